Background: an optimization exercise with open tools, aiming at small area. Do not read the settings as production practice.
At most, simulation tests tie the RTL to the original design; equivalence was not proved.
Runs are listed by start time; runs that overlapped did not see each other's results, and the first one shown may already differ from the original design.
Not every run is shown, and edits may drop behaviour that the tests do not exercise.
For run 5, only the layout was checked, not whether the RTL still works.

--- design/flow/config.mk ---
export PLATFORM = sky130hd
export DESIGN_NAME = manyakproject
export DESIGN_NICKNAME = manyakproject
export VERILOG_FILES = /design/flow/design.v
export SDC_FILE = /design/flow/constraint.sdc
export NUM_CORES = 8
export LEC_CHECK = 0
export CAP_MARGIN = 20
export CORE_MARGIN = 2
export CORE_UTILIZATION = 40
export SLEW_MARGIN = 20
export SYNTH_MEMORY_MAX_BITS = 131072
--- design/flow/constraint.sdc ---
create_clock -name core_clock -period 25.0 [get_ports {clock_50}]
set_input_delay 5.0000 -clock core_clock [delete_from_list [all_inputs] [get_ports {clock_50}]]
set_output_delay 5.0000 -clock core_clock [all_outputs]
set_load 0.01 [all_outputs]
--- design/flow/design.v ---
module GetInput(clock, rst, start, high_button, low_button, out_number, done, accept);
	input clock;
	input rst;
	input start;
	input high_button;
	input low_button;
	output reg [3:0] out_number;
	output done;
	output accept;
	reg [4:0] sh;
	reg [12:0] pcnt;
	wire edge_start;
	wire edge_low;
	wire edge_high;
	FallingEdge fe_start(clock, rst, start, edge_start);
	FallingEdge fe_high(clock, rst, high_button, edge_high);
	FallingEdge fe_low(clock, rst, low_button, edge_low);
	assign done = sh[4];
	assign accept = ~pcnt[12];
	always @(posedge clock) begin
		if (rst) begin
			out_number <= 4'b0000;
			sh <= 5'b00000;
			pcnt <= 13'd0;
		end else if (sh[4]) begin
			out_number <= sh[3:0];
			sh <= 5'b00000;
			if (!pcnt[12])
				pcnt <= pcnt + 13'd1;
		end else if (edge_start) begin
			sh <= 5'b00001;
		end else if (edge_high) begin
			if (sh != 5'b00000)
				sh <= {sh[3:0], 1'b1};
		end else if (edge_low) begin
			if (sh != 5'b00000)
				sh <= {sh[3:0], 1'b0};
		end
	end
endmodule
module FallingEdge (clock, rst, signal, edge_signal);
	input clock;
	input rst;
	input signal;
	output reg edge_signal;
	reg past_signal;
	always @(posedge clock) begin
		if(rst) begin
			past_signal <= 1;
			edge_signal <= 0;
		end else begin
			past_signal <= signal;
			edge_signal <= past_signal && !signal;
		end
	end
endmodule
module BufferContainer(clock, rst, in_number, done, accept,
                       recv1, recv2, recv3, recv4, drop1, drop2, drop3, drop4,
                       outc1, outc2, outc3, outc4, cur1, cur2, cur3, cur4,
                       ent1, ent2, ent3, ent4, outputted_buffer_packet);
	localparam OUT_INTERVAL = 1000;
	input clock;
	input rst;
	input [3:0] in_number;
	input done;
	input accept;
	output [11:0] recv1, recv2, recv3, recv4;
	output [11:0] drop1, drop2, drop3, drop4;
	output [11:0] outc1, outc2, outc3, outc4;
	output [2:0] cur1, cur2, cur3, cur4;
	output [11:0] ent1, ent2, ent3, ent4;
	output reg [3:0] outputted_buffer_packet;
	reg [9:0] clock_count;
	reg pend;           
	reg ev;             
	reg [1:0] evb;
	reg evr;            
	reg [1:0] evd;
	wire [1:0] op1, op2, op3, op4;
	Buffer eren    (clock, rst, ev & (evb == 2'd0), evr, evd, cur1, ent1, op1, recv1, drop1, outc1);
	Buffer erenn   (clock, rst, ev & (evb == 2'd1), evr, evd, cur2, ent2, op2, recv2, drop2, outc2);
	Buffer erennn  (clock, rst, ev & (evb == 2'd2), evr, evd, cur3, ent3, op3, recv3, drop3, outc3);
	Buffer erennnn (clock, rst, ev & (evb == 2'd3), evr, evd, cur4, ent4, op4, recv4, drop4, outc4);
	wire [1:0] max_point_buffer;
	Grader canim(cur1, cur2, cur3, cur4, max_point_buffer);
	wire morbin = (clock_count == OUT_INTERVAL);
	reg [2:0] sel_cur;
	reg [1:0] sel_op;
	always @(*) begin
		case (max_point_buffer)
			2'd0: begin sel_cur = cur1; sel_op = op1; end
			2'd1: begin sel_cur = cur2; sel_op = op2; end
			2'd2: begin sel_cur = cur3; sel_op = op3; end
			default: begin sel_cur = cur4; sel_op = op4; end
		endcase
	end
	always @(posedge clock) begin
		if (rst) begin
			clock_count <= 10'd0;
			pend <= 1'b0;
			ev <= 1'b0;
			outputted_buffer_packet <= 4'b0000;
		end else begin
			pend <= done | (pend & morbin);
			ev <= 1'b0;
			if (morbin) begin
				clock_count <= 10'd0;
				if (sel_cur != 3'd0) begin
					outputted_buffer_packet <= {max_point_buffer, sel_op};
					ev <= 1'b1;
					evb <= max_point_buffer;
					evr <= 1'b1;
				end
			end else begin
				clock_count <= clock_count + 10'd1;
				if (pend & accept) begin
					ev <= 1'b1;
					evb <= in_number[3:2];
					evr <= 1'b0;
					evd <= in_number[1:0];
				end
			end
		end
	end
endmodule
module Buffer(clock, rst, ev, rem, val, cur, ent, op, recv, drop, outc);
	input clock;
	input rst;
	input ev;
	input rem;
	input [1:0] val;
	output reg [2:0] cur;
	output reg [11:0] ent;
	output reg [1:0] op;        
	output reg [11:0] recv;
	output reg [11:0] drop;
	output reg [11:0] outc;
	wire act = ev & ~(&(recv ^ outc));
	always @(posedge clock) begin
		if (rst) begin
			cur <= 3'd0;
			recv <= 12'd0;
			drop <= 12'd0;
			outc <= 12'd0;
		end else if (act) begin
			if (rem) begin
				if (cur != 3'd0) begin
					ent <= {val, ent[11:2]};
					cur <= cur - 3'd1;
					outc <= outc + 12'd1;
				end
			end else if (cur < 3'd6) begin
				ent[cur * 2 +: 2] <= val;
				op <= (cur == 3'd0) ? val : ent[1:0];
				recv <= recv + 12'd1;
				cur <= cur + 3'd1;
			end else begin
				recv <= recv + 12'd1;
				drop <= drop + 12'd1;
				op <= ent[3:2];
				ent <= {val, ent[11:2]};
			end
		end
	end
endmodule
module Grader(c1, c2, c3, c4, max_point_buffer);
	input [2:0] c1, c2, c3, c4;
	output [1:0] max_point_buffer;
	function [2:0] t21(input [2:0] k);  
		case (k) 0: t21 = 1; 1: t21 = 3; 2: t21 = 3; 3: t21 = 4; 4: t21 = 4; default: t21 = 5; endcase
	endfunction
	function [2:0] t43(input [2:0] k);  
		case (k) 0: t43 = 1; 1: t43 = 2; 2: t43 = 3; 3: t43 = 4; 4: t43 = 4; 5: t43 = 5; default: t43 = 6; endcase
	endfunction
	function [2:0] t41(input [2:0] k);
		case (k) 0: t41 = 1; 6: t41 = 5; default: t41 = 4; endcase
	endfunction
	function [2:0] t31(input [2:0] k);
		case (k) 0: t31 = 1; 1: t31 = 3; 2: t31 = 4; 3: t31 = 4; 4: t31 = 4; default: t31 = 5; endcase
	endfunction
	wire gt21 = c2 >= t21(c1);
	wire gt43 = c4 >= t43(c3);
	wire gt42 = c4 >= t21(c2);
	wire gt32 = c3 >= t43(c2);
	wire gt41 = c4 >= t41(c1);
	wire gt31 = c3 >= t31(c1);
	assign max_point_buffer = gt21 ? (gt43 ? (gt42 ? 2'b11 : 2'b01) : (gt32 ? 2'b10 : 2'b01))
	                               : (gt43 ? (gt41 ? 2'b11 : 2'b00) : (gt31 ? 2'b10 : 2'b00));
endmodule
module vga_counters(clk, rst, ce, H, V);
	input clk;
	input rst;
	input ce;
	output reg [9:0] H;
	output reg [9:0] V;
	always @(posedge clk) begin
		if (rst) begin
			H <= 10'd0;
			V <= 10'd524;
		end else if (ce) begin
			H <= (H == 10'd799) ? 10'd0 : H + 10'd1;
			if (H == 10'd0)
				V <= (V == 10'd524) ? 10'd0 : V + 10'd1;
		end
	end
endmodule
module digit_rom(input [3:0] s, input [4:0] r, input [4:0] c, output o);
	wire inbox = (r >= 7) && (r <= 21) && (c >= 5) && (c <= 15);
	wire [3:0] rr = r - 7;
	wire [3:0] cc = c - 5;
	reg [10:0] row;
	always @(*) begin
		row = {11{1'bx}};
		case ({s, rr})
			{4'd0, 4'd0}: row = 11'b11100001111;
			{4'd0, 4'd1}: row = 11'b10000000011;
			{4'd0, 4'd2}: row = 11'b10011110011;
			{4'd0, 4'd3}: row = 11'b10011111001;
			{4'd0, 4'd4}: row = 11'b00111111001;
			{4'd0, 4'd5}: row = 11'b00111111001;
			{4'd0, 4'd6}: row = 11'b00111111001;
			{4'd0, 4'd7}: row = 11'b00111111001;
			{4'd0, 4'd8}: row = 11'b00111111001;
			{4'd0, 4'd9}: row = 11'b00111111001;
			{4'd0, 4'd10}: row = 11'b00111111001;
			{4'd0, 4'd11}: row = 11'b10011111001;
			{4'd0, 4'd12}: row = 11'b10011110011;
			{4'd0, 4'd13}: row = 11'b11000100011;
			{4'd0, 4'd14}: row = 11'b11100000111;
			{4'd1, 4'd0}: row = 11'b11111001111;
			{4'd1, 4'd1}: row = 11'b11111000111;
			{4'd1, 4'd2}: row = 11'b11111000001;
			{4'd1, 4'd3}: row = 11'b11111001001;
			{4'd1, 4'd4}: row = 11'b11111001111;
			{4'd1, 4'd5}: row = 11'b11111001111;
			{4'd1, 4'd6}: row = 11'b11111001111;
			{4'd1, 4'd7}: row = 11'b11111001111;
			{4'd1, 4'd8}: row = 11'b11111001111;
			{4'd1, 4'd9}: row = 11'b11111001111;
			{4'd1, 4'd10}: row = 11'b11111001111;
			{4'd1, 4'd11}: row = 11'b11111001111;
			{4'd1, 4'd12}: row = 11'b11111001111;
			{4'd1, 4'd13}: row = 11'b11110000111;
			{4'd1, 4'd14}: row = 11'b11000000001;
			{4'd2, 4'd0}: row = 11'b11110000011;
			{4'd2, 4'd1}: row = 11'b11100000001;
			{4'd2, 4'd2}: row = 11'b11100111101;
			{4'd2, 4'd3}: row = 11'b11000111111;
			{4'd2, 4'd4}: row = 11'b11000111111;
			{4'd2, 4'd5}: row = 11'b11000111111;
			{4'd2, 4'd6}: row = 11'b11100111111;
			{4'd2, 4'd7}: row = 11'b11100011111;
			{4'd2, 4'd8}: row = 11'b11110011111;
			{4'd2, 4'd9}: row = 11'b11111001111;
			{4'd2, 4'd10}: row = 11'b11111100111;
			{4'd2, 4'd11}: row = 11'b11111110011;
			{4'd2, 4'd12}: row = 11'b11111111001;
			{4'd2, 4'd13}: row = 11'b11000000000;
			{4'd2, 4'd14}: row = 11'b11000000000;
			{4'd3, 4'd0}: row = 11'b11110000011;
			{4'd3, 4'd1}: row = 11'b11100000001;
			{4'd3, 4'd2}: row = 11'b11100111101;
			{4'd3, 4'd3}: row = 11'b11000111111;
			{4'd3, 4'd4}: row = 11'b11000111111;
			{4'd3, 4'd5}: row = 11'b11100111111;
			{4'd3, 4'd6}: row = 11'b11110000011;
			{4'd3, 4'd7}: row = 11'b11110000011;
			{4'd3, 4'd8}: row = 11'b11000111111;
			{4'd3, 4'd9}: row = 11'b11001111111;
			{4'd3, 4'd10}: row = 11'b11001111111;
			{4'd3, 4'd11}: row = 11'b11001111111;
			{4'd3, 4'd12}: row = 11'b11001111110;
			{4'd3, 4'd13}: row = 11'b11100010000;
			{4'd3, 4'd14}: row = 11'b11110000001;
			{4'd4, 4'd0}: row = 11'b11100011111;
			{4'd4, 4'd1}: row = 11'b11100001111;
			{4'd4, 4'd2}: row = 11'b11100001111;
			{4'd4, 4'd3}: row = 11'b11100100111;
			{4'd4, 4'd4}: row = 11'b11100100111;
			{4'd4, 4'd5}: row = 11'b11100110011;
			{4'd4, 4'd6}: row = 11'b11100110011;
			{4'd4, 4'd7}: row = 11'b11100111001;
			{4'd4, 4'd8}: row = 11'b11100111101;
			{4'd4, 4'd9}: row = 11'b11100111100;
			{4'd4, 4'd10}: row = 11'b11000001000;
			{4'd4, 4'd11}: row = 11'b10000000000;
			{4'd4, 4'd12}: row = 11'b11100111111;
			{4'd4, 4'd13}: row = 11'b11100111111;
			{4'd4, 4'd14}: row = 11'b11100111111;
			{4'd5, 4'd0}: row = 11'b11100000001;
			{4'd5, 4'd1}: row = 11'b11100000001;
			{4'd5, 4'd2}: row = 11'b11111111001;
			{4'd5, 4'd3}: row = 11'b11111111101;
			{4'd5, 4'd4}: row = 11'b11111111001;
			{4'd5, 4'd5}: row = 11'b11111100001;
			{4'd5, 4'd6}: row = 11'b11100000001;
			{4'd5, 4'd7}: row = 11'b11000111111;
			{4'd5, 4'd8}: row = 11'b11001111111;
			{4'd5, 4'd9}: row = 11'b11001111111;
			{4'd5, 4'd10}: row = 11'b11001111111;
			{4'd5, 4'd11}: row = 11'b11001111111;
			{4'd5, 4'd12}: row = 11'b11000111111;
			{4'd5, 4'd13}: row = 11'b11100000000;
			{4'd5, 4'd14}: row = 11'b11110000001;
			{4'd6, 4'd0}: row = 11'b11000001111;
			{4'd6, 4'd1}: row = 11'b11000000011;
			{4'd6, 4'd2}: row = 11'b11111110001;
			{4'd6, 4'd3}: row = 11'b11111111001;
			{4'd6, 4'd4}: row = 11'b11111111101;
			{4'd6, 4'd5}: row = 11'b11111111100;
			{4'd6, 4'd6}: row = 11'b11100000100;
			{4'd6, 4'd7}: row = 11'b11000000000;
			{4'd6, 4'd8}: row = 11'b10001111100;
			{4'd6, 4'd9}: row = 11'b10011111100;
			{4'd6, 4'd10}: row = 11'b10011111100;
			{4'd6, 4'd11}: row = 11'b10011111101;
			{4'd6, 4'd12}: row = 11'b11001111001;
			{4'd6, 4'd13}: row = 11'b11000000001;
			{4'd6, 4'd14}: row = 11'b11110000011;
			{4'd7, 4'd0}: row = 11'b10000000000;
			{4'd7, 4'd1}: row = 11'b10000000000;
			{4'd7, 4'd2}: row = 11'b11001111111;
			{4'd7, 4'd3}: row = 11'b11001111111;
			{4'd7, 4'd4}: row = 11'b11100111111;
			{4'd7, 4'd5}: row = 11'b11100111111;
			{4'd7, 4'd6}: row = 11'b11110011111;
			{4'd7, 4'd7}: row = 11'b11110011111;
			{4'd7, 4'd8}: row = 11'b11110011111;
			{4'd7, 4'd9}: row = 11'b11111001111;
			{4'd7, 4'd10}: row = 11'b11111001111;
			{4'd7, 4'd11}: row = 11'b11111100111;
			{4'd7, 4'd12}: row = 11'b11111100111;
			{4'd7, 4'd13}: row = 11'b11111100011;
			{4'd7, 4'd14}: row = 11'b11111110011;
			{4'd8, 4'd0}: row = 11'b11100000011;
			{4'd8, 4'd1}: row = 11'b11000000001;
			{4'd8, 4'd2}: row = 11'b11001111001;
			{4'd8, 4'd3}: row = 11'b11001111101;
			{4'd8, 4'd4}: row = 11'b11001111001;
			{4'd8, 4'd5}: row = 11'b11100111001;
			{4'd8, 4'd6}: row = 11'b11110000011;
			{4'd8, 4'd7}: row = 11'b11110000111;
			{4'd8, 4'd8}: row = 11'b11000010001;
			{4'd8, 4'd9}: row = 11'b11001111000;
			{4'd8, 4'd10}: row = 11'b10011111100;
			{4'd8, 4'd11}: row = 11'b10011111100;
			{4'd8, 4'd12}: row = 11'b11001111100;
			{4'd8, 4'd13}: row = 11'b11000000001;
			{4'd8, 4'd14}: row = 11'b11100000011;
			{4'd9, 4'd0}: row = 11'b11100000111;
			{4'd9, 4'd1}: row = 11'b11000000011;
			{4'd9, 4'd2}: row = 11'b10011111001;
			{4'd9, 4'd3}: row = 11'b10011111001;
			{4'd9, 4'd4}: row = 11'b10011111001;
			{4'd9, 4'd5}: row = 11'b00011111001;
			{4'd9, 4'd6}: row = 11'b00011111001;
			{4'd9, 4'd7}: row = 11'b00000000011;
			{4'd9, 4'd8}: row = 11'b10000000111;
			{4'd9, 4'd9}: row = 11'b10011111111;
			{4'd9, 4'd10}: row = 11'b10011111111;
			{4'd9, 4'd11}: row = 11'b10011111111;
			{4'd9, 4'd12}: row = 11'b11001111111;
			{4'd9, 4'd13}: row = 11'b11100010001;
			{4'd9, 4'd14}: row = 11'b11110000011;
		default: ;
		endcase
	end
	assign o = inbox ? row[cc] : 1'b1;
endmodule
module block_rom(input [1:0] s, input [5:0] r, input [5:0] c, output o);
	wire inbox = (r >= 10) && (r <= 29) && (c >= 13) && (c <= 27);
	wire [4:0] rr = r - 10;
	wire [3:0] cc = c - 13;
	reg [14:0] row;
	always @(*) begin
		row = {15{1'bx}};
		case ({s, rr})
			{2'd0, 5'd0}: row = 15'b111110000001111;
			{2'd0, 5'd1}: row = 15'b111000000000111;
			{2'd0, 5'd2}: row = 15'b110000000000011;
			{2'd0, 5'd3}: row = 15'b110000111000001;
			{2'd0, 5'd4}: row = 15'b100000111100001;
			{2'd0, 5'd5}: row = 15'b100001111110000;
			{2'd0, 5'd6}: row = 15'b100001111110000;
			{2'd0, 5'd7}: row = 15'b100001111110000;
			{2'd0, 5'd8}: row = 15'b100001111110000;
			{2'd0, 5'd9}: row = 15'b100001111110000;
			{2'd0, 5'd10}: row = 15'b100001111110000;
			{2'd0, 5'd11}: row = 15'b100001111110000;
			{2'd0, 5'd12}: row = 15'b100001111110000;
			{2'd0, 5'd13}: row = 15'b100001111110000;
			{2'd0, 5'd14}: row = 15'b100001111110000;
			{2'd0, 5'd15}: row = 15'b100000111100000;
			{2'd0, 5'd16}: row = 15'b110000111100001;
			{2'd0, 5'd17}: row = 15'b111000000000001;
			{2'd0, 5'd18}: row = 15'b111000000000011;
			{2'd0, 5'd19}: row = 15'b111110000001111;
			{2'd1, 5'd0}: row = 15'b111100001111111;
			{2'd1, 5'd1}: row = 15'b111100000011111;
			{2'd1, 5'd2}: row = 15'b111100000001111;
			{2'd1, 5'd3}: row = 15'b111100000000111;
			{2'd1, 5'd4}: row = 15'b111100001000011;
			{2'd1, 5'd5}: row = 15'b111100001110011;
			{2'd1, 5'd6}: row = 15'b111100001111111;
			{2'd1, 5'd7}: row = 15'b111100001111111;
			{2'd1, 5'd8}: row = 15'b111100001111111;
			{2'd1, 5'd9}: row = 15'b111100001111111;
			{2'd1, 5'd10}: row = 15'b111100001111111;
			{2'd1, 5'd11}: row = 15'b111100001111111;
			{2'd1, 5'd12}: row = 15'b111100001111111;
			{2'd1, 5'd13}: row = 15'b111100001111111;
			{2'd1, 5'd14}: row = 15'b111100001111111;
			{2'd1, 5'd15}: row = 15'b111100001111111;
			{2'd1, 5'd16}: row = 15'b111100001111111;
			{2'd1, 5'd17}: row = 15'b000000000000111;
			{2'd1, 5'd18}: row = 15'b000000000000111;
			{2'd1, 5'd19}: row = 15'b000000000000111;
			{2'd2, 5'd0}: row = 15'b111110000001111;
			{2'd2, 5'd1}: row = 15'b111000000000011;
			{2'd2, 5'd2}: row = 15'b111000000000001;
			{2'd2, 5'd3}: row = 15'b110000001111001;
			{2'd2, 5'd4}: row = 15'b110000011111101;
			{2'd2, 5'd5}: row = 15'b110000011111111;
			{2'd2, 5'd6}: row = 15'b110000011111111;
			{2'd2, 5'd7}: row = 15'b110000011111111;
			{2'd2, 5'd8}: row = 15'b111000011111111;
			{2'd2, 5'd9}: row = 15'b111000001111111;
			{2'd2, 5'd10}: row = 15'b111100000111111;
			{2'd2, 5'd11}: row = 15'b111100000111111;
			{2'd2, 5'd12}: row = 15'b111110000011111;
			{2'd2, 5'd13}: row = 15'b111111000001111;
			{2'd2, 5'd14}: row = 15'b111111100000111;
			{2'd2, 5'd15}: row = 15'b111111110000011;
			{2'd2, 5'd16}: row = 15'b111111111000001;
			{2'd2, 5'd17}: row = 15'b100000000000000;
			{2'd2, 5'd18}: row = 15'b100000000000000;
			{2'd2, 5'd19}: row = 15'b100000000000000;
			{2'd3, 5'd0}: row = 15'b111110000001111;
			{2'd3, 5'd1}: row = 15'b111000000000011;
			{2'd3, 5'd2}: row = 15'b111000000000001;
			{2'd3, 5'd3}: row = 15'b110000011110001;
			{2'd3, 5'd4}: row = 15'b110000011111101;
			{2'd3, 5'd5}: row = 15'b110000011111111;
			{2'd3, 5'd6}: row = 15'b110000011111111;
			{2'd3, 5'd7}: row = 15'b111000001111111;
			{2'd3, 5'd8}: row = 15'b111100000000011;
			{2'd3, 5'd9}: row = 15'b111100000000011;
			{2'd3, 5'd10}: row = 15'b111000000000011;
			{2'd3, 5'd11}: row = 15'b110000001111111;
			{2'd3, 5'd12}: row = 15'b100000111111111;
			{2'd3, 5'd13}: row = 15'b100000111111111;
			{2'd3, 5'd14}: row = 15'b100000111111111;
			{2'd3, 5'd15}: row = 15'b100000111111111;
			{2'd3, 5'd16}: row = 15'b110000011111100;
			{2'd3, 5'd17}: row = 15'b110000000000000;
			{2'd3, 5'd18}: row = 15'b111000000000000;
			{2'd3, 5'd19}: row = 15'b111111000000011;
		default: ;
		endcase
	end
	assign o = inbox ? row[cc] : 1'b1;
endmodule
module input_text(input [4:0] r, input [6:0] c, output o);
	wire inbox = (r >= 10) && (r <= 21) && (c >= 16) && (c <= 79);
	wire [3:0] rr = r - 10;
	wire [5:0] cc = c - 16;
	reg [63:0] row;
	always @(*) begin
		row = {64{1'bx}};
		case (rr)
			0: row = 64'b1111111111110011111111110000001111110011111111111111111111111100;
			1: row = 64'b1111111111110011111111100111001111110011111111111111111111111100;
			2: row = 64'b0011100011000001000011100111001111000001011100110000011000101100;
			3: row = 64'b0011001101110011001101001111001111110011011100100110011001001100;
			4: row = 64'b1111001111110011001111001111001111110011011101100110011011101100;
			5: row = 64'b1111000001110011000001001111001111110011011100100110010011101100;
			6: row = 64'b1111001100110011001001100111001111110011011101100110010011101100;
			7: row = 64'b0011001100110011001101100111001111110011001101100110010011101100;
			8: row = 64'b0011000001000111000001110000001111000111010001110000010011101100;
			9: row = 64'b1111111111111111111111111111111111111111111111111110011111111111;
			10: row = 64'b1111111111111111111111111111111111111111111111111110011111111111;
			11: row = 64'b1111111111111111111111111111111111111111111111111110011111111111;
		default: ;
		endcase
	end
	assign o = inbox ? row[cc] : 1'b1;
endmodule
module output_text(input [4:0] r, input [6:0] c, output o);
	wire inbox = (r >= 11) && (r <= 22) && (c >= 7) && (c <= 80);
	wire [3:0] rr = r - 11;
	wire [6:0] cc = c - 7;
	reg [73:0] row;
	always @(*) begin
		row = {74{1'bx}};
		case (rr)
			0: row = 74'b11111111111001111111111100000111111001111111111111111110011111111111000011;
			1: row = 74'b11111111111001111111111001100111111001111111111111111110011111111110011100;
			2: row = 74'b00110000110000110000110011100111100000100110011000101000001001100100111100;
			3: row = 74'b00100111011001100110110011100111111001100110010011001110011001100100111110;
			4: row = 74'b11100111111001100111110011100111111001100110010011001110011001100100111100;
			5: row = 74'b11100000111001100000110011100111111001100110010011001110011001100100111110;
			6: row = 74'b11100110011001100110010011100111111001100110010011001110011001100100111100;
			7: row = 74'b00100010011001100110011001100111111001100110010011001110011001100110011100;
			8: row = 74'b00100000110001100000111100000111110011100000111000001000111010001111000001;
			9: row = 74'b11111111111111111111111111111111111111111111111111001111111111111111111111;
			10: row = 74'b11111111111111111111111111111111111111111111111111001111111111111111111111;
			11: row = 74'b11111111111111111111111111111111111111111111111111001111111111111111111111;
		default: ;
		endcase
	end
	assign o = inbox ? row[cc] : 1'b1;
endmodule
module buffer_text(input [3:0] r, input [7:0] c, output o);
	wire inbox = (r >= 0) && (r <= 8) && (c >= 39) && (c <= 218);
	wire [3:0] rr = r - 0;
	wire [7:0] cc = c - 39;
	reg [179:0] row;
	always @(*) begin
		row = {180{1'bx}};
		case (rr)
			0: row = 180'b111111111111111111111001100111111111111111111111111111111111111111100110011111111111111111111111111111111111111110011001111111111111111111111111111111111111111001100111111111111111;
			1: row = 180'b110111111111111111111100110011111111100000111111000111111111111111110011001111111110000011111100011111111111111111001100111111111000001111111011111111111111111100110011111111100000;
			2: row = 180'b110011111111111111111110111011111111101110111110111011111111111111111011101111111110111011111001101111111111111111101110111111111011101111111000111111111111111110111011111111101110;
			3: row = 180'b110101111100001100011000000001011101101110111110011111110000110001100000000101110110111011111011111111000011000110000000010111011011101111111011111100001100011000000001011101101110;
			4: row = 180'b110101111111001101101110111011011101100000111111000111111100110110111011101101110110000011111101111111110011011011101110110111011000001111111011111111001101101110111011011101100000;
			5: row = 180'b110110111111101000001110111011011101101110111110111111111110100000111011101101110110111011111101111111111010000011101110110111011011101111111011111111101000001110111011011101101110;
			6: row = 180'b000000111111101111101110111011011101001110111110111111111110111110111011101101110100111011111110111111111011111011101110110111010011101111111011111111101111101110111011011101001110;
			7: row = 180'b110111111111101111101110111011011101101110111110111011111110111110111011101101110110111011111111001111111011111011101110110111011011101111111011111111101111101110111011011101101110;
			8: row = 180'b110111111111101100011110111011000011100000111111000011111110110001111011101100001110000011111000001111111011000111101110110000111000001111100000111111101100011110111011000011100000;
		default: ;
		endcase
	end
	assign o = inbox ? row[cc] : 1'b1;
endmodule
module top_text(input [6:0] r, input [8:0] c, output o);
	wire inbox = (r >= 2) && (r <= 64) && (c >= 34) && (c <= 343);
	wire [5:0] rr = r - 2;
	wire [8:0] cc = c - 34;
	reg [309:0] row;
	always @(*) begin
		row = {310{1'bx}};
		case (rr)
			0: row = 310'b1111111111111111111111111111111111111111110111111111111111111111111111001111111111111111111111111111111111111111111111111111110111111111111111111111111101111111111111111111111111111111111111111111111111111111111111111100111111111111111111111111111101111111111111111111111111111111111111111111111111111111111111;
			1: row = 310'b1111111111111111111111111111111111111111110111111111111111111111111111100111111111111111111111111111101111111111110111111111110111111111111111111111111101111111111111011101100111111111111111111111111111111111111110111110011111111111111111111111111101111111111111111111011100111111111111111111111111111111111111;
			2: row = 310'b1111111111111111111111111111111111111111110111111111111111111111111111110111111111111111111111111111101111111111110111111111110111111111111111111111111101111111111111011101111111111111111111111111111111111111111110111111011111111111111111111111111101111111111111111111011100111111111111111111111111111111111111;
			3: row = 310'b1111111111111111111111111100001110000111110000111000110000100001100011000010000111000011100001000010000111100001000010001110110110001111000011000001111100001110001100000000101110001000011000011100001110000100001000011100001100011111000011000111000001100010000110111011011000111111111111111111111111111111111111;
			4: row = 310'b1111111111111111111111111111101101111111110111011011011100111001101101110111110110110011011111110011101111111101110110110111010111110110111111011001111101110110110111011101101110110010011111011011001101111111001110111111011011101111110011011011011001101100100110111011010010111111111111111111111111111111111111;
			5: row = 310'b1111111111111111111111111111001100001111110111010000011110111101000001110111100110111011000011111011101111111001110100000111100111110110000111011101111101110100000111011101101110110111011110011011101100001111101110111111010011101111111010000011011101101101110110111011010110111111111111111111111111111111111111;
			6: row = 310'b1111111111111111111111111100111101110111110111011111011110111101111101110110011110111011011101111011101111100111110111110111010111110110111011011101111101110111110111011101101110110111011001111011101101110111101110111111011011101111111011111011011101101101110110111011000110111111111111111111111111111111111111;
			7: row = 310'b1111111111111111111111111101111100110111110111011111011110111101111101110110111110111011001101111011101111101111110111110110110111110110011011011001111101110111110111011101101110110111011011111011101100110111101110111111011011101111111011111011011001101101110110111011001110111111111111111111111111111111111111;
			8: row = 310'b1111111111111111111111111100001100000111110000111000111110111101100011110110000110111011000001111010011111100001001110001100110110001110000011100001111100001110001100110011101110110111011000011011101100000111101001111111011100011111111011000111000001101101110110000111001110111111111111111111111111111111111111;
			9: row = 310'b1111111111111111111111111111111111111111111111111111111111111111111111111111111111111111111111111111111111111111111111111111111111111111111111111101111111111111111111111111111111111111111111111111111111111111111111111111111111111111111111111111111111111111111111111111111111111111111111111111111111111111111111;
			10: row = 310'b1111111111111111111111111111111111111111111111111111111111111111111111111111111111111111111111111111111111111111111111111111111111111111111111111101111111111111111111111111111111111111111111111111111111111111111111111111111111111111111111111111111111111111111111111111111111111111111111111111111111111111111111;
			11: row = 310'b1111111111111111111111111111111111111111111111111111111111111111111111111111111111111111111111111111111111111111111111111111111111111111111111111111111111111111111111111111111111111111111111111111111111111111111111111111111111111111111111111111111111111111111111111111111111111111111111111111111111111111111111;
			12: row = 310'b1111111111111111111111111111111111111111111111111111111111111111111111111111111111111111111111111111111111111111111111111111111111111111111111111111111111111111111111111111111111111111111111111111111111111111111111111111111111111111111111111111111111111111111111111111111111111111111111111111111111111111111111;
			13: row = 310'b1111111111111111111111111111111111111111111111111111111111111111111111111111111111111111111111111111111111111111111111111111111111111111111111111111111111111111111111111111111111111111111111111111111111111111111111111111111111111111111111111111111111111111111111111111111111111111111111111111111111111111111111;
			14: row = 310'b1111111111111111111111111111111111111111111111111111111111111111111111111111111111111111111111111111111111111111111111111111111111111111111111111111111111111111111111111111111111111111111111111111111111111111111111111111111111111111111111111111111111111111111111111111111111111111111111111111111111111111111111;
			15: row = 310'b1111111111111111111111111111111111111111111111111111111111111111111111111111111111111111111111111111111111111111111111111111111111111111111111111111111111111111111111111111111111111111111111111111111111111111111111111111111111111111111111111111111111111111111111111111111111111111111111111111111111111111111111;
			16: row = 310'b1111111111111111111111111111111111111111111111111111111111111111111111111111111111111111111111111111111111111111111111111111111111111111111111111111111111111111111111111111111111111111111111111111111111111111111111111111111111111111111111111111111111111111111111111111111111111111111111111111111111111111111111;
			17: row = 310'b1111111111111111111111111111111111111111111111111111111111111111111111111111111111111111111111111111111111111111111111111111111111111111111111111111111111111111111111111111111111111111111111111111111111111111111111111111111111111111111111111111111111111111111111111111111111111111111111111111111111111111111111;
			18: row = 310'b1111111111111111111111111111111111111111111111111111111111111111111111111111111111111111111111111111111111111111111111111111111111111101111111111111111111111111111111111111111111111111111111111111111111111111111111111111111111111111111111111111111111111111111111111111111111111111111111111111111111111111111111;
			19: row = 310'b1111111111111111111111111111111111111111111111111111111111111111111111111111111111111111111111111111111111111111111111111111011111111101111111111011111111111111111011111111111111111111111111111111111111111111111111111111111111111111111111111111111111111111111111111111111111111111111111111111111111111111111111;
			20: row = 310'b1111111111111111111111111111111111111111111111111111111111111111111111111111111111111111111111111111111111111111111111111111011111111101111111111011111111111111111011111111111111111111111111111111111111111111111111111111111111111111111111111111111111111111111111111111111111111111111111111111111111111111111111;
			21: row = 310'b1111111111111111111111111111111111111111111111111111111111111111111111111111111111111111111111111111111111111111111110000100001100001100001111100001011101100000100001011101110001111111111111111111111111111111111111111111111111111111111111111111111111111111111111111111111111111111111111111111111111111111111111;
			22: row = 310'b1111111111111111111111111111111111111111111111111111111111111111111111111111111111111111111111111111111111111111111101111111011011111101110111111011011101101100111011011101101110111111111111111111111111111111111111111111111111111111111111111111111111111111111111111111111111111111111111111111111111111111111111;
			23: row = 310'b1111111111111111111111111111111111111111111111111111111111111111111111111111111111111111111111111111111111111111111100001111011000011101110111111011011101101110111011011101001110111111111111111111111111111111111111111111111111111111111111111111111111111111111111111111111111111111111111111111111111111111111111;
			24: row = 310'b1111111111111111111111111111111111111111111111111111111111111111111111111111111111111111111111111111111111111111111101110111011011101101110111111011011101101110111011011101101110111111111111111111111111111111111111111111111111111111111111111111111111111111111111111111111111111111111111111111111111111111111111;
			25: row = 310'b1111111111111111111111111111111111111111111111111111111111111111111111111111111111111111111111111111111111111111111100110111011001101101110111111011011101101100111011011101101110111111111111111111111111111111111111111111111111111111111111111111111111111111111111111111111111111111111111111111111111111111111111;
			26: row = 310'b1111111111111111111111111111111111111111111111111111111111111111111111111111111111111111111111111111111111111111111100000100111000001100001111100111000011110000100111000011110001111111111111111111111111111111111111111111111111111111111111111111111111111111111111111111111111111111111111111111111111111111111111;
			27: row = 310'b1111111111111111111111111111111111111111111111111111111111111111111111111111111111111111111111111111111111111111111111111111111111111111111111111111111111111110111111111111111111111111111111111111111111111111111111111111111111111111111111111111111111111111111111111111111111111111111111111111111111111111111111;
			28: row = 310'b1111111111111111111111111111111111111111111111111111111111111111111111111111111111111111111111111111111111111111111111111111111111111111111111111111111111111110111111111111111111111111111111111111111111111111111111111111111111111111111111111111111111111111111111111111111111111111111111111111111111111111111111;
			29: row = 310'b1111111111111111111111111111111111111111111111111111111111111111111111111111111111111111111111111111111111111111111111111111111111111111111111111111111111111111111111111111111111111111111111111111111111111111111111111111111111111111111111111111111111111111111111111111111111111111111111111111111111111111111111;
			30: row = 310'b1111111111111111111111111111111111111111111111111111111111111111111111111111111111111111111111111111111111111111111111111111111111111111111111111111111111111111111111111111111111111111111111111111111111111111111111111111111111111111111111111111111111111111111111111111111111111111111111111111111111111111111111;
			31: row = 310'b1111111111111111111111111111111111111111111111111111111111111111111111111111111111111111111111111111111111111111111111111111111111111111111111111111111111111111111111111111111111111111111111111111111111111111111111111111111111111111111111111111111111111111111111111111111111111111111111111111111111111111111111;
			32: row = 310'b1111111111111111111111111111111111111111111111111111111111111111111111111111111111111111111111111111111111111111111111111111111111111111111111111111111111111111111111111111111111111111111111111111111111111111111111111111111111111111111111111111111111111111111111111111111111111111111111111111111111111111111111;
			33: row = 310'b1111111111111111111111111111111111111111111111111111111111111111111111111111111111111111111111111111111111111111111111111111111111111111111111111111111111111111111111111111111111111111111111111111111111111111111111111111111111111111111111111111111111111111111111111111111111111111111111111111111111111111111111;
			34: row = 310'b1111111111111111111111111111111111111111111111111111111111111111111111111111111111111111111111111111111111111111111111111111111111111111111111111111111111111111111111111111111111111111111111111111111111111111111111111111111111111111111111111111111111111111111111111111111111111111111111111111111111111111111111;
			35: row = 310'b1111111111111111111111111111111111111111111111111111111111111111111111111111111111111111111111111111111111111111111111111111111111111111111111111111111111111111111111111111111111111111111111111111111111111111111111111111111111111111111111111111111111111111111111111111111111111111111111111111111111111111111111;
			36: row = 310'b1111111111111111111111111111111111111111111111111111111111111111111111111111111111111111111111111111111111111111111111111111111111111111111111111111111111111111111111111111111111111111111111111111111111111111111111111111111111111111111111111111111111111111111111111111111111111111111111111111111111111111111111;
			37: row = 310'b1111111111111111111111111111111111111111111111111111111111111111111111111111111111111111111111111111111111111111111111111111111111111111111111111111111111111111111111111111111111111111111111111111111111111111111111111111111111111111111111111111111111111111111111111111111111111111111111111111111111111111111111;
			38: row = 310'b1111111111111111111111111111111111111111111111111111111111111111111111111111111111111111111111111111111111111111111111111111111111111111111111111111111111111111111111111111111111111111111111111111111111111111111111111111111111111111111111111111111111111111111111111111111111111111111111111111111111111111111111;
			39: row = 310'b1111111111111111111111111111111111111111111111111111111111111111111111111111111111111111111111111111111111111111111111111111111111111111111111111111111111111111111111111111111111111111111111111111111111111111111111111111111111111111111111111111111111111111111111111111111111111111111111111111111111111111111111;
			40: row = 310'b1111111111111111111111111111111111111111111111111111111111111111111111111111111111111111111111111111111111111111111111111111111111111111111111111111111111111111111111111111111111111111111111111111111111111111111111111111111111111111111111111111111111111111111111111111111111111111111111111111111111111111111111;
			41: row = 310'b1111111111111111111111111111111111111111111111111111111111111111111111111111111111111111111111111111111111111111111111111111111111111111111111111111111111111111111111111111111111111111111111111111111111111111111111111111111111111111111111111111111111111111111111111111111111111111111111111111111111111111111111;
			42: row = 310'b1111111111111111111111111111111111111111111111111111111111111111111111111111111111111111111111111111111111111111111111111111111111111111111111111111111111111111111111111111111111111111111111111111111111111111111111111111111111111111111111111111111111111111111111111111111111111111111111111111111111111111111111;
			43: row = 310'b1111111111111111111111111111111111111111111111111111111111111111111111111111111111111111111111111111111111111111111111111111111111111111111111111111111111111111111111111111111111111111111111111111111111111111111111111111111111111111111111111111111111111111111111111111111111111111111111111111111111111111111111;
			44: row = 310'b1111111111111111111111111111111111111111111111111111111111111111111111111111111111111111111111111111111111111111111111111111111111111111111111111111111111111111111111111111111111111111111111111111111111111111111111111111111111111111111111111111111111111111111111111111111111111111111111111111111111111111111111;
			45: row = 310'b1111111111111111111111111111111111111111111111111111111111111111111111111111111111111111111111111111111111111111111111111111111111111111111111111111111111111111111111111111111111111111111111111111111111111111111111111111111111111111111111111111111111111111111111111111111111111111111111111111111111111111111111;
			46: row = 310'b1111111111111111111111111111111111111111111111111111111111111111111111111111111111111111111111111111111111111111111111111111111111111111111111111111111111111111111111111111111111111111111111111111111111111111111111111111111111111111111111111111111111111111111111111111111111111111111111111111111111111111111111;
			47: row = 310'b1111111111111111111111111111111111111111111111111111111111111111111111111111111111111111111111111111111111111111111111111111111111111111111111111111111111111111111111111111111111111111111111111111111111111111111111111111111111111111111111111111111111111111111111111111111111111111111111111111111111111111111111;
			48: row = 310'b1111111111111111111111111111111111111111111111111111111111111111111111111111111111111111111111111111111111111111111111111111111111111111111111111111111111111111111111111111111111111111111111111111111111111111111111111111111111111111111111111111111111111111111111111111111111111111111111111111111111111111111111;
			49: row = 310'b1111111111111111111111111111111111111111111111111111111111111111111111111111111111111111111111111111111111111111111111111111111111111111111111111111111111111111111111111111111111111111111111111111111111111111111111111111111111111111111111111111111111111111111111111111111111111111111111111111111111111111111111;
			50: row = 310'b1111111111111111111111111111111111111111111111111111111111111111111111111111111111111111111111111111111111111111111111111111111111111111111111111111111111111111111111111111111111111111111111111111111111111111111111111111111111111111111111111111111111111111111111111111111111111111111111111111111111111111111111;
			51: row = 310'b1111111111111111111111111111111111111111111111111111111111111111111111111111111111111111111111111111111111111111111111111111111111111111111111111111111111111111111111111111111111111111111111111111111111111111111111111111111111111111111111111111111111111111111111111111111111111111111111111111111111111111111111;
			52: row = 310'b1111111111111111111111111111111111111111111111111111111111111111111111111111111111111111111111111111111111111111111111111111111111111111111111111111111111111111111111111111111111111111111111111111111111111111111111111111111111111111111111111111111111111111111111111111111111111111111111111111111111111111111111;
			53: row = 310'b1111111111111111111111111111111111111111111111111111111111111111111111111111111111111111111111111111111111111111111111111111111111111111111111111111111111111111111111111111111111111111111111111111111111111111111111111111111111111111111111111111111111111111111111111111111111111111111111111111111111111111111111;
			54: row = 310'b0111111111111111111111111111111111111111111111111111111111111111111111111111100110011111111111111111111111111111111111111111111111111111111111111110011001111111111111111111111111111111111111111111111111111111111111111100110011111111111111111111111111111111111111111111111111111111111111111001100111111111111111;
			55: row = 310'b0111111111110111111110000001111111111111111111111111111111011111111111111111110011001111111110000011111111111111111111111111111100011111111111111111001100111111111000001111111111111111111111111111111000111111111111111110011001111111110000011111111111111111111111111111111011111111111111111100110011111111100000;
			56: row = 310'b0111111111110111111111101111111111111111111111111111111111001111111111111111111011101111111110111011111111111111111111111111111011101111111111111111101110111111111011101111111111111111111111111111110011011111111111111111011101111111110111011111111111111111111111111111111000111111111111111110111011111111101110;
			57: row = 310'b0111100001000011000111101111111111111111111111111111111111010111110000110001100000000101110110111011111111111111111111111111111001111111000011000110000000010111011011101111111111111111111111111111110111111110000110001100000000101110110111011111111111111111111111111111111011111100001100011000000001011101101110;
			58: row = 310'b0111011111110110111011101111111111111111111111111111111111010111111100110110111011101101110110000011111111111111111111111111111100011111110011011011101110110111011000001111111111111111111111111111111011111111100110110111011101101110110000011111111111111111111111111111111011111111001101101110111011011101100000;
			59: row = 310'b0111000011110100111011101111111111111111111111111111111111011011111110100000111011101101110110111011111111111111111111111111111011111111111010000011101110110111011011101111111111111111111111111111111011111111110100000111011101101110110111011111111111111111111111111111111011111111101000001110111011011101101110;
			60: row = 310'b0111011101110110111011101111111111111111111111111111111100000011111110111110111011101101110100111011111111111111111111111111111011111111111011111011101110110111010011101111111111111111111111111111111101111111110111110111011101101110100111011111111111111111111111111111111011111111101111101110111011011101001110;
			61: row = 310'b0111001101110110111011101111111111111111111111111111111111011111111110111110111011101101110110111011111111111111111111111111111011101111111011111011101110110111011011101111111111111111111111111111111110011111110111110111011101101110110111011111111111111111111111111111111011111111101111101110111011011101101110;
			62: row = 310'b0111000001001111000111101111111111111111111111111111111111011111111110110001111011101100001110000011111111111111111111111111111100001111111011000111101110110000111000001111111111111111111111111111110000011111110110001111011101100001110000011111111111111111111111111111100000111111101100011110111011000011100000;
		default: ;
		endcase
	end
	assign o = inbox ? row[cc] : 1'b1;
endmodule
module mid_text(input [5:0] r, input [8:0] c, output o);
	wire inbox = (r >= 2) && (r <= 40) && (c >= 37) && (c <= 346);
	wire [5:0] rr = r - 2;
	wire [8:0] cc = c - 37;
	reg [309:0] row;
	always @(*) begin
		row = {310{1'bx}};
		case (rr)
			0: row = 310'b1111111111111111111111111111111111111111111111111111111111111111111110111111111111111111111111111111111111111111111111111111111001111111111111111111111111011111111111111111111111110111111111111111111111111111111111111111111111110011111111111111111111111111110111111111111111111111111111111111111111111111111111;
			1: row = 310'b1111111111111111111111111111111111111111111111111110111011111111111110111111001111000011110000010000011111111111111111111111111100111111111111011111111111011111111111111111111111110111111111111111111001111111111111111111111111111001111111111111111111111111110111111111111111111101110011111111111111111111111111;
			2: row = 310'b1111111111111111111111111111111111111111111111111110111011111111111110111111001111011100110111011111011111111111111111111111111110111111111111011111111111011111111111111111111111110111111111111111111111111111111111111111111111111101111111111111111111111111110111111111111111111101110011111111111111111111111111;
			3: row = 310'b1111111111111111111111111111110000111000011100011000000001011101100000111111010111111110100111011111011111000100001110001100001000011110000100001000111011011000111100001100000111110000111000110111001011100011100011100011000011110000110001111100001100011100000110001000011011101101100011111111111111111111111111;
			4: row = 310'b1111111111111111111111111111111110110110011011101110111011011101101100111110110111111110110111011000011111011001001101110111001110111111110111011011011101011111011011111101100111110111011011011011011011101101111101101101110011111101101110111111001101101101100110110010011011101101001011111111111111111111111111;
			5: row = 310'b1111111111111111111111111111111100110111010011101110111011011101101110111110110111000110111000011111011111011011101001110111101110111111100111010000011110011111011000011101110111110111010000011011011011000001111101000001111011111101001110111111101000001101110110110111011011101101011011111111111111111111111111;
			6: row = 310'b1111111111111111111111111111110011110111011011101110111011011101101110111100000011011110111111011111011111011011101101110111101110111110011111011111011101011111011011101101110111110111011111011010011011111101111101111101111011111101101110111111101111101101110110110111011011101100011011111111111111111111111111;
			7: row = 310'b1111111111111111111111111111110111110111011011101110111011011101101100111101111011011100111111011111011111011011101101110111101110111110111111011111011011011111011001101101100111110111011111011100111011111101111101111101111011111101101110111111101111101101100110110111011011101100111011111111111111111111111111;
			8: row = 310'b1111111111111111111111111111110000110111011100011001100111000011100000111101111001000001111111011111011111011011101110001111101110111110000100111000110011011000111000001110000111110000111000111100111011100011100011100011111011111101110001111111101100011100010110110111011000011100111011111111111111111111111111;
			9: row = 310'b1111111111111111111111111111111111111111111111111111111111111111111111111111111111111111111111111111111111111111111111111111111111111111111111111111111111111111111111111111110111111111111111111111111111111111111111111111111111111111111111111111111111111111111111111111111111111111111111111111111111111111111111;
			10: row = 310'b1111111111111111111111111111111111111111111111111111111111111111111111111111111111111111111111111111111111111111111111111111111111111111111111111111111111111111111111111111110111111111111111111111111111111111111111111111111111111111111111111111111111111111111111111111111111111111111111111111111111111111111111;
			11: row = 310'b1111111111111111111111111111111111111111111111111111111111111111111111111111111111111111111111111111111111111111111111111111111111111111111111111111111111111111111111111111111111111111111111111111111111111111111111111111111111111111111111111111111111111111111111111111111111111111111111111111111111111111111111;
			12: row = 310'b1111111111111111111111111111111111111111111111111111111111111111111111111111111111111111111111111111111111111111111111111111111111111111111111111111111111111111111111111111111111111111111111111111111111111111111111111111111111111111111111111111111111111111111111111111111111111111111111111111111111111111111111;
			13: row = 310'b1111111111111111111111111111111111111111111111111111111111111111111111111111111111111111111111111111111111111111111111111111111111111111111111111111111111111111111111111111111111111111111111111111111111111111111111111111111111111111111111111111111111111111111111111111111111111111111111111111111111111111111111;
			14: row = 310'b1111111111111111111111111111111111111111111111111111111111111111111111111111111111111111111111111111111111111111111111111111111111111111111111111111111111111111111111111111111111111111111111111111111111111111111111111111111111111111111111111111111111111111111111111111111111111111111111111111111111111111111111;
			15: row = 310'b1111111111111111111111111111111111111111111111111111111111111111111111111111111111111111111111111111111111111111111111111111111111111111111111111111111111111111111111111111111111111111111111111111111111111111111111111111111111111111111111111111111111111111111111111111111111111111111111111111111111111111111111;
			16: row = 310'b1111111111111111111111111111111111111111111111111111111111111111111111111111111111111111111111111111111111111111111111111111111111111111111111111111111111111111111111111111111111111111111111111111111111111111111111111111111111111111111111111111111111111111111111111111111111111111111111111111111111111111111111;
			17: row = 310'b1111111111111111111111111111111111111111111111111111111111111111111111111111111111111111111111111111111111111111111111111111111111111111111111111111111111111111111111111111111111111111111111111111111111111111111111111111111111111111111111111111111111111111111111111111111111111111111111111111111111111111111111;
			18: row = 310'b1111111111111111111111111111111111111111111111111111111111111111111111111111111111111111111111111111111111111111111111111111111111111111111111111111111111111111111111111111111111111111111111111111111111111111111111111111111111111111111111111111111111111111111111111111111111111111111111111111111111111111111111;
			19: row = 310'b1111111111111111111111111111111111111111111111111111111111111111111111111111111111111111111111111111111111111111111111111111111111111111111111111111111111111111111111111111111111111111111111111111111111111111111111111111111111111111111111111111111111111111111111111111111111111111111111111111111111111111111111;
			20: row = 310'b1111111111111111111111111111111111111111111111111111111111111111111111111111111111111111111111111111111111111111111111111111111111111111111111111111111111111111111111111111111111111111111111111111111111111111111111111111111111111111111111111111111111111111111111111111111111111111111111111111111111111111111111;
			21: row = 310'b1111111111111111111111111111111111111111111111111111111111111111111111111111111111111111111111111111111111111111111111111111111111111111111111111111111111111111111111111111111111111111111111111111111111111111111111111111111111111111111111111111111111111111111111111111111111111111111111111111111111111111111111;
			22: row = 310'b1111111111111111111111111111111111111111111111111111111111111111111111111111111111111111111111111111111111111111111111111111111111111111111111111111111111111111111111111111111111111111111111111111111111111111111111111111111111111111111111111111111111111111111111111111111111111111111111111111111111111111111111;
			23: row = 310'b1111111111111111111111111111111111111111111111111111111111111111111111111111111111111111111111111111111111111111111111111111111111111111111111111111111111111111111111111111111111111111111111111111111111111111111111111111111111111111111111111111111111111111111111111111111111111111111111111111111111111111111111;
			24: row = 310'b1111111111111111111111111111111111111111111111111111111111111111111111111111111111111111111111111111111111111111111111111111111111111111111111111111111111111111111111111111111111111111111111111111111111111111111111111111111111111111111111111111111111111111111111111111111111111111111111111111111111111111111111;
			25: row = 310'b1111111111111111111111111111111111111111111111111111111111111111111111111111111111111111111111111111111111111111111111111111111111111111111111111111111111111111111111111111111111111111111111111111111111111111111111111111111111111111111111111111111111111111111111111111111111111111111111111111111111111111111111;
			26: row = 310'b1111111111111111111111111111111111111111111111111111111111111111111111111111111111111111111111111111111111111111111111111111111111111111111111111111111111111111111111111111111111111111111111111111111111111111111111111111111111111111111111111111111111111111111111111111111111111111111111111111111111111111111111;
			27: row = 310'b1111111111111111111111111111111111111111111111111111111111111111111111111111111111111111111111111111111111111111111111111111111111111111111111111111111111111111111111111111111111111111111111111111111111111111111111111111111111111111111111111111111111111111111111111111111111111111111111111111111111111111111111;
			28: row = 310'b1111111111111111111111111111111111111111111111111111111111111111111111111111111111111111111111111111111111111111111111111111111111111111111111111111111111111111111111111111111111111111111111111111111111111111111111111111111111111111111111111111111111111111111111111111111111111111111111111111111111111111111111;
			29: row = 310'b1111111111111111111111111111111111111111111111111111111111111111111111111111111111111111111111111111111111111111111111111111111111111111111111111111111111111111111111111111111111111111111111111111111111111111111111111111111111111111111111111111111111111111111111111111111111111111111111111111111111111111111111;
			30: row = 310'b0111111111111111111111111111111111111111111111111111111111111111111111111111100110011111111111111111111111111111111111111111111111111111111111111110011001111111111111111111111111111111111111111111111111111111111111111100110011111111111111111111111111111111111111111111111111111111111111111001100111111111111111;
			31: row = 310'b0111111111110111111110000001111111111111111111111111111111011111111111111111110011001111111110000011111111111111111111111111111100011111111111111111001100111111111000001111111111111111111111111111111000111111111111111110011001111111110000011111111111111111111111111111111011111111111111111100110011111111100000;
			32: row = 310'b0111111111110111111111101111111111111111111111111111111111001111111111111111111011101111111110111011111111111111111111111111111011101111111111111111101110111111111011101111111111111111111111111111110011011111111111111111011101111111110111011111111111111111111111111111111000111111111111111110111011111111101110;
			33: row = 310'b0111100001000011000111101111111111111111111111111111111111010111110000110001100000000101110110111011111111111111111111111111111001111111000011000110000000010111011011101111111111111111111111111111110111111110000110001100000000101110110111011111111111111111111111111111111011111100001100011000000001011101101110;
			34: row = 310'b0111011111110110111011101111111111111111111111111111111111010111111100110110111011101101110110000011111111111111111111111111111100011111110011011011101110110111011000001111111111111111111111111111111011111111100110110111011101101110110000011111111111111111111111111111111011111111001101101110111011011101100000;
			35: row = 310'b0111000011110100111011101111111111111111111111111111111111011011111110100000111011101101110110111011111111111111111111111111111011111111111010000011101110110111011011101111111111111111111111111111111011111111110100000111011101101110110111011111111111111111111111111111111011111111101000001110111011011101101110;
			36: row = 310'b0111011101110110111011101111111111111111111111111111111100000011111110111110111011101101110100111011111111111111111111111111111011111111111011111011101110110111010011101111111111111111111111111111111101111111110111110111011101101110100111011111111111111111111111111111111011111111101111101110111011011101001110;
			37: row = 310'b0111001101110110111011101111111111111111111111111111111111011111111110111110111011101101110110111011111111111111111111111111111011101111111011111011101110110111011011101111111111111111111111111111111110011111110111110111011101101110110111011111111111111111111111111111111011111111101111101110111011011101101110;
			38: row = 310'b0111000001001111000111101111111111111111111111111111111111011111111110110001111011101100001110000011111111111111111111111111111100001111111011000111101110110000111000001111111111111111111111111111110000011111110110001111011101100001110000011111111111111111111111111111100000111111101100011110111011000011100000;
		default: ;
		endcase
	end
	assign o = inbox ? row[cc] : 1'b1;
endmodule
module bot_text(input [5:0] r, input [8:0] c, output o);
	wire inbox = (r >= 2) && (r <= 38) && (c >= 36) && (c <= 345);
	wire [5:0] rr = r - 2;
	wire [8:0] cc = c - 36;
	reg [309:0] row;
	always @(*) begin
		row = {310{1'bx}};
		case (rr)
			0: row = 310'b1111111111111111111111111111111111111111111111111111111111111111111111111111111111111111111111111111111111111110111111111111111111111111101111111111111111111111111111111111111101111111100111111111111111111111111111101111111111111111111111111111111111111111111111111111111111111111111111111111111111111111111111;
			1: row = 310'b1111111111111111111111111111111111111111111111111111111111111111111111111111111111111111111111111110111111111110111111111111111111111111101111111111111111111111111111111111111101111111110011111111111111111111111111101111111111111111111011100111111111111111111111111111111111111111111111111111111111111111111111;
			2: row = 310'b1111111111111111111111111111111111111111111111111111111111111111111111111111111111111111111111111110111111111110111111111111111111111111101111111111111111111111111111111111111101111111111011111111111111111111111111101111111111111111111011100111111111111111111111111111111111111111111111111111111111111111111111;
			3: row = 310'b1111111111111111111111111111111111111111111111111111111111111111111111111111111111111111111100001000010001110110110001111000011000001111100001110001110000011000001110001100001100001111100001100011111000011000111000001100010000110111011011000111111111111111111111111111111111111111111111111111111111111111111111;
			4: row = 310'b1111111111111111111111111111111111111111111111111111111111111111111111111111111111111111111111101110110110111010111110110111111011001111101110110110110110011011001101110111001101110111111011011101111110011011011011001101100100110111011010010111111111111111111111111111111111111111111111111111111111111111111111;
			5: row = 310'b1111111111111111111111111111111111111111111111111111111111111111111111111111111111111111111111001110100000111100111110110000111011101111101110100000110111011011101001110111101101110111111010011101111111010000011011101101101110110111011010110111111111111111111111111111111111111111111111111111111111111111111111;
			6: row = 310'b1111111111111111111111111111111111111111111111111111111111111111111111111111111111111111111100111110111110111010111110110111011011101111101110111110110111011011101101110111101101110111111011011101111111011111011011101101101110110111011000110111111111111111111111111111111111111111111111111111111111111111111111;
			7: row = 310'b1111111111111111111111111111111111111111111111111111111111111111111111111111111111111111111101111110111110110110111110110011011011001111101110111110110110011011001101110111101101110111111011011101111111011111011011001101101110110111011001110111111111111111111111111111111111111111111111111111111111111111111111;
			8: row = 310'b1111111111111111111111111111111111111111111111111111111111111111111111111111111111111111111100001001110001100110110001110000011100001111100001110001111000011100001110001111101100001111111011100011111111011000111000001101101110110000111001110111111111111111111111111111111111111111111111111111111111111111111111;
			9: row = 310'b1111111111111111111111111111111111111111111111111111111111111111111111111111111111111111111111111111111111111111111111111111111111101111111111111111111111011111101111111111111111111111111111111111111111111111111111111111111111111111111111111111111111111111111111111111111111111111111111111111111111111111111111;
			10: row = 310'b1111111111111111111111111111111111111111111111111111111111111111111111111111111111111111111111111111111111111111111111111111111111101111111111111111111111011111101111111111111111111111111111111111111111111111111111111111111111111111111111111111111111111111111111111111111111111111111111111111111111111111111111;
			11: row = 310'b1111111111111111111111111111111111111111111111111111111111111111111111111111111111111111111111111111111111111111111111111111111111111111111111111111111111111111111111111111111111111111111111111111111111111111111111111111111111111111111111111111111111111111111111111111111111111111111111111111111111111111111111;
			12: row = 310'b1111111111111111111111111111111111111111111111111111111111111111111111111111111111111111111111111111111111111111111111111111111111111111111111111111111111111111111111111111111111111111111111111111111111111111111111111111111111111111111111111111111111111111111111111111111111111111111111111111111111111111111111;
			13: row = 310'b1111111111111111111111111111111111111111111111111111111111111111111111111111111111111111111111111111111111111111111111111111111111111111111111111111111111111111111111111111111111111111111111111111111111111111111111111111111111111111111111111111111111111111111111111111111111111111111111111111111111111111111111;
			14: row = 310'b1111111111111111111111111111111111111111111111111111111111111111111111111111111111111111111111111111111111111111111111111111111111111111111111111111111111111111111111111111111111111111111111111111111111111111111111111111111111111111111111111111111111111111111111111111111111111111111111111111111111111111111111;
			15: row = 310'b1111111111111111111111111111111111111111111111111111111111111111111111111111111111111111111111111111111111111111111111111111111111111111111111111111111111111111111111111111111111111111111111111111111111111111111111111111111111111111111111111111111111111111111111111111111111111111111111111111111111111111111111;
			16: row = 310'b1111111111111111111111111111111111111111111111111111111111111111111111111111111111111111111111111111111111111111111111111111111111111111111111111111111111111111111111111111111111111111111111111111111111111111111111111111111111111111111111111111111111111111111111111111111111111111111111111111111111111111111111;
			17: row = 310'b1111111111111111111111111111111111111111111111111111111111111111111111111111111111111111111111111111111111111111111111111111111111111111111111111111111111111111111111111111111111111111111111111111111111111111111111111111111111111111111111111111111111111111111111111111111111111111111111111111111111111111111111;
			18: row = 310'b1111111111111111111111111111111111111111111111111111111111111111111111111111111111111111111111111111111111111111111111111111111111111111111111111111111111111111111111111111111111111111111111111111111111111111111111111111111111111111111111111111111111111111111111111111111111111111111111111111111111111111111111;
			19: row = 310'b1111111111111111111111111111111111111111111111111111111111111111111111111111111111111111111111111111111111111111111111111111111111111111111111111111111111111111111111111111111111111111111111111111111111111111111111111111111111111111111111111111111111111111111111111111111111111111111111111111111111111111111111;
			20: row = 310'b1111111111111111111111111111111111111111111111111111111111111111111111111111111111111111111111111111111111111111111111111111111111111111111111111111111111111111111111111111111111111111111111111111111111111111111111111111111111111111111111111111111111111111111111111111111111111111111111111111111111111111111111;
			21: row = 310'b1111111111111111111111111111111111111111111111111111111111111111111111111111111111111111111111111111111111111111111111111111111111111111111111111111111111111111111111111111111111111111111111111111111111111111111111111111111111111111111111111111111111111111111111111111111111111111111111111111111111111111111111;
			22: row = 310'b1111111111111111111111111111111111111111111111111111111111111111111111111111111111111111111111111111111111111111111111111111111111111111111111111111111111111111111111111111111111111111111111111111111111111111111111111111111111111111111111111111111111111111111111111111111111111111111111111111111111111111111111;
			23: row = 310'b1111111111111111111111111111111111111111111111111111111111111111111111111111111111111111111111111111111111111111111111111111111111111111111111111111111111111111111111111111111111111111111111111111111111111111111111111111111111111111111111111111111111111111111111111111111111111111111111111111111111111111111111;
			24: row = 310'b1111111111111111111111111111111111111111111111111111111111111111111111111111111111111111111111111111111111111111111111111111111111111111111111111111111111111111111111111111111111111111111111111111111111111111111111111111111111111111111111111111111111111111111111111111111111111111111111111111111111111111111111;
			25: row = 310'b1111111111111111111111111111111111111111111111111111111111111111111111111111111111111111111111111111111111111111111111111111111111111111111111111111111111111111111111111111111111111111111111111111111111111111111111111111111111111111111111111111111111111111111111111111111111111111111111111111111111111111111111;
			26: row = 310'b1111111111111111111111111111111111111111111111111111111111111111111111111111111111111111111111111111111111111111111111111111111111111111111111111111111111111111111111111111111111111111111111111111111111111111111111111111111111111111111111111111111111111111111111111111111111111111111111111111111111111111111111;
			27: row = 310'b1111111111111111111111111111111111111111111111111111111111111111111111111111111111111111111111111111111111111111111111111111111111111111111111111111111111111111111111111111111111111111111111111111111111111111111111111111111111111111111111111111111111111111111111111111111111111111111111111111111111111111111111;
			28: row = 310'b0111111111111111111111111111111111111111111111111111111111111111111111111111100110011111111111111111111111111111111111111111111111111111111111111110011001111111111111111111111111111111111111111111111111111111111111111100110011111111111111111111111111111111111111111111111111111111111111111001100111111111111111;
			29: row = 310'b0111111111110111111110000001111111111111111111111111111111011111111111111111110011001111111110000011111111111111111111111111111100011111111111111111001100111111111000001111111111111111111111111111111000111111111111111110011001111111110000011111111111111111111111111111111011111111111111111100110011111111100000;
			30: row = 310'b0111111111110111111111101111111111111111111111111111111111001111111111111111111011101111111110111011111111111111111111111111111011101111111111111111101110111111111011101111111111111111111111111111110011011111111111111111011101111111110111011111111111111111111111111111111000111111111111111110111011111111101110;
			31: row = 310'b0111100001000011000111101111111111111111111111111111111111010111110000110001100000000101110110111011111111111111111111111111111001111111000011000110000000010111011011101111111111111111111111111111110111111110000110001100000000101110110111011111111111111111111111111111111011111100001100011000000001011101101110;
			32: row = 310'b0111011111110110111011101111111111111111111111111111111111010111111100110110111011101101110110000011111111111111111111111111111100011111110011011011101110110111011000001111111111111111111111111111111011111111100110110111011101101110110000011111111111111111111111111111111011111111001101101110111011011101100000;
			33: row = 310'b0111000011110100111011101111111111111111111111111111111111011011111110100000111011101101110110111011111111111111111111111111111011111111111010000011101110110111011011101111111111111111111111111111111011111111110100000111011101101110110111011111111111111111111111111111111011111111101000001110111011011101101110;
			34: row = 310'b0111011101110110111011101111111111111111111111111111111100000011111110111110111011101101110100111011111111111111111111111111111011111111111011111011101110110111010011101111111111111111111111111111111101111111110111110111011101101110100111011111111111111111111111111111111011111111101111101110111011011101001110;
			35: row = 310'b0111001101110110111011101111111111111111111111111111111111011111111110111110111011101101110110111011111111111111111111111111111011101111111011111011101110110111011011101111111111111111111111111111111110011111110111110111011101101110110111011111111111111111111111111111111011111111101111101110111011011101101110;
			36: row = 310'b0111000001001111000111101111111111111111111111111111111111011111111110110001111011101100001110000011111111111111111111111111111100001111111011000111101110110000111000001111111111111111111111111111110000011111110110001111011101100001110000011111111111111111111111111111100000111111101100011110111011000011100000;
		default: ;
		endcase
	end
	assign o = inbox ? row[cc] : 1'b1;
endmodule
module DisplayM(clock_50, rst, clock_25, in_number,
                recv1, recv2, recv3, recv4, drop1, drop2, drop3, drop4,
                outc1, outc2, outc3, outc4,
                cur1, cur2, cur3, cur4, ent1, ent2, ent3, ent4,
                outputted_buffer_packet, red_sig, green_sig, blue_sig, hsync, vsync);
	input clock_50;
	input rst;
	input clock_25;
	input [3:0] in_number;
	input [11:0] recv1, recv2, recv3, recv4;
	input [11:0] drop1, drop2, drop3, drop4;
	input [11:0] outc1, outc2, outc3, outc4;
	input [2:0] cur1, cur2, cur3, cur4;
	input [11:0] ent1, ent2, ent3, ent4;
	input [3:0] outputted_buffer_packet;
	output red_sig, green_sig, blue_sig;
	output hsync, vsync;
	reg red, green, blue;
	wire [9:0] H, V;
	vga_counters u_cnt(clock_50, rst, ~clock_25, H, V);
	assign hsync = (H > 655) && (H < 751);
	assign vsync = (V == 490);
	wire vis = (H != 0) && (H <= 639) && (V != 0) && (V <= 479);
	assign red_sig = vis & red;
	assign green_sig = vis & green;
	assign blue_sig = vis & blue;
	wire left_box  = (H >= 1) && (H <= 239);
	wire right_box = (H >= 240) && (H <= 640);
	wire in_box   = (V >= 1) && (V <= 119);
	wire buf_box  = (V >= 120) && (V <= 366);
	wire btxt_box = (V >= 367) && (V <= 381);
	wire out_box  = (V >= 382) && (V <= 480);
	wire in_rows  = (V >= 46) && (V <= 75);
	wire out_rows = (V >= 406) && (V <= 435);
	wire io_text_cols = (H >= 31) && (H <= 120);
	wire io_dig_cols  = (H >= 121) && (H <= 200);
	wire top_text_rows = (V >= 29) && (V <= 95);
	wire top_dig_rows  = (V >= 96) && (V <= 125);
	wire mid_text_rows = (V >= 195) && (V <= 237);
	wire mid_dig_rows  = (V >= 238) && (V <= 267);
	wire bot_text_rows = (V >= 334) && (V <= 374);
	wire bot_dig_rows  = (V >= 375) && (V <= 404);
	wire dig_rows = top_dig_rows | mid_dig_rows | bot_dig_rows;
	wire t_in, t_out, t_buf, t_top, t_mid, t_bot;
	input_text  u_t_in (5'(V - 46), 7'(H - 31), t_in);
	output_text u_t_out(5'(V - 406), 7'(H - 31), t_out);
	buffer_text u_t_buf(4'(V - 371), 8'(H - 1), t_buf);
	top_text    u_t_top(7'(V - 29), 9'(H - 240), t_top);
	mid_text    u_t_mid(6'(V - 195), 9'(H - 240), t_mid);
	bot_text    u_t_bot(6'(V - 334), 9'(H - 240), t_bot);
	wire [1:0] io_cell = (H <= 140) ? 2'd3 : (H <= 160) ? 2'd2 : (H <= 180) ? 2'd1 : 2'd0;
	wire [4:0] io_c = (H <= 140) ? 5'(H - 121) : (H <= 160) ? 5'(H - 141) : (H <= 180) ? 5'(H - 161) : 5'(H - 181);
	wire [3:0] io_bits = in_box ? in_number : outputted_buffer_packet;
	wire io_bit = io_bits[io_cell];
	wire g1 = (H >= 271) && (H <= 330);
	wire g2 = (H >= 342) && (H <= 401);
	wire g3 = (H >= 413) && (H <= 472);
	wire g4 = (H >= 483) && (H <= 542);
	wire g5 = (H >= 555) && (H <= 614);
	wire any_g = g1 | g2 | g3 | g4 | g5;
	reg [1:0] dcell;
	reg [4:0] rc;
	always @(*) begin
		dcell = 2'd0; rc = 5'd0;
		if (H <= 290)      begin dcell = 2'd2; rc = 5'(H - 271); end
		else if (H <= 310) begin dcell = 2'd1; rc = 5'(H - 291); end
		else if (H <= 330) begin dcell = 2'd0; rc = 5'(H - 311); end
		else if (H <= 361) begin dcell = 2'd2; rc = 5'(H - 342); end
		else if (H <= 381) begin dcell = 2'd1; rc = 5'(H - 362); end
		else if (H <= 401) begin dcell = 2'd0; rc = 5'(H - 382); end
		else if (H <= 432) begin dcell = 2'd2; rc = 5'(H - 413); end
		else if (H <= 452) begin dcell = 2'd1; rc = 5'(H - 433); end
		else if (H <= 472) begin dcell = 2'd0; rc = 5'(H - 453); end
		else if (H <= 502) begin dcell = 2'd2; rc = 5'(H - 483); end
		else if (H <= 522) begin dcell = 2'd1; rc = 5'(H - 503); end
		else if (H <= 542) begin dcell = 2'd0; rc = 5'(H - 523); end
		else if (H <= 574) begin dcell = 2'd2; rc = 5'(H - 555); end
		else if (H <= 594) begin dcell = 2'd1; rc = 5'(H - 575); end
		else               begin dcell = 2'd0; rc = 5'(H - 595); end
	end
	wire [11:0] k1 = top_dig_rows ? outc1 : mid_dig_rows ? recv1 : drop1;
	wire [11:0] k2 = top_dig_rows ? outc2 : mid_dig_rows ? recv2 : drop2;
	wire [11:0] k3 = top_dig_rows ? outc3 : mid_dig_rows ? recv3 : drop3;
	wire [11:0] k4 = top_dig_rows ? outc4 : mid_dig_rows ? recv4 : drop4;
	wire [13:0] ktot = k1 + k2 + k3 + k4;
	wire [13:0] x = g1 ? {2'b00, k1} : g2 ? {2'b00, k2} : g3 ? {2'b00, k3} : g4 ? {2'b00, k4} : ktot;
	wire [3:0] d_u, d_t, d_h;
	bin2dec u_b2d(x, d_u, d_t, d_h);
	wire big = (x >= 14'd1000);
	wire [3:0] cnt_digit = (dcell == 2'd2) ? d_h : (dcell == 2'd1) ? d_t : d_u;
	wire [4:0] dig_r = left_box ? (in_box ? 5'(V - 46) : 5'(V - 406)) :
	                   top_dig_rows ? 5'(V - 96) : mid_dig_rows ? 5'(V - 238) : 5'(V - 375);
	wire [4:0] dig_c = left_box ? io_c : rc;
	wire [3:0] dig_v = left_box ? {3'b000, io_bit} : cnt_digit;
	wire t_dig;
	digit_rom u_dig(dig_v, dig_r, dig_c, t_dig);
	wire b1c = (H >= 40) && (H <= 81);
	wire b2c = (H >= 85) && (H <= 126);
	wire b3c = (H >= 130) && (H <= 171);
	wire b4c = (H >= 175) && (H <= 216);
	wire any_bc = b1c | b2c | b3c | b4c;
	wire edge_col = (H == 40) || (H == 81) || (H == 85) || (H == 126) ||
	                (H == 130) || (H == 171) || (H == 175) || (H == 216);
	wire line_row = (V == 120) || (V == 161) || (V == 202) || (V == 243) ||
	                (V == 284) || (V == 325) || (V == 366);
	reg [2:0] eidx;
	reg [5:0] br;
	always @(*) begin
		if (V <= 160)      begin eidx = 3'd5; br = 6'(V - 121); end
		else if (V <= 201) begin eidx = 3'd4; br = 6'(V - 162); end
		else if (V <= 242) begin eidx = 3'd3; br = 6'(V - 203); end
		else if (V <= 283) begin eidx = 3'd2; br = 6'(V - 244); end
		else if (V <= 324) begin eidx = 3'd1; br = 6'(V - 285); end
		else               begin eidx = 3'd0; br = 6'(V - 326); end
	end
	wire [5:0] bc = b1c ? 6'(H - 41) : b2c ? 6'(H - 86) : b3c ? 6'(H - 131) : 6'(H - 176);
	wire [2:0] bcur = b1c ? cur1 : b2c ? cur2 : b3c ? cur3 : cur4;
	wire [11:0] bent = b1c ? ent1 : b2c ? ent2 : b3c ? ent3 : ent4;
	wire [1:0] bval = bent[eidx * 2 +: 2];
	wire bempty = (eidx >= bcur);
	wire t_blk;
	block_rom u_blk(bval, br, bc, t_blk);
	wire [2:0] bmask = b1c ? 3'b100 : b2c ? 3'b001 : b3c ? 3'b110 : 3'b010;
	reg upd;
	reg p;
	reg [2:0] mask;
	always @(*) begin
		upd = 1'b1; p = 1'b1; mask = 3'b111;
		if (left_box) begin
			if (in_box | out_box) begin
				if (io_text_cols)
					p = (in_box ? in_rows : out_rows) ? (in_box ? t_in : t_out) : 1'b1;
				else if (io_dig_cols)
					p = (in_box ? in_rows : out_rows) ? t_dig : 1'b1;
			end else if (buf_box) begin
				if (any_bc) begin
					if (edge_col | line_row)
						p = 1'b0;
					else if (!bempty) begin
						p = t_blk;
						mask = bmask;
					end
				end
			end else if (btxt_box) begin
				if (H <= 227)
					p = (V >= 371) ? t_buf : 1'b1;
				else
					upd = 1'b0;
			end
		end else if (right_box) begin
			if (top_text_rows) p = t_top;
			else if (mid_text_rows) p = t_mid;
			else if (bot_text_rows) p = t_bot;
			else if (dig_rows & any_g) begin
				if ((dcell == 2'd2) & big) upd = 1'b0;
				else p = t_dig;
			end
		end else
			upd = 1'b0;
	end
	always @(posedge clock_50) begin
		if (rst) begin
			red <= 1'b1;
			green <= 1'b1;
			blue <= 1'b1;
		end else if (upd) begin
			red <= p & mask[2];
			green <= p & mask[1];
			blue <= p & mask[0];
		end
	end
endmodule
module bin2dec(x, d_u, d_t, d_h);
	input [13:0] x;
	output [3:0] d_u, d_t, d_h;
	reg [11:0] bcd;
	integer i;
	always @(*) begin
		bcd = 12'd0;
		for (i = 13; i >= 0; i = i - 1) begin
			if (bcd[3:0] >= 5) bcd[3:0] = bcd[3:0] + 4'd3;
			if (bcd[7:4] >= 5) bcd[7:4] = bcd[7:4] + 4'd3;
			if (bcd[11:8] >= 5) bcd[11:8] = bcd[11:8] + 4'd3;
			bcd = {bcd[10:0], x[i]};
		end
	end
	assign d_u = bcd[3:0];
	assign d_t = bcd[7:4];
	assign d_h = bcd[11:8];
endmodule
module manyakproject(clock_50, rst, clock_25, start, high_button, low_button,
							red_out, blue_out, green_out, hsync, vsync, nsync);
	input clock_50;
	input rst;
	output reg clock_25;
	input start;
	input high_button;
	input low_button;
	output wire [7:0] blue_out;
	output wire [7:0] red_out;
	output wire [7:0] green_out;
	output wire hsync;
	output wire vsync;
	output wire nsync;
	wire red_sig, green_sig, blue_sig;
	wire [3:0] packet;
	wire done, accept;
	wire [11:0] recv1, recv2, recv3, recv4;
	wire [11:0] drop1, drop2, drop3, drop4;
	wire [11:0] outc1, outc2, outc3, outc4;
	wire [2:0] cur1, cur2, cur3, cur4;
	wire [11:0] ent1, ent2, ent3, ent4;
	wire [3:0] outputted_buffer_packet;
	assign blue_out = {8{blue_sig}};
	assign red_out = {8{red_sig}};
	assign green_out = {8{green_sig}};
	assign nsync = 1'b1;
	always @(posedge clock_50) begin
		if (rst)
			clock_25 <= 1'b0;
		else
			clock_25 <= ~clock_25;
	end
	GetInput u_input(clock_50, rst, start, high_button, low_button, packet, done, accept);
	BufferContainer u_buffers(clock_50, rst, packet, done, accept,
		recv1, recv2, recv3, recv4, drop1, drop2, drop3, drop4,
		outc1, outc2, outc3, outc4, cur1, cur2, cur3, cur4,
		ent1, ent2, ent3, ent4, outputted_buffer_packet);
	DisplayM u_display(clock_50, rst, clock_25, packet,
		recv1, recv2, recv3, recv4, drop1, drop2, drop3, drop4,
		outc1, outc2, outc3, outc4, cur1, cur2, cur3, cur4,
		ent1, ent2, ent3, ent4, outputted_buffer_packet,
		red_sig, green_sig, blue_sig, hsync, vsync);
endmodule
--- design/flow/run.sh ---
#!/bin/bash
# synth_recipe.tcl (not shown) runs the flow's synth.tcl, then flattens the netlist and writes it again
# the make line also repeats each setting of config.mk as NAME=value (left out here)
make -C /OpenROAD-flow-scripts/flow DESIGN_CONFIG=/design/flow/config.mk WORK_HOME=/design/flow/orfs CLKGATE_MAP_FILE= SYNTH_SCRIPT=/design/flow/synth_recipe.tcl finish
==> flow_metrics.tcl, run 1 <==
set metrics [dict create \
    maxCapViolCount 0 \
    synth_flop_cell "dfxtp_1" \
    drv_slew 0 \
    regMostFlops "u_input.pcnt" \
    largest_register_ffs 13 \
    route.met2.wl_um 71900 \
    clock_path_buffers 3 \
    cpMaxStageDelayCell "dfxtp_2" \
    synth_nets 6270 \
    ys_ff_latch 285 \
    cp_max_fo 19 \
    status "finished clean" \
    cpPeakStageDelay_ns 0.52 \
    synthTopCellsByArea "dfxtp_1 11%, a21oi_1 7.8%, ha_1 7.0%" \
    cp-end-kind "flip-flop" \
    track_usage_pct 30.8 \
    wl_met3_um 17700 \
    wl_um 168000 \
    yosys.area_share.adder_pct 7.78 \
    cts_tree "built" \
    synthXorXnorAreaFrac_pct 7.16 \
    drt_iter0_drc 7245 \
    min_period_ns 23.26 \
    cts_htree_levels 2 \
    row_count 116 \
    synth-edff-count 61 \
    layout-drive-gt1-share_pct 6.49 \
    grt_start_max_net_pins 85 \
    nets 6035 \
    synth_top_family_by_area "compound AO/OA/AOI/OAI gates" \
    grt_pass1_vias 43454 \
    setup.worst_path.start "u_display.u_cnt.V[3]" \
    drcViolationCount 0 \
    cts_sinks 285 \
    numCtsBuffers 35 \
    critical_path.startpoint_type "flip-flop" \
    fp.dieH_um 323 \
    via_per_inst 6.62 \
    synthSimpleGateAreaFrac_pct 25.6 \
    clk_pin_slew_worst_paths_ns 0.06 \
    synth_mux_area_share_pct 4.03 \
    drtAntennaViolNets 0 \
    path_common_cell "ha_1" \
    fmax_mhz 43.0 \
    wl_per_cell_um 23.4 \
    coreArea_mm2 0.100 \
    grt_pass1_wl_um 258000 \
    hold_class "reg -> reg" \
    worst_slew_margin_rel_pct 18.2 \
    dp_hpwl_um 121000 \
    synth.distinct_cells 117 \
    antenna_found_initial 3 \
    io_buffers 31 \
    dp.cells 7094 \
    drt-met1-wl_um 71100 \
    drt_pass1_iterations 9 \
    insertion_delay_ns 0.55 \
    ios 33 \
    critPathKind "reg -> reg" \
    root_buffer "clkbuf_16" \
    worstPathRequired_ns 25.46 \
    grt.overflow.total 0 \
    routabilityCongestion 1.02 \
    finalHoldViolations 0 \
    synth_top_cell_area_share_pct 11.0 \
    yosys.area.top_type "dfxtp_1" \
    skew_ns 0.0156 \
    tightest_slew_ns 1.22 \
    ys_seq_area_share_pct 15.5 \
    ys_async_sr_fraction_pct 0 \
    arrival_ns 23.72 \
    synth.avg_cell_area_um2 6.75 \
    nFillCells 10626 \
    min-delay-start "u_input.fe_low.past_signal" \
    via_count 47470 \
    netlist_area_mm2 0.0407 \
    fin_crit_sh_pct 93.0 \
    yosys_warnings 17 \
    initial_core_util_pct 40.5 \
    die_x_um 323 \
    whs_ns 0.407 \
    maxUsedRoutingLayer "met5" \
    synth-compound-area-share_pct 33.6 \
    syn_inst 6021 \
    fin_cells 7171 \
    die_area_mm2 0.104 \
    syn_to_final_growth_pct 6.75 \
    setup_viol 0 \
    r2r_start "u_display.u_cnt.V[3]" \
]
cell usage after synthesis, drive strengths merged (124+ instances only):
master	instances
a211oi	124
a21oi	634
clkbuf	352
dfxtp	224
ha	229
inv	177
nand2	656
nand3	170
nor2	761
nor3	166
o21ai	502
xnor2	196
xor2	134
worst paths after layout:
| path | end | slack (ns) | cells past startpoint |
|---|---|---|---|
| max | u_display.red | 1.74 | 101 |
| min | u_input.fe_low.edge_signal | 0.41 | 2 |
| max reg2reg | u_display.red | 1.74 | 101 |
| min reg2reg | u_input.fe_low.edge_signal | 0.41 | 2 |
placed cells by master, fill, tap and decap left out, types with 43 or more instances in the layout:
cell type,instances
nor2_1,758
nand2_1,653
a21oi_1,632
o21ai_0,485
ha_1,222
dfxtp_1,214
xnor2_1,183
inv_1,176
nand3_1,169
nor3_1,162
buf_4,147
xor2_1,128
a211oi_1,119
mux2i_1,102
a31oi_1,94
and3_1,79
o211ai_1,76
o22ai_1,75
a22oi_1,72
nand2b_1,70
or3_1,67
edfxtp_1,61
nand4_1,60
and2_1,45
nor4_1,44
a21o_1,43
o31ai_1,43
what timing repair did:
item	4_1_cts	5_1_grt
hold buffers	0	0
gates resized for setup	0	35
setup buffers	0	11
endpoints found under the setup margin	0	3
per-stage QoR:
stage | area [um2] | utilization (%) | setup WS, ns | setup TNS [ns]
detailed placement | 42000 | 41.9 | 0.594 | 0
CTS | 43200 | 43.0 | 0.482 | 0
global placement | 42000 | 41.9 | 1.03 | 0
global route | 43400 | 43.2 | -0.0367 | -0.0378
finish | 43400 | 43.2 | 1.74 | 0
floorplan | 40700 | - | 3.48 | 0
area by class of cell:
class	count	area [um2]	share of cell area (%)
Clock buffer	55	1040	2.40
Tap cell	1357	1700	3.91
Sequential cell	285	6340	14.6
Multi-Input combinational cell	5094	32100	73.9
Inverter	190	717	1.65
Timing Repair Buffer	180	1440	3.31
Clock inverter	9	78.8	0.182
Antenna cell	1	2.50	0.00576
routing by layer:
metal | vias to the layer above | track usage, %
met2 | 2884 | 47.1
met3 | 587 | 6.22
li1 | 21734 | -
met5 | - | 0
met1 | 22263 | 42.2
met4 | 2 | 12.7
logic make-up after synthesis:
family,count (synthesis)
XOR/XNOR,330
other,1
AO/OA/AOI/OAI,2119
multiplexers,140
adder cells (fa/ha/maj),244
AND/OR/NAND/NOR,2260
flip-flops,285
buffers and inverters,642
critical path: cells and delay by family (launching register included):
family,cells,cell delay [ns]
XOR/XNOR,8,1.60
AO/OA/AOI/OAI,40,9.03
multiplexers,1,0.30
buffers and inverters,8,0.79
flip-flops,1,0.52
AND/OR/NAND/NOR,29,6.61
adder cells (fa/ha/maj),15,4.22
Power of run 1 is left out: the tool's default activity adds up to more than one toggle a clock period on the data nets, which glitch-free logic cannot reach.
==> run 2: changes to the inputs <==
==> design/flow/design.v (replaced) <==
module GetInput(clock, rst, start, high_button, low_button, out_number, done, accept);
	input clock;
	input rst;
	input start;
	input high_button;
	input low_button;
	output reg [3:0] out_number;
	output done;
	output accept;
	reg [4:0] sh;
	reg [12:0] pcnt;
	wire edge_start;
	wire edge_low;
	wire edge_high;
	FallingEdge fe_start(clock, rst, start, edge_start);
	FallingEdge fe_high(clock, rst, high_button, edge_high);
	FallingEdge fe_low(clock, rst, low_button, edge_low);
	assign done = sh[4];
	reg [12:0] pcnt_inc;
	reg pc;
	integer i;
	always @(*) begin
		pc = ~pcnt[12];
		for (i = 0; i < 13; i = i + 1) begin
			pcnt_inc[i] = pcnt[i] ^ pc;
			pc = pc & pcnt[i];
		end
	end
	assign accept = ~pcnt[12];
	always @(posedge clock) begin
		if (rst) begin
			out_number <= 4'b0000;
			sh <= 5'b00000;
			pcnt <= 13'd0;
		end else if (sh[4]) begin
			out_number <= sh[3:0];
			sh <= 5'b00000;
			pcnt <= pcnt_inc;
		end else if (edge_start) begin
			sh <= 5'b00001;
		end else if (edge_high) begin
			if (sh != 5'b00000)
				sh <= {sh[3:0], 1'b1};
		end else if (edge_low) begin
			if (sh != 5'b00000)
				sh <= {sh[3:0], 1'b0};
		end
	end
endmodule
module FallingEdge (clock, rst, signal, edge_signal);
	input clock;
	input rst;
	input signal;
	output reg edge_signal;
	reg past_signal;
	always @(posedge clock) begin
		if(rst) begin
			past_signal <= 1;
			edge_signal <= 0;
		end else begin
			past_signal <= signal;
			edge_signal <= past_signal && !signal;
		end
	end
endmodule
module BufferContainer(clock, rst, in_number, done, accept,
                       recv1, recv2, recv3, recv4, drop1, drop2, drop3, drop4,
                       outc1, outc2, outc3, outc4, cur1, cur2, cur3, cur4,
                       ent1, ent2, ent3, ent4, outputted_buffer_packet,
                       recv1_d, recv2_d, recv3_d, recv4_d, drop1_d, drop2_d, drop3_d, drop4_d,
                       outc1_d, outc2_d, outc3_d, outc4_d);
	localparam OUT_INTERVAL = 1000;
	input clock;
	input rst;
	input [3:0] in_number;
	input done;
	input accept;
	output [11:0] recv1, recv2, recv3, recv4;
	output [11:0] drop1, drop2, drop3, drop4;
	output [11:0] outc1, outc2, outc3, outc4;
	output [2:0] cur1, cur2, cur3, cur4;
	output [11:0] ent1, ent2, ent3, ent4;
	output reg [3:0] outputted_buffer_packet;
	output [11:0] recv1_d, recv2_d, recv3_d, recv4_d;
	output [11:0] drop1_d, drop2_d, drop3_d, drop4_d;
	output [11:0] outc1_d, outc2_d, outc3_d, outc4_d;
	reg [9:0] clock_count;
	reg pend;           
	reg ev;             
	reg [1:0] evb;
	reg evr;            
	reg [1:0] evd;
	wire [1:0] op1, op2, op3, op4;
	Buffer eren    (clock, rst, ev & (evb == 2'd0), evr, evd, cur1, ent1, op1, recv1, drop1, outc1,
		recv1_d, drop1_d, outc1_d);
	Buffer erenn   (clock, rst, ev & (evb == 2'd1), evr, evd, cur2, ent2, op2, recv2, drop2, outc2,
		recv2_d, drop2_d, outc2_d);
	Buffer erennn  (clock, rst, ev & (evb == 2'd2), evr, evd, cur3, ent3, op3, recv3, drop3, outc3,
		recv3_d, drop3_d, outc3_d);
	Buffer erennnn (clock, rst, ev & (evb == 2'd3), evr, evd, cur4, ent4, op4, recv4, drop4, outc4,
		recv4_d, drop4_d, outc4_d);
	wire [1:0] max_point_buffer;
	Grader canim(cur1, cur2, cur3, cur4, max_point_buffer);
	wire morbin = (clock_count == OUT_INTERVAL);
	wire [9:0] cc_inc;
	inc10 u_cci(clock_count, 1'b1, cc_inc);
	reg [2:0] sel_cur;
	reg [1:0] sel_op;
	always @(*) begin
		case (max_point_buffer)
			2'd0: begin sel_cur = cur1; sel_op = op1; end
			2'd1: begin sel_cur = cur2; sel_op = op2; end
			2'd2: begin sel_cur = cur3; sel_op = op3; end
			default: begin sel_cur = cur4; sel_op = op4; end
		endcase
	end
	always @(posedge clock) begin
		if (rst) begin
			clock_count <= 10'd0;
			pend <= 1'b0;
			ev <= 1'b0;
			outputted_buffer_packet <= 4'b0000;
		end else begin
			pend <= done | (pend & morbin);
			ev <= 1'b0;
			if (morbin) begin
				clock_count <= 10'd0;
				if (sel_cur != 3'd0) begin
					outputted_buffer_packet <= {max_point_buffer, sel_op};
					ev <= 1'b1;
					evb <= max_point_buffer;
					evr <= 1'b1;
				end
			end else begin
				clock_count <= cc_inc;
				if (pend & accept) begin
					ev <= 1'b1;
					evb <= in_number[3:2];
					evr <= 1'b0;
					evd <= in_number[1:0];
				end
			end
		end
	end
endmodule
module Buffer(clock, rst, ev, rem, val, cur, ent, op, recv, drop, outc, recv_d, drop_d, outc_d);
	input clock;
	input rst;
	input ev;
	input rem;
	input [1:0] val;
	output reg [2:0] cur;
	output reg [11:0] ent;
	output reg [1:0] op;        
	output reg [11:0] recv;
	output reg [11:0] drop;
	output reg [11:0] outc;
	output [11:0] recv_d, drop_d, outc_d;
	function [11:0] inc12(input [11:0] q, input en);
		reg c;
		integer i;
		begin
			c = en;
			for (i = 0; i < 12; i = i + 1) begin
				inc12[i] = q[i] ^ c;
				c = c & q[i];
			end
		end
	endfunction
	wire act = ev & ~(&(recv ^ outc));
	wire full = cur[2] & cur[1];
	wire empty = (cur == 3'd0);
	wire do_rem = act & rem & ~empty;
	wire do_ins = act & ~rem;
	wire do_drop = do_ins & full;
	assign recv_d = rst ? 12'd0 : inc12(recv, do_ins);
	assign drop_d = rst ? 12'd0 : inc12(drop, do_drop);
	assign outc_d = rst ? 12'd0 : inc12(outc, do_rem);
	always @(posedge clock) begin
		recv <= recv_d;
		drop <= drop_d;
		outc <= outc_d;
	end
	always @(posedge clock) begin
		if (rst)
			cur <= 3'd0;
		else if (do_rem)
			cur <= cur - 3'd1;
		else if (do_ins & ~full)
			cur <= cur + 3'd1;
	end
	always @(posedge clock) begin
		if (do_rem | do_drop)
			ent <= {val, ent[11:2]};
		else if (do_ins)
			ent[cur * 2 +: 2] <= val;
		if (do_ins)
			op <= full ? ent[3:2] : empty ? val : ent[1:0];
	end
endmodule
module Grader(c1, c2, c3, c4, max_point_buffer);
	input [2:0] c1, c2, c3, c4;
	output [1:0] max_point_buffer;
	function [2:0] t21(input [2:0] k);  
		case (k) 0: t21 = 1; 1: t21 = 3; 2: t21 = 3; 3: t21 = 4; 4: t21 = 4; default: t21 = 5; endcase
	endfunction
	function [2:0] t43(input [2:0] k);  
		case (k) 0: t43 = 1; 1: t43 = 2; 2: t43 = 3; 3: t43 = 4; 4: t43 = 4; 5: t43 = 5; default: t43 = 6; endcase
	endfunction
	function [2:0] t41(input [2:0] k);
		case (k) 0: t41 = 1; 6: t41 = 5; default: t41 = 4; endcase
	endfunction
	function [2:0] t31(input [2:0] k);
		case (k) 0: t31 = 1; 1: t31 = 3; 2: t31 = 4; 3: t31 = 4; 4: t31 = 4; default: t31 = 5; endcase
	endfunction
	wire gt21 = c2 >= t21(c1);
	wire gt43 = c4 >= t43(c3);
	wire gt42 = c4 >= t21(c2);
	wire gt32 = c3 >= t43(c2);
	wire gt41 = c4 >= t41(c1);
	wire gt31 = c3 >= t31(c1);
	assign max_point_buffer = gt21 ? (gt43 ? (gt42 ? 2'b11 : 2'b01) : (gt32 ? 2'b10 : 2'b01))
	                               : (gt43 ? (gt41 ? 2'b11 : 2'b00) : (gt31 ? 2'b10 : 2'b00));
endmodule
module vga_counters(clk, rst, ce, H, V, H_d, V_d);
	input clk;
	input rst;
	input ce;
	output reg [9:0] H;
	output reg [9:0] V;
	output [9:0] H_d;
	output [9:0] V_d;
	wire h_end = (H == 10'd799);
	wire v_end = (V == 10'd524);
	wire v_step = ce & (H == 10'd0);
	wire [9:0] h_inc, v_inc;
	inc10 u_hi(H, ce, h_inc);
	inc10 u_vi(V, v_step, v_inc);
	assign H_d = (rst | (ce & h_end)) ? 10'd0 : h_inc;
	assign V_d = rst ? 10'd524 : (v_step & v_end) ? 10'd0 : v_inc;
	always @(posedge clk) begin
		H <= H_d;
		V <= V_d;
	end
endmodule
module inc10(a, en, y);
	input [9:0] a;
	input en;
	output [9:0] y;
	wire [10:0] c;
	assign c[0] = en;
	genvar i;
	generate for (i = 0; i < 10; i = i + 1) begin : g
		assign y[i] = a[i] ^ c[i];
		assign c[i + 1] = a[i] & c[i];
	end endgenerate
endmodule
module digit_rom(input [3:0] s, input [4:0] r, input [4:0] c, output o);
	wire inbox = (r >= 7) && (r <= 21) && (c >= 5) && (c <= 15);
	wire [3:0] rr = r - 7;
	wire [3:0] cc = c - 5;
	reg [10:0] row;
	always @(*) begin
		row = {11{1'bx}};
		case ({s, rr})
			{4'd0, 4'd0}: row = 11'b11100001111;
			{4'd0, 4'd1}: row = 11'b10000000011;
			{4'd0, 4'd2}: row = 11'b10011110011;
			{4'd0, 4'd3}: row = 11'b10011111001;
			{4'd0, 4'd4}: row = 11'b00111111001;
			{4'd0, 4'd5}: row = 11'b00111111001;
			{4'd0, 4'd6}: row = 11'b00111111001;
			{4'd0, 4'd7}: row = 11'b00111111001;
			{4'd0, 4'd8}: row = 11'b00111111001;
			{4'd0, 4'd9}: row = 11'b00111111001;
			{4'd0, 4'd10}: row = 11'b00111111001;
			{4'd0, 4'd11}: row = 11'b10011111001;
			{4'd0, 4'd12}: row = 11'b10011110011;
			{4'd0, 4'd13}: row = 11'b11000100011;
			{4'd0, 4'd14}: row = 11'b11100000111;
			{4'd1, 4'd0}: row = 11'b11111001111;
			{4'd1, 4'd1}: row = 11'b11111000111;
			{4'd1, 4'd2}: row = 11'b11111000001;
			{4'd1, 4'd3}: row = 11'b11111001001;
			{4'd1, 4'd4}: row = 11'b11111001111;
			{4'd1, 4'd5}: row = 11'b11111001111;
			{4'd1, 4'd6}: row = 11'b11111001111;
			{4'd1, 4'd7}: row = 11'b11111001111;
			{4'd1, 4'd8}: row = 11'b11111001111;
			{4'd1, 4'd9}: row = 11'b11111001111;
			{4'd1, 4'd10}: row = 11'b11111001111;
			{4'd1, 4'd11}: row = 11'b11111001111;
			{4'd1, 4'd12}: row = 11'b11111001111;
			{4'd1, 4'd13}: row = 11'b11110000111;
			{4'd1, 4'd14}: row = 11'b11000000001;
			{4'd2, 4'd0}: row = 11'b11110000011;
			{4'd2, 4'd1}: row = 11'b11100000001;
			{4'd2, 4'd2}: row = 11'b11100111101;
			{4'd2, 4'd3}: row = 11'b11000111111;
			{4'd2, 4'd4}: row = 11'b11000111111;
			{4'd2, 4'd5}: row = 11'b11000111111;
			{4'd2, 4'd6}: row = 11'b11100111111;
			{4'd2, 4'd7}: row = 11'b11100011111;
			{4'd2, 4'd8}: row = 11'b11110011111;
			{4'd2, 4'd9}: row = 11'b11111001111;
			{4'd2, 4'd10}: row = 11'b11111100111;
			{4'd2, 4'd11}: row = 11'b11111110011;
			{4'd2, 4'd12}: row = 11'b11111111001;
			{4'd2, 4'd13}: row = 11'b11000000000;
			{4'd2, 4'd14}: row = 11'b11000000000;
			{4'd3, 4'd0}: row = 11'b11110000011;
			{4'd3, 4'd1}: row = 11'b11100000001;
			{4'd3, 4'd2}: row = 11'b11100111101;
			{4'd3, 4'd3}: row = 11'b11000111111;
			{4'd3, 4'd4}: row = 11'b11000111111;
			{4'd3, 4'd5}: row = 11'b11100111111;
			{4'd3, 4'd6}: row = 11'b11110000011;
			{4'd3, 4'd7}: row = 11'b11110000011;
			{4'd3, 4'd8}: row = 11'b11000111111;
			{4'd3, 4'd9}: row = 11'b11001111111;
			{4'd3, 4'd10}: row = 11'b11001111111;
			{4'd3, 4'd11}: row = 11'b11001111111;
			{4'd3, 4'd12}: row = 11'b11001111110;
			{4'd3, 4'd13}: row = 11'b11100010000;
			{4'd3, 4'd14}: row = 11'b11110000001;
			{4'd4, 4'd0}: row = 11'b11100011111;
			{4'd4, 4'd1}: row = 11'b11100001111;
			{4'd4, 4'd2}: row = 11'b11100001111;
			{4'd4, 4'd3}: row = 11'b11100100111;
			{4'd4, 4'd4}: row = 11'b11100100111;
			{4'd4, 4'd5}: row = 11'b11100110011;
			{4'd4, 4'd6}: row = 11'b11100110011;
			{4'd4, 4'd7}: row = 11'b11100111001;
			{4'd4, 4'd8}: row = 11'b11100111101;
			{4'd4, 4'd9}: row = 11'b11100111100;
			{4'd4, 4'd10}: row = 11'b11000001000;
			{4'd4, 4'd11}: row = 11'b10000000000;
			{4'd4, 4'd12}: row = 11'b11100111111;
			{4'd4, 4'd13}: row = 11'b11100111111;
			{4'd4, 4'd14}: row = 11'b11100111111;
			{4'd5, 4'd0}: row = 11'b11100000001;
			{4'd5, 4'd1}: row = 11'b11100000001;
			{4'd5, 4'd2}: row = 11'b11111111001;
			{4'd5, 4'd3}: row = 11'b11111111101;
			{4'd5, 4'd4}: row = 11'b11111111001;
			{4'd5, 4'd5}: row = 11'b11111100001;
			{4'd5, 4'd6}: row = 11'b11100000001;
			{4'd5, 4'd7}: row = 11'b11000111111;
			{4'd5, 4'd8}: row = 11'b11001111111;
			{4'd5, 4'd9}: row = 11'b11001111111;
			{4'd5, 4'd10}: row = 11'b11001111111;
			{4'd5, 4'd11}: row = 11'b11001111111;
			{4'd5, 4'd12}: row = 11'b11000111111;
			{4'd5, 4'd13}: row = 11'b11100000000;
			{4'd5, 4'd14}: row = 11'b11110000001;
			{4'd6, 4'd0}: row = 11'b11000001111;
			{4'd6, 4'd1}: row = 11'b11000000011;
			{4'd6, 4'd2}: row = 11'b11111110001;
			{4'd6, 4'd3}: row = 11'b11111111001;
			{4'd6, 4'd4}: row = 11'b11111111101;
			{4'd6, 4'd5}: row = 11'b11111111100;
			{4'd6, 4'd6}: row = 11'b11100000100;
			{4'd6, 4'd7}: row = 11'b11000000000;
			{4'd6, 4'd8}: row = 11'b10001111100;
			{4'd6, 4'd9}: row = 11'b10011111100;
			{4'd6, 4'd10}: row = 11'b10011111100;
			{4'd6, 4'd11}: row = 11'b10011111101;
			{4'd6, 4'd12}: row = 11'b11001111001;
			{4'd6, 4'd13}: row = 11'b11000000001;
			{4'd6, 4'd14}: row = 11'b11110000011;
			{4'd7, 4'd0}: row = 11'b10000000000;
			{4'd7, 4'd1}: row = 11'b10000000000;
			{4'd7, 4'd2}: row = 11'b11001111111;
			{4'd7, 4'd3}: row = 11'b11001111111;
			{4'd7, 4'd4}: row = 11'b11100111111;
			{4'd7, 4'd5}: row = 11'b11100111111;
			{4'd7, 4'd6}: row = 11'b11110011111;
			{4'd7, 4'd7}: row = 11'b11110011111;
			{4'd7, 4'd8}: row = 11'b11110011111;
			{4'd7, 4'd9}: row = 11'b11111001111;
			{4'd7, 4'd10}: row = 11'b11111001111;
			{4'd7, 4'd11}: row = 11'b11111100111;
			{4'd7, 4'd12}: row = 11'b11111100111;
			{4'd7, 4'd13}: row = 11'b11111100011;
			{4'd7, 4'd14}: row = 11'b11111110011;
			{4'd8, 4'd0}: row = 11'b11100000011;
			{4'd8, 4'd1}: row = 11'b11000000001;
			{4'd8, 4'd2}: row = 11'b11001111001;
			{4'd8, 4'd3}: row = 11'b11001111101;
			{4'd8, 4'd4}: row = 11'b11001111001;
			{4'd8, 4'd5}: row = 11'b11100111001;
			{4'd8, 4'd6}: row = 11'b11110000011;
			{4'd8, 4'd7}: row = 11'b11110000111;
			{4'd8, 4'd8}: row = 11'b11000010001;
			{4'd8, 4'd9}: row = 11'b11001111000;
			{4'd8, 4'd10}: row = 11'b10011111100;
			{4'd8, 4'd11}: row = 11'b10011111100;
			{4'd8, 4'd12}: row = 11'b11001111100;
			{4'd8, 4'd13}: row = 11'b11000000001;
			{4'd8, 4'd14}: row = 11'b11100000011;
			{4'd9, 4'd0}: row = 11'b11100000111;
			{4'd9, 4'd1}: row = 11'b11000000011;
			{4'd9, 4'd2}: row = 11'b10011111001;
			{4'd9, 4'd3}: row = 11'b10011111001;
			{4'd9, 4'd4}: row = 11'b10011111001;
			{4'd9, 4'd5}: row = 11'b00011111001;
			{4'd9, 4'd6}: row = 11'b00011111001;
			{4'd9, 4'd7}: row = 11'b00000000011;
			{4'd9, 4'd8}: row = 11'b10000000111;
			{4'd9, 4'd9}: row = 11'b10011111111;
			{4'd9, 4'd10}: row = 11'b10011111111;
			{4'd9, 4'd11}: row = 11'b10011111111;
			{4'd9, 4'd12}: row = 11'b11001111111;
			{4'd9, 4'd13}: row = 11'b11100010001;
			{4'd9, 4'd14}: row = 11'b11110000011;
		default: ;
		endcase
	end
	assign o = inbox ? row[cc] : 1'b1;
endmodule
module block_rom(input [1:0] s, input [5:0] r, input [5:0] c, output o);
	wire inbox = (r >= 10) && (r <= 29) && (c >= 13) && (c <= 27);
	wire [4:0] rr = r - 10;
	wire [3:0] cc = c - 13;
	reg [14:0] row;
	always @(*) begin
		row = {15{1'bx}};
		case ({s, rr})
			{2'd0, 5'd0}: row = 15'b111110000001111;
			{2'd0, 5'd1}: row = 15'b111000000000111;
			{2'd0, 5'd2}: row = 15'b110000000000011;
			{2'd0, 5'd3}: row = 15'b110000111000001;
			{2'd0, 5'd4}: row = 15'b100000111100001;
			{2'd0, 5'd5}: row = 15'b100001111110000;
			{2'd0, 5'd6}: row = 15'b100001111110000;
			{2'd0, 5'd7}: row = 15'b100001111110000;
			{2'd0, 5'd8}: row = 15'b100001111110000;
			{2'd0, 5'd9}: row = 15'b100001111110000;
			{2'd0, 5'd10}: row = 15'b100001111110000;
			{2'd0, 5'd11}: row = 15'b100001111110000;
			{2'd0, 5'd12}: row = 15'b100001111110000;
			{2'd0, 5'd13}: row = 15'b100001111110000;
			{2'd0, 5'd14}: row = 15'b100001111110000;
			{2'd0, 5'd15}: row = 15'b100000111100000;
			{2'd0, 5'd16}: row = 15'b110000111100001;
			{2'd0, 5'd17}: row = 15'b111000000000001;
			{2'd0, 5'd18}: row = 15'b111000000000011;
			{2'd0, 5'd19}: row = 15'b111110000001111;
			{2'd1, 5'd0}: row = 15'b111100001111111;
			{2'd1, 5'd1}: row = 15'b111100000011111;
			{2'd1, 5'd2}: row = 15'b111100000001111;
			{2'd1, 5'd3}: row = 15'b111100000000111;
			{2'd1, 5'd4}: row = 15'b111100001000011;
			{2'd1, 5'd5}: row = 15'b111100001110011;
			{2'd1, 5'd6}: row = 15'b111100001111111;
			{2'd1, 5'd7}: row = 15'b111100001111111;
			{2'd1, 5'd8}: row = 15'b111100001111111;
			{2'd1, 5'd9}: row = 15'b111100001111111;
			{2'd1, 5'd10}: row = 15'b111100001111111;
			{2'd1, 5'd11}: row = 15'b111100001111111;
			{2'd1, 5'd12}: row = 15'b111100001111111;
			{2'd1, 5'd13}: row = 15'b111100001111111;
			{2'd1, 5'd14}: row = 15'b111100001111111;
			{2'd1, 5'd15}: row = 15'b111100001111111;
			{2'd1, 5'd16}: row = 15'b111100001111111;
			{2'd1, 5'd17}: row = 15'b000000000000111;
			{2'd1, 5'd18}: row = 15'b000000000000111;
			{2'd1, 5'd19}: row = 15'b000000000000111;
			{2'd2, 5'd0}: row = 15'b111110000001111;
			{2'd2, 5'd1}: row = 15'b111000000000011;
			{2'd2, 5'd2}: row = 15'b111000000000001;
			{2'd2, 5'd3}: row = 15'b110000001111001;
			{2'd2, 5'd4}: row = 15'b110000011111101;
			{2'd2, 5'd5}: row = 15'b110000011111111;
			{2'd2, 5'd6}: row = 15'b110000011111111;
			{2'd2, 5'd7}: row = 15'b110000011111111;
			{2'd2, 5'd8}: row = 15'b111000011111111;
			{2'd2, 5'd9}: row = 15'b111000001111111;
			{2'd2, 5'd10}: row = 15'b111100000111111;
			{2'd2, 5'd11}: row = 15'b111100000111111;
			{2'd2, 5'd12}: row = 15'b111110000011111;
			{2'd2, 5'd13}: row = 15'b111111000001111;
			{2'd2, 5'd14}: row = 15'b111111100000111;
			{2'd2, 5'd15}: row = 15'b111111110000011;
			{2'd2, 5'd16}: row = 15'b111111111000001;
			{2'd2, 5'd17}: row = 15'b100000000000000;
			{2'd2, 5'd18}: row = 15'b100000000000000;
			{2'd2, 5'd19}: row = 15'b100000000000000;
			{2'd3, 5'd0}: row = 15'b111110000001111;
			{2'd3, 5'd1}: row = 15'b111000000000011;
			{2'd3, 5'd2}: row = 15'b111000000000001;
			{2'd3, 5'd3}: row = 15'b110000011110001;
			{2'd3, 5'd4}: row = 15'b110000011111101;
			{2'd3, 5'd5}: row = 15'b110000011111111;
			{2'd3, 5'd6}: row = 15'b110000011111111;
			{2'd3, 5'd7}: row = 15'b111000001111111;
			{2'd3, 5'd8}: row = 15'b111100000000011;
			{2'd3, 5'd9}: row = 15'b111100000000011;
			{2'd3, 5'd10}: row = 15'b111000000000011;
			{2'd3, 5'd11}: row = 15'b110000001111111;
			{2'd3, 5'd12}: row = 15'b100000111111111;
			{2'd3, 5'd13}: row = 15'b100000111111111;
			{2'd3, 5'd14}: row = 15'b100000111111111;
			{2'd3, 5'd15}: row = 15'b100000111111111;
			{2'd3, 5'd16}: row = 15'b110000011111100;
			{2'd3, 5'd17}: row = 15'b110000000000000;
			{2'd3, 5'd18}: row = 15'b111000000000000;
			{2'd3, 5'd19}: row = 15'b111111000000011;
		default: ;
		endcase
	end
	assign o = inbox ? row[cc] : 1'b1;
endmodule
module text_engine(clk, rst, ce, H, V, px);
	input clk, rst, ce;
	input [9:0] H, V;
	output px;
	reg [7:0] idx;
	reg [3:0] col;
	reg [5:0] gid;
	reg [3:0] am1;
	always @(*) begin
		case (idx)
			0: begin gid = 0; am1 = 0; end
			1: begin gid = 2; am1 = 7; end
			2: begin gid = 3; am1 = 6; end
			3: begin gid = 4; am1 = 9; end
			4: begin gid = 5; am1 = 6; end
			5: begin gid = 6; am1 = 5; end
			6: begin gid = 7; am1 = 7; end
			7: begin gid = 8; am1 = 12; end
			8: begin gid = 9; am1 = 4; end
			9: begin gid = 7; am1 = 4; end
			10: begin gid = 10; am1 = 6; end
			11: begin gid = 11; am1 = 6; end
			12: begin gid = 12; am1 = 5; end
			13: begin gid = 4; am1 = 9; end
			14: begin gid = 13; am1 = 2; end
			15: begin gid = 14; am1 = 8; end
			16: begin gid = 6; am1 = 5; end
			17: begin gid = 15; am1 = 9; end
			18: begin gid = 16; am1 = 6; end
			19: begin gid = 10; am1 = 6; end
			20: begin gid = 17; am1 = 5; end
			21: begin gid = 18; am1 = 5; end
			22: begin gid = 19; am1 = 9; end
			23: begin gid = 12; am1 = 7; end
			24: begin gid = 9; am1 = 4; end
			25: begin gid = 7; am1 = 4; end
			26: begin gid = 10; am1 = 6; end
			27: begin gid = 11; am1 = 6; end
			28: begin gid = 12; am1 = 4; end
			29: begin gid = 20; am1 = 4; end
			30: begin gid = 6; am1 = 5; end
			31: begin gid = 7; am1 = 4; end
			32: begin gid = 7; am1 = 4; end
			33: begin gid = 6; am1 = 5; end
			34: begin gid = 15; am1 = 9; end
			35: begin gid = 10; am1 = 6; end
			36: begin gid = 12; am1 = 3; end
			37: begin gid = 0; am1 = 0; end
			38: begin gid = 21; am1 = 6; end
			39: begin gid = 3; am1 = 5; end
			40: begin gid = 9; am1 = 4; end
			41: begin gid = 16; am1 = 6; end
			42: begin gid = 3; am1 = 5; end
			43: begin gid = 9; am1 = 7; end
			44: begin gid = 15; am1 = 6; end
			45: begin gid = 10; am1 = 5; end
			46: begin gid = 9; am1 = 4; end
			47: begin gid = 10; am1 = 4; end
			48: begin gid = 0; am1 = 0; end
			49: begin gid = 22; am1 = 6; end
			50: begin gid = 3; am1 = 5; end
			51: begin gid = 23; am1 = 8; end
			52: begin gid = 6; am1 = 5; end
			53: begin gid = 7; am1 = 7; end
			54: begin gid = 24; am1 = 15; end
			55: begin gid = 1; am1 = 15; end
			56: begin gid = 1; am1 = 2; end
			57: begin gid = 22; am1 = 6; end
			58: begin gid = 3; am1 = 5; end
			59: begin gid = 23; am1 = 8; end
			60: begin gid = 6; am1 = 5; end
			61: begin gid = 7; am1 = 7; end
			62: begin gid = 25; am1 = 15; end
			63: begin gid = 1; am1 = 15; end
			64: begin gid = 1; am1 = 2; end
			65: begin gid = 22; am1 = 6; end
			66: begin gid = 3; am1 = 5; end
			67: begin gid = 23; am1 = 8; end
			68: begin gid = 6; am1 = 5; end
			69: begin gid = 7; am1 = 7; end
			70: begin gid = 26; am1 = 15; end
			71: begin gid = 1; am1 = 15; end
			72: begin gid = 1; am1 = 1; end
			73: begin gid = 22; am1 = 6; end
			74: begin gid = 3; am1 = 5; end
			75: begin gid = 23; am1 = 8; end
			76: begin gid = 6; am1 = 5; end
			77: begin gid = 7; am1 = 7; end
			78: begin gid = 27; am1 = 15; end
			79: begin gid = 1; am1 = 15; end
			80: begin gid = 1; am1 = 2; end
			81: begin gid = 28; am1 = 6; end
			82: begin gid = 29; am1 = 10; end
			83: begin gid = 10; am1 = 7; end
			84: begin gid = 30; am1 = 0; end
			85: begin gid = 0; am1 = 0; end
			86: begin gid = 2; am1 = 7; end
			87: begin gid = 3; am1 = 6; end
			88: begin gid = 4; am1 = 9; end
			89: begin gid = 31; am1 = 6; end
			90: begin gid = 6; am1 = 5; end
			91: begin gid = 7; am1 = 7; end
			92: begin gid = 8; am1 = 13; end
			93: begin gid = 7; am1 = 4; end
			94: begin gid = 6; am1 = 5; end
			95: begin gid = 17; am1 = 5; end
			96: begin gid = 6; am1 = 5; end
			97: begin gid = 13; am1 = 2; end
			98: begin gid = 32; am1 = 6; end
			99: begin gid = 6; am1 = 5; end
			100: begin gid = 15; am1 = 9; end
			101: begin gid = 16; am1 = 6; end
			102: begin gid = 10; am1 = 6; end
			103: begin gid = 17; am1 = 5; end
			104: begin gid = 18; am1 = 5; end
			105: begin gid = 19; am1 = 9; end
			106: begin gid = 12; am1 = 7; end
			107: begin gid = 20; am1 = 4; end
			108: begin gid = 7; am1 = 4; end
			109: begin gid = 21; am1 = 6; end
			110: begin gid = 4; am1 = 12; end
			111: begin gid = 33; am1 = 5; end
			112: begin gid = 34; am1 = 6; end
			113: begin gid = 35; am1 = 6; end
			114: begin gid = 36; am1 = 10; end
			115: begin gid = 5; am1 = 6; end
			116: begin gid = 3; am1 = 5; end
			117: begin gid = 14; am1 = 8; end
			118: begin gid = 21; am1 = 6; end
			119: begin gid = 11; am1 = 6; end
			120: begin gid = 12; am1 = 3; end
			121: begin gid = 0; am1 = 0; end
			122: begin gid = 2; am1 = 7; end
			123: begin gid = 3; am1 = 6; end
			124: begin gid = 4; am1 = 9; end
			125: begin gid = 5; am1 = 6; end
			126: begin gid = 6; am1 = 5; end
			127: begin gid = 7; am1 = 7; end
			128: begin gid = 8; am1 = 13; end
			129: begin gid = 15; am1 = 6; end
			130: begin gid = 7; am1 = 4; end
			131: begin gid = 21; am1 = 6; end
			132: begin gid = 16; am1 = 6; end
			133: begin gid = 16; am1 = 6; end
			134: begin gid = 6; am1 = 5; end
			135: begin gid = 15; am1 = 9; end
			136: begin gid = 16; am1 = 6; end
			137: begin gid = 10; am1 = 6; end
			138: begin gid = 17; am1 = 5; end
			139: begin gid = 18; am1 = 5; end
			140: begin gid = 19; am1 = 9; end
			141: begin gid = 12; am1 = 3; end
			142: begin gid = 0; am1 = 0; end
			143: begin gid = 37; am1 = 3; end
			144: begin gid = 38; am1 = 6; end
			145: begin gid = 39; am1 = 6; end
			146: begin gid = 40; am1 = 6; end
			147: begin gid = 41; am1 = 8; end
			148: begin gid = 42; am1 = 8; end
			149: begin gid = 43; am1 = 5; end
			150: begin gid = 44; am1 = 12; end
			151: begin gid = 45; am1 = 1; end
			152: begin gid = 0; am1 = 0; end
			153: begin gid = 46; am1 = 8; end
			154: begin gid = 47; am1 = 6; end
			155: begin gid = 41; am1 = 5; end
			156: begin gid = 48; am1 = 6; end
			157: begin gid = 49; am1 = 6; end
			158: begin gid = 50; am1 = 8; end
			159: begin gid = 51; am1 = 7; end
			160: begin gid = 52; am1 = 6; end
			161: begin gid = 53; am1 = 4; end
			162: begin gid = 54; am1 = 6; end
			163: begin gid = 45; am1 = 1; end
			164: begin gid = 0; am1 = 0; end
			165: begin gid = 22; am1 = 6; end
			166: begin gid = 3; am1 = 5; end
			167: begin gid = 23; am1 = 8; end
			168: begin gid = 6; am1 = 5; end
			169: begin gid = 7; am1 = 7; end
			170: begin gid = 24; am1 = 9; end
			171: begin gid = 22; am1 = 6; end
			172: begin gid = 3; am1 = 5; end
			173: begin gid = 23; am1 = 8; end
			174: begin gid = 6; am1 = 5; end
			175: begin gid = 7; am1 = 7; end
			176: begin gid = 25; am1 = 9; end
			177: begin gid = 22; am1 = 6; end
			178: begin gid = 3; am1 = 5; end
			179: begin gid = 23; am1 = 8; end
			180: begin gid = 6; am1 = 5; end
			181: begin gid = 7; am1 = 7; end
			182: begin gid = 26; am1 = 9; end
			183: begin gid = 22; am1 = 6; end
			184: begin gid = 3; am1 = 5; end
			185: begin gid = 23; am1 = 8; end
			186: begin gid = 6; am1 = 5; end
			187: begin gid = 7; am1 = 7; end
			188: begin gid = 27; am1 = 5; end
			189: begin gid = 0; am1 = 0; end
			default: begin gid = {6{1'bx}}; am1 = 4'bx; end
		endcase
	end
	reg ldL, ldR;
	reg [9:0] xL, xR;
	reg [7:0] sL, sR;
	reg [3:0] rL, rR;
	always @(*) begin
		ldL = 1'b0; xL = 10'bx; sL = {8{1'bx}}; rL = 4'bx;
		ldR = 1'b0; xR = 10'bx; sR = {8{1'bx}}; rR = 4'bx;
		if (V >= 56 && V <= 67) begin ldL = 1'b1; xL = 46; sL = 143; rL = 4'(V - 56); end
		if (V >= 417 && V <= 428) begin ldL = 1'b1; xL = 37; sL = 153; rL = 4'(V - 417); end
		if (V >= 371 && V <= 379) begin ldL = 1'b1; xL = 39; sL = 165; rL = 4'(V - 371); end
		if (V >= 31 && V <= 41) begin ldR = 1'b1; xR = 309; sR = 1; rR = 4'(V - 31); end
		if (V >= 49 && V <= 59) begin ldR = 1'b1; xR = 405; sR = 38; rR = 4'(V - 49); end
		if (V >= 85 && V <= 93) begin ldR = 1'b1; xR = 273; sR = 49; rR = 4'(V - 85); end
		if (V >= 197 && V <= 207) begin ldR = 1'b1; xR = 302; sR = 86; rR = 4'(V - 197); end
		if (V >= 227 && V <= 235) begin ldR = 1'b1; xR = 276; sR = 49; rR = 4'(V - 227); end
		if (V >= 336 && V <= 346) begin ldR = 1'b1; xR = 344; sR = 122; rR = 4'(V - 336); end
		if (V >= 364 && V <= 372) begin ldR = 1'b1; xR = 275; sR = 49; rR = 4'(V - 364); end
	end
	wire load = (ldL && H == xL) || (ldR && H == xR);
	reg [7:0] idx_inc;
	reg [3:0] col_inc;
	reg ic;
	integer i;
	always @(*) begin
		ic = 1'b1;
		for (i = 0; i < 8; i = i + 1) begin idx_inc[i] = idx[i] ^ ic; ic = ic & idx[i]; end
		ic = 1'b1;
		for (i = 0; i < 4; i = i + 1) begin col_inc[i] = col[i] ^ ic; ic = ic & col[i]; end
	end
	wire [7:0] snew = (ldL && H == xL) ? sL : sR;
	always @(posedge clk) begin
		if (rst) begin
			idx <= 8'd0;
			col <= 4'd0;
		end else if (ce) begin
			if (load) begin
				idx <= snew;
				col <= 4'd0;
			end else if (gid != 0 && col == am1) begin
				idx <= idx_inc;
				col <= 4'd0;
			end else
				col <= col_inc;
		end
	end
	wire [3:0] row = (H < 240) ? rL : rR;
	reg [10:0] bits;
	always @(*) begin
		bits = {11{1'b1}};
		case ({gid, row})
			{6'd2, 4'd1}: bits = 11'b11111011100;
			{6'd2, 4'd2}: bits = 11'b11111011100;
			{6'd2, 4'd3}: bits = 11'b11111011000;
			{6'd2, 4'd4}: bits = 11'b11111010010;
			{6'd2, 4'd5}: bits = 11'b11111010110;
			{6'd2, 4'd6}: bits = 11'b11111000110;
			{6'd2, 4'd7}: bits = 11'b11111001110;
			{6'd2, 4'd8}: bits = 11'b11111001110;
			{6'd3, 4'd3}: bits = 11'b11111101110;
			{6'd3, 4'd4}: bits = 11'b11111101110;
			{6'd3, 4'd5}: bits = 11'b11111101110;
			{6'd3, 4'd6}: bits = 11'b11111101110;
			{6'd3, 4'd7}: bits = 11'b11111101110;
			{6'd3, 4'd8}: bits = 11'b11111100001;
			{6'd4, 4'd3}: bits = 11'b11100010000;
			{6'd4, 4'd4}: bits = 11'b11101100100;
			{6'd4, 4'd5}: bits = 11'b11101101110;
			{6'd4, 4'd6}: bits = 11'b11101101110;
			{6'd4, 4'd7}: bits = 11'b11101101110;
			{6'd4, 4'd8}: bits = 11'b11101101110;
			{6'd5, 4'd0}: bits = 11'b11111111110;
			{6'd5, 4'd1}: bits = 11'b11111111110;
			{6'd5, 4'd2}: bits = 11'b11111111110;
			{6'd5, 4'd3}: bits = 11'b11111100000;
			{6'd5, 4'd4}: bits = 11'b11111101100;
			{6'd5, 4'd5}: bits = 11'b11111101110;
			{6'd5, 4'd6}: bits = 11'b11111101110;
			{6'd5, 4'd7}: bits = 11'b11111101100;
			{6'd5, 4'd8}: bits = 11'b11111100000;
			{6'd6, 4'd3}: bits = 11'b11111110001;
			{6'd6, 4'd4}: bits = 11'b11111110110;
			{6'd6, 4'd5}: bits = 11'b11111100000;
			{6'd6, 4'd6}: bits = 11'b11111111110;
			{6'd6, 4'd7}: bits = 11'b11111111110;
			{6'd6, 4'd8}: bits = 11'b11111110001;
			{6'd7, 4'd3}: bits = 11'b11111110000;
			{6'd7, 4'd4}: bits = 11'b11111111100;
			{6'd7, 4'd5}: bits = 11'b11111111110;
			{6'd7, 4'd6}: bits = 11'b11111111110;
			{6'd7, 4'd7}: bits = 11'b11111111110;
			{6'd7, 4'd8}: bits = 11'b11111111110;
			{6'd8, 4'd0}: bits = 11'b10011111111;
			{6'd8, 4'd1}: bits = 11'b11001111111;
			{6'd8, 4'd2}: bits = 11'b11101111111;
			{6'd8, 4'd3}: bits = 11'b10000110001;
			{6'd8, 4'd4}: bits = 11'b11101101110;
			{6'd8, 4'd5}: bits = 11'b11101001110;
			{6'd8, 4'd6}: bits = 11'b11101101110;
			{6'd8, 4'd7}: bits = 11'b11101101110;
			{6'd8, 4'd8}: bits = 11'b11101110001;
			{6'd9, 4'd1}: bits = 11'b11111111101;
			{6'd9, 4'd2}: bits = 11'b11111111101;
			{6'd9, 4'd3}: bits = 11'b11111110000;
			{6'd9, 4'd4}: bits = 11'b11111111101;
			{6'd9, 4'd5}: bits = 11'b11111111101;
			{6'd9, 4'd6}: bits = 11'b11111111101;
			{6'd9, 4'd7}: bits = 11'b11111111101;
			{6'd9, 4'd8}: bits = 11'b11111110011;
			{6'd10, 4'd3}: bits = 11'b11111110000;
			{6'd10, 4'd4}: bits = 11'b11111101111;
			{6'd10, 4'd5}: bits = 11'b11111100001;
			{6'd10, 4'd6}: bits = 11'b11111101110;
			{6'd10, 4'd7}: bits = 11'b11111100110;
			{6'd10, 4'd8}: bits = 11'b11111100000;
			{6'd11, 4'd3}: bits = 11'b11111110000;
			{6'd11, 4'd4}: bits = 11'b11111101100;
			{6'd11, 4'd5}: bits = 11'b11111101110;
			{6'd11, 4'd6}: bits = 11'b11111101110;
			{6'd11, 4'd7}: bits = 11'b11111101110;
			{6'd11, 4'd8}: bits = 11'b11111101110;
			{6'd12, 4'd3}: bits = 11'b11111110000;
			{6'd12, 4'd4}: bits = 11'b11111111110;
			{6'd12, 4'd5}: bits = 11'b11111111100;
			{6'd12, 4'd6}: bits = 11'b11111110011;
			{6'd12, 4'd7}: bits = 11'b11111110111;
			{6'd12, 4'd8}: bits = 11'b11111110000;
			{6'd13, 4'd1}: bits = 11'b11111111100;
			{6'd13, 4'd3}: bits = 11'b11111111101;
			{6'd13, 4'd4}: bits = 11'b11111111101;
			{6'd13, 4'd5}: bits = 11'b11111111101;
			{6'd13, 4'd6}: bits = 11'b11111111101;
			{6'd13, 4'd7}: bits = 11'b11111111101;
			{6'd13, 4'd8}: bits = 11'b11111111101;
			{6'd14, 4'd1}: bits = 11'b11111011101;
			{6'd14, 4'd2}: bits = 11'b11111011101;
			{6'd14, 4'd3}: bits = 11'b11100000000;
			{6'd14, 4'd4}: bits = 11'b11111011101;
			{6'd14, 4'd5}: bits = 11'b11111011101;
			{6'd14, 4'd6}: bits = 11'b11111011101;
			{6'd14, 4'd7}: bits = 11'b11111011101;
			{6'd14, 4'd8}: bits = 11'b11100110011;
			{6'd15, 4'd0}: bits = 11'b11111101111;
			{6'd15, 4'd1}: bits = 11'b11111101111;
			{6'd15, 4'd2}: bits = 11'b11111101111;
			{6'd15, 4'd3}: bits = 11'b11111100001;
			{6'd15, 4'd4}: bits = 11'b11111101110;
			{6'd15, 4'd5}: bits = 11'b11111101110;
			{6'd15, 4'd6}: bits = 11'b11111101110;
			{6'd15, 4'd7}: bits = 11'b11111101110;
			{6'd15, 4'd8}: bits = 11'b11111100001;
			{6'd16, 4'd3}: bits = 11'b11111100000;
			{6'd16, 4'd4}: bits = 11'b11111101100;
			{6'd16, 4'd5}: bits = 11'b11111101110;
			{6'd16, 4'd6}: bits = 11'b11111101110;
			{6'd16, 4'd7}: bits = 11'b11111101100;
			{6'd16, 4'd8}: bits = 11'b11111110000;
			{6'd16, 4'd9}: bits = 11'b11111111110;
			{6'd16, 4'd10}: bits = 11'b11111111110;
			{6'd17, 4'd3}: bits = 11'b11111110001;
			{6'd17, 4'd4}: bits = 11'b11111111110;
			{6'd17, 4'd5}: bits = 11'b11111111110;
			{6'd17, 4'd6}: bits = 11'b11111111110;
			{6'd17, 4'd7}: bits = 11'b11111111110;
			{6'd17, 4'd8}: bits = 11'b11111110001;
			{6'd18, 4'd0}: bits = 11'b11111111110;
			{6'd18, 4'd1}: bits = 11'b11111111110;
			{6'd18, 4'd2}: bits = 11'b11111111110;
			{6'd18, 4'd3}: bits = 11'b11111110110;
			{6'd18, 4'd4}: bits = 11'b11111111010;
			{6'd18, 4'd5}: bits = 11'b11111111100;
			{6'd18, 4'd6}: bits = 11'b11111111010;
			{6'd18, 4'd7}: bits = 11'b11111110110;
			{6'd18, 4'd8}: bits = 11'b11111100110;
			{6'd19, 4'd1}: bits = 11'b11110111111;
			{6'd19, 4'd2}: bits = 11'b11110111111;
			{6'd19, 4'd3}: bits = 11'b11000010001;
			{6'd19, 4'd4}: bits = 11'b11110110110;
			{6'd19, 4'd5}: bits = 11'b11110100000;
			{6'd19, 4'd6}: bits = 11'b11110111110;
			{6'd19, 4'd7}: bits = 11'b11110111110;
			{6'd19, 4'd8}: bits = 11'b11001110001;
			{6'd20, 4'd0}: bits = 11'b11111110011;
			{6'd20, 4'd1}: bits = 11'b11111111001;
			{6'd20, 4'd2}: bits = 11'b11111111101;
			{6'd20, 4'd3}: bits = 11'b11111110000;
			{6'd20, 4'd4}: bits = 11'b11111111101;
			{6'd20, 4'd5}: bits = 11'b11111111101;
			{6'd20, 4'd6}: bits = 11'b11111111101;
			{6'd20, 4'd7}: bits = 11'b11111111101;
			{6'd20, 4'd8}: bits = 11'b11111111101;
			{6'd21, 4'd3}: bits = 11'b11111110001;
			{6'd21, 4'd4}: bits = 11'b11111101110;
			{6'd21, 4'd5}: bits = 11'b11111001110;
			{6'd21, 4'd6}: bits = 11'b11111101110;
			{6'd21, 4'd7}: bits = 11'b11111101110;
			{6'd21, 4'd8}: bits = 11'b11111110001;
			{6'd22, 4'd1}: bits = 11'b11111100000;
			{6'd22, 4'd2}: bits = 11'b11111101110;
			{6'd22, 4'd3}: bits = 11'b11111101110;
			{6'd22, 4'd4}: bits = 11'b11111100000;
			{6'd22, 4'd5}: bits = 11'b11111101110;
			{6'd22, 4'd6}: bits = 11'b11111001110;
			{6'd22, 4'd7}: bits = 11'b11111101110;
			{6'd22, 4'd8}: bits = 11'b11111100000;
			{6'd23, 4'd0}: bits = 11'b11100110011;
			{6'd23, 4'd1}: bits = 11'b11110011001;
			{6'd23, 4'd2}: bits = 11'b11111011101;
			{6'd23, 4'd3}: bits = 11'b11100000000;
			{6'd23, 4'd4}: bits = 11'b11111011101;
			{6'd23, 4'd5}: bits = 11'b11111011101;
			{6'd23, 4'd6}: bits = 11'b11111011101;
			{6'd23, 4'd7}: bits = 11'b11111011101;
			{6'd23, 4'd8}: bits = 11'b11111011101;
			{6'd24, 4'd1}: bits = 11'b11111111011;
			{6'd24, 4'd2}: bits = 11'b11111111000;
			{6'd24, 4'd3}: bits = 11'b11111111011;
			{6'd24, 4'd4}: bits = 11'b11111111011;
			{6'd24, 4'd5}: bits = 11'b11111111011;
			{6'd24, 4'd6}: bits = 11'b11111111011;
			{6'd24, 4'd7}: bits = 11'b11111111011;
			{6'd24, 4'd8}: bits = 11'b11111100000;
			{6'd25, 4'd1}: bits = 11'b11111110001;
			{6'd25, 4'd2}: bits = 11'b11111100110;
			{6'd25, 4'd3}: bits = 11'b11111101111;
			{6'd25, 4'd4}: bits = 11'b11111110111;
			{6'd25, 4'd5}: bits = 11'b11111110111;
			{6'd25, 4'd6}: bits = 11'b11111111011;
			{6'd25, 4'd7}: bits = 11'b11111111100;
			{6'd25, 4'd8}: bits = 11'b11111100000;
			{6'd26, 4'd1}: bits = 11'b11111110001;
			{6'd26, 4'd2}: bits = 11'b11111101110;
			{6'd26, 4'd3}: bits = 11'b11111100111;
			{6'd26, 4'd4}: bits = 11'b11111110001;
			{6'd26, 4'd5}: bits = 11'b11111101111;
			{6'd26, 4'd6}: bits = 11'b11111101111;
			{6'd26, 4'd7}: bits = 11'b11111101110;
			{6'd26, 4'd8}: bits = 11'b11111110000;
			{6'd27, 4'd1}: bits = 11'b11111110111;
			{6'd27, 4'd2}: bits = 11'b11111110011;
			{6'd27, 4'd3}: bits = 11'b11111110101;
			{6'd27, 4'd4}: bits = 11'b11111110101;
			{6'd27, 4'd5}: bits = 11'b11111110110;
			{6'd27, 4'd6}: bits = 11'b11111000000;
			{6'd27, 4'd7}: bits = 11'b11111110111;
			{6'd27, 4'd8}: bits = 11'b11111110111;
			{6'd28, 4'd1}: bits = 11'b11111000000;
			{6'd28, 4'd2}: bits = 11'b11111110111;
			{6'd28, 4'd3}: bits = 11'b11111110111;
			{6'd28, 4'd4}: bits = 11'b11111110111;
			{6'd28, 4'd5}: bits = 11'b11111110111;
			{6'd28, 4'd6}: bits = 11'b11111110111;
			{6'd28, 4'd7}: bits = 11'b11111110111;
			{6'd28, 4'd8}: bits = 11'b11111110111;
			{6'd29, 4'd1}: bits = 11'b11101111111;
			{6'd29, 4'd2}: bits = 11'b11101111111;
			{6'd29, 4'd3}: bits = 11'b10000110001;
			{6'd29, 4'd4}: bits = 11'b11101101110;
			{6'd29, 4'd5}: bits = 11'b11101001110;
			{6'd29, 4'd6}: bits = 11'b11101101110;
			{6'd29, 4'd7}: bits = 11'b11101101110;
			{6'd29, 4'd8}: bits = 11'b10011110001;
			{6'd30, 4'd0}: bits = 11'b11111111110;
			{6'd30, 4'd1}: bits = 11'b11111111110;
			{6'd30, 4'd2}: bits = 11'b11111111110;
			{6'd30, 4'd3}: bits = 11'b11111111110;
			{6'd30, 4'd4}: bits = 11'b11111111110;
			{6'd30, 4'd5}: bits = 11'b11111111110;
			{6'd30, 4'd6}: bits = 11'b11111111110;
			{6'd30, 4'd7}: bits = 11'b11111111110;
			{6'd30, 4'd8}: bits = 11'b11111111110;
			{6'd31, 4'd0}: bits = 11'b11111111110;
			{6'd31, 4'd1}: bits = 11'b11111111110;
			{6'd31, 4'd2}: bits = 11'b11111111110;
			{6'd31, 4'd3}: bits = 11'b11111100000;
			{6'd31, 4'd4}: bits = 11'b11111101100;
			{6'd31, 4'd5}: bits = 11'b11111101110;
			{6'd31, 4'd6}: bits = 11'b11111101110;
			{6'd31, 4'd7}: bits = 11'b11111101100;
			{6'd31, 4'd8}: bits = 11'b11111100010;
			{6'd32, 4'd3}: bits = 11'b11111011100;
			{6'd32, 4'd4}: bits = 11'b11111101101;
			{6'd32, 4'd5}: bits = 11'b11111101101;
			{6'd32, 4'd6}: bits = 11'b11111101001;
			{6'd32, 4'd7}: bits = 11'b11111110011;
			{6'd32, 4'd8}: bits = 11'b11111110011;
			{6'd33, 4'd1}: bits = 11'b11111100000;
			{6'd33, 4'd2}: bits = 11'b11111111110;
			{6'd33, 4'd3}: bits = 11'b11111111110;
			{6'd33, 4'd4}: bits = 11'b11111110000;
			{6'd33, 4'd5}: bits = 11'b11111111110;
			{6'd33, 4'd6}: bits = 11'b11111111110;
			{6'd33, 4'd7}: bits = 11'b11111111110;
			{6'd33, 4'd8}: bits = 11'b11111111110;
			{6'd34, 4'd1}: bits = 11'b11111100000;
			{6'd34, 4'd2}: bits = 11'b11111101110;
			{6'd34, 4'd3}: bits = 11'b11111001110;
			{6'd34, 4'd4}: bits = 11'b11111101110;
			{6'd34, 4'd5}: bits = 11'b11111110000;
			{6'd34, 4'd6}: bits = 11'b11111111110;
			{6'd34, 4'd7}: bits = 11'b11111111110;
			{6'd34, 4'd8}: bits = 11'b11111111110;
			{6'd35, 4'd1}: bits = 11'b11111000011;
			{6'd35, 4'd2}: bits = 11'b11111011100;
			{6'd35, 4'd3}: bits = 11'b11111111110;
			{6'd35, 4'd4}: bits = 11'b11111111110;
			{6'd35, 4'd5}: bits = 11'b11111000110;
			{6'd35, 4'd6}: bits = 11'b11111011110;
			{6'd35, 4'd7}: bits = 11'b11111011100;
			{6'd35, 4'd8}: bits = 11'b11111000001;
			{6'd36, 4'd1}: bits = 11'b11111100111;
			{6'd36, 4'd2}: bits = 11'b11111100111;
			{6'd36, 4'd3}: bits = 11'b11111101011;
			{6'd36, 4'd4}: bits = 11'b11111011011;
			{6'd36, 4'd5}: bits = 11'b11111011011;
			{6'd36, 4'd6}: bits = 11'b11110000001;
			{6'd36, 4'd7}: bits = 11'b11110111101;
			{6'd36, 4'd8}: bits = 11'b11110111100;
			{6'd37, 4'd0}: bits = 11'b11111111100;
			{6'd37, 4'd1}: bits = 11'b11111111100;
			{6'd37, 4'd2}: bits = 11'b11111111100;
			{6'd37, 4'd3}: bits = 11'b11111111100;
			{6'd37, 4'd4}: bits = 11'b11111111100;
			{6'd37, 4'd5}: bits = 11'b11111111100;
			{6'd37, 4'd6}: bits = 11'b11111111100;
			{6'd37, 4'd7}: bits = 11'b11111111100;
			{6'd37, 4'd8}: bits = 11'b11111111100;
			{6'd38, 4'd2}: bits = 11'b11111100010;
			{6'd38, 4'd3}: bits = 11'b11111100100;
			{6'd38, 4'd4}: bits = 11'b11111101110;
			{6'd38, 4'd5}: bits = 11'b11111001110;
			{6'd38, 4'd6}: bits = 11'b11111001110;
			{6'd38, 4'd7}: bits = 11'b11111001110;
			{6'd38, 4'd8}: bits = 11'b11111001110;
			{6'd39, 4'd2}: bits = 11'b11111100000;
			{6'd39, 4'd3}: bits = 11'b11111001100;
			{6'd39, 4'd4}: bits = 11'b11111001100;
			{6'd39, 4'd5}: bits = 11'b11111001100;
			{6'd39, 4'd6}: bits = 11'b11111001100;
			{6'd39, 4'd7}: bits = 11'b11111001100;
			{6'd39, 4'd8}: bits = 11'b11111100000;
			{6'd39, 4'd9}: bits = 11'b11111111100;
			{6'd39, 4'd10}: bits = 11'b11111111100;
			{6'd39, 4'd11}: bits = 11'b11111111100;
			{6'd40, 4'd2}: bits = 11'b11111011100;
			{6'd40, 4'd3}: bits = 11'b11111011100;
			{6'd40, 4'd4}: bits = 11'b11111011101;
			{6'd40, 4'd5}: bits = 11'b11111011100;
			{6'd40, 4'd6}: bits = 11'b11111011101;
			{6'd40, 4'd7}: bits = 11'b11111001101;
			{6'd40, 4'd8}: bits = 11'b11111010001;
			{6'd41, 4'd0}: bits = 11'b11111111001;
			{6'd41, 4'd1}: bits = 11'b11111111001;
			{6'd41, 4'd2}: bits = 11'b11111100000;
			{6'd41, 4'd3}: bits = 11'b11111111001;
			{6'd41, 4'd4}: bits = 11'b11111111001;
			{6'd41, 4'd5}: bits = 11'b11111111001;
			{6'd41, 4'd6}: bits = 11'b11111111001;
			{6'd41, 4'd7}: bits = 11'b11111111001;
			{6'd41, 4'd8}: bits = 11'b11111100011;
			{6'd42, 4'd0}: bits = 11'b11111000000;
			{6'd42, 4'd1}: bits = 11'b11110011100;
			{6'd42, 4'd2}: bits = 11'b11110011100;
			{6'd42, 4'd3}: bits = 11'b11100111100;
			{6'd42, 4'd4}: bits = 11'b11100111100;
			{6'd42, 4'd5}: bits = 11'b11100111100;
			{6'd42, 4'd6}: bits = 11'b11110011100;
			{6'd42, 4'd7}: bits = 11'b11110011100;
			{6'd42, 4'd8}: bits = 11'b11111000000;
			{6'd43, 4'd2}: bits = 11'b11111100001;
			{6'd43, 4'd3}: bits = 11'b11111100110;
			{6'd43, 4'd4}: bits = 11'b11111100111;
			{6'd43, 4'd5}: bits = 11'b11111100000;
			{6'd43, 4'd6}: bits = 11'b11111100100;
			{6'd43, 4'd7}: bits = 11'b11111100110;
			{6'd43, 4'd8}: bits = 11'b11111100000;
			{6'd44, 4'd0}: bits = 11'b11111111001;
			{6'd44, 4'd1}: bits = 11'b11111111001;
			{6'd44, 4'd2}: bits = 11'b10001100000;
			{6'd44, 4'd3}: bits = 11'b00110111001;
			{6'd44, 4'd4}: bits = 11'b00111111001;
			{6'd44, 4'd5}: bits = 11'b00000111001;
			{6'd44, 4'd6}: bits = 11'b00110011001;
			{6'd44, 4'd7}: bits = 11'b00110011001;
			{6'd44, 4'd8}: bits = 11'b00000100011;
			{6'd45, 4'd2}: bits = 11'b11111111100;
			{6'd45, 4'd3}: bits = 11'b11111111100;
			{6'd45, 4'd7}: bits = 11'b11111111100;
			{6'd45, 4'd8}: bits = 11'b11111111100;
			{6'd46, 4'd0}: bits = 11'b11111000011;
			{6'd46, 4'd1}: bits = 11'b11110011100;
			{6'd46, 4'd2}: bits = 11'b11100111100;
			{6'd46, 4'd3}: bits = 11'b11100111110;
			{6'd46, 4'd4}: bits = 11'b11100111100;
			{6'd46, 4'd5}: bits = 11'b11100111110;
			{6'd46, 4'd6}: bits = 11'b11100111100;
			{6'd46, 4'd7}: bits = 11'b11110011100;
			{6'd46, 4'd8}: bits = 11'b11111000001;
			{6'd47, 4'd2}: bits = 11'b11111001100;
			{6'd47, 4'd3}: bits = 11'b11111001100;
			{6'd47, 4'd4}: bits = 11'b11111001100;
			{6'd47, 4'd5}: bits = 11'b11111001100;
			{6'd47, 4'd6}: bits = 11'b11111001100;
			{6'd47, 4'd7}: bits = 11'b11111001100;
			{6'd47, 4'd8}: bits = 11'b11111010001;
			{6'd48, 4'd2}: bits = 11'b11111100010;
			{6'd48, 4'd3}: bits = 11'b11111001100;
			{6'd48, 4'd4}: bits = 11'b11111001100;
			{6'd48, 4'd5}: bits = 11'b11111001100;
			{6'd48, 4'd6}: bits = 11'b11111001100;
			{6'd48, 4'd7}: bits = 11'b11111001100;
			{6'd48, 4'd8}: bits = 11'b11111100000;
			{6'd48, 4'd9}: bits = 11'b11111111100;
			{6'd48, 4'd10}: bits = 11'b11111111100;
			{6'd48, 4'd11}: bits = 11'b11111111100;
			{6'd49, 4'd2}: bits = 11'b11111001100;
			{6'd49, 4'd3}: bits = 11'b11111001100;
			{6'd49, 4'd4}: bits = 11'b11111001100;
			{6'd49, 4'd5}: bits = 11'b11111001100;
			{6'd49, 4'd6}: bits = 11'b11111001100;
			{6'd49, 4'd7}: bits = 11'b11111001100;
			{6'd49, 4'd8}: bits = 11'b11111000001;
			{6'd50, 4'd0}: bits = 11'b11111111001;
			{6'd50, 4'd1}: bits = 11'b11111111001;
			{6'd50, 4'd2}: bits = 11'b11111100000;
			{6'd50, 4'd3}: bits = 11'b11111111001;
			{6'd50, 4'd4}: bits = 11'b11111111001;
			{6'd50, 4'd5}: bits = 11'b11111111001;
			{6'd50, 4'd6}: bits = 11'b11111111001;
			{6'd50, 4'd7}: bits = 11'b11111111001;
			{6'd50, 4'd8}: bits = 11'b11111110011;
			{6'd51, 4'd0}: bits = 11'b11111100000;
			{6'd51, 4'd1}: bits = 11'b11111001100;
			{6'd51, 4'd2}: bits = 11'b11110011100;
			{6'd51, 4'd3}: bits = 11'b11110011100;
			{6'd51, 4'd4}: bits = 11'b11110011100;
			{6'd51, 4'd5}: bits = 11'b11110011100;
			{6'd51, 4'd6}: bits = 11'b11110011100;
			{6'd51, 4'd7}: bits = 11'b11111001100;
			{6'd51, 4'd8}: bits = 11'b11111100000;
			{6'd52, 4'd2}: bits = 11'b11111100001;
			{6'd52, 4'd3}: bits = 11'b11111001101;
			{6'd52, 4'd4}: bits = 11'b11111001111;
			{6'd52, 4'd5}: bits = 11'b11111000001;
			{6'd52, 4'd6}: bits = 11'b11111001100;
			{6'd52, 4'd7}: bits = 11'b11111001100;
			{6'd52, 4'd8}: bits = 11'b11111000001;
			{6'd53, 4'd0}: bits = 11'b11111111001;
			{6'd53, 4'd1}: bits = 11'b11111111001;
			{6'd53, 4'd2}: bits = 11'b11111110000;
			{6'd53, 4'd3}: bits = 11'b11111111001;
			{6'd53, 4'd4}: bits = 11'b11111111001;
			{6'd53, 4'd5}: bits = 11'b11111111001;
			{6'd53, 4'd6}: bits = 11'b11111111001;
			{6'd53, 4'd7}: bits = 11'b11111111001;
			{6'd53, 4'd8}: bits = 11'b11111110001;
			{6'd54, 4'd2}: bits = 11'b11111100001;
			{6'd54, 4'd3}: bits = 11'b11111001110;
			{6'd54, 4'd4}: bits = 11'b11111001111;
			{6'd54, 4'd5}: bits = 11'b11111000001;
			{6'd54, 4'd6}: bits = 11'b11111001100;
			{6'd54, 4'd7}: bits = 11'b11111000100;
			{6'd54, 4'd8}: bits = 11'b11111000001;
			default: ;
		endcase
	end
	assign px = (col < 11) ? bits[col] : 1'b1;
endmodule
module DisplayM(clock_50, rst, clock_25, in_number,
                recv1, recv2, recv3, recv4, drop1, drop2, drop3, drop4,
                outc1, outc2, outc3, outc4,
                cur1, cur2, cur3, cur4, ent1, ent2, ent3, ent4,
                outputted_buffer_packet, red_sig, green_sig, blue_sig, hsync, vsync,
                recv1_d, recv2_d, recv3_d, recv4_d, drop1_d, drop2_d, drop3_d, drop4_d,
                outc1_d, outc2_d, outc3_d, outc4_d);
	input clock_50;
	input rst;
	input clock_25;
	input [3:0] in_number;
	input [11:0] recv1, recv2, recv3, recv4;
	input [11:0] drop1, drop2, drop3, drop4;
	input [11:0] outc1, outc2, outc3, outc4;
	input [2:0] cur1, cur2, cur3, cur4;
	input [11:0] ent1, ent2, ent3, ent4;
	input [3:0] outputted_buffer_packet;
	output red_sig, green_sig, blue_sig;
	output hsync, vsync;
	input [11:0] recv1_d, recv2_d, recv3_d, recv4_d;
	input [11:0] drop1_d, drop2_d, drop3_d, drop4_d;
	input [11:0] outc1_d, outc2_d, outc3_d, outc4_d;
	reg red, green, blue;
	wire [9:0] H, V, H_d, V_d;
	vga_counters u_cnt(clock_50, rst, ~clock_25, H, V, H_d, V_d);
	wire [3:0] digit_n;
	wire dhold_n;
	reg [3:0] digit;
	reg dhold;
	DigitCalc u_dc(H_d, V_d, recv1_d, recv2_d, recv3_d, recv4_d, drop1_d, drop2_d, drop3_d, drop4_d,
		outc1_d, outc2_d, outc3_d, outc4_d, digit_n, dhold_n);
	always @(posedge clock_50) begin
		digit <= digit_n;
		dhold <= dhold_n;
	end
	assign hsync = (H > 655) && (H < 751);
	assign vsync = (V == 490);
	wire vis = (H != 0) && (H <= 639) && (V != 0) && (V <= 479);
	assign red_sig = vis & red;
	assign green_sig = vis & green;
	assign blue_sig = vis & blue;
	wire t_txt;
	text_engine u_txt(clock_50, rst, ~clock_25, H, V, t_txt);
	wire upd;
	wire [2:0] rgb;
	DispCore u_core(H, V, t_txt, digit, dhold, in_number, cur1, cur2, cur3, cur4, ent1, ent2, ent3, ent4,
		outputted_buffer_packet, upd, rgb);
	always @(posedge clock_50) begin
		if (rst) begin
			red <= 1'b1;
			green <= 1'b1;
			blue <= 1'b1;
		end else if (upd) begin
			red <= rgb[2];
			green <= rgb[1];
			blue <= rgb[0];
		end
	end
endmodule
module DispCore(H, V, t_txt, digit, dhold, in_number, cur1, cur2, cur3, cur4, ent1, ent2, ent3, ent4,
                outputted_buffer_packet, upd, rgb);
	input [9:0] H, V;
	input t_txt;
	input [3:0] digit;
	input dhold;
	input [3:0] in_number;
	input [2:0] cur1, cur2, cur3, cur4;
	input [11:0] ent1, ent2, ent3, ent4;
	input [3:0] outputted_buffer_packet;
	output reg upd;
	output [2:0] rgb;
	wire left_box  = (H >= 1) && (H <= 239);
	wire right_box = (H >= 240) && (H <= 640);
	wire in_box   = (V >= 1) && (V <= 119);
	wire buf_box  = (V >= 120) && (V <= 366);
	wire btxt_box = (V >= 367) && (V <= 381);
	wire out_box  = (V >= 382) && (V <= 480);
	wire io_rows  = in_box ? ((V >= 46) && (V <= 75)) : ((V >= 406) && (V <= 435));
	wire io_text_cols = (H >= 31) && (H <= 120);
	wire io_dig_cols  = (H >= 121) && (H <= 200);
	wire text_rows = ((V >= 29) && (V <= 95)) || ((V >= 195) && (V <= 237)) || ((V >= 334) && (V <= 374));
	wire top_dig_rows  = (V >= 96) && (V <= 125);
	wire mid_dig_rows  = (V >= 238) && (V <= 267);
	wire bot_dig_rows  = (V >= 375) && (V <= 404);
	wire dig_rows = top_dig_rows | mid_dig_rows | bot_dig_rows;
	reg [1:0] io_cell;
	reg [4:0] io_off;
	always @(*) begin
		if (H <= 140)      begin io_cell = 2'd3; io_off = 5'd25; end   
		else if (H <= 160) begin io_cell = 2'd2; io_off = 5'd13; end   
		else if (H <= 180) begin io_cell = 2'd1; io_off = 5'd1;  end   
		else               begin io_cell = 2'd0; io_off = 5'd21; end   
	end
	wire [3:0] io_bits = in_box ? in_number : outputted_buffer_packet;
	wire io_bit = io_bits[io_cell];
	wire any_grp = ((H >= 271) && (H <= 330)) || ((H >= 342) && (H <= 401)) || ((H >= 413) && (H <= 472)) ||
	               ((H >= 483) && (H <= 542)) || ((H >= 555) && (H <= 614));
	reg [4:0] rc_off;   
	always @(*) begin
		if (H <= 290)      rc_off = 5'd15;  
		else if (H <= 310) rc_off = 5'd3;   
		else if (H <= 330) rc_off = 5'd23;  
		else if (H <= 361) rc_off = 5'd22;  
		else if (H <= 381) rc_off = 5'd10;  
		else if (H <= 401) rc_off = 5'd30;  
		else if (H <= 432) rc_off = 5'd29;  
		else if (H <= 452) rc_off = 5'd17;  
		else if (H <= 472) rc_off = 5'd5;   
		else if (H <= 502) rc_off = 5'd3;   
		else if (H <= 522) rc_off = 5'd23;  
		else if (H <= 542) rc_off = 5'd11;  
		else if (H <= 574) rc_off = 5'd11;  
		else if (H <= 594) rc_off = 5'd31;  
		else               rc_off = 5'd19;  
	end
	wire [4:0] r_off = left_box ? (in_box ? 5'd14 : 5'd22) :        
	                   top_dig_rows ? 5'd0 : mid_dig_rows ? 5'd14 : 5'd23;   
	wire [4:0] dig_r = V[4:0] - r_off;
	wire [4:0] dig_c = H[4:0] - (left_box ? io_off : rc_off);
	wire [3:0] dig_v = left_box ? {3'b000, io_bit} : digit;
	wire t_dig;
	digit_rom u_dig(dig_v, dig_r, dig_c, t_dig);
	reg [1:0] bsel;
	reg any_bc, edge_col;
	reg [5:0] bc_off;
	always @(*) begin
		bsel = 2'd0; any_bc = 1'b1; bc_off = 6'd41;
		if (H >= 40 && H <= 81) begin bsel = 2'd0; bc_off = 6'd41; end        
		else if (H >= 85 && H <= 126) begin bsel = 2'd1; bc_off = 6'd22; end  
		else if (H >= 130 && H <= 171) begin bsel = 2'd2; bc_off = 6'd3; end  
		else if (H >= 175 && H <= 216) begin bsel = 2'd3; bc_off = 6'd48; end  
		else any_bc = 1'b0;
		edge_col = (H == 40) || (H == 81) || (H == 85) || (H == 126) ||
		           (H == 130) || (H == 171) || (H == 175) || (H == 216);
	end
	wire line_row = (V == 120) || (V == 161) || (V == 202) || (V == 243) ||
	                (V == 284) || (V == 325) || (V == 366);
	reg [2:0] eidx;
	reg [5:0] br_off;
	always @(*) begin
		if (V <= 160)      begin eidx = 3'd5; br_off = 6'd57; end  
		else if (V <= 201) begin eidx = 3'd4; br_off = 6'd34; end  
		else if (V <= 242) begin eidx = 3'd3; br_off = 6'd11; end  
		else if (V <= 283) begin eidx = 3'd2; br_off = 6'd52; end  
		else if (V <= 324) begin eidx = 3'd1; br_off = 6'd29; end  
		else               begin eidx = 3'd0; br_off = 6'd6;  end  
	end
	wire [5:0] br = V[5:0] - br_off;
	wire [5:0] bc = H[5:0] - bc_off;
	reg [2:0] bcur;
	reg [11:0] bent;
	reg [2:0] bmask;    
	always @(*) begin
		case (bsel)
			2'd0: begin bcur = cur1; bent = ent1; bmask = 3'b100; end
			2'd1: begin bcur = cur2; bent = ent2; bmask = 3'b001; end
			2'd2: begin bcur = cur3; bent = ent3; bmask = 3'b110; end
			default: begin bcur = cur4; bent = ent4; bmask = 3'b010; end
		endcase
	end
	reg [1:0] bval;
	always @(*) begin
		case (eidx)
			3'd0: bval = bent[1:0];
			3'd1: bval = bent[3:2];
			3'd2: bval = bent[5:4];
			3'd3: bval = bent[7:6];
			3'd4: bval = bent[9:8];
			default: bval = bent[11:10];
		endcase
	end
	wire bempty = (eidx >= bcur);
	wire t_blk;
	block_rom u_blk(bval, br, bc, t_blk);
	reg p;
	reg [2:0] mask;
	always @(*) begin
		upd = 1'b1; p = 1'b1; mask = 3'b111;
		if (left_box) begin
			if (in_box | out_box) begin
				if (io_text_cols)
					p = io_rows ? t_txt : 1'b1;
				else if (io_dig_cols)
					p = io_rows ? t_dig : 1'b1;
			end else if (buf_box) begin
				if (any_bc) begin
					if (edge_col | line_row)
						p = 1'b0;
					else if (!bempty) begin
						p = t_blk;
						mask = bmask;
					end
				end
			end else if (btxt_box) begin
				if (H <= 227)
					p = (V >= 371) ? t_txt : 1'b1;
				else
					upd = 1'b0;
			end
		end else if (right_box) begin
			if (text_rows) p = t_txt;
			else if (dig_rows && any_grp) begin
				if (dhold) upd = 1'b0;
				else p = t_dig;
			end
		end else
			upd = 1'b0;
	end
	assign rgb = {p & mask[2], p & mask[1], p & mask[0]};
endmodule
module DigitCalc(H, V, recv1, recv2, recv3, recv4, drop1, drop2, drop3, drop4,
                 outc1, outc2, outc3, outc4, digit, hold);
	input [9:0] H, V;
	input [11:0] recv1, recv2, recv3, recv4;
	input [11:0] drop1, drop2, drop3, drop4;
	input [11:0] outc1, outc2, outc3, outc4;
	output [3:0] digit;
	output hold;
	wire top_dig_rows = (V >= 96) && (V <= 125);
	wire mid_dig_rows = (V >= 238) && (V <= 267);
	reg [2:0] grp;
	reg [1:0] dcell;
	always @(*) begin
		if (H <= 330) grp = 3'd1;
		else if (H <= 401) grp = 3'd2;
		else if (H <= 472) grp = 3'd3;
		else if (H <= 542) grp = 3'd4;
		else grp = 3'd5;
		if (H <= 290)      dcell = 2'd2;
		else if (H <= 310) dcell = 2'd1;
		else if (H <= 330) dcell = 2'd0;
		else if (H <= 361) dcell = 2'd2;
		else if (H <= 381) dcell = 2'd1;
		else if (H <= 401) dcell = 2'd0;
		else if (H <= 432) dcell = 2'd2;
		else if (H <= 452) dcell = 2'd1;
		else if (H <= 472) dcell = 2'd0;
		else if (H <= 502) dcell = 2'd2;
		else if (H <= 522) dcell = 2'd1;
		else if (H <= 542) dcell = 2'd0;
		else if (H <= 574) dcell = 2'd2;
		else if (H <= 594) dcell = 2'd1;
		else               dcell = 2'd0;
	end
	wire [11:0] k1 = top_dig_rows ? outc1 : mid_dig_rows ? recv1 : drop1;
	wire [11:0] k2 = top_dig_rows ? outc2 : mid_dig_rows ? recv2 : drop2;
	wire [11:0] k3 = top_dig_rows ? outc3 : mid_dig_rows ? recv3 : drop3;
	wire [11:0] k4 = top_dig_rows ? outc4 : mid_dig_rows ? recv4 : drop4;
	wire [13:0] ktot;
	add4x12 u_add(k1, k2, k3, k4, ktot);
	reg [13:0] x;
	always @(*) begin
		case (grp)
			3'd1: x = {2'b00, k1};
			3'd2: x = {2'b00, k2};
			3'd3: x = {2'b00, k3};
			3'd4: x = {2'b00, k4};
			default: x = ktot;
		endcase
	end
	wire [3:0] d_u, d_t, d_h;
	bin2dec u_b2d(x, d_u, d_t, d_h);
	assign digit = (dcell == 2'd2) ? d_h : (dcell == 2'd1) ? d_t : d_u;
	assign hold = (dcell == 2'd2) && (x >= 14'd1000);
endmodule
module bin2dec(x, d_u, d_t, d_h);
	input [13:0] x;
	output [3:0] d_u, d_t, d_h;
	reg [11:0] bcd;
	integer i;
	always @(*) begin
		bcd = 12'd0;
		for (i = 13; i >= 0; i = i - 1) begin
			if (bcd[3:0] >= 5) bcd[3:0] = bcd[3:0] + 4'd3;
			if (bcd[7:4] >= 5) bcd[7:4] = bcd[7:4] + 4'd3;
			if (bcd[11:8] >= 5) bcd[11:8] = bcd[11:8] + 4'd3;
			bcd = {bcd[10:0], x[i]};
		end
	end
	assign d_u = bcd[3:0];
	assign d_t = bcd[7:4];
	assign d_h = bcd[11:8];
endmodule
module add4x12(a, b, c, d, s);
	input [11:0] a, b, c, d;
	output [13:0] s;
	wire [12:0] s1 = {1'b0, a ^ b ^ c};
	wire [12:0] c1 = {(a & b) | (a & c) | (b & c), 1'b0};
	wire [12:0] d1 = {1'b0, d};
	wire [12:0] s2 = s1 ^ c1 ^ d1;
	wire [13:0] c2 = {(s1 & c1) | (s1 & d1) | (c1 & d1), 1'b0};
	wire [13:0] p = {1'b0, s2};
	wire [14:0] cy;
	assign cy[0] = 1'b0;
	genvar i;
	generate for (i = 0; i < 14; i = i + 1) begin : rc
		assign s[i] = p[i] ^ c2[i] ^ cy[i];
		assign cy[i + 1] = (p[i] & c2[i]) | (p[i] & cy[i]) | (c2[i] & cy[i]);
	end endgenerate
endmodule
module manyakproject(clock_50, rst, clock_25, start, high_button, low_button,
							red_out, blue_out, green_out, hsync, vsync, nsync);
	input clock_50;
	input rst;
	output reg clock_25;
	input start;
	input high_button;
	input low_button;
	output wire [7:0] blue_out;
	output wire [7:0] red_out;
	output wire [7:0] green_out;
	output wire hsync;
	output wire vsync;
	output wire nsync;
	wire red_sig, green_sig, blue_sig;
	wire [3:0] packet;
	wire done, accept;
	wire [11:0] recv1, recv2, recv3, recv4;
	wire [11:0] drop1, drop2, drop3, drop4;
	wire [11:0] outc1, outc2, outc3, outc4;
	wire [2:0] cur1, cur2, cur3, cur4;
	wire [11:0] ent1, ent2, ent3, ent4;
	wire [3:0] outputted_buffer_packet;
	wire [11:0] recv1_d, recv2_d, recv3_d, recv4_d;
	wire [11:0] drop1_d, drop2_d, drop3_d, drop4_d;
	wire [11:0] outc1_d, outc2_d, outc3_d, outc4_d;
	assign blue_out = {8{blue_sig}};
	assign red_out = {8{red_sig}};
	assign green_out = {8{green_sig}};
	assign nsync = 1'b1;
	always @(posedge clock_50) begin
		if (rst)
			clock_25 <= 1'b0;
		else
			clock_25 <= ~clock_25;
	end
	GetInput u_input(clock_50, rst, start, high_button, low_button, packet, done, accept);
	BufferContainer u_buffers(clock_50, rst, packet, done, accept,
		recv1, recv2, recv3, recv4, drop1, drop2, drop3, drop4,
		outc1, outc2, outc3, outc4, cur1, cur2, cur3, cur4,
		ent1, ent2, ent3, ent4, outputted_buffer_packet,
		recv1_d, recv2_d, recv3_d, recv4_d, drop1_d, drop2_d, drop3_d, drop4_d,
		outc1_d, outc2_d, outc3_d, outc4_d);
	DisplayM u_display(clock_50, rst, clock_25, packet,
		recv1, recv2, recv3, recv4, drop1, drop2, drop3, drop4,
		outc1, outc2, outc3, outc4, cur1, cur2, cur3, cur4,
		ent1, ent2, ent3, ent4, outputted_buffer_packet,
		red_sig, green_sig, blue_sig, hsync, vsync,
		recv1_d, recv2_d, recv3_d, recv4_d, drop1_d, drop2_d, drop3_d, drop4_d,
		outc1_d, outc2_d, outc3_d, outc4_d);
endmodule
--- a/design/flow/config.mk
+++ b/design/flow/config.mk
@@ -7,2 +7,3 @@
 export LEC_CHECK = 0
+export ABC_AREA = 1
 export CAP_MARGIN = 20
==> flow_metrics.tcl, run 2 <==
set metrics [dict create \
    status "finished clean" \
    cts_htree_levels 2 \
    cts_tree "built" \
    largest_register_ffs 13 \
    min_period_ns 21.13 \
    skew_ns 0.0158 \
    track_usage_pct 27.5 \
    yosys_warnings 14 \
    synthTopCellsByArea "dfxtp_1 15%, ha_1 13%, nand2_1 10%" \
    fp.dieH_um 293 \
    initial_core_util_pct 40.2 \
    via_count 35498 \
    syn_inst 5177 \
    setup_tns_ns 0 \
    nets 5485 \
    io_buffers 31 \
    cp-end-kind "flip-flop" \
    hold_class "reg -> reg" \
    grt_pass1_wl_um 190000 \
    yosys-top-cells-count "924 x nand2_1, 766 x inv_1, 712 x nor2_1" \
    ios 33 \
    ys_async_sr_fraction_pct 0 \
    ys_ff_latch 312 \
    numCtsBuffers 36 \
    fin_cells 6207 \
    utilization_pct 43.0 \
    final_common_cell "nand2_1" \
    busiest_layer "met2" \
    drtAntennaViolNets 0 \
    dpl-instance-area_mm2 0.0346 \
    via_per_inst 5.72 \
    yosys.area.top_type "dfxtp_1" \
    grt_start_max_net_pins 72 \
    cp_max_fo 71 \
    row_count 106 \
    grtUsageMet3_pct 3.32 \
    cpMaxStageDelayCell "fa_1" \
    fin_crit_sh_pct 84.5 \
    reg2reg_slack_ns 5.98 \
    wl_um 121000 \
    arrival_ns 21.57 \
    layout_common_cells "923 x nand2_1, 766 x inv_1, 711 x nor2_1, 459 x o21ai_0, 343 x ha_1" \
    grt.overflow.total 0 \
    dp.cells 6140 \
    min-delay-start "u_input.fe_high.past_signal" \
    clk_pin_slew_worst_paths_ns 0.06 \
    finalHoldViolations 0 \
    routabilityCongestion 1.01 \
    tightest_slew_ns 1.12 \
    dp_hpwl_um 92800 \
    rsz0062_at_grt "false" \
    r2r_start "u_display.u_cnt.H[2]" \
    path_common_cell "nand2_1" \
    final_area_mm2 0.0358 \
    grt_util_met2_pct 45.4 \
    cts_resized 0 \
    ys_seq_area_share_pct 20.5 \
    drcViolationCount 0 \
    synth_nets 5564 \
    synth.distinct_cells 82 \
    post_cts_buffers 0 \
    drt_iter0_drc 3891 \
    cts_sinks 312 \
    synth_top_cell_area_share_pct 15.0 \
    setup_viol 0 \
    insertion_delay_ns 0.56 \
    maxCapViolCount 0 \
    fmax_mhz 47.3 \
    root_buffer "clkbuf_16" \
    antenna_found_initial 2 \
    grt_pass1_vias 33640 \
    layout-drive-gt1-share_pct 5.13 \
    grtUsageMet1_pct 36.5 \
    wl_per_cell_um 19.5 \
    drt_pass1_iterations 9 \
    syn_to_final_growth_pct 6.95 \
    synth.avg_cell_area_um2 6.47 \
    critPathKind "in -> reg" \
    synth-edff-count 61 \
    worst_slew_margin_rel_pct 25.1 \
    drv_slew 0 \
    netlist_area_mm2 0.0335 \
    regMostFlops "u_input.pcnt" \
    coreArea_mm2 0.0833 \
    cpPeakStageDelay_ns 0.56 \
    die_x_um 293 \
    die_area_mm2 0.0861 \
    synth_most_common_cell "nand2_1" \
    cts_hold_buf 0 \
    clock_path_buffers 3 \
    critical_path.startpoint_type "input port" \
    setup.worst_path.start "rst" \
    synth_flop_cell "dfxtp_1" \
    worstPathRequired_ns 25.44 \
]
==> run 2: path summary, 6_finish.rpt <==
kind / to / cells after the start
setup / recovery: u_display.digit[2] / 99
hold / removal: u_input.fe_high.edge_signal / 2
setup reg to reg: u_display.digit[2] / 112
hold reg to reg: u_input.fe_high.edge_signal / 2
==> run 2: layout make-up <==
class,count,area [um2]
tap,1080,1350
clock buffer,56,1130
inverter,808,3040
multi-input combinational,3860,22700
fill,8927,47500
timing repair buffer,80,679
antenna,1,2.50
clock inverter,10,92.6
sequential,312,6860
==> run 2: routing by layer <==
metal	vias to the layer above	part of all wire, %
met5	-	0
met4	0	3.8
met3	323	8.0
met2	1662	45
met1	16276	43
li1	17237	-
==> run 2: worst max-delay path: cells and delay by family <==
kind / cells / cell delay [ns]
simple gates: 53 / 5.83
fa+ha+maj: 25 / 7.47
buf+inv: 18 / 2.36
compound gates: 3 / 0.74
==> run 2: stage by stage <==
step           hold slack, ns  setup slack, ns
6_report                0.406             3.87
5_1_grt                 0.421             2.43
4_1_cts                 0.407             3.87
3_5_place_dp            0.398             3.29
3_3_place_gp            0.396             3.66
2_1_floorplan           0.392             2.90
==> run 2: cell families after synthesis <==
group / share of synthesized area [%]
other: 0.0112
buffers and inverters: 11.9
muxes: 0.0336
adders and majority gates: 15.1
AOI/OAI and AO/OA: 20.7
and+or+nand+nor: 29.3
DFF: 20.5
xor gates and xnor gates: 2.46
Power of run 2 is not shown: the default activity estimate is doubtful for this run.
--- run 3: outline of the changes from run 2 ---
design/flow/design.v: 1534 -> 10141 lines; modules unchanged: 0
  manyakproject: edited, 51 -> 10141 lines, shown in part
  removed: GetInput, FallingEdge, BufferContainer, Buffer, Grader, vga_counters, inc10, digit_rom, block_rom, text_engine, DisplayM, DispCore, DigitCalc, bin2dec, add4x12
==> module manyakproject as of run 3, first 106 of 10141 lines <==
module manyakproject(clock_50, rst, clock_25, start, high_button, low_button, red_out, blue_out, green_out, hsync, vsync, nsync);
  input clock_50;
  wire clock_50;
  input rst;
  wire rst;
  output clock_25;
  reg clock_25;
  input start;
  wire start;
  input high_button;
  wire high_button;
  input low_button;
  wire low_button;
  output [7:0] red_out;
  wire [7:0] red_out;
  output [7:0] blue_out;
  wire [7:0] blue_out;
  output [7:0] green_out;
  wire [7:0] green_out;
  output hsync;
  wire hsync;
  output vsync;
  wire vsync;
  output nsync;
  wire nsync;
  wire [9:0] gw0000;
  wire gw0001;
  wire gw0002;
  wire gw0003;
  wire gw0004;
  wire gw0005;
  wire gw0006;
  wire gw0007;
  wire gw0008;
  wire gw0009;
  wire gw0010;
  wire gw0011;
  wire gw0012;
  wire gw0013;
  wire gw0014;
  wire gw0015;
  wire gw0016;
  wire gw0017;
  wire gw0018;
  wire gw0019;
  wire gw0020;
  wire gw0021;
  wire gw0022;
  wire gw0023;
  wire gw0024;
  wire gw0025;
  wire gw0026;
  wire gw0027;
  wire gw0028;
  wire gw0029;
  wire gw0030;
  wire gw0031;
  wire gw0032;
  wire gw0033;
  wire gw0034;
  wire gw0035;
  wire gw0036;
  wire gw0037;
  wire gw0038;
  wire gw0039;
  wire gw0040;
  wire gw0041;
  wire gw0042;
  wire gw0043;
  wire gw0044;
  wire gw0045;
  wire gw0046;
  wire gw0047;
  wire gw0048;
  wire gw0049;
  wire gw0050;
  wire gw0051;
  wire gw0052;
  wire gw0053;
  wire gw0054;
  wire gw0055;
  wire gw0056;
  wire gw0057;
  wire gw0058;
  wire gw0059;
  wire gw0060;
  wire gw0061;
  wire gw0062;
  wire gw0063;
  wire gw0064;
  wire gw0065;
  wire gw0066;
  wire gw0067;
  wire gw0068;
  wire gw0069;
  wire gw0070;
  wire gw0071;
  wire gw0072;
  wire gw0073;
  wire gw0074;
  wire gw0075;
  wire gw0076;
  wire gw0077;
  wire gw0078;
  wire gw0079;
  wire gw0080;
==> flow_metrics.tcl, run 3 <==
set metrics [dict create \
    min-delay-start "u_input.fe_high.past_signal" \
    insertion_delay_ns 0.56 \
    grt.overflow.total 0 \
    crit_family "simple AND/OR/NAND/NOR gates" \
    fp.dieH_um 265 \
    setup_tns_ns 0 \
    drv_slew 0 \
    cpPeakStageDelay_ns 0.54 \
    maxCapViolCount 0 \
    largest_register_ffs 13 \
    clock_path_buffers 3 \
    cp-end-kind "flip-flop" \
    cts_hold_buf 0 \
    tightest_slew_ns 1.05 \
    cts_sinks 312 \
    initial_core_util_pct 40.5 \
    grt_start_max_net_pins 63 \
    rsz0062_at_grt "false" \
    wl_um 106000 \
    grt_pass1_wl_um 164000 \
    layout-drive-gt1-share_pct 6.35 \
    drt_pass1_iterations 9 \
    finalHoldViolations 0 \
    whs_path_depth 2 \
    hold_class "reg -> reg" \
    yosys_warnings 1 \
    fin_crit_sh_pct 67.2 \
    root_buffer "clkbuf_16" \
    synth.avg_cell_area_um2 6.31 \
    cts_tree "built" \
    synth_top_cell_area_share_pct 18.5 \
    regMostFlops "u_input.pcnt" \
    yosys.area.top_type "dfxtp_1" \
    synth_flop_cell "dfxtp_1" \
    worstPathRequired_ns 25.43 \
    drt-met1-wl_um 47500 \
    nets 4435 \
    layout_common_cells "860 x nand2_1, 688 x inv_1, 582 x nor2_1, 385 x o21ai_0, 251 x dfxtp_1" \
    synth_nets 4461 \
    die_x_um 265 \
    ios 33 \
    drtAntennaViolNets 0 \
    drcViolationCount 0 \
    arrival_ns 17.23 \
    r2r_start "u_display.V[2]" \
    ys_seq_area_share_pct 25.2 \
    min_period_ns 16.79 \
    clk_pin_slew_worst_paths_ns 0.06 \
    critPathKind "in -> reg" \
    syn_inst 4314 \
    drt_iter0_drc 3992 \
    wl_met3_um 11000 \
    antenna_found_initial 2 \
    coreArea_mm2 0.0673 \
    dp_hpwl_um 82100 \
    cp_max_fo 59 \
    routabilityCongestion 1.06 \
    cpMaxStageDelayCell "fa_1" \
    maxUsedRoutingLayer "met5" \
    wl_per_cell_um 20.4 \
    numCtsBuffers 39 \
    syn_to_final_growth_pct 8.37 \
    status "finished clean" \
    final_common_cell "nand2_1" \
    grt_pass1_vias 27540 \
    ys_async_sr_fraction_pct 0 \
    r2r-end "u_display.digit[2]" \
    reg2reg_slack_ns 11.62 \
    route.met2.wl_um 43900 \
    ys_ff_latch 312 \
    path_buf_inv 13 \
    skew_ns 0.0224 \
    path_common_cell "nand2_1" \
    track_usage_pct 29.5 \
    netlist_area_mm2 0.0272 \
    die_area_mm2 0.0702 \
    via_count 30164 \
    post_cts_buffers 0 \
    io_buffers 31 \
    synthTopCellsByArea "dfxtp_1 18%, nand2_1 12%, inv_1 9.5%" \
    via_per_inst 5.81 \
    synth.distinct_cells 85 \
    row_count 95 \
    r2r_cells 86 \
    critical_path.startpoint_type "input port" \
    min_to "u_input.edge_high" \
    cts_resized 0 \
    yosys-top-cells-count "860 x nand2_1, 688 x inv_1, 582 x nor2_1" \
    synth_most_common_cell "nand2_1" \
    fmax_mhz 59.6 \
    synth-edff-count 61 \
    setup_viol 0 \
    cts_htree_levels 2 \
    worst_slew_margin_rel_pct 29.2 \
]
[run 3: worst reg2reg max path: cells and delay by family, from the launching register on]
family / cells / cell delay [ns]
fa+ha+maj: 16 / 4.66
simple gates: 48 / 4.71
compound gates: 9 / 1.35
buf+inv: 13 / 1.70
flops: 1 / 0.79
[run 3: per-stage QoR]
step                      hold WS (ns)  instance area (um2)  util (%)  setup slack [ns]  instances
final                            0.408                29500      43.9              8.21       5191
after global routing             0.422                29500      43.9              7.00       5190
after CTS                        0.409                29500      43.9              8.26       5190
after detailed placement         0.402                28200      41.9              7.69       5120
after global placement           0.400                28200      41.9              7.93       5120
after floorplan                  0.392                27200         -              9.03       4314
[run 3: layout make-up]
| class | instances | area (um2) |
|---|---|---|
| tap | 873 | 1090 |
| sequential | 312 | 6860 |
| multi-input combinational | 3139 | 17000 |
| antenna | 1 | 2.50 |
| clock buffer | 57 | 1170 |
| timing repair buffer | 59 | 515 |
| fill | 7201 | 37800 |
| inverter | 737 | 2770 |
| clock inverter | 13 | 148 |
[run 3: routing by layer]
metal	global-route usage [%]	up-vias
met5	0	-
met2	44.3	1708
met3	5.44	307
met1	42.5	13845
met4	9.09	2
li1	-	14302
[run 3: how the worst max path moves through the flow]
stage,start,cells past startpoint,end,slack [ns]
after detailed placement,rst,79,u_display.digit[2],7.69
after global routing,rst,76,u_display.digit[2],7.00
after floorplan,rst,85,u_display.digit[2],9.03
after global placement,rst,78,u_display.digit[2],7.93
after CTS,rst,79,u_display.digit[2],8.26
final,rst,81,u_display.digit[2],8.21
[run 3: cell families after synthesis]
kind of cell | synth area share [%]
adder cells (fa/ha/maj) | 7.35
flip-flops | 25.2
XOR/XNOR | 1.16
AND/OR/NAND/NOR | 31.9
other | 0.0138
buffers and inverters | 12.6
multiplexers | 0.0368
AO/OA/AOI/OAI | 21.8
Power of run 3 is not shown: the default activity estimate is doubtful for this run.
==> run 4: changes to the inputs <==
--- a/design/flow/config.mk
+++ b/design/flow/config.mk
@@ -11,2 +11,3 @@
 export CORE_UTILIZATION = 40
+export CTS_BUF_LIST = sky130_fd_sc_hd__clkbuf_4
 export SLEW_MARGIN = 20
==> flow_metrics.tcl, run 4 <==
set metrics [dict create \
    cts_htree_levels 3 \
    synth.distinct_cells 85 \
    cpMaxStageDelayCell "buf_4" \
    synth-edff-count 61 \
    drt_iter0_drc 3993 \
    cp-end-kind "flip-flop" \
    root_buffer "clkbuf_4" \
    skew_ns 0.106 \
    fin_ws_ns 8.51 \
    routabilityCongestion 1.06 \
    multi_input_area_mm2 0.0170 \
    track_usage_pct 29.7 \
    post_cts_buffers 0 \
    setup_viol 0 \
    drv_slew 0 \
    die_x_um 265 \
    netlist_area_mm2 0.0272 \
    ys_ff_latch 312 \
    path_common_cell "nand2_1" \
    cts_resized 0 \
    yosys.area.top_type "dfxtp_1" \
    die_area_mm2 0.0702 \
    synth_nets 4461 \
    largest_register_ffs 13 \
    synth.avg_cell_area_um2 6.31 \
    clk_pin_slew_worst_paths_ns 0.06 \
    dp.cells 5120 \
    place_ws_ns 7.69 \
    synth_top_cell_area_share_pct 18.5 \
    r2r_cells 84 \
    io_buffers 31 \
    wl_um 107000 \
    min_period_ns 16.49 \
    insertion_delay_ns 0.90 \
    clock_path_buffers 3 \
    final_area_mm2 0.0294 \
    setup_tns_ns 0 \
    hold_class "reg -> reg" \
    drt_pass1_iterations 7 \
    finalHoldViolations 0 \
    numCtsBuffers 90 \
    initial_core_util_pct 40.5 \
    maxCapViolCount 0 \
    grt.overflow.total 0 \
    layout_common_cells "860 x nand2_1, 688 x inv_1, 582 x nor2_1, 385 x o21ai_0, 251 x dfxtp_1" \
    drcViolationCount 0 \
    cp_max_fo 62 \
    fin_cells 5288 \
    syn_inst 4314 \
    grt_pass1_wl_um 164000 \
    dpl-instance-area_mm2 0.0282 \
    ys_async_sr_fraction_pct 0 \
    wl_per_cell_um 20.2 \
    status "finished clean" \
    via_per_inst 5.74 \
    dp_hpwl_um 82100 \
    final_common_cell "nand2_1" \
    worst_slew_margin_rel_pct 24.3 \
    nets 4486 \
    arrival_ns 17.19 \
    yosys_warnings 1 \
    synth_flop_cell "dfxtp_1" \
    fmax_mhz 60.7 \
    tightest_slew_ns 1.12 \
    via_count 30371 \
    nFillCells 7280 \
    cts_tree "built" \
    grt_start_max_net_pins 63 \
    synth_most_common_cell "nand2_1" \
    cts_sinks 312 \
    layout-drive-gt1-share_pct 8.18 \
    synthTopCellsByArea "dfxtp_1 18%, nand2_1 12%, inv_1 9.5%" \
    worstPathRequired_ns 25.71 \
    critPathKind "in -> reg" \
    critical_path.startpoint_type "input port" \
    ys_seq_area_share_pct 25.2 \
    rsz0062_at_grt "false" \
    cts_hold_buf 0 \
    antenna_found_initial 3 \
    cpPeakStageDelay_ns 0.65 \
    yosys-top-cells-count "860 x nand2_1, 688 x inv_1, 582 x nor2_1" \
    regMostFlops "u_input.pcnt" \
    drtAntennaViolNets 0 \
    ios 33 \
    fp.dieH_um 265 \
    fin_crit_sh_pct 65.9 \
    coreArea_mm2 0.0673 \
    row_count 95 \
    whs_path_depth 2 \
    grt_pass1_vias 28067 \
    regArea_mm2 0.00686 \
    syn_to_final_growth_pct 7.89 \
]
## run 4: cell count changes in the layout (fill, tap and decap cells not counted), moves of 4 or more
cell and change:
clkbuf_8 -4, clkinv_1 +19, clkbuf_4 +136, clkbuf_16 -43, clkbuf_1 -10
## run 4: area by class of cell
| type | instances | share of cell area, % |
|---|---|---|
| clock inverters | 30 | 0.549 |
| inverters | 737 | 9.43 |
| flip-flops and latches | 312 | 23.3 |
| clock buffers | 136 | 3.48 |
| diodes | 2 | 0.0170 |
| well taps | 873 | 3.72 |
| multi-input cells | 3139 | 57.7 |
| repair buffers | 59 | 1.75 |
## run 4: worst paths after layout
path	slack (ns)	start	endpoint
max	8.51	rst	u_display.digit[2]
max reg2reg	11.56	u_display.V[2]	u_display.digit[2]
min	0.38	u_input.fe_high.past_signal	u_input.edge_high
min reg2reg	0.38	u_input.fe_high.past_signal	u_input.edge_high
## run 4: layer usage
layer	GRT usage, %	vias up	wire length [um]
met5	0	-	18
met4	10.3	2	3910
met3	6.37	328	11300
met2	44.4	1741	44400
met1	41.9	13839	47200
li1	-	14461	-
## run 4: critical path: cells and delay by family
kind | cells | cell delay, ns
AOI/OAI and AO/OA | 8 | 1.14
buffers and inverters | 12 | 2.56
and+or+nand+nor | 40 | 3.82
adders and majority gates | 16 | 4.47
## run 4: kinds of logic (layout without fill, tap and decap cells)
group                      Yosys count  in the layout  share of synthesized area, %
and+or+nand+nor                   1976           1976                          31.9
AOI/OAI and AO/OA                  983            983                          21.8
buffers and inverters              863            962                          12.6
DFF                                312            312                          25.2
adders and majority gates          142            142                          7.35
xor gates and xnor gates            36             36                          1.16
other                                1              3                        0.0138
muxes                                1              1                        0.0368
## run 4: per-stage QoR
stage	util [%]	hold WS (ns)
after floorplan	-	0.392
after global placement	41.9	0.400
after detailed placement	41.9	0.402
after CTS	43.7	0.373
after global routing	43.7	0.397
final	43.7	0.376
Power of run 4 is not shown: the default activity estimate is doubtful for this run.
## Run 5: large edit since run 4, in outline
design/flow/design.v: 10141 -> 9980 lines; modules unchanged: 0
  manyakproject: edited, 10141 -> 9980 lines, shown in part
==> module manyakproject as of run 5, first 107 of 9980 lines <==
module manyakproject(clock_50, rst, clock_25, start, high_button, low_button, red_out, blue_out, green_out, hsync, vsync, nsync);
  input clock_50;
  wire clock_50;
  input rst;
  wire rst;
  output clock_25;
  reg clock_25;
  input start;
  wire start;
  input high_button;
  wire high_button;
  input low_button;
  wire low_button;
  output [7:0] red_out;
  wire [7:0] red_out;
  output [7:0] blue_out;
  wire [7:0] blue_out;
  output [7:0] green_out;
  wire [7:0] green_out;
  output hsync;
  wire hsync;
  output vsync;
  wire vsync;
  output nsync;
  wire nsync;
  wire gw0000;
  wire gw0001;
  wire gw0002;
  wire gw0003;
  wire gw0004;
  wire gw0005;
  wire gw0006;
  wire gw0007;
  wire gw0008;
  wire gw0009;
  wire gw0010;
  wire gw0011;
  wire gw0012;
  wire gw0013;
  wire gw0014;
  wire gw0015;
  wire gw0016;
  wire gw0017;
  wire gw0018;
  wire gw0019;
  wire gw0020;
  wire gw0021;
  wire gw0022;
  wire gw0023;
  wire gw0024;
  wire gw0025;
  wire gw0026;
  wire gw0027;
  wire gw0028;
  wire gw0029;
  wire gw0030;
  wire gw0031;
  wire gw0032;
  wire gw0033;
  wire gw0034;
  wire gw0035;
  wire gw0036;
  wire gw0037;
  wire gw0038;
  wire gw0039;
  wire gw0040;
  wire gw0041;
  wire gw0042;
  wire gw0043;
  wire gw0044;
  wire gw0045;
  wire gw0046;
  wire gw0047;
  wire gw0048;
  wire gw0049;
  wire gw0050;
  wire gw0051;
  wire gw0052;
  wire gw0053;
  wire gw0054;
  wire gw0055;
  wire gw0056;
  wire gw0057;
  wire gw0058;
  wire gw0059;
  wire gw0060;
  wire gw0061;
  wire gw0062;
  wire gw0063;
  wire gw0064;
  wire gw0065;
  wire gw0066;
  wire gw0067;
  wire gw0068;
  wire gw0069;
  wire gw0070;
  wire gw0071;
  wire gw0072;
  wire gw0073;
  wire gw0074;
  wire gw0075;
  wire gw0076;
  wire gw0077;
  wire gw0078;
  wire gw0079;
  wire gw0080;
  wire gw0081;
removed: design/flow/run.sh
==> design/flow/flow/run.sh (new file) <==
#!/bin/bash
# Own layout flow: the standard synthesis, then the combinational logic is
# re-mapped with ABC's area mapper (registers untouched), then the standard
# layout from floorplan to finish on that netlist.
set -euo pipefail
W=$(pwd)
R=orfs/results/$FLOW_PLATFORM/manyakproject/base
LIB=$FLOW_HOME/platforms/$FLOW_PLATFORM/lib/sky130_fd_sc_hd__tt_025C_1v80.lib
YOSYS=$(command -v yosys || true)
[[ -n "$YOSYS" ]] || YOSYS=$FLOW_HOME/../tools/install/yosys/bin/yosys

# 1. standard synthesis
bash standard.sh synth > log_1_standard_synth.txt 2>&1
cp $R/1_2_yosys.v std_1_2_yosys.v

# 2. re-map the logic between the registers
sed -e "s|@LIB@|$LIB|g" -e "s|@IN@|$W/std_1_2_yosys.v|" -e "s|@OUT@|$W/$R/1_2_yosys.v|" \
    -e "s|@ABC@|$W/flow/remap.abc|" -e "s|@TOP@|$FLOW_TOP|" flow/remap.ys.in > remap.ys
"$YOSYS" -l log_2_remap.txt -q remap.ys > /dev/null

# 3. standard layout on the new netlist (1_synth.odb is rebuilt from it)
rm -f $R/1_synth.odb $R/1_synth.sdc
bash standard.sh > log_3_standard_layout.txt 2>&1
==> design/flow/flow/remap.abc (new file) <==
strash
&get -n
&deepsyn -T 120
&put
dch -f
amap -m
topo
==> design/flow/flow/remap.ys.in (new file) <==
# Re-maps the combinational cells of the standard synthesis netlist with ABC's
# area mapper. Every register instance keeps its name and cell: the register
# cells are black boxes here, the other cells are read as their functions.
read_liberty -ignore_miss_func @LIB@
blackbox sky130_fd_sc_hd__*df* sky130_fd_sc_hd__*dl*
read_verilog @IN@
hierarchy -top @TOP@
flatten
opt_clean
abc -liberty @LIB@ -script @ABC@ -dont_use sky130_fd_sc_hd__probe_p_8 -dont_use sky130_fd_sc_hd__probec_p_8 -dont_use sky130_fd_sc_hd__lpflow_*
opt_clean -purge
hilomap -singleton -hicell sky130_fd_sc_hd__conb_1 HI -locell sky130_fd_sc_hd__conb_1 LO
insbuf -buf sky130_fd_sc_hd__buf_1 A X
tee -o remap_stat.txt stat -liberty @LIB@
write_verilog -noattr -noexpr -nohex -nodec @OUT@
==> design/flow/standard.sh (new file) <==
#!/bin/bash
# synth_recipe.tcl (not shown) runs the flow's synth.tcl, then flattens the netlist and writes it again
# the make line also repeats each setting of config.mk as NAME=value (left out here)
make -C /OpenROAD-flow-scripts/flow DESIGN_CONFIG=/design/flow/config.mk WORK_HOME=/design/flow/orfs CLKGATE_MAP_FILE= SYNTH_SCRIPT=/design/flow/synth_recipe.tcl "${@:-finish}"
--- a/design/flow/config.mk
+++ b/design/flow/config.mk
@@ -11,3 +11,2 @@
 export CORE_UTILIZATION = 40
-export CTS_BUF_LIST = sky130_fd_sc_hd__clkbuf_4
 export SLEW_MARGIN = 20
==> flow_metrics.tcl, run 5 <==
set metrics [dict create \
    numCtsBuffers 35 \
    cp.depth 87 \
    worst_slew_margin_rel_pct 28.6 \
    root_buffer "clkbuf_16" \
    insertion_delay_ns 0.56 \
    path_buf_inv 15 \
    final_common_cell "nor2_1" \
    fmax_mhz 51.1 \
    drtAntennaViolNets 0 \
    cts_htree_levels 2 \
    layout_common_cells "845 x nor2_1, 449 x clkinv_1, 281 x o21ai_0, 271 x nand2_1, 241 x dfxtp_1" \
    critPathKind "in -> reg" \
    cts_hold_buf 0 \
    clk_pin_slew_worst_paths_ns 0.06 \
    dp_hpwl_um 70600 \
    synth.avg_cell_area_um2 6.55 \
    diodes 0 \
    min_period_ns 19.55 \
    hold_class "reg -> reg" \
    worstPathRequired_ns 25.46 \
    initial_core_util_pct 40.3 \
    status "finished clean" \
    via_per_inst 6.26 \
    nets 3626 \
    grt_pass1_wl_um 144000 \
    setup_tns_ns 0 \
    tightest_slew_ns 1.06 \
    synth_nets 3534 \
    r2r_cells 98 \
    rsz0062_at_grt "false" \
    grt_pass1_vias 25175 \
    fin_crit_sh_pct 78.2 \
    yosys_warnings 1 \
    cts_resized 0 \
    crit_family "simple AND/OR/NAND/NOR gates" \
    track_usage_pct 30.2 \
    drcViolationCount 0 \
    clock_path_buffers 3 \
    setup_viol 0 \
    layout-drive-gt1-share_pct 3.13 \
    skew_ns 0.0324 \
    antenna_found_initial 0 \
    path_common_cell "nor2_1" \
    setup.worst_path.start "rst" \
    die_x_um 244 \
    nFillCells 5892 \
    syn_to_final_growth_pct 12.2 \
    syn_inst 3529 \
    post_cts_buffers 0 \
    regMostFlops "u_input.pcnt" \
    crit_end "u_display.digit[2]" \
    grt_start_max_net_pins 76 \
    row_count 88 \
    netlist_area_mm2 0.0231 \
    r2r_start "u_display.H[3]" \
    final_area_mm2 0.0259 \
    cp-end-kind "flip-flop" \
    largest_register_ffs 13 \
    cp_max_fo 44 \
    critical_path.startpoint_type "input port" \
    cts_sinks 302 \
    cts_tree "built" \
    wl_per_cell_um 21.1 \
    routabilityCongestion 1.09 \
    coreArea_mm2 0.0574 \
    r2r-end "u_display.digit[2]" \
    grt.overflow.total 0 \
    reg2reg_slack_ns 7.34 \
    cpMaxStageDelayCell "clkinv_1" \
    via_count 27607 \
    drt_pass1_iterations 9 \
    cpPeakStageDelay_ns 0.58 \
    maxCapViolCount 0 \
    io_buffers 31 \
    drv_slew 0 \
    fp.dieH_um 244 \
    whs_ns 0.442 \
    dpl-instance-area_mm2 0.0247 \
    wl_um 93200 \
    drt_iter0_drc 3963 \
    finalHoldViolations 0 \
    die_area_mm2 0.0597 \
    ios 33 \
    arrival_ns 20.01 \
]
-- run 5: cell count changes in the layout (fill, tap and decap cells not counted), moves of 72 or more --
cell,previous run,this run
inv_1,688,0
nand2_1,860,271
clkinv_1,33,449
nor2_1,582,845
nand3_1,204,41
clkbuf_4,136,0
nor3_1,71,196
ha_1,112,0
o21ai_0,385,281
nand4_1,81,8
a211oi_1,24,96
-- run 5: area by class of cell --
class	instances	area (um2)	area share (%)
tap	765	957	3.69
multi-input combinational	2756	14700	56.8
clock inverter	18	265	1.02
inverter	448	1680	6.49
timing repair buffer	78	664	2.56
clock buffer	45	973	3.76
sequential	302	6660	25.7
-- run 5: worst register-to-register path: cells and delay by family (launching register included) --
family | cells | cell delay [ns]
simple gates | 60 | 8.10
compound gates | 22 | 4.75
buf+inv | 16 | 4.14
flops | 1 | 0.65
-- run 5: routing by layer --
metal,up-vias,GRT usage (%),part of all wire [%]
met5,-,0,0
met4,0,12.5,5.3
met3,412,5.10,10
met2,1740,49.8,45
met1,12309,38.9,40
li1,13146,-,-
-- run 5: stage by stage --
step	util, %	setup slack [ns]	std cells
after global routing	45.2	3.20	4412
after CTS	45.2	5.76	4412
after detailed placement	43.0	5.26	4349
final	45.2	5.45	4412
after global placement	43.0	5.70	4349
after floorplan	-	6.77	3529
-- run 5: worst min-delay path by stage --
| stage | startpoint | end | slack, ns | cells past startpoint |
|---|---|---|---|---|
| 6_report | u_buffers.clock_count[0] | u_buffers.clock_count[0] | 0.44 | 1 |
| 2_1_floorplan | u_buffers.clock_count[0] | u_buffers.clock_count[0] | 0.41 | 1 |
| 3_3_place_gp | u_input.fe_start.past_signal | u_input.edge_start | 0.43 | 1 |
| 3_5_place_dp | u_input.fe_start.past_signal | u_input.edge_start | 0.43 | 1 |
| 5_1_grt | u_input.fe_start.past_signal | u_input.edge_start | 0.47 | 1 |
| 4_1_cts | u_input.fe_start.past_signal | u_input.edge_start | 0.45 | 1 |
Power of run 5 is not shown: the default activity estimate is doubtful for this run.
## Run 6: large edit since run 5, in outline
design/flow/design.v: 9980 -> 9330 lines; modules unchanged: 0
  manyakproject: edited, 9980 -> 9330 lines, shown in part
==> module manyakproject as of run 6, first 107 of 9330 lines <==
module manyakproject(clock_50, rst, clock_25, start, high_button, low_button, red_out, blue_out, green_out, hsync, vsync, nsync);
  input clock_50;
  wire clock_50;
  input rst;
  wire rst;
  output clock_25;
  reg clock_25;
  input start;
  wire start;
  input high_button;
  wire high_button;
  input low_button;
  wire low_button;
  output [7:0] red_out;
  wire [7:0] red_out;
  output [7:0] blue_out;
  wire [7:0] blue_out;
  output [7:0] green_out;
  wire [7:0] green_out;
  output hsync;
  wire hsync;
  output vsync;
  wire vsync;
  output nsync;
  wire nsync;
  wire gw0000;
  wire gw0001;
  wire gw0002;
  wire gw0003;
  wire gw0004;
  wire gw0005;
  wire gw0006;
  wire gw0007;
  wire gw0008;
  wire gw0009;
  wire gw0010;
  wire gw0011;
  wire gw0012;
  wire gw0013;
  wire gw0014;
  wire gw0015;
  wire gw0016;
  wire gw0017;
  wire gw0018;
  wire gw0019;
  wire gw0020;
  wire gw0021;
  wire gw0022;
  wire gw0023;
  wire gw0024;
  wire gw0025;
  wire gw0026;
  wire gw0027;
  wire gw0028;
  wire gw0029;
  wire gw0030;
  wire gw0031;
  wire gw0032;
  wire gw0033;
  wire gw0034;
  wire gw0035;
  wire gw0036;
  wire gw0037;
  wire gw0038;
  wire gw0039;
  wire gw0040;
  wire gw0041;
  wire gw0042;
  wire gw0043;
  wire gw0044;
  wire gw0045;
  wire gw0046;
  wire gw0047;
  wire gw0048;
  wire gw0049;
  wire gw0050;
  wire gw0051;
  wire gw0052;
  wire gw0053;
  wire gw0054;
  wire gw0055;
  wire gw0056;
  wire gw0057;
  wire gw0058;
  wire gw0059;
  wire gw0060;
  wire gw0061;
  wire gw0062;
  wire gw0063;
  wire gw0064;
  wire gw0065;
  wire gw0066;
  wire gw0067;
  wire gw0068;
  wire gw0069;
  wire gw0070;
  wire gw0071;
  wire gw0072;
  wire gw0073;
  wire gw0074;
  wire gw0075;
  wire gw0076;
  wire gw0077;
  wire gw0078;
  wire gw0079;
  wire gw0080;
  wire gw0081;
--- a/design/flow/flow/run.sh
+++ b/design/flow/flow/run.sh
@@ -3,3 +3,3 @@
 # re-mapped with ABC's area mapper (registers untouched), then the standard
-# layout from floorplan to finish on that netlist.
+# layout from floorplan to finish on that netlist, with a smaller clock tree.
 set -euo pipefail
@@ -22,2 +22,3 @@
 rm -f $R/1_synth.odb $R/1_synth.sdc
-bash standard.sh > log_3_standard_layout.txt 2>&1
+# clock tree: clkbuf_8 buffers for clusters of up to 12 registers, no dummy loads
+bash standard.sh finish "CTS_ARGS=-sink_clustering_enable -repair_clock_nets -dont_use_dummy_load -buf_list sky130_fd_sc_hd__clkbuf_8 -sink_clustering_size 12 -sink_clustering_max_diameter 60" > log_3_standard_layout.txt 2>&1
==> flow_metrics.tcl, run 6 <==
set metrics [dict create \
    busiest_layer "met2" \
    dp_hpwl_um 75800 \
    clk_pin_slew_worst_paths_ns 0.08 \
    via_count 27224 \
    grt_util_met2_pct 50.4 \
    grt.overflow.total 0 \
    largest_register_ffs 13 \
    finalHoldViolations 0 \
    fin_crit_sh_pct 70.1 \
    cpMaxStageDelayCell "dfxtp_1" \
    via_per_inst 6.20 \
    drtAntennaViolNets 0 \
    cts_resized 0 \
    clock_path_buffers 3 \
    regMostFlops "u_input.pcnt" \
    diodes 0 \
    path_common_cell "nor2_1" \
    cts_sinks 297 \
    layout-drive-gt1-share_pct 2.72 \
    grt_pass1_vias 24799 \
    synth_nets 3541 \
    arrival_ns 17.95 \
    grt_start_max_net_pins 61 \
    setup_viol 0 \
    drt_pass1_iterations 8 \
    layout_common_cells "888 x nor2_1, 450 x clkinv_1, 327 x nand2_1, 302 x o21ai_0, 266 x a21oi_1" \
    cts_tree "built" \
    drcViolationCount 0 \
    fin_cells 4390 \
    post_cts_buffers 0 \
    whs_ns 0.451 \
    track_usage_pct 32.3 \
    row_count 87 \
    die_x_um 242 \
    io_buffers 31 \
    wl_per_cell_um 22.3 \
    grtUsageMet1_pct 44.9 \
    syn_inst 3536 \
    drt_iter0_drc 3521 \
    critical_path.startpoint_type "flip-flop" \
    nets 3641 \
    critPathKind "reg -> reg" \
    drv_slew 0 \
    final_common_cell "nor2_1" \
    initial_core_util_pct 40.3 \
    grtUsageMet3_pct 4.91 \
    tightest_slew_ns 1.06 \
    cts_hold_buf 0 \
    worstPathRequired_ns 25.41 \
    cts_htree_levels 2 \
    rsz0062_at_grt "false" \
    syn_to_final_growth_pct 9.32 \
    ios 33 \
    netlist_area_mm2 0.0227 \
    cp-end-kind "flip-flop" \
    fp.dieH_um 242 \
    nFillCells 6028 \
    min_period_ns 17.54 \
    worst_slew_margin_rel_pct 29.1 \
    antenna_found_initial 1 \
    wl_um 97700 \
    dp.cells 4355 \
    cpPeakStageDelay_ns 0.63 \
    status "finished clean" \
    maxCapViolCount 0 \
    root_buffer "clkbuf_8" \
    fmax_mhz 57.0 \
    yosys_warnings 1 \
    cp_max_fo 51 \
    setup_tns_ns 0 \
    synth.avg_cell_area_um2 6.42 \
    routabilityCongestion 1.05 \
    coreArea_mm2 0.0563 \
    die_area_mm2 0.0587 \
    numCtsBuffers 35 \
    hold_class "reg -> reg" \
    grt_pass1_wl_um 150000 \
    insertion_delay_ns 0.62 \
    skew_ns 0.0731 \
]
## run 6: final cells by class
| type | instances | area (um2) | area share (%) |
|---|---|---|---|
| multi-input combinational | 2765 | 14400 | 58.1 |
| clock buffer | 35 | 482 | 1.94 |
| inverter | 451 | 1690 | 6.82 |
| tap | 756 | 946 | 3.81 |
| timing repair buffer | 86 | 718 | 2.89 |
| sequential | 297 | 6560 | 26.4 |
## run 6: routing by layer
metal / vias to the layer above / part of all wire, % / wire, um
met4: 0 / 4.2 / 4130
met5: - / 0 / 0
met3: 309 / 9.1 / 8920
li1: 13042 / - / -
met2: 1458 / 43 / 42400
met1: 12415 / 43 / 42300
## run 6: worst max-delay path: cells and delay by family, from the launching register on
family	cells	cell delay, ns
buf+inv	11	2.78
xor+xnor	1	0.19
simple gates	50	7.28
compound gates	30	6.47
flops	1	0.63
## run 6: path summary, 6_finish.rpt
kind	startpoint	end	slack, ns	cells past startpoint
setup / recovery	u_display.V[2]	u_display.red	7.46	92
hold / removal	u_buffers.clock_count[0]	u_buffers.clock_count[0]	0.45	1
setup reg to reg	u_display.V[2]	u_display.red	7.46	92
hold reg to reg	u_buffers.clock_count[0]	u_buffers.clock_count[0]	0.45	1
## run 6: through the flow
stage | setup WS [ns] | area [um2] | util (%)
final | 7.46 | 24800 | 44.1
after floorplan | 7.00 | 22700 | -
after CTS | 7.83 | 24800 | 44.1
after global placement | 8.32 | 24300 | 43.2
after global routing | 4.99 | 24800 | 44.1
after detailed placement | 7.96 | 24300 | 43.2
Power of run 6 is not shown: the default activity estimate is doubtful for this run.
==> run 7: changes to the inputs <==
--- a/design/flow/config.mk
+++ b/design/flow/config.mk
@@ -11,2 +11,3 @@
 export CORE_UTILIZATION = 40
+export GPL_TIMING_DRIVEN = 0
 export SLEW_MARGIN = 20
==> flow_metrics.tcl, run 7 <==
set metrics [dict create \
    status "finished clean" \
    routabilityCongestion 1.08 \
    min-delay-start "u_input.fe_low.past_signal" \
    grt_start_max_net_pins 87 \
    grt_pass1_wl_um 140000 \
    via_per_inst 6.20 \
    cts_resized 0 \
    fin_ws_ns 5.08 \
    syn_inst 3536 \
    dp_hpwl_um 67400 \
    cpPeakStageDelay_ns 0.74 \
    cts_htree_levels 1 \
    worst_slew_margin_rel_pct 15.6 \
    final_common_cell "nor2_1" \
    fmax_mhz 50.2 \
    synth_nets 3541 \
    dp.cells 4338 \
    synth.avg_cell_area_um2 6.42 \
    hold_class "reg -> reg" \
    track_usage_pct 29.4 \
    die_area_mm2 0.0587 \
    wl_um 89400 \
    rsz0062_at_grt "false" \
    cpMaxStageDelayCell "o221ai_1" \
    regMostFlops "u_input.pcnt" \
    root_buffer "clkbuf_8" \
    path_common_cell "nor2_1" \
    fin_cells 4368 \
    nFillCells 5976 \
    ios 33 \
    cp-end-kind "flip-flop" \
    critical_path.startpoint_type "flip-flop" \
    layout-drive-gt1-share_pct 1.83 \
    coreArea_mm2 0.0563 \
    clock_path_buffers 3 \
    grt_pass1_vias 24781 \
    io_buffers 31 \
    cts_tree "built" \
    r2r_start "u_display.V[2]" \
    drcViolationCount 0 \
    cts_hold_buf 0 \
    via_count 27093 \
    fin_crit_sh_pct 79.7 \
    die_x_um 242 \
    diodes 0 \
    drv_slew 0 \
    layout_common_cells "887 x nor2_1, 448 x clkinv_1, 327 x nand2_1, 300 x o21ai_0, 266 x a21oi_1" \
    syn_to_final_growth_pct 8.87 \
    worstPathRequired_ns 25.41 \
    numCtsBuffers 30 \
    cts_sinks 297 \
    antenna_found_initial 0 \
    largest_register_ffs 13 \
    wl_per_cell_um 20.5 \
    yosys_warnings 1 \
    arrival_ns 20.34 \
    drtAntennaViolNets 0 \
    maxCapViolCount 0 \
    finalHoldViolations 0 \
    critPathKind "reg -> reg" \
    whs_ns 0.441 \
    fp.dieH_um 242 \
    min_period_ns 19.92 \
    netlist_area_mm2 0.0227 \
    tightest_slew_ns 1.25 \
    grt.overflow.total 0 \
    setup_viol 0 \
    clk_pin_slew_worst_paths_ns 0.08 \
    post_cts_buffers 0 \
    insertion_delay_ns 0.68 \
    skew_ns 0.105 \
    drt_iter0_drc 3420 \
    place_ws_ns 5.62 \
    drt_pass1_iterations 8 \
    initial_core_util_pct 40.3 \
    nets 3619 \
    row_count 87 \
    cp_max_fo 35 \
    setup.worst_path.start "u_display.V[2]" \
]
## run 7: final cells by class
type,instances,area (um2),area share [%]
multi-input combinational,2765,14500,58.7
sequential,297,6560,26.5
inverter,451,1700,6.88
tap,756,946,3.83
timing repair buffer,46,515,2.09
clock buffer,30,413,1.67
buffer,23,86.3,0.349
## run 7: final timing paths
| path | endpoint | slack, ns | depth (start not counted) |
|---|---|---|---|
| worst min-delay path | u_input.edge_low | 0.44 | 1 |
| worst max register to register | u_display.red | 5.08 | 96 |
| worst min register to register | u_input.edge_low | 0.44 | 1 |
| worst max-delay path | u_display.red | 5.08 | 96 |
## run 7: stage by stage
step	setup TNS [ns]	area, um2	util (%)
floorplan	0	22700	-
global placement	-9.01	24000	42.6
detailed placement	0	24300	43.2
CTS	0	24700	43.9
global route	0	24700	43.9
finish	0	24700	43.9
## run 7: metal layers
layer / wire length (um) / GRT usage, %
met1: 38100 / 40.3
met2: 38200 / 46.2
met3: 8950 / 5.04
met4: 4160 / 11.0
met5: 0 / 0
## run 7: critical path, delay by kind of cell (launching register included)
family | cells | cell delay, ns
AO/OA/AOI/OAI | 29 | 6.82
XOR/XNOR | 1 | 0.20
AND/OR/NAND/NOR | 53 | 8.72
flip-flops | 1 | 0.73
buffers and inverters | 13 | 3.21
Power of run 7 is not shown: the default activity estimate is doubtful for this run.
==> run 8: changes to the inputs <==
--- a/design/flow/flow/run.sh
+++ b/design/flow/flow/run.sh
@@ -22,3 +22,4 @@
 rm -f $R/1_synth.odb $R/1_synth.sdc
-# clock tree: clkbuf_8 buffers for clusters of up to 12 registers, no dummy loads
-bash standard.sh finish "CTS_ARGS=-sink_clustering_enable -repair_clock_nets -dont_use_dummy_load -buf_list sky130_fd_sc_hd__clkbuf_8 -sink_clustering_size 12 -sink_clustering_max_diameter 60" > log_3_standard_layout.txt 2>&1
+# port buffers: buf_1; clock tree: clkbuf_8 buffers for clusters of up to 12
+# registers, no dummy loads
+bash standard.sh finish "BUFFER_PORTS_ARGS=-buffer_cell sky130_fd_sc_hd__buf_1" "CTS_ARGS=-sink_clustering_enable -repair_clock_nets -dont_use_dummy_load -buf_list sky130_fd_sc_hd__clkbuf_8 -sink_clustering_size 12 -sink_clustering_max_diameter 60" > log_3_standard_layout.txt 2>&1
==> flow_metrics.tcl, run 8 <==
set metrics [dict create \
    cts_resized 0 \
    tightest_slew_ns 1.09 \
    critical_path.startpoint_type "flip-flop" \
    syn_inst 3536 \
    ios 33 \
    worstPathRequired_ns 25.44 \
    clock_path_buffers 3 \
    finalHoldViolations 0 \
    critPathKind "reg -> reg" \
    dp.cells 4343 \
    clk_pin_slew_worst_paths_ns 0.08 \
    diodes 0 \
    cp-end-kind "flip-flop" \
    initial_core_util_pct 40.3 \
    netlist_area_mm2 0.0227 \
    largest_register_ffs 13 \
    regMostFlops "u_input.pcnt" \
    path_buf_inv 12 \
    drt_pass1_iterations 8 \
    fin_cells 4379 \
    die_x_um 242 \
    grt.overflow.total 0 \
    root_buffer "clkbuf_8" \
    setup_viol 0 \
    maxCapViolCount 0 \
    setup_tns_ns 0 \
    min-delay-start "u_input.fe_start.past_signal" \
    final_common_cell "nor2_1" \
    cts_hold_buf 0 \
    antenna_found_initial 0 \
    layout_common_cells "886 x nor2_1, 448 x clkinv_1, 327 x nand2_1, 301 x o21ai_0, 266 x a21oi_1" \
    r2r_start "u_display.V[3]" \
    grt_pass1_wl_um 144000 \
    via_count 26775 \
    cts_tree "built" \
    cp_max_fo 35 \
    syn_to_final_growth_pct 8.59 \
    cts_htree_levels 2 \
    whs_ns 0.442 \
    drt_iter0_drc 3109 \
    coreArea_mm2 0.0563 \
    routabilityCongestion 1.01 \
    cpPeakStageDelay_ns 0.77 \
    post_cts_buffers 0 \
    grt_pass1_vias 24793 \
    min_period_ns 19.66 \
    path_common_cell "nor2_1" \
    status "finished clean" \
    crit_family "simple AND/OR/NAND/NOR gates" \
    skew_ns 0.108 \
    arrival_ns 20.10 \
    hold_class "reg -> reg" \
    die_area_mm2 0.0587 \
    numCtsBuffers 36 \
    wl_per_cell_um 21.4 \
    track_usage_pct 31.0 \
    fin_crit_sh_pct 78.6 \
    wl_um 93800 \
    reg2reg_slack_ns 5.34 \
    setup.worst_path.start "u_display.V[3]" \
    cts_sinks 297 \
    dp_hpwl_um 71400 \
    synth_nets 3541 \
    worst_slew_margin_rel_pct 27.0 \
    rsz0062_at_grt "false" \
    drv_slew 0 \
    drtAntennaViolNets 0 \
    insertion_delay_ns 0.63 \
    row_count 87 \
    nets 3630 \
    synth.avg_cell_area_um2 6.42 \
    cpMaxStageDelayCell "o221ai_1" \
    grt_start_max_net_pins 78 \
    yosys_warnings 1 \
    via_per_inst 6.11 \
    drcViolationCount 0 \
    layout-drive-gt1-share_pct 2.10 \
    fmax_mhz 50.9 \
    io_buffers 31 \
    fp.dieH_um 242 \
]
[run 8: changes by cell type in the layout (fill, tap and decap cells not counted), sizes merged]
cell / before / now
clkdlybuf4s18: 0 / 1
clkbuf: 30 / 36
buf: 39 / 73
clkdlybuf4s50: 30 / 0
[run 8: worst paths after layout]
kind	endpoint	cells after the start
setup / recovery	u_display.green	92
hold / removal	u_input.edge_start	1
setup reg to reg	u_display.green	92
hold reg to reg	u_input.edge_start	1
[run 8: stage by stage]
| step | utilization [%] | setup WS [ns] | instance area [um2] |
|---|---|---|---|
| floorplan | - | 7.00 | 22700 |
| global placement | 42.2 | -3.28 | 23800 |
| detailed placement | 42.9 | 5.82 | 24200 |
| CTS | 43.8 | 5.70 | 24700 |
| global route | 43.8 | 3.62 | 24700 |
| finish | 43.8 | 5.34 | 24700 |
[run 8: final cells by class]
| type | count | area (um2) |
|---|---|---|
| inverters | 451 | 1700 |
| fillers | 5991 | 31600 |
| clock buffers | 36 | 495 |
| multi-input cells | 2765 | 14500 |
| well taps | 756 | 946 |
| plain buffers | 23 | 86.3 |
| repair buffers | 51 | 388 |
| flip-flops and latches | 297 | 6560 |
[run 8: layer usage]
metal  track usage (%)  routed length [um]
met1              38.5               38500
met2              52.4               43100
met3              3.90                6530
met4              16.1                5690
met5                 0                   0
[run 8: worst register-to-register path, delay by kind of cell, from the launching register on]
family / cells / cell delay [ns]
flip-flops: 1 / 0.61
XOR/XNOR: 1 / 0.20
AO/OA/AOI/OAI: 30 / 7.65
AND/OR/NAND/NOR: 49 / 7.95
buffers and inverters: 12 / 3.12
Power of run 8 is not shown: the default activity estimate is doubtful for this run.
==> run 9: changes to the inputs <==
--- a/design/flow/config.mk
+++ b/design/flow/config.mk
@@ -10,3 +10,3 @@
 export CORE_MARGIN = 2
-export CORE_UTILIZATION = 40
+export CORE_UTILIZATION = 55
 export GPL_TIMING_DRIVEN = 0
==> flow_metrics.tcl, run 9 <==
set metrics [dict create \
    grtUsageMet1_pct 55.6 \
    cpPeakStageDelay_ns 0.63 \
    maxCapViolCount 0 \
    post_cts_buffers 0 \
    final_area_mm2 0.0243 \
    nFillCells 3674 \
    worstPathRequired_ns 25.54 \
    cts_sinks 297 \
    row_count 74 \
    hold_class "reg -> reg" \
    antenna_found_initial 0 \
    final_common_cell "nor2_1" \
    status "finished clean" \
    dp_hpwl_um 69900 \
    drt_iter0_drc 4917 \
    die_area_mm2 0.0429 \
    numCtsBuffers 31 \
    fp.dieH_um 207 \
    nets 3624 \
    worst_slew_margin_rel_pct 16.2 \
    finalHoldViolations 0 \
    cts_resized 0 \
    grt_util_met2_pct 61.6 \
    layout_common_cells "887 x nor2_1, 448 x clkinv_1, 327 x nand2_1, 301 x o21ai_0, 266 x a21oi_1" \
    multi_input_area_mm2 0.0145 \
    via_count 29205 \
    netlist_area_mm2 0.0227 \
    synth.avg_cell_area_um2 6.42 \
    wl_um 92500 \
    insertion_delay_ns 0.68 \
    grt.overflow.total 0 \
    tightest_slew_ns 1.25 \
    critPathKind "reg -> reg" \
    min_period_ns 19.22 \
    drtAntennaViolNets 0 \
    via_per_inst 7.04 \
    cts_tree "built" \
    arrival_ns 19.76 \
    grt_pass1_vias 26612 \
    busiest_layer "met2" \
    critical_path.startpoint_type "flip-flop" \
    path_common_cell "nor2_1" \
    reg2reg_slack_ns 5.78 \
    rsz0062_at_grt "false" \
    cts_htree_levels 1 \
    grt_pass1_wl_um 144000 \
    clk_pin_slew_worst_paths_ns 0.10 \
    drv_slew 0 \
    fin_crit_sh_pct 76.9 \
    wl_per_cell_um 22.3 \
    track_usage_pct 40.8 \
    drt_pass1_iterations 9 \
    largest_register_ffs 13 \
    initial_core_util_pct 55.6 \
    cp_max_fo 35 \
    root_buffer "clkbuf_8" \
    regArea_mm2 0.00656 \
    regMostFlops "u_input.pcnt" \
    yosys_warnings 1 \
    setup_viol 0 \
    grt_start_max_net_pins 46 \
    layout-drive-gt1-share_pct 1.94 \
    synth_nets 3541 \
    coreArea_mm2 0.0408 \
    drcViolationCount 0 \
    die_x_um 207 \
    clock_path_buffers 3 \
    routabilityCongestion 1.11 \
    grtUsageMet3_pct 10.4 \
    ios 33 \
    syn_inst 3536 \
    syn_to_final_growth_pct 7.08 \
    cts_hold_buf 0 \
    dpl-instance-area_mm2 0.0238 \
    cpMaxStageDelayCell "dfxtp_1" \
    fmax_mhz 52.0 \
    skew_ns 0.0790 \
    io_buffers 31 \
    cp-end-kind "flip-flop" \
]
[run 9: cell count changes in the layout (fill, tap and decap cells not counted), moves of 2 or more]
cell      before  now
clkbuf_8      36   31
buf_6          2    5
buf_8          6    3
buf_16         1    3
buf_2          3    1
[run 9: worst max-delay path: cells and delay by family (launching register included)]
kind | cells | cell delay [ns]
xor gates and xnor gates | 1 | 0.19
AOI/OAI and AO/OA | 30 | 7.20
buffers and inverters | 10 | 2.82
and+or+nand+nor | 52 | 8.21
DFF | 1 | 0.63
[run 9: worst paths after layout]
kind | start | cells after the start | end
worst max-delay path | u_display.V[3] | 93 | u_display.green
worst min-delay path | u_input.fe_low.past_signal | 1 | u_input.edge_low
worst max register to register | u_display.V[3] | 93 | u_display.green
worst min register to register | u_input.fe_low.past_signal | 1 | u_input.edge_low
[run 9: final cells by class]
cell class | instances | share of cell area, %
multi-input cells | 2765 | 59.6
clock buffers | 31 | 1.76
well taps | 532 | 2.74
flip-flops and latches | 297 | 27.0
repair buffers | 50 | 1.63
inverters | 451 | 6.98
plain buffers | 23 | 0.355
diodes | 1 | 0.0103
[run 9: layer usage]
metal,vias up,share of wire (%)
li1,12984,-
met1,13122,38
met2,2544,41
met3,555,15
met4,0,5.6
met5,-,0
[run 9: per-stage QoR]
stage	hold slack, ns	setup WS (ns)	TNS [ns]	util (%)	instances
after floorplan	0.414	7.00	0	-	3536
after detailed placement	0.436	7.00	0	58.4	4117
after CTS	0.455	6.88	0	59.5	4148
final	0.447	5.78	0	59.5	4150
after global placement	0.422	-0.859	-2.56	57.5	4099
after global routing	0.464	4.35	0	59.5	4149
Power of run 9 is not shown: the default activity estimate is doubtful for this run.
==> run 10: too many edits to list; what changed since run 9 <==
design/flow/design.v: 9330 -> 8952 lines; modules unchanged: 0
  manyakproject: edited, 9330 -> 8952 lines, shown in part
==> module manyakproject as of run 10, first 107 of 8952 lines <==
module manyakproject(clock_50, rst, clock_25, start, high_button, low_button, red_out, blue_out, green_out, hsync, vsync, nsync);
  input clock_50;
  wire clock_50;
  input rst;
  wire rst;
  output clock_25;
  reg clock_25;
  input start;
  wire start;
  input high_button;
  wire high_button;
  input low_button;
  wire low_button;
  output [7:0] red_out;
  wire [7:0] red_out;
  output [7:0] blue_out;
  wire [7:0] blue_out;
  output [7:0] green_out;
  wire [7:0] green_out;
  output hsync;
  wire hsync;
  output vsync;
  wire vsync;
  output nsync;
  wire nsync;
  wire gw0000;
  wire gw0001;
  wire gw0002;
  wire gw0003;
  wire gw0004;
  wire gw0005;
  wire gw0006;
  wire gw0007;
  wire gw0008;
  wire gw0009;
  wire gw0010;
  wire gw0011;
  wire gw0012;
  wire gw0013;
  wire gw0014;
  wire gw0015;
  wire gw0016;
  wire gw0017;
  wire gw0018;
  wire gw0019;
  wire gw0020;
  wire gw0021;
  wire gw0022;
  wire gw0023;
  wire gw0024;
  wire gw0025;
  wire gw0026;
  wire gw0027;
  wire gw0028;
  wire gw0029;
  wire gw0030;
  wire gw0031;
  wire gw0032;
  wire gw0033;
  wire gw0034;
  wire gw0035;
  wire gw0036;
  wire gw0037;
  wire gw0038;
  wire gw0039;
  wire gw0040;
  wire gw0041;
  wire gw0042;
  wire gw0043;
  wire gw0044;
  wire gw0045;
  wire gw0046;
  wire gw0047;
  wire gw0048;
  wire gw0049;
  wire gw0050;
  wire gw0051;
  wire gw0052;
  wire gw0053;
  wire gw0054;
  wire gw0055;
  wire gw0056;
  wire gw0057;
  wire gw0058;
  wire gw0059;
  wire gw0060;
  wire gw0061;
  wire gw0062;
  wire gw0063;
  wire gw0064;
  wire gw0065;
  wire gw0066;
  wire gw0067;
  wire gw0068;
  wire gw0069;
  wire gw0070;
  wire gw0071;
  wire gw0072;
  wire gw0073;
  wire gw0074;
  wire gw0075;
  wire gw0076;
  wire gw0077;
  wire gw0078;
  wire gw0079;
  wire gw0080;
  wire gw0081;
==> flow_metrics.tcl, run 10 <==
set metrics [dict create \
    status "finished clean" \
    skew_ns 0.0707 \
    drcViolationCount 0 \
    setup_tns_ns 0 \
    grt_pass1_vias 26284 \
    via_per_inst 7.04 \
    clk_pin_slew_worst_paths_ns 0.08 \
    cts_htree_levels 1 \
    dp_hpwl_um 69800 \
    setup_viol 0 \
    final_common_cell "nor2_1" \
    crit_family "compound AO/OA/AOI/OAI gates" \
    hold_class "reg -> reg" \
    drtAntennaViolNets 0 \
    io_buffers 31 \
    grtUsageMet1_pct 56.0 \
    cts_resized 0 \
    fp.dieH_um 206 \
    routabilityCongestion 1.08 \
    via_count 28705 \
    layout_common_cells "865 x nor2_1, 454 x clkinv_1, 305 x nand2_1, 278 x o21ai_0, 236 x dfxtp_1" \
    wl_um 92500 \
    ios 33 \
    fin_crit_sh_pct 81.6 \
    maxCapViolCount 0 \
    numCtsBuffers 31 \
    coreArea_mm2 0.0406 \
    drv_slew 0 \
    synth_nets 3474 \
    nFillCells 3697 \
    grtUsageMet3_pct 10.9 \
    initial_core_util_pct 55.5 \
    arrival_ns 20.92 \
    nets 3554 \
    synth.avg_cell_area_um2 6.50 \
    busiest_layer "met2" \
    track_usage_pct 41.8 \
    die_area_mm2 0.0426 \
    layout-drive-gt1-share_pct 1.95 \
    path_buf_inv 12 \
    drt_iter0_drc 5072 \
    syn_inst 3469 \
    syn_to_final_growth_pct 6.81 \
    largest_register_ffs 13 \
    tightest_slew_ns 1.36 \
    worstPathRequired_ns 25.52 \
    worst_slew_margin_rel_pct 8.00 \
    rsz0062_at_grt "false" \
    drt_pass1_iterations 14 \
    cts_tree "built" \
    grt_start_max_net_pins 79 \
    grt_util_met2_pct 63.4 \
    critPathKind "reg -> reg" \
    die_x_um 206 \
    netlist_area_mm2 0.0225 \
    critical_path.startpoint_type "flip-flop" \
    wl_per_cell_um 22.7 \
    min_period_ns 20.40 \
    antenna_found_initial 0 \
    cts_hold_buf 0 \
    diodes 0 \
    row_count 74 \
    regMostFlops "u_input.pcnt" \
    cts_sinks 297 \
    regArea_mm2 0.00656 \
    clock_path_buffers 3 \
    path_common_cell "nor2_1" \
    cpMaxStageDelayCell "o311ai_0" \
    final_area_mm2 0.0241 \
    cp-end-kind "flip-flop" \
    post_cts_buffers 0 \
    cpPeakStageDelay_ns 0.84 \
    fmax_mhz 49.0 \
    dpl-instance-area_mm2 0.0236 \
    grt.overflow.total 0 \
    root_buffer "clkbuf_8" \
    yosys_warnings 1 \
    insertion_delay_ns 0.64 \
    multi_input_area_mm2 0.0143 \
    finalHoldViolations 0 \
    grt_pass1_wl_um 142000 \
    cp_max_fo 19 \
]
==> run 10: cell types whose count changed in the layout (fill, tap and decap cells not counted), moves of 10 or more <==
| cell | before | now |
|---|---|---|
| o211ai_1 | 10 | 20 |
| a21o_1 | 15 | 42 |
| o22ai_1 | 76 | 86 |
| nor2_1 | 887 | 865 |
| a21oi_1 | 266 | 215 |
| o21ai_0 | 301 | 278 |
| o22a_1 | 18 | 7 |
| nand2_1 | 327 | 305 |
| a222oi_1 | 26 | 14 |
| o21a_1 | 48 | 62 |
==> run 10: metal layers <==
metal | vias to the layer above | wire length, um
li1 | 12771 | -
met5 | - | 0
met1 | 13076 | 35800
met3 | 479 | 13000
met4 | 0 | 4680
met2 | 2379 | 39100
==> run 10: final timing paths <==
path / cells after the start / from / endpoint / slack (ns)
worst max-delay path: 90 / u_display.V[2] / u_display.red / 4.60
worst min-delay path: 1 / u_input.fe_start.past_signal / u_input.edge_start / 0.44
worst max register to register: 90 / u_display.V[2] / u_display.red / 4.60
worst min register to register: 1 / u_input.fe_start.past_signal / u_input.edge_start / 0.44
==> run 10: layout make-up <==
class | count | area share, %
inverters | 455 | 7.11
clock buffers | 31 | 1.77
well taps | 532 | 2.76
flip-flops and latches | 297 | 27.2
repair buffers | 47 | 1.32
plain buffers | 23 | 0.358
multi-input cells | 2694 | 59.4
==> run 10: through the flow <==
| stage | setup WS, ns | util [%] | hold WS, ns | cells |
|---|---|---|---|---|
| detailed placement | 5.75 | 58.2 | 0.424 | 4048 |
| CTS | 5.63 | 59.2 | 0.443 | 4079 |
| global placement | 4.50 | 57.4 | 0.422 | 4032 |
| floorplan | 9.57 | - | 0.414 | 3469 |
| global route | 2.83 | 59.3 | 0.450 | 4079 |
| finish | 4.60 | 59.3 | 0.443 | 4079 |
Power of run 10 is not shown: the default activity estimate is doubtful for this run.
==> run 11: changes to the inputs <==
--- a/design/flow/config.mk
+++ b/design/flow/config.mk
@@ -8,3 +8,3 @@
 export ABC_AREA = 1
-export CAP_MARGIN = 20
+export CAP_MARGIN = 0
 export CORE_MARGIN = 2
@@ -12,3 +12,3 @@
 export GPL_TIMING_DRIVEN = 0
-export SLEW_MARGIN = 20
+export SLEW_MARGIN = 0
 export SYNTH_MEMORY_MAX_BITS = 131072
==> flow_metrics.tcl, run 11 <==
set metrics [dict create \
    cpPeakStageDelay_ns 1.22 \
    reg2reg_slack_ns 3.38 \
    synth.avg_cell_area_um2 6.44 \
    row_count 74 \
    nets 3584 \
    initial_core_util_pct 55.4 \
    via_per_inst 7.00 \
    cts_tree "built" \
    drtAntennaViolNets 0 \
    layout_common_cells "891 x nor2_1, 464 x clkinv_1, 329 x o21ai_0, 311 x nand2_1, 236 x dfxtp_1" \
    clock_path_buffers 3 \
    critical_path.startpoint_type "flip-flop" \
    largest_register_ffs 13 \
    setup_tns_ns 0 \
    worstPathRequired_ns 25.52 \
    regArea_mm2 0.00656 \
    cts_hold_buf 0 \
    regMostFlops "u_input.pcnt" \
    final_common_cell "nor2_1" \
    grt_pass1_wl_um 141000 \
    cts_sinks 297 \
    track_usage_pct 41.4 \
    wl_um 91600 \
    cp-end-kind "flip-flop" \
    routabilityCongestion 1.09 \
    cpMaxStageDelayCell "nor3_1" \
    diodes 0 \
    drt_pass1_iterations 10 \
    drv_slew 0 \
    path_common_cell "nor2_1" \
    fp.dieH_um 206 \
    numCtsBuffers 29 \
    worst_slew_margin_rel_pct 11.2 \
    critPathKind "reg -> reg" \
    finalHoldViolations 0 \
    coreArea_mm2 0.0406 \
    clk_pin_slew_worst_paths_ns 0.08 \
    tightest_slew_ns 1.32 \
    maxCapViolCount 0 \
    synth_nets 3503 \
    min_period_ns 21.62 \
    fin_crit_sh_pct 86.5 \
    io_buffers 31 \
    nFillCells 3672 \
    root_buffer "clkbuf_8" \
    post_cts_buffers 0 \
    die_area_mm2 0.0426 \
    yosys_warnings 1 \
    arrival_ns 22.14 \
    wl_per_cell_um 22.3 \
    cts_htree_levels 1 \
    ios 33 \
    grt_pass1_vias 26224 \
    grt.overflow.total 0 \
    syn_inst 3498 \
    drcViolationCount 0 \
    layout-drive-gt1-share_pct 1.68 \
    via_count 28770 \
    multi_input_area_mm2 0.0142 \
    rsz0062_at_grt "false" \
    netlist_area_mm2 0.0225 \
    hold_class "reg -> reg" \
    cts_resized 0 \
    die_x_um 206 \
    skew_ns 0.0640 \
    antenna_found_initial 2 \
    cp_max_fo 16 \
    insertion_delay_ns 0.66 \
    syn_to_final_growth_pct 6.49 \
    fmax_mhz 46.2 \
    status "finished clean" \
    drt_iter0_drc 4541 \
    grt_start_max_net_pins 65 \
    setup_viol 0 \
    dp_hpwl_um 69400 \
]
[run 11: cell types whose count changed in the layout (fill, tap and decap cells not counted), sizes merged, moves of 11 or more]
cell	change
a21oi	+12
nand3	-12
nor2	+24
nor4	-14
o21a	-41
o21ai	+50
o221a	-11
o22ai	-24
[run 11: path summary, 6_finish.rpt]
kind,start,cells past startpoint,to
worst max register to register,u_display.V[2],94,u_display.red
worst max-delay path,u_display.V[2],94,u_display.red
worst min-delay path,u_input.fe_high.past_signal,1,u_input.edge_high
worst min register to register,u_input.fe_high.past_signal,1,u_input.edge_high
[run 11: final cells by class]
type                            instances  area share [%]
Inverter                              465            7.28
Timing Repair Buffer                   50            1.37
Buffer                                 23           0.360
Multi-Input combinational cell       2713            59.2
Sequential cell                       297            27.3
Clock buffer                           29            1.66
Tap cell                              532            2.77
[run 11: layer usage]
| layer | routed length [um] | track usage (%) | up-vias |
|---|---|---|---|
| met5 | 13 | 0 | - |
| met4 | 5260 | 20.0 | 2 |
| met3 | 12800 | 11.6 | 518 |
| met2 | 38600 | 62.3 | 2448 |
| met1 | 34900 | 54.4 | 13003 |
| li1 | - | - | 12799 |
[run 11: metrics by stage]
step	instances	cell area [um2]	setup WS, ns	utilization [%]	hold slack (ns)
after floorplan	3498	22500	9.67	-	0.414
after detailed placement	4078	23600	4.73	58.0	0.426
final	4109	24000	3.38	59.0	0.441
after global placement	4061	23300	4.29	57.4	0.422
after CTS	4107	24000	4.62	59.0	0.441
after global routing	4109	24000	1.65	59.0	0.454
[run 11: worst max-delay path: cells and delay by family, from the launching register on]
kind	cells	cell delay, ns
compound gates	44	9.86
buf+inv	11	3.35
flops	1	0.60
simple gates	39	7.68
Power of run 11 is not shown: the default activity estimate is doubtful for this run.
## Run 12: large edit since run 11, in outline
design/flow/design.v: 8952 -> 8958 lines; modules unchanged: 0
  manyakproject: edited, 8952 -> 8958 lines, shown in part
==> module manyakproject, changes in run 12, first 46 of 8131 lines <==
@@ -3923,4 +3923,7 @@
   wire gw3897;
-  wire [32:0] gw3898;
-  wire [2:0] gw3899;
+  wire gw3898;
+  wire gw3899;
+  wire gw3900;
+  wire [32:0] gw3901;
+  wire [2:0] gw3902;
   wire blue_sig;
@@ -4002,3727 +4005,3715 @@
   wire [4:0] \u_input.sh ;
-  assign gw3542 = \u_display.V [1] & \u_display.V [0];
-  assign gw3543 = ~(gw3542 & \u_display.V [3]);
-  assign gw3544 = ~(\u_display.V [3] & \u_display.V [2]);
-  assign gw3545 = \u_display.V [9] | ~(\u_display.V [8]);
-  assign gw3546 = gw3544 & ~(gw3545);
-  assign gw3547 = \u_display.V [6] & ~(\u_display.V [7]);
-  assign gw3548 = \u_display.V [5] | ~(\u_display.V [4]);
-  assign gw3549 = gw3547 & ~(gw3548);
-  assign gw3550 = ~(gw3549 & gw3546);
-  assign gw3551 = gw3543 & ~(gw3550);
-  assign gw3552 = ~\u_display.V [3];
-  assign gw3553 = ~(\u_display.V [1] | \u_display.V [0]);
-  assign gw3554 = \u_display.V [2] & ~(gw3553);
-  assign gw3555 = gw3552 & ~(gw3554);
-  assign gw3556 = \u_display.V [4] & ~(gw3555);
-  assign gw3557 = gw3545 | ~(gw3547);
-  assign gw3558 = ~\u_display.V [5];
-  assign gw3559 = gw3544 & ~(\u_display.V [4]);
-  assign gw3560 = gw3559 | gw3558;
-  assign gw3561 = gw3560 | gw3557;
-  assign gw3562 = ~(gw3561 | gw3556);
-  assign gw3563 = gw3562 | gw3551;
-  assign gw3564 = ~gw3547;
-  assign gw3565 = \u_display.V [8] | \u_display.V [9];
-  assign gw3566 = gw3565 | \u_display.V [5];
-  assign gw3567 = gw3566 | gw3564;
-  assign gw3568 = ~(\u_display.V [3] | \u_display.V [2]);
-  assign gw3569 = gw3568 & ~(gw3542);
-  assign gw3570 = \u_display.V [1] & ~(gw3544);
-  assign gw3571 = gw3570 | gw3569;
-  assign gw3572 = gw3571 | gw3567;
-  assign gw3573 = gw3556 & ~(gw3572);
-  assign gw3574 = ~(gw3573 | gw3563);
-  assign gw3575 = gw3544 & ~(gw3569);
==> design/flow/flow/run.sh (replaced) <==
#!/bin/bash
# Own layout flow: the standard synthesis, then the combinational logic is
# re-mapped with ABC's area mapper (registers untouched), then the standard
# layout from floorplan to finish on that netlist, with a smaller clock tree.
set -euo pipefail
W=$(pwd)
R=orfs/results/$FLOW_PLATFORM/manyakproject/base
LIB=$FLOW_HOME/platforms/$FLOW_PLATFORM/lib/sky130_fd_sc_hd__tt_025C_1v80.lib
YOSYS=$(command -v yosys || true)
[[ -n "$YOSYS" ]] || YOSYS=$FLOW_HOME/../tools/install/yosys/bin/yosys

# 1. standard synthesis
bash standard.sh synth > log_1_standard_synth.txt 2>&1
cp $R/1_2_yosys.v std_1_2_yosys.v

# 2. re-map the logic between the registers: four ABC runs (deepsyn seeds 0..3)
#    in parallel, keeping the smallest result
for s in 0 1 2 3; do
  sed -e "s|&deepsyn -T 120|\&deepsyn -T 120 -S $s|" flow/remap.abc > remap_$s.abc
  sed -e "s|@LIB@|$LIB|g" -e "s|@IN@|$W/std_1_2_yosys.v|" -e "s|@OUT@|$W/remap_$s.v|" \
      -e "s|@ABC@|$W/remap_$s.abc|" -e "s|@TOP@|$FLOW_TOP|" -e "s|remap_stat.txt|remap_stat_$s.txt|" \
      flow/remap.ys.in > remap_$s.ys
  ("$YOSYS" -l log_2_remap_$s.txt -q remap_$s.ys > /dev/null) &
done
wait
best=$(for s in 0 1 2 3; do a=$(grep -o 'Chip area.*: [0-9.]*' remap_stat_$s.txt 2>/dev/null | grep -o '[0-9.]*$' || true); echo "${a:-1e12} $s"; done | sort -g | head -1 | cut -d' ' -f2)
echo "remap seed $best" > remap_choice.txt
cp remap_$best.v $R/1_2_yosys.v

# 3. standard layout on the new netlist (1_synth.odb is rebuilt from it)
rm -f $R/1_synth.odb $R/1_synth.sdc
# port buffers: buf_1; clock tree: clkbuf_8 buffers for clusters of up to 14
# registers, no dummy loads
bash standard.sh finish "BUFFER_PORTS_ARGS=-buffer_cell sky130_fd_sc_hd__buf_1" "CTS_ARGS=-sink_clustering_enable -repair_clock_nets -dont_use_dummy_load -buf_list sky130_fd_sc_hd__clkbuf_8 -sink_clustering_size 14 -sink_clustering_max_diameter 60" > log_3_standard_layout.txt 2>&1
--- a/design/flow/config.mk
+++ b/design/flow/config.mk
@@ -8,3 +8,3 @@
 export ABC_AREA = 1
-export CAP_MARGIN = 0
+export CAP_MARGIN = 20
 export CORE_MARGIN = 2
@@ -12,3 +12,3 @@
 export GPL_TIMING_DRIVEN = 0
-export SLEW_MARGIN = 0
+export SLEW_MARGIN = 20
 export SYNTH_MEMORY_MAX_BITS = 131072
==> flow_metrics.tcl, run 12 <==
set metrics [dict create \
    fin_ws_ns 4.97 \
    track_usage_pct 42.7 \
    crit_family "compound AO/OA/AOI/OAI gates" \
    hold_class "reg -> reg" \
    whs_path_depth 1 \
    drt_pass1_iterations 10 \
    cts_tree "built" \
    syn_to_final_growth_pct 6.06 \
    grt_pass1_vias 25767 \
    reg2reg_slack_ns 4.97 \
    min-delay-start "u_buffers.clock_count[0]" \
    cpPeakStageDelay_ns 0.82 \
    maxCapViolCount 0 \
    routabilityCongestion 1.08 \
    netlist_area_mm2 0.0221 \
    fmax_mhz 49.9 \
    rsz0062_at_grt "false" \
    cpMaxStageDelayCell "nor2_1" \
    r2r_cells 89 \
    path_buf_inv 9 \
    nets 3440 \
    largest_register_ffs 13 \
    wl_per_cell_um 23.4 \
    layout_common_cells "790 x nor2_1, 455 x clkinv_1, 285 x nand2_1, 259 x o21ai_0, 257 x a21oi_1" \
    critPathKind "reg -> reg" \
    root_buffer "clkbuf_8" \
    yosys_warnings 1 \
    drv_slew 0 \
    diodes 0 \
    via_per_inst 7.10 \
    drtAntennaViolNets 0 \
    initial_core_util_pct 55.7 \
    worstPathRequired_ns 25.42 \
    dpl-instance-area_mm2 0.0230 \
    insertion_delay_ns 0.71 \
    skew_ns 0.180 \
    worst_slew_margin_rel_pct 19.1 \
    cts_resized 0 \
    setup_viol 0 \
    critical_path.startpoint_type "flip-flop" \
    io_buffers 31 \
    setup.worst_path.start "u_display.V[3]" \
    ios 33 \
    grt.overflow.total 0 \
    r2r_start "u_display.V[3]" \
    tightest_slew_ns 1.20 \
    finalHoldViolations 0 \
    cts_htree_levels 1 \
    fp.dieH_um 204 \
    r2r-end "u_display.red" \
    arrival_ns 20.45 \
    coreArea_mm2 0.0396 \
    clock_path_buffers 3 \
    clk_pin_slew_worst_paths_ns 0.09 \
    min_period_ns 20.03 \
    cp-end-kind "flip-flop" \
    numCtsBuffers 28 \
    place_ws_ns 6.21 \
    die_area_mm2 0.0418 \
    regMostFlops "u_input.pcnt" \
    cts_hold_buf 0 \
    synth.avg_cell_area_um2 6.56 \
    status "finished clean" \
    via_count 28118 \
    post_cts_buffers 0 \
    dp_hpwl_um 68900 \
    cp_max_fo 14 \
    final_area_mm2 0.0234 \
    fin_crit_sh_pct 80.1 \
    syn_inst 3364 \
    cp.depth 89 \
    setup_tns_ns 0 \
    min_to "u_buffers.clock_count[0]" \
    row_count 73 \
    whs_ns 0.453 \
    wl_um 92600 \
    path_common_cell "nor2_1" \
    antenna_found_initial 1 \
    synth_nets 3369 \
    drcViolationCount 0 \
    grt_pass1_wl_um 142000 \
    drt_iter0_drc 4884 \
    layout-drive-gt1-share_pct 1.40 \
    die_x_um 204 \
    cts_sinks 297 \
    final_common_cell "nor2_1" \
    grt_start_max_net_pins 80 \
]
-- run 12: cell types whose count changed in the layout (fill, tap and decap cells not counted), sizes merged, moves of 14 or more --
cell	change
nor2	-101
o21ai	-70
o22ai	+52
a21oi	+29
nand2	-26
a222oi	+25
a221oi	-15
a2111oi	-14
-- run 12: per-stage QoR --
stage          utilization, %  std cells
2_1_floorplan               -       3364
3_3_place_gp             57.7       3920
3_5_place_dp             58.1       3930
4_1_cts                  59.1       3958
5_1_grt                  59.1       3958
6_report                 59.1       3958
-- run 12: worst max-delay path by stage --
stage | slack (ns) | endpoint
final | 4.97 | u_display.red
after floorplan | 10.69 | u_display.red
after global routing | 3.26 | u_display.red
after global placement | 6.16 | u_display.red
after CTS | 6.09 | u_display.red
after detailed placement | 6.21 | u_display.red
-- run 12: worst register-to-register path: cells and delay by family, from the launching register on --
| family | cells | cell delay [ns] |
|---|---|---|
| and+or+nand+nor | 41 | 8.32 |
| AOI/OAI and AO/OA | 39 | 8.81 |
| buffers and inverters | 9 | 2.06 |
| DFF | 1 | 0.67 |
-- run 12: routing by layer --
metal / track usage [%] / vias to the layer above / wire length [um]
li1: - / 12468 / -
met1: 51.7 / 12715 / 33000
met2: 70.2 / 2353 / 41700
met3: 7.89 / 580 / 11100
met4: 26.6 / 2 / 6760
met5: 0 / - / 12
-- run 12: final cells by class --
type | count | area [um2]
fill | 3570 | 16200
multi-input combinational | 2588 | 13800
tap | 525 | 657
timing repair buffer | 41 | 241
buffer | 23 | 86.3
sequential | 297 | 6560
inverter | 456 | 1720
clock buffer | 28 | 385
Power of run 12 is not shown: the default activity estimate is doubtful for this run.
## Run 13: large edit since run 12, in outline
design/flow/design.v: 8958 -> 8725 lines; modules unchanged: 0
  manyakproject: edited, 8958 -> 8725 lines, shown in part
==> module manyakproject as of run 13, first 107 of 8725 lines <==
module manyakproject(clock_50, rst, clock_25, start, high_button, low_button, red_out, blue_out, green_out, hsync, vsync, nsync);
  input clock_50;
  wire clock_50;
  input rst;
  wire rst;
  output clock_25;
  reg clock_25;
  input start;
  wire start;
  input high_button;
  wire high_button;
  input low_button;
  wire low_button;
  output [7:0] red_out;
  wire [7:0] red_out;
  output [7:0] blue_out;
  wire [7:0] blue_out;
  output [7:0] green_out;
  wire [7:0] green_out;
  output hsync;
  wire hsync;
  output vsync;
  wire vsync;
  output nsync;
  wire nsync;
  wire gw0000;
  wire gw0001;
  wire gw0002;
  wire gw0003;
  wire gw0004;
  wire gw0005;
  wire gw0006;
  wire gw0007;
  wire gw0008;
  wire gw0009;
  wire gw0010;
  wire gw0011;
  wire gw0012;
  wire gw0013;
  wire gw0014;
  wire gw0015;
  wire gw0016;
  wire gw0017;
  wire gw0018;
  wire gw0019;
  wire gw0020;
  wire gw0021;
  wire gw0022;
  wire gw0023;
  wire gw0024;
  wire gw0025;
  wire gw0026;
  wire gw0027;
  wire gw0028;
  wire gw0029;
  wire gw0030;
  wire gw0031;
  wire gw0032;
  wire gw0033;
  wire gw0034;
  wire gw0035;
  wire gw0036;
  wire gw0037;
  wire gw0038;
  wire gw0039;
  wire gw0040;
  wire gw0041;
  wire gw0042;
  wire gw0043;
  wire gw0044;
  wire gw0045;
  wire gw0046;
  wire gw0047;
  wire gw0048;
  wire gw0049;
  wire gw0050;
  wire gw0051;
  wire gw0052;
  wire gw0053;
  wire gw0054;
  wire gw0055;
  wire gw0056;
  wire gw0057;
  wire gw0058;
  wire gw0059;
  wire gw0060;
  wire gw0061;
  wire gw0062;
  wire gw0063;
  wire gw0064;
  wire gw0065;
  wire gw0066;
  wire gw0067;
  wire gw0068;
  wire gw0069;
  wire gw0070;
  wire gw0071;
  wire gw0072;
  wire gw0073;
  wire gw0074;
  wire gw0075;
  wire gw0076;
  wire gw0077;
  wire gw0078;
  wire gw0079;
  wire gw0080;
  wire gw0081;
==> flow_metrics.tcl, run 13 <==
set metrics [dict create \
    status "finished clean" \
    layout-drive-gt1-share_pct 1.63 \
    critical_path.startpoint_type "flip-flop" \
    row_count 72 \
    antenna_found_initial 3 \
    setup_viol 0 \
    grt_pass1_wl_um 137000 \
    worstPathRequired_ns 25.50 \
    hold_class "reg -> reg" \
    cp-end-kind "flip-flop" \
    cp_max_fo 19 \
    dp.cells 3923 \
    regMostFlops "u_input.pcnt" \
    rsz0062_at_grt "false" \
    clock_path_buffers 3 \
    syn_to_final_growth_pct 6.41 \
    fp.dieH_um 203 \
    cpMaxStageDelayCell "nor2_1" \
    insertion_delay_ns 0.68 \
    arrival_ns 21.80 \
    grt_start_max_net_pins 84 \
    yosys_warnings 1 \
    maxCapViolCount 0 \
    setup_tns_ns 0 \
    grt_pass1_vias 25551 \
    drt_pass1_iterations 13 \
    coreArea_mm2 0.0389 \
    layout_common_cells "819 x nor2_1, 430 x clkinv_1, 306 x o21ai_0, 306 x nand2_1, 236 x dfxtp_1" \
    drv_slew 0 \
    nFillCells 3497 \
    tightest_slew_ns 1.16 \
    path_common_cell "nor2_1" \
    root_buffer "clkbuf_8" \
    ios 33 \
    drt_iter0_drc 4918 \
    wl_per_cell_um 22.4 \
    drcViolationCount 0 \
    post_cts_buffers 0 \
    cts_hold_buf 0 \
    track_usage_pct 40.9 \
    initial_core_util_pct 56.1 \
    worst_slew_margin_rel_pct 22.4 \
    die_area_mm2 0.0413 \
    utilization_pct 59.7 \
    cts_sinks 295 \
    nets 3441 \
    finalHoldViolations 0 \
    cts_htree_levels 1 \
    die_x_um 203 \
    cts_tree "built" \
    drtAntennaViolNets 0 \
    cts_resized 0 \
    syn_inst 3359 \
    fin_crit_sh_pct 85.2 \
    fin_cells 3954 \
    fmax_mhz 46.9 \
    grt.overflow.total 0 \
    synth_nets 3364 \
    synth.avg_cell_area_um2 6.50 \
    via_per_inst 7.08 \
    io_buffers 31 \
    wl_um 88400 \
    via_count 27995 \
    netlist_area_mm2 0.0218 \
    routabilityCongestion 1.11 \
    clk_pin_slew_worst_paths_ns 0.08 \
    final_common_cell "nor2_1" \
    critPathKind "reg -> reg" \
    min_period_ns 21.30 \
    largest_register_ffs 13 \
    skew_ns 0.147 \
    dp_hpwl_um 66200 \
    numCtsBuffers 28 \
    cpPeakStageDelay_ns 0.76 \
]
## run 13: cell types whose count changed in the layout (fill, tap and decap cells not counted), moves of 10 or more
cell and delta:
o221ai_1 +18, nor2_1 +29, nand2_1 +21, a311oi_1 -10, a211oi_1 +12, a21o_1 -25, o21a_1 -13, a221oi_1 -15
nor4_1 +13, o22a_1 -12, a21oi_1 -28, clkinv_1 -25, o21ai_0 +47, nand3_1 +12
## run 13: routing by layer
metal	share of wire [%]	vias to the layer above	track usage [%]
li1	-	12436	-
met1	36	12552	52.8
met2	43	2441	64.3
met3	15	564	10.3
met4	6.2	2	19.1
met5	0.052	-	0.833
## run 13: critical path: cells and delay by family, from the launching register on
kind / cells / cell delay (ns)
AOI/OAI and AO/OA: 32 / 8.88
DFF: 1 / 0.62
buffers and inverters: 14 / 3.33
and+or+nand+nor: 57 / 8.34
## run 13: metrics by stage
step                      setup slack (ns)  area, um2  hold slack (ns)
after global routing                  1.76      23200            0.480
after detailed placement              4.48      22800            0.428
after global placement               0.714      22600            0.422
final                                 3.70      23200            0.441
after floorplan                       7.74      21800            0.414
after CTS                             4.40      23200            0.442
## run 13: area by class of cell
cell class / instances / area (um2) / area share (%)
multi-input combinational: 2610 / 13700 / 59.0
sequential: 295 / 6500 / 28.0
inverter: 431 / 1620 / 6.99
tap: 518 / 648 / 2.79
clock buffer: 28 / 385 / 1.66
timing repair buffer: 47 / 285 / 1.23
buffer: 23 / 86.3 / 0.372
antenna: 2 / 5.00 / 0.0215
## run 13: worst paths after layout
| path | startpoint | to | slack [ns] | cells after the start |
|---|---|---|---|---|
| min reg2reg | u_buffers.clock_count[0] | u_buffers.clock_count[0] | 0.44 | 1 |
| max | u_display.H[2] | u_display.green | 3.70 | 103 |
| max reg2reg | u_display.H[2] | u_display.green | 3.70 | 103 |
| min | u_buffers.clock_count[0] | u_buffers.clock_count[0] | 0.44 | 1 |
Power of run 13 is not shown: the default activity estimate is doubtful for this run.
==> run 14: changes to the inputs <==
--- a/design/flow/config.mk
+++ b/design/flow/config.mk
@@ -8,3 +8,3 @@
 export ABC_AREA = 1
-export CAP_MARGIN = 20
+export CAP_MARGIN = 10
 export CORE_MARGIN = 2
@@ -12,3 +12,3 @@
 export GPL_TIMING_DRIVEN = 0
-export SLEW_MARGIN = 20
+export SLEW_MARGIN = 10
 export SYNTH_MEMORY_MAX_BITS = 131072
==> flow_metrics.tcl, run 14 <==
set metrics [dict create \
    status "finished clean" \
    syn_inst 3359 \
    rsz0062_at_grt "false" \
    worstPathRequired_ns 25.49 \
    root_buffer "clkbuf_8" \
    grtUsageMet3_pct 9.22 \
    reg2reg_slack_ns 3.24 \
    initial_core_util_pct 56.1 \
    r2r_cells 102 \
    drt_pass1_iterations 14 \
    die_x_um 203 \
    cts_sinks 295 \
    cpMaxStageDelayCell "o21ai_0" \
    routabilityCongestion 1.11 \
    track_usage_pct 40.7 \
    nFillCells 3529 \
    syn_to_final_growth_pct 6.44 \
    setup_viol 0 \
    worst_slew_margin_rel_pct 11.1 \
    fin_crit_sh_pct 87.0 \
    clock_path_buffers 3 \
    fmax_mhz 46.0 \
    min_period_ns 21.76 \
    min-delay-start "u_buffers.clock_count[0]" \
    io_buffers 31 \
    finalHoldViolations 0 \
    synth.avg_cell_area_um2 6.50 \
    fp.dieH_um 203 \
    layout-drive-gt1-share_pct 1.54 \
    grtUsageMet1_pct 53.1 \
    coreArea_mm2 0.0389 \
    cp_max_fo 19 \
    cts_resized 0 \
    path_common_cell "nor2_1" \
    synth_nets 3364 \
    min_to "u_buffers.clock_count[0]" \
    antenna_found_initial 3 \
    critical_path.startpoint_type "flip-flop" \
    arrival_ns 22.25 \
    insertion_delay_ns 0.67 \
    yosys_warnings 1 \
    whs_path_depth 1 \
    row_count 72 \
    cp-end-kind "flip-flop" \
    critPathKind "reg -> reg" \
    nets 3439 \
    via_count 27966 \
    wl_per_cell_um 22.3 \
    cts_tree "built" \
    busiest_layer "met2" \
    r2r-end "u_display.green" \
    wl_um 88100 \
    skew_ns 0.167 \
    layout_common_cells "819 x nor2_1, 430 x clkinv_1, 309 x o21ai_0, 306 x nand2_1, 236 x dfxtp_1" \
    tightest_slew_ns 1.32 \
    numCtsBuffers 28 \
    grt_start_max_net_pins 58 \
    netlist_area_mm2 0.0218 \
    via_per_inst 7.08 \
    regMostFlops "u_input.pcnt" \
    grt_pass1_vias 25468 \
    die_area_mm2 0.0413 \
    drtAntennaViolNets 0 \
    drt_iter0_drc 4956 \
    utilization_pct 59.7 \
    final_common_cell "nor2_1" \
    ios 33 \
    grt.overflow.total 0 \
    drv_slew 0 \
    dp_hpwl_um 66400 \
    post_cts_buffers 0 \
    cts_htree_levels 1 \
    grt_pass1_wl_um 136000 \
    cpPeakStageDelay_ns 0.86 \
    drcViolationCount 0 \
    r2r_start "u_display.H[2]" \
    hold_class "reg -> reg" \
    cts_hold_buf 0 \
    clk_pin_slew_worst_paths_ns 0.08 \
    grt_util_met2_pct 64.0 \
    setup_tns_ns 0 \
    largest_register_ffs 13 \
    maxCapViolCount 0 \
]
run 14: how the worst max path moves through the flow:
stage / start / to / slack [ns] / depth (start not counted)
floorplan: u_display.H[2] / u_display.blue / 7.74 / 102
global placement: u_display.H[2] / u_display.green / 0.71 / 98
detailed placement: u_display.H[2] / u_display.green / 4.46 / 102
CTS: u_display.H[2] / u_display.green / 4.42 / 102
global route: u_display.H[2] / u_display.green / 1.10 / 105
finish: u_display.H[2] / u_display.green / 3.24 / 102
run 14: worst max-delay path: cells and delay by family (launching register included):
family                 cells  cell delay (ns)
DFF                        1             0.61
and+or+nand+nor           56             8.32
buffers and inverters     14             3.50
AOI/OAI and AO/OA         32             9.27
run 14: cell type report:
cell class                 instances  area, um2  share of cell area, %
multi-input combinational       2610      13700                   58.9
clock buffer                      28        385                   1.66
timing repair buffer              45        303                   1.30
tap                              518        648                   2.79
inverter                         431       1620                   6.97
antenna                            2       5.00                 0.0215
buffer                            23       86.3                  0.372
sequential                       295       6500                   28.0
run 14: metal layers:
layer / vias to the layer above / routed length, um
met3: 579 / 12300
met5: - / 0
met4: 0 / 5440
li1: 12426 / -
met1: 12543 / 33000
met2: 2418 / 37400
run 14: metrics by stage:
stage | hold slack, ns | cell area, um2 | setup slack, ns | cells
2_1_floorplan | 0.414 | 21800 | 7.74 | 3359
3_3_place_gp | 0.422 | 22600 | 0.714 | 3908
3_5_place_dp | 0.428 | 22800 | 4.46 | 3921
4_1_cts | 0.442 | 23200 | 4.42 | 3949
5_1_grt | 0.479 | 23200 | 1.10 | 3951
6_report | 0.442 | 23200 | 3.24 | 3952
Power of run 14 is not shown: the default activity estimate is doubtful for this run.
==> run 15: changes to the inputs <==
--- a/design/flow/config.mk
+++ b/design/flow/config.mk
@@ -8,7 +8,7 @@
 export ABC_AREA = 1
-export CAP_MARGIN = 10
+export CAP_MARGIN = 20
 export CORE_MARGIN = 2
-export CORE_UTILIZATION = 55
+export CORE_UTILIZATION = 65
 export GPL_TIMING_DRIVEN = 0
-export SLEW_MARGIN = 10
+export SLEW_MARGIN = 20
 export SYNTH_MEMORY_MAX_BITS = 131072
==> flow_metrics.tcl, run 15 <==
set metrics [dict create \
    fp.dieH_um 187 \
    io_buffers 31 \
    cts_htree_levels 1 \
    drcViolationCount 0 \
    final_common_cell "nor2_1" \
    cts_sinks 295 \
    critical_path.startpoint_type "flip-flop" \
    path_buf_inv 13 \
    cpMaxStageDelayCell "nor2_1" \
    via_count 27855 \
    synth_nets 3364 \
    r2r_cells 103 \
    largest_register_ffs 13 \
    synth.avg_cell_area_um2 6.50 \
    via_per_inst 7.18 \
    initial_core_util_pct 65.6 \
    critPathKind "reg -> reg" \
    routabilityCongestion 1.27 \
    cts_tree "built" \
    die_area_mm2 0.0351 \
    row_count 67 \
    fin_crit_sh_pct 83.8 \
    cp.depth 103 \
    place_ws_ns 5.00 \
    maxCapViolCount 0 \
    dpl-instance-area_mm2 0.0227 \
    rsz0062_at_grt "false" \
    setup_viol 0 \
    finalHoldViolations 0 \
    worst_slew_margin_rel_pct 16.5 \
    wl_um 84200 \
    min_period_ns 20.96 \
    skew_ns 0.145 \
    tightest_slew_ns 1.22 \
    grt_pass1_vias 25939 \
    cpPeakStageDelay_ns 0.71 \
    cts_resized 0 \
    drt_pass1_iterations 21 \
    clk_pin_slew_worst_paths_ns 0.10 \
    nets 3438 \
    cp-end-kind "flip-flop" \
    fmax_mhz 47.7 \
    whs_path_depth 1 \
    final_area_mm2 0.0231 \
    cts_hold_buf 0 \
    grt.overflow.total 0 \
    hold_class "reg -> reg" \
    clock_path_buffers 3 \
    antenna_found_initial 0 \
    grt_start_max_net_pins 84 \
    yosys_warnings 1 \
    coreArea_mm2 0.0333 \
    fin_ws_ns 4.04 \
    layout-drive-gt1-share_pct 1.46 \
    dp_hpwl_um 61600 \
    drtAntennaViolNets 0 \
    insertion_delay_ns 0.69 \
    netlist_area_mm2 0.0218 \
    regMostFlops "u_input.pcnt" \
    numCtsBuffers 28 \
    crit_family "compound AO/OA/AOI/OAI gates" \
    grt_pass1_wl_um 134000 \
    setup_tns_ns 0 \
    syn_inst 3359 \
    root_buffer "clkbuf_8" \
    die_x_um 187 \
    ios 33 \
    syn_to_final_growth_pct 5.96 \
    path_common_cell "nor2_1" \
    track_usage_pct 46.8 \
    post_cts_buffers 0 \
    worstPathRequired_ns 25.53 \
    diodes 0 \
    drt_iter0_drc 4735 \
    cp_max_fo 15 \
    drv_slew 0 \
    status "finished clean" \
    wl_per_cell_um 21.7 \
    layout_common_cells "819 x nor2_1, 430 x clkinv_1, 307 x o21ai_0, 306 x nand2_1, 236 x dfxtp_1" \
    arrival_ns 21.49 \
]
-- run 15: layout make-up --
class	instances	area, um2
Multi-Input combinational cell	2610	13700
Fill cell	2737	10200
Sequential cell	295	6500
Inverter	431	1620
Tap cell	448	561
Clock buffer	28	385
Timing Repair Buffer	44	292
Buffer	23	86.3
-- run 15: path summary, 6_finish.rpt --
kind	start	to	slack, ns
setup / recovery	u_display.H[2]	u_display.blue	4.04
hold reg to reg	u_buffers.clock_count[0]	u_buffers.clock_count[0]	0.44
hold / removal	u_buffers.clock_count[0]	u_buffers.clock_count[0]	0.44
setup reg to reg	u_display.H[2]	u_display.blue	4.04
-- run 15: routing by layer --
metal,part of all wire (%),global-route usage [%],up-vias
met3,13,13.9,760
met1,34,53.2,12185
met5,0,0,-
met4,9.3,33.1,0
li1,-,-,12420
met2,44,75.5,2490
-- run 15: per-stage QoR --
stage | utilization (%) | cells | hold slack (ns)
floorplan | - | 3359 | 0.414
detailed placement | 68.3 | 3851 | 0.429
global route | 69.5 | 3879 | 0.464
CTS | 69.5 | 3879 | 0.445
global placement | 67.6 | 3838 | 0.422
finish | 69.5 | 3879 | 0.445
Power of run 15 is not shown: the default activity estimate is doubtful for this run.

[re-timing with driven ports]
In the flow no input, the clock included, has a driving cell. The finished layouts below were timed again as built, in two steps. Step 1 (the two cells are an assumption about what drives the block):
set clk [get_ports {clock_50}]
set_driving_cell -lib_cell sky130_fd_sc_hd__clkbuf_16 $clk
set_driving_cell -lib_cell sky130_fd_sc_hd__buf_2 [delete_from_list [all_inputs] $clk]
Step 2 adds t to the input delays and takes it off the output delays; t is the mean of the earliest and latest rising clock arrival at the registers after step 1. Input paths then give back, and output paths get back, about the clock's delay inside the block. Slacks: ideal ports / drivers / drivers and shift; pairs: ideal ports / drivers.
run	t (ns)	setup slack, ns	worst setup path after step 2
run 1	0.607	1.741 / 1.741 / 1.741	register to register
run 2	0.610	3.873 / 3.872 / 3.262	input to register
run 3	0.617	8.208 / 8.252 / 7.635	input to register
run 4	0.901	8.513 / 8.548 / 7.647	input to register
run 5	0.601	5.448 / 5.448 / 4.847	input to register
run 6	0.631	7.464 / 7.464 / 7.464	register to register
run 7	0.679	5.078 / 5.078 / 5.078	register to register
run 8	0.627	5.343 / 5.343 / 5.343	register to register
run 9	0.696	5.775 / 5.775 / 5.775	register to register
run 10	0.656	4.598 / 4.598 / 4.598	register to register
run 11	0.682	3.378 / 3.378 / 3.378	register to register
run 12	0.663	4.970 / 4.970 / 4.970	register to register
run 13	0.665	3.698 / 3.698 / 3.698	register to register
run 14	0.649	3.240 / 3.240 / 3.240	register to register
run 15	0.670	4.040 / 4.040 / 4.040	register to register
After both steps setup and hold are still met in every run listed. The setup slack of run 4, which loses most, moves by +0.035 ns with the drivers and by -0.866 ns with both steps.
